Source: an optimization exercise on an open RTL-to-GDS flow (aim: small area). Production flows keep margins and buffers that such runs may drop. Where RTL was checked, it was by simulation tests only, not by an equivalence proof against the original. Runs are listed by start time; runs that overlapped did not see each other's results, and the first one shown may already differ from the original design. The series may have gaps, and a smaller design here may also do less where the tests do not look. No functional check of the RTL was part of runs 3, 4 and 10. The flow treats the clock pin as an ideal source, which a real chip does not have. Power is estimated from default activity; no workload was simulated.

==> design.v <==
module tensor_interface(
    input               clock,
    input               reset_n,
input [106:0]           config_in_tdata,
    input               config_in_tvalid,
    output              config_in_tready,
    output reg [15:0]   ar_addr,
    output reg          ar_valid,
input                   ar_ready,
    input [31:0]        r_data,
    input               r_last,
    input               r_valid,
    output              r_ready,
    output reg [15:0]   aw_addr,
    output reg          aw_valid,
    input               aw_ready,   
    output reg [31:0]   w_data,
    output              w_last,
    output reg          w_valid,
    input               w_ready,
    input               b_resp,
    input               b_valid,
    output              b_ready,
    output reg [31:0]   out_data,
    output reg          out_last,
    output reg          out_valid,
    input               out_ready        
);
reg [2:0] state,next_state;
reg [1:0] rd_wr; 
reg [10:0] rd_base_addr;
reg [15:0] no_of_rd;
reg [15:0] rd_addr_count;
reg [10:0] wr_base_addr;
reg [15:0] no_of_wr;
reg [15:0] wr_addr_count;
always @(posedge clock) begin
    if (!reset_n) no_of_rd <= 0;
    else if (config_in_tvalid && config_in_tready) begin
        rd_wr = config_in_tdata[106:105];
        case (config_in_tdata[104:102])
            0: no_of_rd <= 0;
            1: no_of_rd <= config_in_tdata[90:51] >> 2;
            2: no_of_rd <= config_in_tdata[90:51] >> 1;
            3: no_of_rd <= config_in_tdata[90:51];
            4: no_of_rd <= config_in_tdata[90:51];
            5: no_of_rd <= (config_in_tdata[90:51]*5)>>2 + 1;
            6: no_of_rd <= (config_in_tdata[90:51]*6)>>2 + 1;
            7: no_of_rd <= (config_in_tdata[90:51]*7)>>2 + 1;
            default: no_of_rd <= config_in_tdata[90:51];
        endcase
        rd_base_addr <= config_in_tdata[101:91];
        case (config_in_tdata[104:102])
            0: no_of_wr <= 0;
            1: no_of_wr <= config_in_tdata[39:0] >> 2;
            2: no_of_wr <= config_in_tdata[39:0] >> 1;
            3: no_of_wr <= config_in_tdata[39:0];
            4: no_of_wr <= config_in_tdata[39:0];
            5: no_of_wr <= (config_in_tdata[39:0]*5)>>2 + 1;
            6: no_of_wr <= (config_in_tdata[39:0]*6)>>2 + 1;
            7: no_of_wr <= (config_in_tdata[39:0]*7)>>2 + 1;
            default: no_of_wr <= config_in_tdata[39:0];
        endcase
        wr_base_addr <= config_in_tdata[50:40];
    end
end
always @(posedge clock) begin
    if (!reset_n) state <= 0;
    else state <= next_state;
end
always @(*) begin
    case (state)
        0:  if (config_in_tvalid) 
                if (config_in_tdata[106:105]==1) next_state = 3;
                else if (config_in_tdata[106:105]==2 || config_in_tdata[106:105]==3) next_state = 1;
                else next_state = 0;
            else next_state = 0;
        1:  if (ar_ready) next_state = 2;
            else next_state = 1;
        2:  if (r_valid && r_last) 
                if (rd_wr==3) next_state = 3;
                else next_state = 0;
            else next_state = 2;
        3:  if(aw_ready) next_state = 4;
            else next_state = 3;
        4:  if(w_ready && wr_addr_count == no_of_wr-1) next_state = 5;
            else next_state = 4;
        5:  if(b_valid && b_resp) next_state = 0;
            else next_state = 5;
        default: next_state = 0;
    endcase
end
always @(posedge clock) begin
    if (state == 1 && ar_ready) begin
        ar_addr  <= rd_base_addr;
        ar_valid <= 1;
    end
    else if (state == 2 && r_valid) begin
        ar_addr  <= rd_base_addr + rd_addr_count;
        ar_valid <= 1;
    end
    else begin 
        ar_addr  <= 0;
        ar_valid <= 0;
    end 
    if (state == 2) begin
        out_data  <= r_data;
        out_valid <= r_valid;
        out_last  <= r_last;
    end
    if (!reset_n) out_valid <= 0;
    if (state == 3 && aw_ready) begin
        aw_addr  <= wr_base_addr;
        aw_valid <= 1;
    end
    else if (state == 4 && w_ready) begin
        aw_addr  <= wr_base_addr + wr_addr_count;
        aw_valid <= 1;
    end
    else begin
        aw_addr  <= 0;
        aw_valid <= 0;
    end
    if (state == 4 && w_ready) begin
        w_data  <= 0; 
        w_valid <= 1;
    end
    if (!reset_n) w_valid <= 0;
    if (state == 0) rd_addr_count <= 0;
    else if(state == 2) rd_addr_count <= rd_addr_count + 1;
    if (state == 0) wr_addr_count <= 0;
    else if(state == 4) wr_addr_count <= wr_addr_count + 1;
end
assign w_last = 1'b0;
assign b_ready = state == 5;
assign r_ready = out_ready && (state==2);
assign config_in_tready = state == 0;
endmodule
==> run.sh <==
#!/bin/bash
# synth_recipe.tcl (not shown) runs the flow's synth.tcl, then flattens the netlist and writes it again
# the make line also repeats each setting of config.mk as NAME=value (left out here)
make -C /OpenROAD-flow-scripts/flow DESIGN_CONFIG=/design/flow/config.mk WORK_HOME=/design/flow/orfs CLKGATE_MAP_FILE= SYNTH_SCRIPT=/design/flow/synth_recipe.tcl finish
==> config.mk <==
export PLATFORM = sky130hd
export DESIGN_NAME = tensor_interface
export DESIGN_NICKNAME = tensor_interface
export VERILOG_FILES = /design/flow/design.v
export SDC_FILE = /design/flow/constraint.sdc
export NUM_CORES = 4
export LEC_CHECK = 0
export CAP_MARGIN = 20
export CORE_MARGIN = 2
export CORE_UTILIZATION = 40
export SLEW_MARGIN = 20
==> constraint.sdc <==
create_clock -name core_clock -period 6.0 [get_ports {clock}]
set_input_delay 1.2000 -clock core_clock [delete_from_list [all_inputs] [get_ports {clock}]]
set_output_delay 1.2000 -clock core_clock [all_outputs]
set_load 0.01 [all_outputs]
==> run summary, run 1 <==
* Multi-input gate area at 0.00620 mm²
* Global Route Usage Sum at 17.7%
* CTS Root Cell: clkbuf_16
* Cell row count at between 50 and 60
* Hold Path Depth at 1
* Die width at around 160 µm
* Unrepaired setup endpoints after global routing: no
* Share of cells above drive strength 1 at 5.79%
* Worst hold path class: flop to flop
* Sequential fraction of the synthesis area at 35.6%
* Capturing point of the worst reg2reg path: ar_addr[12]
* Final Hold Fails at 0
* Synth area leader: edfxtp_1
* Detail Route Antenna Nets at 0
* DP HPWL at between 15000 and 20000 µm
* Synth area leaders: edfxtp_1 22%, dfxtp_1 14%, ha_1 11%, xor2_1 4.8%, fa_1 4.1%
* Initial antenna violation count at 0
* Syn-to-layout area delta at 24.2%
* Yosys top cell area share at 21.6%
* CP Capture Type: flop
* CTS max path bufs at 2
* Residual DRC count at 0
* Max-slew violations at 0
* WHS Endpoint: w_valid
* H-tree level count at 4
* EDFF count, synth at 73
* Worst IR Drop VDD at between 0.15 and 0.2 mV
* Setup TNS at 0 ps
* Worst EP arrival at 4830 ps
* Initial core utilization at 40.5%
* Die Ht at 163 µm
* Drt first pass iters at 7
* Syn Area/Cell at 9.59 µm²
* Leakage power at 4.81 nW
* Slew @ Worst Pin at 946 ps
* Placer Congestion at 0.831
* Power Density at 229 mW/mm²
* R2R setup slack at 3240 ps
* Crit Path Category: primary input to flop
* Vias per inst at 5.21
* Largest net degree at the start of global routing at 43
* Synthesis-stage register bit count at approximately 140
* CTS tree: done
* Slowest cell on crit path: clkdlybuf4s50_1
* Core area at about 0.025 mm²
* Detailed Route Iter0 Violations at between 400 and 500
* Critical Path Max Stage Delay at 810 ps
* Total gr overflow at 0
* Worst r2r src: rd_base_addr[0]
* Fin nets at between 1k and 1.5k
* Die footprint at ~0.027 mm²
* Cell repeated most along the worst path: fa_1
* CP Cell Sequence: clkdlybuf4s50_1, fa_1, and2_1, fa_1, a21o_1, a22oi_1, o21bai_1, o41ai_2, a31oi_1, xnor2_1, a221oi_1, o211ai_1
* Clk Latency, worst-skew pair at around 420 ps
* Num CTS Buffers at 17
* F_max at 214 MHz
* WHS at 479 ps
* Setup violations, final at 0
* Gate Count Post-Synth at approximately 1.1k
* Num ports at 255
* Post-Syn Area at approximately 0.01 mm²
* YS warnings at 1
* Post-CTS Resized at 0
* Final min period at 4680 ps
* Data required time of the worst path at ~6000 ps
* Avg WL per Cell at 15.3 µm
* Final Util at 50.3%
* CP startpoint: config_in_tdata[2]
* Critical path fanouts, max at 11
* Port bufs at 160
* Clock-pin transition on the worst setup and hold timing paths at roughly 70 ps
* Hold Crit Start: w_valid
* Status: finished clean
* Main synth FF type: edfxtp_1
* Cts hold-fix bufs at 0
* Postcts setup bufs at 0
* Final wirelength at 23800 µm
* CTS sink count at 144
* Tcrit/Tclk final at 78.0%
* FF+latch area at 0.00361 mm²
* Diode count at 0
* Worst Skew at between 10 and 15 ps
* Netlist cell types at 77
* Vias in the first global route at around 7.7k
* Max-Cap Viols at 0
* Setup crit start kind: primary input
* # fillers at 2292
* Routed vias at just over 8k
* FF-to-FF path depth at 10
* Global-route wire length before repair at 38200 µm
* Synth async-reset ratio at 0%
* Relative slew margins at 36.7%
-- Yosys cell counts (all sizes together), types with 5 or more instances --
library cell	count
nor2	82
o21bai	8
fa	21
o21a	5
nor3b	7
inv	25
and2	6
o31ai	7
o221ai	6
nand4	7
dfxtp	71
xor2	56
xnor2	45
a21oi	83
buf	39
a221oi	8
o21ai	73
a21o	19
nand2b	8
nand2	89
and3	13
nor3	28
clkbuf	23
o211ai	8
a22o	8
mux2i	17
nand3b	5
or3	16
a211oi	20
ha	86
nor2b	9
a31oi	8
nand3	28
edfxtp	73
-- critical path: cells and delay by family --
kind,cells,cell delay [ps]
buffers and inverters,1,810
and+or+nand+nor,1,160
adders and majority gates,2,920
AOI/OAI and AO/OA,7,1570
xor gates and xnor gates,1,160
-- how the worst max path moves through the flow --
stage          slack, ps      endpoint
6_report            1320  no_of_wr[15]
3_3_place_gp         950  no_of_wr[15]
3_5_place_dp         890  no_of_wr[15]
5_1_grt             1080  no_of_wr[15]
2_1_floorplan       2150  no_of_wr[15]
4_1_cts             1340  no_of_wr[15]
-- flip-flops by register name (all words and copies together), names as in the netlist, 2 cells and up --
register	flops
rd_base_addr	11
ar_addr	16
wr_base_addr	11
no_of_wr	16
wr_addr_count	16
state	3
rd_wr	2
rd_addr_count	16
aw_addr	16
out_data	32
-- cells by family after synthesis --
| kind of cell | synth area share [%] |
|---|---|
| other cells | 0.0370 |
| compound gates | 19.2 |
| buf+inv | 4.48 |
| simple gates | 14.9 |
| mux | 2.23 |
| flops | 35.6 |
| xor+xnor | 8.73 |
| fa+ha+maj | 14.8 |
-- cell usage in the layout, fill, tap and decap left out, types with 27 or more instances in the layout --
| master | netlist | final |
|---|---|---|
| clkdlybuf4s50_1 | 0 | 160 |
| nand2_1 | 89 | 89 |
| ha_1 | 86 | 86 |
| a21oi_1 | 81 | 81 |
| nor2_1 | 80 | 79 |
| edfxtp_1 | 73 | 73 |
| o21ai_0 | 72 | 72 |
| dfxtp_1 | 71 | 71 |
| xor2_1 | 56 | 56 |
| xnor2_1 | 45 | 45 |
| conb_1 | 1 | 33 |
| nand3_1 | 27 | 27 |
-- report_power, final --
group / switching (W) / leakage (nW) / internal [W]
Sequential: 0.0000253 / 1.25 / 0.00108
Combinational: 0.000379 / 3.27 / 0.000319
Clock: 0.000420 / 0.292 / 0.000661
-- per-stage QoR --
| stage | setup WS, ps | area (µm²) | cells | power (W) |
|---|---|---|---|---|
| after CTS | 1340 | 12600 | 1557 | 0.00292 |
| final | 1320 | 12600 | 1557 | 0.00289 |
| after global routing | 1080 | 12600 | 1557 | 0.00304 |
| after floorplan | 2150 | 10300 | 1089 | 0.00161 |
| after detailed placement | 888 | 12000 | 1525 | 0.00183 |
| after global placement | 946 | 12000 | 1525 | 0.00182 |
-- metal layers --
| metal | share of wire (%) | GRT usage, % | vias to the layer above |
|---|---|---|---|
| met2 | 47 | 30.0 | 174 |
| met5 | 0 | 0 | - |
| li1 | - | - | 4147 |
| met1 | 48 | 23.9 | 3777 |
| met3 | 3.9 | 2.13 | 19 |
| met4 | 1.2 | 4.87 | 0 |
-- final cells by class --
cell class	instances	area share (%)
Multi-Input combinational cell	858	49.2
Sequential cell	144	28.7
Timing Repair Buffer	168	13.2
Clock buffer	18	3.41
Tap cell	330	3.28
Clock inverter	14	1.43
Inverter	25	0.745
==> inputs of run 2 (changes only) <==
==> design.v (replaced) <==
module tensor_interface(
    input               clock,
    input               reset_n,
    input [106:0]       config_in_tdata,
    input               config_in_tvalid,
    output              config_in_tready,
    output reg [15:0]   ar_addr,
    output reg          ar_valid,
    input               ar_ready,
    input [31:0]        r_data,
    input               r_last,
    input               r_valid,
    output              r_ready,
    output reg [15:0]   aw_addr,
    output reg          aw_valid,
    input               aw_ready,
    output [31:0]       w_data,
    output              w_last,
    output reg          w_valid,
    input               w_ready,
    input               b_resp,
    input               b_valid,
    output              b_ready,
    output reg [31:0]   out_data,
    output reg          out_last,
    output reg          out_valid,
    input               out_ready
);
localparam [2:0] S_IDLE = 3'd0,
                 S_AR   = 3'd1,
                 S_R1   = 3'd2,    
                 S_R    = 3'd3,
                 S_AW   = 3'd4,
                 S_W1   = 3'd5,    
                 S_W    = 3'd6,
                 S_B    = 3'd7;
reg [2:0]  state, next_state;
reg        rd_then_wr;    
reg        wr_nz;         
reg [15:0] wr_left;       
wire [1:0]  mode = config_in_tdata[106:105];
wire [2:0]  esz  = config_in_tdata[104:102];
wire [39:0] dim  = config_in_tdata[39:0];
wire [18:0] mul_a = esz[1] & esz[0] ? {dim[15:0], 3'b0} : {dim[16:0], 2'b0};
wire [18:0] mul_b = esz[1] & esz[0] ? ~dim[18:0] :
                    esz[0]          ? dim[18:0] : {dim[17:0], 1'b0};
wire [18:0] mul   = mul_a + mul_b + (esz[1] & esz[0]);
reg  [15:0] n_beats;
always @(*) begin
    case (esz)
        3'd0:       n_beats = 16'd0;
        3'd1:       n_beats = dim[17:2];
        3'd2:       n_beats = dim[16:1];
        3'd3, 3'd4: n_beats = dim[15:0];
        default:    n_beats = mul[18:3];
    endcase
end
wire in_r = state == S_R1 || state == S_R;
wire in_w = state == S_W1 || state == S_W;
always @(*) begin
    case (state)
        S_IDLE: next_state = !config_in_tvalid ? S_IDLE :
                             mode == 2'd1 ? S_AW :
                             mode[1] ? S_AR : S_IDLE;
        S_AR:   next_state = ar_ready ? S_R1 : S_AR;
        S_R1,
        S_R:    next_state = (r_valid && r_last) ? (rd_then_wr ? S_AW : S_IDLE) : S_R;
        S_AW:   next_state = aw_ready ? S_W1 : S_AW;
        S_W1,
        S_W:    next_state = (w_ready && wr_nz && wr_left == 16'd1) ? S_B : S_W;
        default: next_state = (b_valid && b_resp) ? S_IDLE : S_B;
    endcase
end
always @(posedge clock) begin
    if (!reset_n) state <= S_IDLE;
    else          state <= next_state;
end
always @(posedge clock) begin
    if (state == S_IDLE) begin
        rd_then_wr <= mode[0];
        wr_nz      <= |n_beats;
        wr_left    <= n_beats;
        ar_addr    <= {5'd0, config_in_tdata[101:91]};
        aw_addr    <= {5'd0, config_in_tdata[50:40]};
    end
    if (state == S_R) ar_addr <= ar_addr + 16'd1;
    if (state == S_W) aw_addr <= aw_addr + 16'd1;
    if (in_w) wr_left <= wr_left - 16'd1;
    ar_valid <= (state == S_AR && ar_ready) || (in_r && r_valid);
    aw_valid <= (state == S_AW && aw_ready) || (in_w && w_ready);
    if (in_r) begin
        out_data  <= r_data;
        out_valid <= r_valid;
        out_last  <= r_last;
    end
    if (in_w && w_ready) w_valid <= 1'b1;
    if (!reset_n) begin
        out_valid <= 1'b0;
        w_valid   <= 1'b0;
    end
end
assign w_data           = 32'd0;
assign w_last           = 1'b0;
assign b_ready          = state == S_B;
assign r_ready          = out_ready && in_r;
assign config_in_tready = state == S_IDLE;
endmodule
==> run summary, run 2 <==
* Setup TNS at 0 ps
* CTS sink count at 90
* FF-to-FF path depth at 4
* CP Cell Sequence: clkdlybuf4s50_1, and2_1, buf_4, mux2_2, ha_1, a2111oi_2, buf_4, and2_1, a2111o_1, a21boi_2, o211ai_1, a2111oi_2, nand4_1
* Vias per inst at 5.13
* Port bufs at 160
* Most common cell in the netlist: edfxtp_1
* Hold Path Depth at 2
* Cell count along the critical path at 13
* Clk Latency, worst-skew pair at about 340 ps
* Setup crit start kind: primary input
* Vias in the first global route at 4688
* Worst path top cell family by delay: compound AO/OA/AOI/OAI gates
* Largest net degree at the start of global routing at 57
* Worst Skew at between 8 and 9 ps
* Data required time of the worst path at 6060 ps
* Slew @ Worst Pin at 1030 ps
* Biggest register: out_data
* Synthesis-stage register bit count at 90
* Syn-to-layout area delta at 31.9%
* Cts hold-fix bufs at 0
* Num CTS Buffers at 9
* Unrepaired setup endpoints after global routing: no
* Global Route Usage Sum at 18.0%
* Max-slew violations at 0
* Placed insts at ~1.0k
* Placer Congestion at slightly above 0.8
* Num ports at 255
* Netlist cell types at between 60 and 70
* Worst hold path class: flop to flop
* Sequential fraction of the synthesis area at 41.9%
* Status: finished clean
* Crit Path Category: primary input to flop
* Detail Route Antenna Nets at 0
* Setup violations, final at 0
* DP HPWL at 12000 µm
* Final Hold Fails at 0
* Relative slew margins at 31.5%
* Share of cells above drive strength 1 at 7.05%
* Max reg flops at 32
* Initial core utilization at between 40 and 50%
* Core area at between 0.015 and 0.02 mm²
* Slowest cell on crit path: clkdlybuf4s50_1
* Postcts setup bufs at 0
* CTS tree: done
* Drt first pass iters at 5
* Yosys top cell area share at 39.7%
* Worst EP arrival at around 4800 ps
* Critical Path Max Stage Delay at 470 ps
* Crit path buf inv count at 3
* Syn Area/Cell at 9.34 µm²
* Fin cells at 1034
* Residual DRC count at 0
* Fin nets at 988
* Synth async-reset ratio at 0%
* Worst IR Drop VDD at 0.174 mV
* Leakage power at between 3 and 4 nW
* Initial antenna violation count at 0
* YS warnings at 1
* Power Density at 252 mW/mm²
* CP Capture Type: flop
* Main synth FF type: edfxtp_1
* CTS max path bufs at 2
* Top post-synthesis cells by count: 83 x edfxtp_1, 73 x nor2_1, 63 x nand2_1
* Die footprint at 0.0167 mm²
* Detailed Route Iter0 Violations at 262
* Post-Syn Area at 0.00628 mm²
* Commonest cells after routing, fill and taps aside: 159 x clkdlybuf4s50_1, 83 x edfxtp_1, 73 x nor2_1, 63 x nand2_1, 62 x a21oi_1
* Most common cell after layout, fill and taps aside: clkdlybuf4s50_1
* Critical path fanouts, max at 12
* EDFF count, synth at 83
* Synth area leaders: edfxtp_1 40%, xnor2_1 5.2%, a21oi_1 4.9%, nor2_1 4.4%, mux2_2 4.1%
* Final min period at 4750 ps
* Routed vias at 5305
* CTS Root Cell: clkbuf_16
* Global-route wire length before repair at between 20000 and 25000 µm
* WHS at 489 ps
* F_max at ~210 MHz
* Final wirelength at 15600 µm
* Max-Cap Viols at 0
* Gate Count Post-Synth at approximately 670
* Die width at approximately 130 µm
* H-tree level count at 3
* Clock-pin transition on the worst setup and hold timing paths at 70 ps
* Post-CTS Resized at 0
* Cell row count at 45
* Avg WL per Cell at around 15 µm
* Die Ht at approximately 130 µm
* Synth area leader: edfxtp_1
* Tcrit/Tclk final at 79.2%
* Total gr overflow at 0
* Diode count at 0
-- run 2: cell count changes after synthesis, sizes merged, moves of 21 or more --
cell,delta
ha,-66
dfxtp,-64
xor2,-36
o21ai,-29
nand2,-26
fa,-21
-- run 2: metal layers --
layer / part of all wire, % / vias up / track usage [%]
met5: 0 / - / 0
met4: 0.80 / 0 / 4.22
met3: 7.0 / 8 / 2.81
met2: 47 / 171 / 29.6
met1: 45 / 2447 / 25.0
li1: - / 2679 / -
-- run 2: final timing paths --
| check | slack (ps) | start | end |
|---|---|---|---|
| hold reg to reg | 490 | w_valid | w_valid |
| setup / recovery | 1250 | config_in_tdata[103] | wr_nz |
| hold / removal | 490 | w_valid | w_valid |
| setup reg to reg | 3080 | state[1] | ar_addr[14] |
-- run 2: cell families (layout without fill, tap and decap cells) --
logic type / after synthesis / after routing / share of synthesized area, %
compound gates: 161 / 161 / 16.3
mux: 32 / 32 / 5.56
fa+ha+maj: 20 / 20 / 3.99
flops: 90 / 90 / 41.9
xor+xnor: 57 / 57 / 7.95
buf+inv: 81 / 200 / 6.96
other cells: 1 / 33 / 0.0597
simple gates: 230 / 230 / 17.2
-- run 2: tightest hold or removal path, stage by stage, from the launching register on --
cell and delay [ps]:
dfxtp_1 330, nor2_1 50, nor2_1 80
-- run 2: report_power, final --
group | total, W | switching (W) | internal (W) | leakage, nW
clock network | 0.000620 | 0.000247 | 0.000373 | 0.160
registers | 0.000863 | 0.0000720 | 0.000791 | 0.868
logic | 0.000606 | 0.000312 | 0.000294 | 2.00
total | 0.00209 | 0.000631 | 0.00146 | 3.03
-- run 2: final cells by class --
cell class	count	area (µm²)
tap	211	264
fill	1375	6980
clock buffer	9	225
timing repair buffer	168	1660
inverter	16	60.1
clock inverter	7	108
sequential	90	2630
multi-input combinational	533	3340
-- run 2: metrics by stage --
stage          utilization [%]  area, µm²  total power, W  setup slack, ps
2_1_floorplan                -       6400         0.00125             1130
3_3_place_gp              52.1       7950         0.00147              888
3_5_place_dp              52.1       7950         0.00148              911
4_1_cts                   54.3       8280         0.00211             1260
5_1_grt                   54.3       8280         0.00220              968
6_report                  54.3       8280         0.00209             1250
==> inputs of run 3 (changes only) <==
--- a/design.v
+++ b/design.v
@@ -4,14 +4,14 @@
     input [106:0]       config_in_tdata,
     input               config_in_tvalid,
     output              config_in_tready,
-    output reg [15:0]   ar_addr,
+    output [15:0]       ar_addr,
     output reg          ar_valid,
     input               ar_ready,
     input [31:0]        r_data,
     input               r_last,
     input               r_valid,
     output              r_ready,
-    output reg [15:0]   aw_addr,
+    output [15:0]       aw_addr,
     output reg          aw_valid,
     input               aw_ready,
     output [31:0]       w_data,
@@ -38,23 +38,41 @@
 reg        rd_then_wr;    
 reg        wr_nz;         
 reg [15:0] wr_left;       
+reg [10:0] wr_base;
+reg [15:0] addr;          
 wire [1:0]  mode = config_in_tdata[106:105];
 wire [2:0]  esz  = config_in_tdata[104:102];
 wire [39:0] dim  = config_in_tdata[39:0];
-wire [18:0] mul_a = esz[1] & esz[0] ? {dim[15:0], 3'b0} : {dim[16:0], 2'b0};
-wire [18:0] mul_b = esz[1] & esz[0] ? ~dim[18:0] :
-                    esz[0]          ? dim[18:0] : {dim[17:0], 1'b0};
-wire [18:0] mul   = mul_a + mul_b + (esz[1] & esz[0]);
-reg  [15:0] n_beats;
-always @(*) begin
-    case (esz)
-        3'd0:       n_beats = 16'd0;
-        3'd1:       n_beats = dim[17:2];
-        3'd2:       n_beats = dim[16:1];
-        3'd3, 3'd4: n_beats = dim[15:0];
-        default:    n_beats = mul[18:3];
-    endcase
-end
+wire        e7    = esz == 3'd7;
+wire        a_4d  = esz == 3'd2 || esz == 3'd5 || esz == 3'd6;
+wire        a_8d  = esz == 3'd3 || esz == 3'd4 || e7;
+wire        b_1d  = esz == 3'd5;
+wire        b_2d  = esz == 3'd1 || esz == 3'd6;
+wire [18:0] mul_a = ({19{a_4d}} & {dim[16:0], 2'b0}) | ({19{a_8d}} & {dim[15:0], 3'b0});
+wire [18:0] mul_b = ({19{b_1d}} & dim[18:0]) | ({19{b_2d}} & {dim[17:0], 1'b0}) |
+                    ({19{e7}} & ~dim[18:0]);
+wire [18:0] mul;
+wire [19:0] cc;
+assign cc[0] = e7;
+assign {cc[7], mul[6:0]} = mul_a[6:0] + mul_b[6:0] + cc[0];
+wire [6:0] s0_1 = mul_a[12:7] + mul_b[12:7];
+wire [6:0] s1_1 = mul_a[12:7] + mul_b[12:7] + 1'b1;
+assign {cc[13], mul[12:7]} = cc[7] ? s1_1 : s0_1;
+wire [6:0] s0_2 = mul_a[18:13] + mul_b[18:13];
+wire [6:0] s1_2 = mul_a[18:13] + mul_b[18:13] + 1'b1;
+assign {cc[19], mul[18:13]} = cc[13] ? s1_2 : s0_2;
+wire [15:0] n_beats = mul[18:3];
+genvar gi;
+wire [15:0] addr_inc, wl_dec;
+wire [16:0] addr_c, wl_b;
+assign addr_c[0] = 1'b1;
+assign wl_b[0]   = 1'b1;
+generate for (gi = 0; gi < 16; gi = gi + 1) begin : g_inc
+    assign addr_inc[gi] = addr[gi] ^ addr_c[gi];
+    assign addr_c[gi+1] = addr[gi] & addr_c[gi];
+    assign wl_dec[gi]   = wr_left[gi] ^ wl_b[gi];
+    assign wl_b[gi+1]   = ~wr_left[gi] & wl_b[gi];
+end endgenerate
 wire in_r = state == S_R1 || state == S_R;
 wire in_w = state == S_W1 || state == S_W;
 always @(*) begin
@@ -78,14 +96,17 @@
 always @(posedge clock) begin
     if (state == S_IDLE) begin
         rd_then_wr <= mode[0];
-        wr_nz      <= |n_beats;
         wr_left    <= n_beats;
-        ar_addr    <= {5'd0, config_in_tdata[101:91]};
-        aw_addr    <= {5'd0, config_in_tdata[50:40]};
+        wr_base    <= config_in_tdata[50:40];
     end
-    if (state == S_R) ar_addr <= ar_addr + 16'd1;
-    if (state == S_W) aw_addr <= aw_addr + 16'd1;
-    if (in_w) wr_left <= wr_left - 16'd1;
+    if (state == S_AW) wr_nz <= |wr_left;
+    if (in_w) wr_left <= wl_dec;
+    case (state)
+        S_IDLE:     addr <= {5'd0, config_in_tdata[101:91]};
+        S_AW:       addr <= {5'd0, wr_base};
+        S_R, S_W:   addr <= addr_inc;
+        default:    ;
+    endcase
     ar_valid <= (state == S_AR && ar_ready) || (in_r && r_valid);
     aw_valid <= (state == S_AW && aw_ready) || (in_w && w_ready);
     if (in_r) begin
@@ -99,6 +120,8 @@
         w_valid   <= 1'b0;
     end
 end
+assign ar_addr          = addr;
+assign aw_addr          = addr;
 assign w_data           = 32'd0;
 assign w_last           = 1'b0;
 assign b_ready          = state == S_B;
--- a/config.mk
+++ b/config.mk
@@ -8,4 +8,5 @@
 export CAP_MARGIN = 20
 export CORE_MARGIN = 2
 export CORE_UTILIZATION = 40
+export CTS_BUF_LIST = sky130_fd_sc_hd__clkbuf_8
 export SLEW_MARGIN = 20
==> run summary, run 3 <==
* Die width at 122 µm
* Residual DRC count at 0
* Initial core utilization at approximately two fifths
* Postcts setup bufs at 0
* Slowest cell on crit path: clkdlybuf4s50_1
* Biggest register: out_data
* F_max at 197 MHz
* Die Ht at 122 µm
* Sequential fraction of the synthesis area at 44.9%
* Synthesis-stage register bit count at 85
* Core area at 0.0133 mm²
* Critical Path Max Stage Delay at 740 ps
* Placer Congestion at 0.790
* Worst IR Drop VDD at roughly 0.11 mV
* Gate Count Post-Synth at a little under 500
* Clock-pin transition on the worst setup and hold timing paths at 90 ps
* Detail Route Antenna Nets at 0
* Max-slew violations at 0
* Critical path fanouts, max at 17
* # fillers at 1205
* CTS Root Cell: clkbuf_8
* Netlist cell types at 58
* P_sw at 0.000507 W
* Final Hold Fails at 0
* Avg WL per Cell at 15.5 µm
* Combinational share of power at 28.7%
* Commonest cells after routing, fill and taps aside: 160 x clkdlybuf4s50_1, 78 x edfxtp_1, 47 x ha_1, 46 x a22o_1, 39 x nand2_1
* Leakage power at 3.05 nW
* Cell row count at 42
* Largest net degree at the start of global routing at 36
* Num CTS Buffers at 9
* Synth area leader: edfxtp_1
* Switching fraction of total power at between 20% and 30%
* CP Cell Sequence: clkdlybuf4s50_1, nand2_1, o21bai_2, a22o_1, ha_1, a21o_1, and4_4, or4_4, and4_4, a21oi_1, nor4_1, o31a_1
* Most common cell after layout, fill and taps aside: clkdlybuf4s50_1
* Setup TNS at 0 ps
* Diode count at 0
* Routed vias at 4073
* Placed insts at 799
* YS warnings at 1
* CTS max path bufs at 2
* Worst Skew at 12.2 ps
* Unrepaired setup endpoints after global routing: no
* Slew @ Worst Pin at 1030 ps
* Num ports at 255
* Clk network pwr share at about a quarter
* Max reg flops at 32
* Internal Pwr Total at ~0.0012 W
* Cell repeated most along the worst path: and4_4
* Synth async-reset ratio at 0%
* Final Util at 54.7%
* Worst path top cell family by delay: compound AO/OA/AOI/OAI gates
* CTS tree: done
* Syn Area/Cell at 11.2 µm²
* Data required time of the worst path at a little over 6000 ps
* Synth area leaders: edfxtp_1 42%, ha_1 11%, a22o_1 7.3%, buf_4 6.8%, xor2_1 4.0%
* Vias in the first global route at roughly 3.8k
* Crit path buf inv count at 1
* Worst hold path class: flop to flop
* Main synth FF type: edfxtp_1
* Sequential group share of total power at 45.3%
* Fin cells at 815
* Most common cell in the netlist: edfxtp_1
* EDFF count, synth at just under 80
* Setup violations, final at 0
* Fin nets at 833
* Drt first pass iters at 4
* Cts hold-fix bufs at 0
* Total gr overflow at 0
* Relative slew margins at 31.1%
* Setup crit start kind: primary input
* DP HPWL at 9930 µm
* Global-route wire length before repair at slightly below 20000 µm
* Status: finished clean
* Vias per inst at 5.00
* Detailed Route Iter0 Violations at 260
* CTS sink count at 85
* Share of cells above drive strength 1 at 6.26%
* Post-Syn Area at 0.00553 mm²
* Top post-synthesis cells by count: 78 x edfxtp_1, 50 x buf_4, 47 x ha_1
* Clk Latency, worst-skew pair at 360 ps
* Final min period at 5070 ps
* Initial antenna violation count at 0
* Worst EP arrival at 5180 ps
* Final wirelength at ~13000 µm
* Post-CTS Resized at 0
* Top Registers: out_data (32), addr (16), wr_left (16)
* Power Density at 240 mW/mm²
* Crit Path Category: primary input to flop
* H-tree level count at 3
* Yosys top cell area share at approximately 42%
* Max-Cap Viols at 0
* Tcrit/Tclk final at 84.5%
* Syn-to-layout area delta at 32.0%
* Port bufs at between 150 and 200
* Global Route Usage Sum at 16.9%
* CP Capture Type: flop
* Die footprint at 0.0148 mm²
run 3: stage by stage:
stage	hold slack (ps)	total power [W]	cell area [µm²]	worst slack, ps
floorplan	519	0.00112	5650	1360
global placement	484	0.00130	7080	599
detailed placement	503	0.00131	7080	529
CTS	526	0.00177	7300	916
global route	542	0.00186	7300	687
finish	513	0.00175	7300	929
run 3: power groups by stage:
| stage | Clock, W | Sequential, W | Combinational (W) |
|---|---|---|---|
| finish | 0.000454 | 0.000794 | 0.000503 |
| global route | 0.000495 | 0.000805 | 0.000561 |
| CTS | 0.000467 | 0.000796 | 0.000508 |
| detailed placement | 0 | 0.000810 | 0.000503 |
| global placement | 0 | 0.000805 | 0.000496 |
| floorplan | 0 | 0.000802 | 0.000318 |
run 3: cells by family (layout without fill, tap and decap cells):
logic type	Yosys count	count (layout)	synth area share, %
AO/OA/AOI/OAI	114	114	16.1
XOR/XNOR	36	36	5.70
adder cells (fa/ha/maj)	49	49	11.4
buffers and inverters	92	204	10.0
flip-flops	85	85	44.9
multiplexers	4	4	0.747
other	1	33	0.0678
AND/OR/NAND/NOR	114	114	11.1
run 3: area by class of cell:
cell class	count	area, µm²	share of cell area [%]
clock inverters	7	97.6	1.34
well taps	176	220	3.02
multi-input cells	350	2630	36.0
repair buffers	170	1680	23.0
clock buffers	9	124	1.70
inverters	18	67.6	0.926
flip-flops and latches	85	2480	34.0
run 3: routing by layer:
layer | share of wire (%) | track usage (%) | vias up | wire length [µm]
li1 | - | - | 2041 | -
met1 | 46 | 23.1 | 1866 | 5840
met2 | 45 | 26.8 | 158 | 5630
met3 | 8.1 | 5.15 | 8 | 1020
met4 | 0.87 | 3.52 | 0 | 110
met5 | 0 | 0 | - | 0
run 3: path summary, 6_finish.rpt:
kind	to	slack [ps]	startpoint	cells past startpoint
max	wr_left[13]	930	config_in_tdata[102]	12
min	w_valid	510	w_valid	2
max reg2reg	addr[15]	2350	addr[0]	16
min reg2reg	w_valid	510	w_valid	2
run 3: worst register-to-register path, cell delays in order (launching register included):
cell and delay, ps:
edfxtp_1 470, ha_1 240, ha_1 180, ha_1 180
ha_1 190, ha_1 180, ha_1 180, ha_1 190
ha_1 180, ha_1 180, ha_1 180, ha_1 180
ha_1 180, ha_1 180, ha_1 180, xor2_1 160
and3_1 180
==> inputs of run 4 (changes only) <==
--- a/config.mk
+++ b/config.mk
@@ -8,5 +8,4 @@
 export CAP_MARGIN = 20
 export CORE_MARGIN = 2
 export CORE_UTILIZATION = 40
-export CTS_BUF_LIST = sky130_fd_sc_hd__clkbuf_8
 export SLEW_MARGIN = 20
==> run summary, run 4 <==
* Worst path top cell family by delay: compound AO/OA/AOI/OAI gates
* Top Registers: out_data (32), addr (16), wr_left (16)
* FF+latch area at about 0.0025 mm²
* Multi-input gate area at 0.00263 mm²
* Detailed Route Iter0 Violations at 227
* Setup TNS at 0 ps
* Port bufs at 160
* Slowest cell on crit path: clkdlybuf4s50_1
* Unrepaired setup endpoints after global routing: no
* Global Route Usage Sum at 17.0%
* Top post-synthesis cells by count: 78 x edfxtp_1, 50 x buf_4, 47 x ha_1
* Worst hold path class: flop to flop
* Clk Latency, worst-skew pair at 340 ps
* Crit path buf inv count at 1
* Leakage power at 3.09 nW
* Synth async-reset ratio at 0%
* Post-synthesis adder-cell area fraction at 11.4%
* Main synth FF type: edfxtp_1
* CP Cell Sequence: clkdlybuf4s50_1, nand2_1, o21bai_2, a22o_1, ha_1, a21o_1, and4_4, or4_4, and4_4, a21oi_1, nor4_1, o31a_1
* Synthesis-stage register bit count at 85
* Diode count at 0
* Xor/xnor share of the synthesized area at 5.70%
* CP Capture Type: flop
* Max-Cap Viols at 0
* Cell row count at 42
* Post-Syn Area at 0.00553 mm²
* EDFF count, synth at 78
* CTS max path bufs at 2
* Max reg flops at 32
* Cts hold-fix bufs at 0
* CTS sink count at 85
* Vias in the first global route at 3773
* Status: finished clean
* YS warnings at 1
* Die footprint at 0.0148 mm²
* Synth area leader: edfxtp_1
* Initial core utilization at between 40% and 50%
* Postcts setup bufs at 0
* Cell repeated most along the worst path: and4_4
* Syn Area/Cell at ~11 µm²
* Post-CTS Resized at 0
* Data required time of the worst path at about 6000 ps
* Mux share of post-synthesis cell area at 0.747%
* Critical Path Max Stage Delay at 740 ps
* Final wirelength at 12600 µm
* Power Density at 256 mW/mm²
* Commonest cells after routing, fill and taps aside: 160 x clkdlybuf4s50_1, 78 x edfxtp_1, 47 x ha_1, 46 x a22o_1, 39 x nand2_1
* Routed vias at 4075
* Largest net degree at the start of global routing at 36
* Setup crit start kind: primary input
* Synth area leaders: edfxtp_1 42%, ha_1 11%, a22o_1 7.3%, buf_4 6.8%, xor2_1 4.0%
* Slew @ Worst Pin at 1010 ps
* Final min period at a little over 5000 ps
* Gate Count Post-Synth at 495
* Relative slew margins at 32.2%
* Most common cell after layout, fill and taps aside: clkdlybuf4s50_1
* Setup violations, final at 0
* Worst IR Drop VDD at between 0.1 and 0.15 mV
* Tcrit/Tclk final at ~85%
* Initial antenna violation count at 0
* Post-Synth Simple-Gate Area at between 10 and 15%
* Avg WL per Cell at 15.4 µm
* Critical path fanouts, max at 17
* Num CTS Buffers at 9
* Die width at ~120 µm
* Placer Congestion at 0.790
* Residual DRC count at 0
* Biggest register: out_data
* Vias per inst at 5.00
* Sequential fraction of the synthesis area at 44.9%
* Final Hold Fails at 0
* Netlist cell types at a little under 60
* Worst EP arrival at 5190 ps
* Worst Skew at 10.3 ps
* Fin nets at 833
* CTS tree: done
* Synth Area in Compound Gates at 16.1%
* Syn-to-layout area delta at 33.9%
* Clock-pin transition on the worst setup and hold timing paths at around 60 ps
* Most common cell in the netlist: edfxtp_1
* Yosys top cell area share at 42.4%
* Share of cells above drive strength 1 at around 6.3%
* H-tree level count at 3
* Total gr overflow at 0
* Max-slew violations at 0
* Num ports at 255
* CTS Root Cell: clkbuf_16
* Detail Route Antenna Nets at 0
* Largest family of logic cells by synthesized area: compound AO/OA/AOI/OAI gates
* DP HPWL at about 9900 µm
* Crit Path Category: primary input to flop
* Drt first pass iters at 4
* Core area at approximately 0.013 mm²
* Final Total Pwr at between 0.0015 and 0.002 W
* Global-route wire length before repair at 19800 µm
* Die Ht at between 100 and 150 µm
* # fillers at between 1k and 1.5k
* F_max at 196 MHz
run 4: cell counts after synthesis:
No cell type changed its count.
run 4: metal layers:
layer | GRT usage, % | up-vias | share of wire (%)
li1 | - | 2046 | -
met1 | 23.3 | 1859 | 47
met2 | 26.6 | 162 | 44
met3 | 4.40 | 8 | 8.0
met4 | 4.74 | 0 | 0.99
met5 | 0 | - | 0
run 4: area by class of cell:
type                    instances  share of cell area (%)
multi-input cells             350                    35.5
flip-flops and latches         85                    33.5
repair buffers                170                    22.7
clock buffers                   9                    3.04
well taps                     176                    2.98
clock inverters                 7                    1.32
inverters                      18                   0.913
run 4: cell families (layout without fill, tap and decap cells):
family | after synthesis | count (layout)
AOI/OAI and AO/OA | 114 | 114
and+or+nand+nor | 114 | 114
adders and majority gates | 49 | 49
muxes | 4 | 4
DFF | 85 | 85
other | 1 | 33
xor gates and xnor gates | 36 | 36
buffers and inverters | 92 | 204
run 4: path summary, 6_finish.rpt:
| check | startpoint | endpoint | slack (ps) | depth (start not counted) |
|---|---|---|---|---|
| max | config_in_tdata[102] | wr_left[13] | 890 | 12 |
| min | w_valid | w_valid | 510 | 2 |
| max reg2reg | addr[0] | addr[15] | 2360 | 16 |
| min reg2reg | w_valid | w_valid | 510 | 2 |
run 4: worst register-to-register path, stage by stage (launching register included):
cell,delay (ps)
edfxtp_1,460
ha_1,240
ha_1,180
ha_1,180
ha_1,200
ha_1,180
ha_1,180
ha_1,190
ha_1,180
ha_1,180
ha_1,180
ha_1,180
ha_1,180
ha_1,180
ha_1,180
xor2_1,160
and3_1,180
run 4: report_power, final:
part | switching (W) | internal, W | total (W)
registers | 0.0000490 | 0.000746 | 0.000795
clock network | 0.000230 | 0.000367 | 0.000596
logic | 0.000241 | 0.000262 | 0.000503
total | 0.000519 | 0.00137 | 0.00189
run 4: through the flow:
step / instances / util, % / hold slack, ps / worst slack [ps] / area [µm²]
global placement: 799 / 53.0 / 484 / 599 / 7080
global route: 815 / 55.4 / 537 / 645 / 7400
finish: 815 / 55.4 / 506 / 894 / 7400
floorplan: 527 / - / 519 / 1360 / 5650
CTS: 815 / 55.4 / 520 / 884 / 7400
detailed placement: 799 / 53.0 / 503 / 529 / 7080
==> inputs of run 5 (changes only) <==
--- a/design.v
+++ b/design.v
@@ -43,14 +43,18 @@
 wire [1:0]  mode = config_in_tdata[106:105];
 wire [2:0]  esz  = config_in_tdata[104:102];
 wire [39:0] dim  = config_in_tdata[39:0];
-wire        e7    = esz == 3'd7;
-wire        a_4d  = esz == 3'd2 || esz == 3'd5 || esz == 3'd6;
-wire        a_8d  = esz == 3'd3 || esz == 3'd4 || e7;
-wire        b_1d  = esz == 3'd5;
-wire        b_2d  = esz == 3'd1 || esz == 3'd6;
-wire [18:0] mul_a = ({19{a_4d}} & {dim[16:0], 2'b0}) | ({19{a_8d}} & {dim[15:0], 3'b0});
+wire idle = state == S_IDLE;
+wire in_r = state == S_R1 || state == S_R;
+wire in_w = state == S_W1 || state == S_W;
+wire        e7    = idle && esz == 3'd7;
+wire        a_4d  = idle && (esz == 3'd2 || esz == 3'd5 || esz == 3'd6);
+wire        a_8d  = idle && (esz == 3'd3 || esz == 3'd4 || esz == 3'd7);
+wire        b_1d  = idle && esz == 3'd5;
+wire        b_2d  = idle && (esz == 3'd1 || esz == 3'd6);
+wire [18:0] mul_a = ({19{a_4d}} & {dim[16:0], 2'b0}) | ({19{a_8d}} & {dim[15:0], 3'b0}) |
+                    ({19{in_w}} & {wr_left, 3'b0});
 wire [18:0] mul_b = ({19{b_1d}} & dim[18:0]) | ({19{b_2d}} & {dim[17:0], 1'b0}) |
-                    ({19{e7}} & ~dim[18:0]);
+                    ({19{e7}} & ~dim[18:0]) | {{16{in_w}}, 3'b0};
 wire [18:0] mul;
 wire [19:0] cc;
 assign cc[0] = e7;
@@ -61,20 +65,14 @@
 wire [6:0] s0_2 = mul_a[18:13] + mul_b[18:13];
 wire [6:0] s1_2 = mul_a[18:13] + mul_b[18:13] + 1'b1;
 assign {cc[19], mul[18:13]} = cc[13] ? s1_2 : s0_2;
-wire [15:0] n_beats = mul[18:3];
 genvar gi;
-wire [15:0] addr_inc, wl_dec;
-wire [16:0] addr_c, wl_b;
+wire [15:0] addr_inc;
+wire [16:0] addr_c;
 assign addr_c[0] = 1'b1;
-assign wl_b[0]   = 1'b1;
 generate for (gi = 0; gi < 16; gi = gi + 1) begin : g_inc
     assign addr_inc[gi] = addr[gi] ^ addr_c[gi];
     assign addr_c[gi+1] = addr[gi] & addr_c[gi];
-    assign wl_dec[gi]   = wr_left[gi] ^ wl_b[gi];
-    assign wl_b[gi+1]   = ~wr_left[gi] & wl_b[gi];
 end endgenerate
-wire in_r = state == S_R1 || state == S_R;
-wire in_w = state == S_W1 || state == S_W;
 always @(*) begin
     case (state)
         S_IDLE: next_state = !config_in_tvalid ? S_IDLE :
@@ -96,11 +94,10 @@
 always @(posedge clock) begin
     if (state == S_IDLE) begin
         rd_then_wr <= mode[0];
-        wr_left    <= n_beats;
         wr_base    <= config_in_tdata[50:40];
     end
     if (state == S_AW) wr_nz <= |wr_left;
-    if (in_w) wr_left <= wl_dec;
+    if (idle || in_w) wr_left <= mul[18:3];
     case (state)
         S_IDLE:     addr <= {5'd0, config_in_tdata[101:91]};
         S_AW:       addr <= {5'd0, wr_base};
--- a/config.mk
+++ b/config.mk
@@ -8,4 +8,5 @@
 export CAP_MARGIN = 20
 export CORE_MARGIN = 2
 export CORE_UTILIZATION = 40
+export CTS_BUF_LIST = sky130_fd_sc_hd__clkbuf_8
 export SLEW_MARGIN = 20
==> run summary, run 5 <==
* Status: finished clean
* CP endpoint: wr_left[11]
* Synth area leader: edfxtp_1
* Netlist cell types at 54
* Drt first pass iters at 5
* Critical path fanouts, max at 17
* Fin nets at roughly 780
* DP HPWL at 9850 µm
* Syn Area/Cell at 11.2 µm²
* Post-CTS Resized at 0
* Largest net degree at the start of global routing at 37
* Worst hold path class: flop to flop
* Clk Latency, worst-skew pair at 370 ps
* Top post-synthesis cells by count: 78 x edfxtp_1, 65 x nand2_1, 49 x buf_4
* Unrepaired setup endpoints after global routing: no
* Vias per inst at around 5.1
* Yosys top cell area share at 46.1%
* Synth area leaders: edfxtp_1 46%, ha_1 7.9%, buf_4 7.2%, nand2_1 4.8%, a222oi_1 3.2%
* YS warnings at 1
* Max-Cap Viols at 0
* Most common cell in the netlist: edfxtp_1
* DP Worst Slack at 774 ps
* Worst EP arrival at about 5000 ps
* CP Capture Type: flop
* Tcrit/Tclk final at 80.8%
* Syn-to-layout area delta at 33.9%
* Detailed Route Iter0 Violations at 309
* CTS max path bufs at 2
* Synth async-reset ratio at 0%
* CTS sink count at 85
* Setup TNS at 0 ps
* Cts hold-fix bufs at 0
* Leakage power at between 2 and 3 nW
* Commonest cells after routing, fill and taps aside: 160 x clkdlybuf4s50_1, 78 x edfxtp_1, 65 x nand2_1, 33 x conb_1, 32 x ha_1
* FF-to-FF path depth at 12
* Num ports at 255
* Worst Skew at 9.26 ps
* Die width at 117 µm
* Setup violations, final at 0
* Core area at 0.0125 mm²
* Global-route wire length before repair at 19200 µm
* Die footprint at 0.0136 mm²
* Routed vias at 3960
* Clock-pin transition on the worst setup and hold timing paths at around 90 ps
* Setup crit start kind: primary input
* CTS Root Cell: clkbuf_8
* CTS tree: done
* Data required time of the worst path at 6110 ps
* Biggest register: out_data
* Slew @ Worst Pin at 978 ps
* Avg WL per Cell at 16.6 µm
* Worst IR Drop VDD at 0.105 mV
* CP Cell Sequence: clkdlybuf4s50_1, or3b_2, a21oi_1, buf_4, nand2_1, o2111ai_1, ha_1, fa_1, nand3_1, a2111oi_0, a221oi_1, a211oi_4, xnor2_1, mux2_1
* Num CTS Buffers at 9
* F_max at approximately 210 MHz
* Postcts setup bufs at 0
* Crit Path Category: primary input to flop
* Gate Count Post-Synth at 454
* Final min period at 4850 ps
* Initial antenna violation count at 0
* Cell row count at 41
* Final Total Pwr at 0.00167 W
* Residual DRC count at 0
* Most common cell after layout, fill and taps aside: clkdlybuf4s50_1
* H-tree level count at 3
* Die Ht at 117 µm
* Post-Syn Area at 0.00508 mm²
* Final Hold Fails at 0
* Top Registers: out_data (32), addr (16), wr_left (16)
* Slowest cell on crit path: clkdlybuf4s50_1
* Sequential fraction of the synthesis area at 48.8%
* Critical Path Max Stage Delay at 560 ps
* Max reg flops at 32
* Final setup margin at 1150 ps
* Vias in the first global route at 3671
* Power Density at 246 mW/mm²
* Worst r2r src: state[1]
* Final wirelength at 12800 µm
* Diode count at 0
* Placer Congestion at just over 0.8
* Initial core utilization at 40.6%
* Port bufs at 160
* Main synth FF type: edfxtp_1
* Synthesis-stage register bit count at 85
* Max-slew violations at 0
* Relative slew margins at 34.5%
* # fillers at 1145
* Detail Route Antenna Nets at 0
* Global Route Usage Sum at 18.5%
* EDFF count, synth at 78
* Capturing point of the worst reg2reg path: wr_left[11]
* Total gr overflow at 0
* R2R setup slack at between 1500 and 2000 ps
* Share of cells above drive strength 1 at 5.31%
* CP startpoint: config_in_tdata[102]
[run 5: changes by cell type in the layout (fill, tap and decap cells not counted), sizes merged, moves of 4 or more]
cell     change
nand2       +26
o211ai       -5
nand4        +5
xor2        -11
a22o        -46
ha          -15
o31ai        -4
a222oi      +16
o2111ai     +15
nand3        -5
[run 5: worst min path at each step]
stage	start	to	slack, ps	cells past startpoint
2_1_floorplan	wr_base[10]	addr[10]	520	2
4_1_cts	w_valid	w_valid	510	2
5_1_grt	w_valid	w_valid	550	2
6_report	w_valid	w_valid	510	2
3_5_place_dp	w_valid	w_valid	490	2
3_3_place_gp	w_valid	w_valid	480	2
[run 5: area by class of cell]
type                            instances  area, µm²  area share [%]
Inverter                               21       81.3            1.19
Sequential cell                        85       2480            36.5
Clock inverter                          7       51.3           0.754
Timing Repair Buffer                  167       1650            24.3
Multi-Input combinational cell        314       2200            32.3
Clock buffer                            9        124            1.82
Tap cell                              172        215            3.16
[run 5: worst max-delay path: cells and delay by family]
| kind | cells | cell delay [ps] |
|---|---|---|
| adder cells (fa/ha/maj) | 2 | 430 |
| buffers and inverters | 2 | 800 |
| XOR/XNOR | 1 | 220 |
| AO/OA/AOI/OAI | 5 | 1250 |
| multiplexers | 1 | 390 |
| AND/OR/NAND/NOR | 3 | 660 |
[run 5: metrics by stage]
stage / area, µm² / hold WS, ps / instances / util [%]
5_1_grt: 6810 / 546 / 775 / 54.4
3_3_place_gp: 6630 / 478 / 759 / 53.0
2_1_floorplan: 5200 / 519 / 486 / -
3_5_place_dp: 6630 / 486 / 759 / 53.0
4_1_cts: 6810 / 507 / 775 / 54.4
6_report: 6810 / 510 / 775 / 54.4
[run 5: kinds of logic after synthesis]
logic type | synth area share, %
and+or+nand+nor | 12.2
xor gates and xnor gates | 4.75
muxes | 1.43
buffers and inverters | 10.4
adders and majority gates | 8.66
other | 0.0738
DFF | 48.8
AOI/OAI and AO/OA | 13.7
[run 5: routing by layer]
layer  global-route usage (%)  routed length [µm]  vias up
met3                     3.53                 959       13
met1                     24.5                5550     1882
met4                     5.80                 160        0
li1                         -                   -     1903
met2                     30.6                6170      162
met5                        0                   0        -
[run 5: power by group]
group / switching (W) / internal, W / total (W)
Combinational: 0.000249 / 0.000243 / 0.000491
Clock: 0.000220 / 0.000152 / 0.000372
Sequential: 0.0000525 / 0.000756 / 0.000809
==> inputs of run 6 (changes only) <==
==> flow/run.sh (new file) <==
#!/bin/bash
# The standard ORFS layout (standard.sh, the standard flow's own synthesis and steps),
# with two changes to the cells the flow picks:
#  - the port buffers are sky130_fd_sc_hd__buf_1 (buffer_ports -buffer_cell)
#    instead of the delay-cell buffer buffer_ports picks by itself;
#  - clock tree synthesis builds from clkbuf_8 and adds no dummy loads.
# Every step's full output goes to standard.log here; ORFS also keeps its
# per-step logs under orfs/logs.
set -euo pipefail
export BUFFER_PORTS_ARGS="-buffer_cell sky130_fd_sc_hd__buf_1"
export CTS_ARGS="-sink_clustering_enable -repair_clock_nets -dont_use_dummy_load -buf_list sky130_fd_sc_hd__clkbuf_8"
bash standard.sh > standard.log 2>&1
==> standard.sh (new file) <==
#!/bin/bash
# synth_recipe.tcl (not shown) runs the flow's synth.tcl, then flattens the netlist and writes it again
# the make line also repeats each setting of config.mk as NAME=value (left out here)
make -C /OpenROAD-flow-scripts/flow DESIGN_CONFIG=/design/flow/config.mk WORK_HOME=/design/flow/orfs CLKGATE_MAP_FILE= SYNTH_SCRIPT=/design/flow/synth_recipe.tcl "${@:-finish}"
--- a/config.mk
+++ b/config.mk
@@ -8,5 +8,4 @@
 export CAP_MARGIN = 20
 export CORE_MARGIN = 2
 export CORE_UTILIZATION = 40
-export CTS_BUF_LIST = sky130_fd_sc_hd__clkbuf_8
 export SLEW_MARGIN = 20
removed: run.sh
==> run summary, run 6 <==
* Status: finished clean
* Final wirelength at ~12000 µm
* Fin nets at 781
* Setup TNS at 0 ps
* Post-Place Cell Area at 0.00563 mm²
* Initial core utilization at 40.6%
* Slew @ Worst Pin at 949 ps
* Synth area leaders: edfxtp_1 46%, ha_1 7.9%, buf_4 7.2%, nand2_1 4.8%, a222oi_1 3.2%
* Cts hold-fix bufs at 0
* Core area at 0.0125 mm²
* EDFF count, synth at 78
* Most common cell in the netlist: edfxtp_1
* Sequential fraction of the synthesis area at 48.8%
* Main synth FF type: edfxtp_1
* F_max at roughly 210 MHz
* Num ports at 255
* Residual DRC count at 0
* Worst EP arrival at 4800 ps
* Syn Area/Cell at 11.2 µm²
* Yosys top cell area share at a little under half
* Fin area at 0.00575 mm²
* Initial antenna violation count at 0
* CTS Root Cell: clkbuf_8
* YS warnings at 1
* Largest net degree at the start of global routing at 37
* Max-slew violations at 0
* Share of cells above drive strength 1 at 4.20%
* Total gr overflow at 0
* H-tree level count at 3
* Crit Path Category: primary input to flop
* Relative slew margins at 36.6%
* CTS sink count at 85
* Detailed Route Iter0 Violations at 307
* Top Registers: out_data (32), addr (16), wr_left (16)
* Synthesis-stage register bit count at 85
* Synth async-reset ratio at 0%
* Die Ht at 117 µm
* Tcrit/Tclk final at 78.5%
* Drt first pass iters at 5
* Detail Route Antenna Nets at 0
* Most common cell after layout, fill and taps aside: buf_1
* Avg WL per Cell at 15.3 µm
* Num CTS Buffers at 9
* Post-CTS Resized at 0
* Netlist cell types at 54
* Data required time of the worst path at approximately 6100 ps
* CTS tree: done
* Setup crit start kind: primary input
* Die width at 117 µm
* Clock-pin transition on the worst setup and hold timing paths at 70 ps
* Worst IR Drop VDD at 0.107 mV
* CP Capture Type: flop
* Final Total Pwr at 0.00151 W
* Commonest cells after routing, fill and taps aside: 160 x buf_1, 78 x edfxtp_1, 65 x nand2_1, 33 x conb_1, 32 x ha_1
* CTS max path bufs at 2
* Biggest register: out_data
* Syn-to-layout area delta at 13.2%
* Global Route Usage Sum at 16.9%
* DP Worst Slack at 994 ps
* Final Hold Fails at 0
* Routed vias at 3902
* Top post-synthesis cells by count: 78 x edfxtp_1, 65 x nand2_1, 49 x buf_4
* Power Density at 263 mW/mm²
* Worst hold path class: flop to flop
* Placer Congestion at 0.837
* Global-route wire length before repair at roughly 18000 µm
* Clk Latency, worst-skew pair at about 350 ps
* Final min period at 4710 ps
* Max reg flops at 32
* Setup violations, final at 0
* Critical path fanouts, max at 17
* Postcts setup bufs at 0
* DP HPWL at 8990 µm
* Leakage power at 2.28 nW
* Vias per inst at 5.09
* Max-Cap Viols at 0
* Port bufs at between 150 and 200
* Unrepaired setup endpoints after global routing: no
* Cell row count at between 40 and 50
* Die footprint at 0.0136 mm²
* Vias in the first global route at about 3.6k
* Synth area leader: edfxtp_1
* Final setup margin at between 1000 and 1500 ps
* Worst Skew at approximately 13 ps
* Gate Count Post-Synth at 454
* Post-Syn Area at 0.00508 mm²
* WHS at 496 ps
* Diode count at 0
run 6: kinds of logic (layout without fill, tap and decap cells):
group | after synthesis | in the layout | synth area share (%)
compound gates | 85 | 85 | 13.7
xor+xnor | 26 | 26 | 4.75
fa+ha+maj | 34 | 34 | 8.66
buf+inv | 87 | 196 | 10.4
flops | 85 | 85 | 48.8
mux | 7 | 7 | 1.43
other cells | 1 | 33 | 0.0738
simple gates | 129 | 129 | 12.2
run 6: layout make-up:
| class | count | area (µm²) |
|---|---|---|
| inverter | 21 | 81.3 |
| tap | 172 | 215 |
| multi-input combinational | 314 | 2200 |
| sequential | 85 | 2480 |
| fill | 1206 | 6760 |
| clock buffer | 9 | 124 |
| timing repair buffer | 166 | 646 |
run 6: path summary, 6_finish.rpt:
path,to,from,cells past startpoint,slack (ps)
max reg2reg,wr_left[11],state[1],12,1470
max,wr_left[11],config_in_tdata[102],14,1290
min reg2reg,w_valid,w_valid,2,500
min,w_valid,w_valid,2,500
run 6: report_power, final:
group,switching [W],leakage (nW),internal [W]
sequential,0.0000509,0.827,0.000757
combinational,0.000243,1.39,0.000150
clock,0.000177,0.0647,0.000134
run 6: stage by stage:
stage	util, %	std cells
after floorplan	-	486
after global placement	45.0	758
after detailed placement	45.0	758
after CTS	46.0	767
after global routing	46.0	767
final	46.0	767
run 6: routing by layer:
metal	vias to the layer above	track usage, %	part of all wire [%]	routed length (µm)
li1	1900	-	-	-
met2	184	28.9	49	5730
met1	1801	21.4	41	4820
met5	-	0	0	0
met4	0	7.22	1.9	221
met3	17	2.49	8.0	935
run 6: critical path, cell delays in order:
cell and delay, ps:
buf_1 190, or3b_2 470, a21oi_1 180, buf_4 260
nand2_1 80, o2111ai_1 110, ha_1 240, fa_1 230
nand3_1 130, a2111oi_0 530, a221oi_1 180, a211oi_4 420
xnor2_1 210, mux2_1 350
==> inputs of run 7 (changes only) <==
--- a/design.v
+++ b/design.v
@@ -46,7 +46,7 @@
 wire idle = state == S_IDLE;
 wire in_r = state == S_R1 || state == S_R;
 wire in_w = state == S_W1 || state == S_W;
-wire        e7    = idle && esz == 3'd7;
+wire        sub_d = idle && esz == 3'd7;
 wire        a_4d  = idle && (esz == 3'd2 || esz == 3'd5 || esz == 3'd6);
 wire        a_8d  = idle && (esz == 3'd3 || esz == 3'd4 || esz == 3'd7);
 wire        b_1d  = idle && esz == 3'd5;
@@ -54,18 +54,30 @@
 wire [18:0] mul_a = ({19{a_4d}} & {dim[16:0], 2'b0}) | ({19{a_8d}} & {dim[15:0], 3'b0}) |
                     ({19{in_w}} & {wr_left, 3'b0});
 wire [18:0] mul_b = ({19{b_1d}} & dim[18:0]) | ({19{b_2d}} & {dim[17:0], 1'b0}) |
-                    ({19{e7}} & ~dim[18:0]) | {{16{in_w}}, 3'b0};
+                    ({19{sub_d}} & ~dim[18:0]) | {{16{in_w}}, 3'b0};
+function automatic blk_start(input integer i);
+    blk_start = i == 0 || i == 6 || i == 11 || i == 15;
+endfunction
+genvar gi;
 wire [18:0] mul;
-wire [19:0] cc;
-assign cc[0] = e7;
-assign {cc[7], mul[6:0]} = mul_a[6:0] + mul_b[6:0] + cc[0];
-wire [6:0] s0_1 = mul_a[12:7] + mul_b[12:7];
-wire [6:0] s1_1 = mul_a[12:7] + mul_b[12:7] + 1'b1;
-assign {cc[13], mul[12:7]} = cc[7] ? s1_1 : s0_1;
-wire [6:0] s0_2 = mul_a[18:13] + mul_b[18:13];
-wire [6:0] s1_2 = mul_a[18:13] + mul_b[18:13] + 1'b1;
-assign {cc[19], mul[18:13]} = cc[13] ? s1_2 : s0_2;
-genvar gi;
+wire [18:0] rs, is;        
+wire [19:0] rc, ic;        
+wire [19:0] bc;            
+generate for (gi = 0; gi < 19; gi = gi + 1) begin : g_mul
+    wire r_in = gi == 0 ? sub_d : blk_start(gi) ? 1'b0 : rc[gi];
+    wire i_in = blk_start(gi) ? 1'b1 : ic[gi];
+    assign rs[gi]   = mul_a[gi] ^ mul_b[gi] ^ r_in;
+    assign rc[gi+1] = (mul_a[gi] & mul_b[gi]) | (r_in & (mul_a[gi] ^ mul_b[gi]));
+    assign is[gi]   = rs[gi] ^ i_in;
+    assign ic[gi+1] = rs[gi] & i_in;
+    if (gi == 0)
+        assign bc[gi] = 1'b0;
+    else if (blk_start(gi))
+        assign bc[gi] = rc[gi] | (bc[gi-1] & ic[gi]);
+    else
+        assign bc[gi] = bc[gi-1];
+    assign mul[gi] = bc[gi] ? is[gi] : rs[gi];
+end endgenerate
 wire [15:0] addr_inc;
 wire [16:0] addr_c;
 assign addr_c[0] = 1'b1;
==> run summary, run 7 <==
* CTS Root Cell: clkbuf_8
* Die Ht at 113 µm
* Worst hold path class: flop to flop
* Sequential fraction of the synthesis area at 51.9%
* Top Registers: out_data (32), addr (16), wr_left (16)
* Setup TNS at 0 ps
* CP Capture Type: flop
* Synthesis-stage register bit count at 85
* Fin nets at 742
* Drt first pass iters at 5
* Max-Cap Viols at 0
* Port bufs at 160
* CTS max path bufs at 2
* CP Cell Sequence: buf_1, or3b_2, a21oi_1, nand2_1, o2111ai_1, ha_1, inv_1, fa_1, fa_1, fa_1, fa_1, inv_1, ha_1, nor2b_1, o21ai_0, a21boi_0, xnor3_1, xor2_1
* R2R setup slack at 880 ps
* Final Total Pwr at 0.00152 W
* Power Density at 280 mW/mm²
* CTS tree: done
* Switching fraction of total power at 31.1%
* Sequential group share of total power at a little over half
* P_sw at roughly 0.00047 W
* YS warnings at 1
* Max-slew violations at 0
* Worst Skew at 15.5 ps
* Syn-to-layout area delta at 13.7%
* Initial antenna violation count at 0
* Cell row count at 39
* Die width at 113 µm
* Clk Latency, worst-skew pair at 350 ps
* Slowest cell on crit path: fa_1
* Post-Syn Area at 0.00478 mm²
* Combinational share of power at 24.7%
* Gate Count Post-Synth at 406
* Worst EP arrival at 5620 ps
* Postcts setup bufs at 0
* EDFF count, synth at 78
* Met3 global-route usage at 4.77%
* Diode count at 0
* Internal Pwr Total at 0.00105 W
* Critical path fanouts, max at 7
* Data required time of the worst path at just over 6000 ps
* Yosys top cell area share at 49.0%
* Post-CTS Resized at 0
* F_max at around 180 MHz
* Unrepaired setup endpoints after global routing: no
* Final wirelength at ~11000 µm
* Commonest cells after routing, fill and taps aside: 160 x buf_1, 78 x edfxtp_1, 56 x nand2_1, 33 x conb_1, 27 x ha_1
* Cell repeated most along the worst path: fa_1
* Global Route Usage Sum at 16.8%
* Crit Path Category: primary input to flop
* DP HPWL at slightly above 8000 µm
* Max reg flops at 32
* Most common cell after layout, fill and taps aside: buf_1
* Status: finished clean
* Vias per inst at 5.11
* Tcrit/Tclk final at 92.0%
* Clock-pin transition on the worst setup and hold timing paths at 80 ps
* Relative slew margins at about a third
* Num CTS Buffers at 9
* Placer Congestion at 0.801
* Share of cells above drive strength 1 at under 10%
* Die footprint at 0.0128 mm²
* Final Util at 47.0%
* Synth async-reset ratio at 0%
* Clk network pwr share at about a fifth
* Initial core utilization at 41.4%
* Slew @ Worst Pin at 973 ps
* Residual DRC count at 0
* Critical Path Max Stage Delay at 540 ps
* Global-route wire length before repair at 16600 µm
* Setup crit start kind: primary input
* Main synth FF type: edfxtp_1
* Synth area leader: edfxtp_1
* Detailed Route Iter0 Violations at 295
* CTS sink count at 85
* Biggest register: out_data
* GR Layer Usage met2 at 28.9%
* Leakage power at 2.14 nW
* Routed vias at ~3.5k
* Total gr overflow at 0
* Num ports at about 260
* # fillers at 1109
* Largest net degree at the start of global routing at 37
* Top post-synthesis cells by count: 78 x edfxtp_1, 56 x nand2_1, 49 x buf_4
* Cts hold-fix bufs at 0
* Avg WL per Cell at 15.7 µm
* Met1 usage at 20.5%
* Vias in the first global route at 3374
* Syn Area/Cell at 11.8 µm²
* Final min period at 5520 ps
* Netlist cell types at 42
* Grt peak-use layer: met2
* Worst IR Drop VDD at about 0.14 mV
* Final Hold Fails at 0
* Synth area leaders: edfxtp_1 49%, buf_4 7.7%, ha_1 7.1%, fa_1 5.0%, nand2_1 4.4%
* H-tree level count at 3
* Placed insts at between 600 and 700
* Detail Route Antenna Nets at 0
* Fin cells at 694
* Core area at 0.0116 mm²
* Setup violations, final at 0
* Most common cell in the netlist: edfxtp_1
## run 7: cell types whose count changed in the layout (fill, tap and decap cells not counted), moves of 5 or more
cell | before | now
o2111ai_1 | 15 | 6
a21oi_1 | 16 | 21
xor2_1 | 14 | 6
ha_1 | 32 | 27
xnor2_1 | 11 | 2
buf_4 | 6 | 11
nand4_1 | 7 | 2
o211ai_1 | 1 | 10
fa_1 | 2 | 12
nand2_1 | 65 | 56
## run 7: through the flow
stage	cell area [µm²]	hold slack [ps]	worst slack [ps]
finish	5440	508	481
global route	5440	551	179
CTS	5440	517	437
detailed placement	5320	495	63.1
global placement	5320	494	157
floorplan	4900	502	461
## run 7: path summary, 6_finish.rpt
kind,from,end,cells after the start
max,config_in_tdata[102],wr_left[15],18
min,out_valid,out_valid,2
max reg2reg,state[2],wr_left[15],17
min reg2reg,out_valid,out_valid,2
## run 7: cell type report
class / instances / area [µm²] / area share [%]
multi-input combinational: 266 / 1900 / 34.9
tap: 143 / 179 / 3.29
inverter: 20 / 75.1 / 1.38
timing repair buffer: 171 / 683 / 12.6
sequential: 85 / 2480 / 45.6
clock buffer: 9 / 124 / 2.28
## run 7: routing by layer
layer / up-vias / share of wire [%] / wire, µm
li1: 1696 / - / -
met1: 1660 / 41 / 4480
met2: 181 / 51 / 5500
met3: 7 / 7.7 / 840
met4: 0 / 0.58 / 63
met5: - / 0 / 0
## run 7: kinds of logic (layout without fill, tap and decap cells)
group	count (synthesis)	in the layout	synth area share, %
and+or+nand+nor	104	104	10.1
adders and majority gates	39	39	12.1
AOI/OAI and AO/OA	77	77	11.8
muxes	4	4	0.915
DFF	85	85	51.9
xor gates and xnor gates	9	9	1.94
buffers and inverters	87	200	11.1
other	1	33	0.0784
## run 7: critical path, delay by kind of cell
kind            cells  cell delay [ps]
compound gates      4              800
xor+xnor            2              360
fa+ha+maj           6             2290
buf+inv             3              290
simple gates        3              680
## run 7: power groups by stage
stage                     combinational [W]  sequential, W  clock (W)
after detailed placement           0.000378       0.000842          0
after CTS                          0.000380       0.000830   0.000332
after floorplan                    0.000276       0.000836          0
final                              0.000375       0.000829   0.000317
after global placement             0.000367       0.000838          0
after global routing               0.000430       0.000839   0.000353
==> inputs of run 8 (changes only) <==
--- a/config.mk
+++ b/config.mk
@@ -5,7 +5,8 @@
 export SDC_FILE = /design/flow/constraint.sdc
 export NUM_CORES = 4
 export LEC_CHECK = 0
-export CAP_MARGIN = 20
+export CAP_MARGIN = 0
 export CORE_MARGIN = 2
 export CORE_UTILIZATION = 40
-export SLEW_MARGIN = 20
+export GPL_TIMING_DRIVEN = 0
+export SLEW_MARGIN = 0
==> run summary, run 8 <==
* Status: finished clean
* Setup crit start kind: primary input
* Total gr overflow at 0
* DP HPWL at 8730 µm
* Largest net degree at the start of global routing at 36
* Num CTS Buffers at 9
* Detail Route Antenna Nets at 0
* Main synth FF type: edfxtp_1
* Die footprint at 0.0128 mm²
* Worst hold path class: flop to flop
* Routed length on met3 at between 700 and 800 µm
* Placed insts at 742
* Tcrit/Tclk final at a little over nine tenths
* Core area at 0.0116 mm²
* F_max at 173 MHz
* Synthesis-stage register bit count at between 80 and 90
* Vias in the first global route at approximately 3.6k
* Setup TNS at 0 ps
* Placer Congestion at 0.870
* Final Hold Fails at 0
* Die Ht at 113 µm
* Critical path fanouts, max at 10
* Netlist cell types at 42
* Max-slew violations at 0
* Num ports at around 260
* Top Registers: out_data (32), addr (16), wr_left (16)
* Worst EP arrival at 5850 ps
* Residual DRC count at 0
* EDFF count, synth at 78
* Syn Area/Cell at 11.8 µm²
* Leakage power at 2.43 nW
* CTS Root Cell: clkbuf_8
* Data required time of the worst path at 6080 ps
* Slew @ Worst Pin at 1010 ps
* Post-Place Cell Area at 0.00572 mm²
* Top sig layer: met4
* CTS tree: done
* Final wirelength at ~11000 µm
* Max reg flops at 32
* Final min period at 5760 ps
* Syn-to-layout area delta at 23.3%
* Commonest cells after routing, fill and taps aside: 160 x buf_1, 78 x edfxtp_1, 56 x nand2_1, 55 x buf_4, 33 x conb_1
* Detailed Route Iter0 Violations at 340
* Avg WL per Cell at between 10 and 15 µm
* Post-Syn Area at about 0.0048 mm²
* Unrepaired setup endpoints after global routing: no
* Worst Skew at between 20 and 25 ps
* Worst IR Drop VDD at 0.0797 mV
* Max-Cap Viols at 0
* Relative slew margins at 32.3%
* Sequential fraction of the synthesis area at 51.9%
* Synth async-reset ratio at 0%
* H-tree level count at 3
* Final Util at between 50% and 60%
* Synth area leader: edfxtp_1
* Cts hold-fix bufs at 0
* Drt first pass iters at 8
* Die width at 113 µm
* Cell row count at 39
* Routed wl met2 at 5470 µm
* Most common cell after layout, fill and taps aside: buf_1
* Gate Count Post-Synth at 406
* Fin area at 0.00590 mm²
* Yosys top cell area share at 49.0%
* M1 WL at 4820 µm
* CTS max path bufs at 2
* Setup violations, final at 0
* Share of cells above drive strength 1 at between 10 and 15%
* Port bufs at 160
* Global-route wire length before repair at roughly 18000 µm
* Crit Path Category: primary input to flop
* Synth area leaders: edfxtp_1 49%, buf_4 7.7%, ha_1 7.1%, fa_1 5.0%, nand2_1 4.4%
* Top post-synthesis cells by count: 78 x edfxtp_1, 56 x nand2_1, 49 x buf_4
* Clk Latency, worst-skew pair at 340 ps
* Diode count at 0
* Global Route Usage Sum at 17.5%
* YS warnings at 1
* Initial core utilization at 41.4%
* Power Density at roughly 270 mW/mm²
* CP Capture Type: flop
* Clock-pin transition on the worst setup and hold timing paths at 80 ps
* Routed vias at between 3k and 4k
* Final Total Pwr at 0.00157 W
* Fin cells at 757
* CTS sink count at 85
* Most common cell in the netlist: edfxtp_1
* Vias per inst at slightly below 5
* Fin nets at roughly 810
* Biggest register: out_data
* Initial antenna violation count at 0
## run 8: cell counts after synthesis
Identical to the previous run, type by type.
## run 8: path summary, 6_finish.rpt
path              slack (ps)                  from  cells past startpoint     endpoint
setup reg to reg         530              state[1]                     21  wr_left[15]
hold reg to reg          500             out_valid                      2    out_valid
setup / recovery         240  config_in_tdata[104]                     16  wr_left[15]
hold / removal           500             out_valid                      2    out_valid
## run 8: where the power goes
part	switching, W	internal (W)
Clock	0.000180	0.000135
Combinational	0.000245	0.000187
Sequential	0.0000570	0.000771
Total	0.000482	0.00109
## run 8: what timing repair did
action,4_1_cts,5_1_grt
hold endpoints to repair,0,0
gates resized for setup,2,5
pin swaps,0,1
endpoints found under the setup margin,3,5
setup buffers,0,6
## run 8: cells by family after synthesis
family | synth area share, %
AND/OR/NAND/NOR | 10.1
buffers and inverters | 11.1
flip-flops | 51.9
AO/OA/AOI/OAI | 11.8
adder cells (fa/ha/maj) | 12.1
XOR/XNOR | 1.94
multiplexers | 0.915
other | 0.0784
## run 8: layout make-up
| class | count | area (µm²) |
|---|---|---|
| multi-input combinational | 266 | 1910 |
| fill | 1073 | 5670 |
| timing repair buffer | 167 | 666 |
| inverter | 20 | 78.8 |
| sequential | 85 | 2480 |
| buffer | 67 | 460 |
| clock buffer | 9 | 124 |
| tap | 143 | 179 |
## run 8: per-stage QoR
stage          hold slack [ps]  worst slack, ps
6_report                   498              236
5_1_grt                    562             2.45
3_3_place_gp               479             -377
4_1_cts                    504             64.4
2_1_floorplan              502              461
3_5_place_dp               484             -447
## run 8: worst max-delay path: stages
cell and delay, ps:
buf_1 160, or3b_2 480, a21oi_2 340, clkbuf_1 430
a222oi_1 190, fa_1 430, fa_1 460, fa_1 460
fa_1 540, inv_1 50, ha_1 170, nor2b_1 140
o21ai_0 280, a21boi_0 160, xnor3_1 200, xor2_1 150
## run 8: layer usage
metal  GRT usage (%)  up-vias
met1            22.4     1749
met4            5.85        0
met5               0        -
li1                -     1821
met3            4.07       12
met2            29.2      168
==> inputs of run 9 (changes only) <==
--- a/flow/run.sh
+++ b/flow/run.sh
@@ -8,5 +8,5 @@
 # per-step logs under orfs/logs.
 set -euo pipefail
 export BUFFER_PORTS_ARGS="-buffer_cell sky130_fd_sc_hd__buf_1"
-export CTS_ARGS="-sink_clustering_enable -repair_clock_nets -dont_use_dummy_load -buf_list sky130_fd_sc_hd__clkbuf_8"
+export CTS_ARGS="-sink_clustering_enable -repair_clock_nets -dont_use_dummy_load -sink_clustering_size 10 -sink_clustering_max_diameter 60 -buf_list {sky130_fd_sc_hd__clkbuf_4 sky130_fd_sc_hd__clkbuf_8}"
 bash standard.sh > standard.log 2>&1
==> config.mk (replaced) <==
export PLATFORM = sky130hd
export DESIGN_NAME = tensor_interface
export DESIGN_NICKNAME = tensor_interface
export VERILOG_FILES = /design/flow/design.v
export SDC_FILE = /design/flow/constraint.sdc
export NUM_CORES = 4
export LEC_CHECK = 0
export CAP_MARGIN = 20
export CORE_MARGIN = 2
export CORE_UTILIZATION = 65
export SLEW_MARGIN = 20
==> run summary, run 9 <==
* Clk Latency, worst-skew pair at 350 ps
* CP Capture Type: flop
* Data required time of the worst path at 6080 ps
* Routed vias at roughly 3.6k
* Num ports at 255
* Placer Congestion at 0.806
* GR Layer Usage met2 at 42.4%
* # fillers at 529
* Met1 usage at 36.4%
* Clock-pin transition on the worst setup and hold timing paths at around 80 ps
* Main synth FF type: edfxtp_1
* Detailed Route Iter0 Violations at 222
* Hold Crit Start: w_valid
* Synth Area in Compound Gates at 11.8%
* CP startpoint: config_in_tdata[102]
* Sequential fraction of the synthesis area at 51.9%
* Most common cell after layout, fill and taps aside: buf_1
* EDFF count, synth at 78
* Post-Syn Area at 0.00478 mm²
* Post-CTS Resized at 0
* CTS max path bufs at 2
* Top Registers: out_data (32), addr (16), wr_left (16)
* Vias in the first global route at roughly 3.4k
* Residual DRC count at 0
* Xor/xnor share of the synthesized area at 1.94%
* Relative slew margins at about 37%
* Netlist cell types at 42
* Final Util at between 70% and 80%
* Drt first pass iters at 10
* Die Ht at between 80 and 90 µm
* Biggest register: out_data
* Worst path top cell family by delay: adder cells
* CTS tree: done
* Vias per inst at between 5 and 6
* Total gr overflow at 0
* DP HPWL at 8180 µm
* Largest family of logic cells by synthesized area: adder cells
* Gate Count Post-Synth at 406
* Synthesis-stage register bit count at 85
* Port bufs at between 150 and 200
* Commonest cells after routing, fill and taps aside: 160 x buf_1, 78 x edfxtp_1, 56 x nand2_1, 33 x conb_1, 27 x ha_1
* Mux share of post-synthesis cell area at 0.916%
* Die width at roughly 90 µm
* Postcts setup bufs at 0
* Post-synthesis adder-cell area fraction at 12.1%
* Slew @ Worst Pin at 949 ps
* Setup crit start kind: primary input
* Initial antenna violation count at 1
* Worst Skew at 22.2 ps
* Worst hold path class: flop to flop
* Yosys top cell area share at 49.0%
* Final Hold Fails at 0
* H-tree level count at 3
* Critical Path Max Stage Delay at roughly 490 ps
* Most common cell in the netlist: edfxtp_1
* Synth async-reset ratio at 0%
* Worst EP arrival at 5560 ps
* F_max at roughly 180 MHz
* Die footprint at just over 0.008 mm²
* Max-Cap Viols at 0
* Power Density at 281 mW/mm²
* CTS Root Cell: clkbuf_8
* Max reg flops at 32
* Final wirelength at 10700 µm
* Worst IR Drop VDD at 0.167 mV
* Detail Route Antenna Nets at 0
* Status: finished clean
* Core area at 0.00718 mm²
* Syn-to-layout area delta at 12.5%
* CTS sink count at 85
* Crit Path Category: primary input to flop
* YS warnings at 1
* Worst r2r src: state[1]
* CP Cell Sequence: buf_1, or3b_2, a21oi_1, nand2_1, o2111ai_1, ha_1, inv_1, fa_1, fa_1, fa_1, fa_1, inv_1, ha_1, nor2b_1, o21ai_0, a21boi_0, xnor3_1, xor2_1
* Num CTS Buffers at 9
* Largest net degree at the start of global routing at 37
* Tcrit/Tclk final at between 90% and 100%
* Global Route Usage Sum at 26.8%
* Max-slew violations at 0
* Final min period at 5470 ps
* Leakage power at 2.14 nW
* Critical path fanouts, max at 7
* Crit path buf inv count at 3
* Synth area leaders: edfxtp_1 49%, buf_4 7.7%, ha_1 7.1%, fa_1 5.0%, nand2_1 4.4%
* Avg WL per Cell at 16.5 µm
* Setup violations, final at 0
* Initial core utilization at 66.7%
* Post-Synth Simple-Gate Area at between 10% and 20%
* Cell repeated most along the worst path: fa_1
* Syn Area/Cell at 11.8 µm²
* Cts hold-fix bufs at 0
* Cell row count at 31
* Unrepaired setup endpoints after global routing: no
* Grt peak-use layer: met2
* Share of cells above drive strength 1 at 5.09%
* Synth area leader: edfxtp_1
* Global-route wire length before repair at 16900 µm
* Met3 global-route usage at 5.36%
* Fin nets at 741
* Slowest cell on crit path: fa_1
* Setup TNS at 0 ps
* Top post-synthesis cells by count: 78 x edfxtp_1, 56 x nand2_1, 49 x buf_4
==> run 9: cell count changes in the layout (fill, tap and decap cells not counted), moves of 2 or more <==
cell	change
buf_4	-45
buf_6	-3
clkbuf_1	-13
clkbuf_2	-2
==> run 9: metal layers <==
layer  up-vias  part of all wire (%)  wire length (µm)
met4         0                   2.9               314
met2       211                    48              5130
met5         -                     0                 0
met3        17                   9.4              1010
met1      1658                    40              4250
li1       1696                     -                 -
==> run 9: logic make-up after synthesis <==
family          after synthesis
compound gates               77
xor+xnor                      9
fa+ha+maj                    39
buf+inv                      87
flops                        85
mux                           4
other cells                   1
simple gates                104
==> run 9: area by class of cell <==
class / instances / area, µm² / share of cell area [%]
sequential: 85 / 2480 / 46.2
multi-input combinational: 266 / 1900 / 35.2
timing repair buffer: 170 / 676 / 12.6
clock buffer: 9 / 124 / 2.30
tap: 99 / 124 / 2.30
inverter: 20 / 75.1 / 1.40
antenna: 1 / 2.50 / 0.0465
==> run 9: tightest hold or removal path: cells and delay by family, from the launching register on <==
family,cells,cell delay [ps]
simple gates,1,70
flops,1,330
compound gates,1,40
==> run 9: worst paths after layout <==
check / to / slack [ps] / depth (start not counted)
max reg2reg: wr_left[15] / 930 / 17
min reg2reg: w_valid / 480 / 2
max: wr_left[15] / 530 / 18
min: w_valid / 480 / 2
==> run 9: power breakdown <==
group | switching, W | internal (W)
registers | 0.0000583 | 0.000771
clock network | 0.000172 | 0.000134
logic | 0.000232 | 0.000146
total | 0.000462 | 0.00105
==> run 9: through the flow <==
step	hold slack [ps]	setup WS, ps	total power [W]	instances	instance area, µm²
2_1_floorplan	502	461	0.00111	438	4900
3_3_place_gp	460	225	0.00119	640	5250
3_5_place_dp	464	131	0.00122	640	5250
4_1_cts	490	478	0.00152	649	5380
5_1_grt	523	263	0.00160	650	5380
6_report	481	526	0.00151	650	5380
==> inputs of run 10 (changes only) <==
--- a/design.v
+++ b/design.v
@@ -35,8 +35,7 @@
                  S_W    = 3'd6,
                  S_B    = 3'd7;
 reg [2:0]  state, next_state;
-reg        rd_then_wr;    
-reg        wr_nz;         
+reg        flag;          
 reg [15:0] wr_left;       
 reg [10:0] wr_base;
 reg [15:0] addr;          
@@ -92,10 +91,10 @@
                              mode[1] ? S_AR : S_IDLE;
         S_AR:   next_state = ar_ready ? S_R1 : S_AR;
         S_R1,
-        S_R:    next_state = (r_valid && r_last) ? (rd_then_wr ? S_AW : S_IDLE) : S_R;
+        S_R:    next_state = (r_valid && r_last) ? (flag ? S_AW : S_IDLE) : S_R;
         S_AW:   next_state = aw_ready ? S_W1 : S_AW;
         S_W1,
-        S_W:    next_state = (w_ready && wr_nz && wr_left == 16'd1) ? S_B : S_W;
+        S_W:    next_state = (w_ready && flag && wr_left == 16'd1) ? S_B : S_W;
         default: next_state = (b_valid && b_resp) ? S_IDLE : S_B;
     endcase
 end
@@ -105,10 +104,10 @@
 end
 always @(posedge clock) begin
     if (state == S_IDLE) begin
-        rd_then_wr <= mode[0];
+        flag       <= mode[0];
         wr_base    <= config_in_tdata[50:40];
     end
-    if (state == S_AW) wr_nz <= |wr_left;
+    if (state == S_AW) flag <= |wr_left;
     if (idle || in_w) wr_left <= mul[18:3];
     case (state)
         S_IDLE:     addr <= {5'd0, config_in_tdata[101:91]};
--- a/flow/run.sh
+++ b/flow/run.sh
@@ -8,5 +8,5 @@
 # per-step logs under orfs/logs.
 set -euo pipefail
 export BUFFER_PORTS_ARGS="-buffer_cell sky130_fd_sc_hd__buf_1"
-export CTS_ARGS="-sink_clustering_enable -repair_clock_nets -dont_use_dummy_load -sink_clustering_size 10 -sink_clustering_max_diameter 60 -buf_list {sky130_fd_sc_hd__clkbuf_4 sky130_fd_sc_hd__clkbuf_8}"
+export CTS_ARGS="-sink_clustering_enable -repair_clock_nets -dont_use_dummy_load -buf_list sky130_fd_sc_hd__clkbuf_8"
 bash standard.sh > standard.log 2>&1
--- a/config.mk
+++ b/config.mk
@@ -7,5 +7,5 @@
 export LEC_CHECK = 0
 export CAP_MARGIN = 20
 export CORE_MARGIN = 2
-export CORE_UTILIZATION = 65
+export CORE_UTILIZATION = 40
 export SLEW_MARGIN = 20
==> run summary, run 10 <==
* Clk Latency, worst-skew pair at around 360 ps
* Vias per inst at between 5 and 6
* CP Capture Type: flop
* Worst Skew at roughly 19 ps
* Detail Route Antenna Nets at 0
* Total gr overflow at 0
* Synth async-reset ratio at 0%
* Max-slew violations at 0
* Most common cell in the netlist: edfxtp_1
* Final wirelength at 11300 µm
* Port bufs at 160
* Synthesis-stage register bit count at 84
* Power Density at 278 mW/mm²
* Setup crit start kind: primary input
* Cell repeated most along the worst path: fa_1
* Leakage power at 2.09 nW
* Die width at 114 µm
* Syn-to-layout area delta at 13.5%
* Max-Cap Viols at 0
* Slowest cell on crit path: fa_1
* Clk network pwr share at 20.6%
* Main synth FF type: edfxtp_1
* Core area at 0.0119 mm²
* Num ports at 255
* CTS Root Cell: clkbuf_8
* Final min period at 5520 ps
* Share of cells above drive strength 1 at 5.17%
* Worst hold path class: flop to flop
* Initial antenna violation count at 0
* Top post-synthesis cells by count: 77 x edfxtp_1, 49 x buf_4, 36 x nand2_1
* Fin nets at 752
* Postcts setup bufs at 0
* CTS sink count at 84
* CTS tree: done
* Relative slew margins at 37.1%
* Residual DRC count at 0
* Commonest cells after routing, fill and taps aside: 160 x buf_1, 77 x edfxtp_1, 36 x nand2_1, 33 x conb_1, 27 x ha_1
* Initial core utilization at between 40% and 50%
* Netlist cell types at between 40 and 50
* Biggest register: out_data
* Num CTS Buffers at 9
* Final Hold Fails at 0
* F_max at 181 MHz
* Internal Pwr Total at roughly 0.0010 W
* CTS max path bufs at 2
* Clock-pin transition on the worst setup and hold timing paths at around 70 ps
* Most common cell after layout, fill and taps aside: buf_1
* Die footprint at 0.0130 mm²
* Avg WL per Cell at 16.0 µm
* Combinational share of power at 25.5%
* Vias in the first global route at between 3k and 4k
* Diode count at 0
* Setup TNS at 0 ps
* Crit Path Category: primary input to flop
* Routed vias at between 3k and 4k
* Global Route Usage Sum at 17.2%
* Worst IR Drop VDD at 0.114 mV
* Data required time of the worst path at between 6000 and 7000 ps
* Drt first pass iters at 6
* Status: finished clean
* Unrepaired setup endpoints after global routing: no
* DP HPWL at about 8800 µm
* H-tree level count at 3
* Sequential fraction of the synthesis area at between 50% and 60%
* EDFF count, synth at 77
* Critical path fanouts, max at 7
* Top Registers: out_data (32), addr (16), wr_left (16)
* Placer Congestion at 0.902
* Max reg flops at 32
* Gate Count Post-Synth at 419
* Worst EP arrival at about 5600 ps
* Setup violations, final at 0
* Post-CTS Resized at 0
* Syn Area/Cell at approximately 12 µm²
* Largest net degree at the start of global routing at 36
* YS warnings at 1
* Critical Path Max Stage Delay at 510 ps
* Cts hold-fix bufs at 0
* Post-Place Cell Area at 0.00536 mm²
* Sequential group share of total power at 53.9%
* Cell row count at 40
* Synth area leader: edfxtp_1
* Slew @ Worst Pin at 942 ps
* Synth area leaders: edfxtp_1 48%, buf_4 7.6%, ha_1 7.0%, fa_1 5.0%, a222oi_1 3.3%
* Detailed Route Iter0 Violations at 284
* Die Ht at 114 µm
* Switching fraction of total power at 31.4%
* Post-Syn Area at 0.00483 mm²
* Global-route wire length before repair at 17300 µm
* P_sw at 0.000478 W
* Yosys top cell area share at a little under half
* CP Cell Sequence: buf_1, or3b_2, a21oi_1, nand2_1, o2111ai_1, ha_1, inv_1, fa_1, fa_1, fa_1, fa_1, inv_1, ha_1, nor2b_1, o21ai_0, buf_4, a21boi_0, xnor3_1, xor2_1
* Tcrit/Tclk final at 91.9%
* Fin area at 0.00549 mm²
==> run 10: cells by family after synthesis <==
group,after synthesis,share of synthesized area (%)
muxes,3,0.673
DFF,84,50.8
buffers and inverters,92,11.3
xor gates and xnor gates,8,1.73
adders and majority gates,39,12.0
AOI/OAI and AO/OA,96,14.0
and+or+nand+nor,96,9.50
other,1,0.0776
==> run 10: critical path, delay by kind of cell <==
kind	cells	cell delay, ps
buf+inv	4	460
compound gates	4	670
xor+xnor	2	410
simple gates	3	700
fa+ha+maj	6	2180
==> run 10: area by class of cell <==
class,instances,area (µm²)
Clock buffer,9,124
Fill cell,1160,6430
Inverter,22,82.6
Multi-Input combinational cell,275,1960
Sequential cell,84,2450
Tap cell,147,184
Timing Repair Buffer,171,683
==> run 10: layer usage <==
metal  vias to the layer above  global-route usage (%)  wire length, µm
met1                      1691                    20.8             4670
met3                        17                    3.99              854
met2                       152                    29.7             5610
met4                         0                    7.15              213
met5                         -                       0                0
li1                       1765                       -                -
==> run 10: worst paths after layout <==
path | from | end | slack (ps) | cells after the start
min | w_valid | w_valid | 510 | 2
max | config_in_tdata[102] | wr_left[15] | 480 | 19
min reg2reg | w_valid | w_valid | 510 | 2
max reg2reg | state[0] | wr_left[15] | 1010 | 18
==> run 10: per-stage QoR <==
step | cells | utilization (%) | total power, W | hold slack, ps | setup WS (ps)
final | 708 | 46.1 | 0.00152 | 507 | 485
after global routing | 708 | 46.1 | 0.00162 | 543 | 121
after CTS | 708 | 46.1 | 0.00154 | 514 | 468
after detailed placement | 699 | 45.0 | 0.00123 | 492 | 114
after global placement | 699 | 45.0 | 0.00121 | 484 | 228
after floorplan | 451 | - | 0.00111 | 524 | 443
==> run 10: power by group through the flow <==
stage	sequential, W	combinational [W]	clock, W
CTS	0.000822	0.000393	0.000326
detailed placement	0.000835	0.000392	0
global route	0.000830	0.000444	0.000342
floorplan	0.000824	0.000289	0
finish	0.000822	0.000388	0.000314
global placement	0.000830	0.000381	0
==> inputs of run 11 (changes only) <==
--- a/design.v
+++ b/design.v
@@ -55,7 +55,7 @@
 wire [18:0] mul_b = ({19{b_1d}} & dim[18:0]) | ({19{b_2d}} & {dim[17:0], 1'b0}) |
                     ({19{sub_d}} & ~dim[18:0]) | {{16{in_w}}, 3'b0};
 function automatic blk_start(input integer i);
-    blk_start = i == 0 || i == 6 || i == 11 || i == 15;
+    blk_start = i == 0 || i == 8 || i == 12 || i == 16;
 endfunction
 genvar gi;
 wire [18:0] mul;
==> run summary, run 11 <==
* Netlist cell types at between 40 and 50
* Crit path buf inv count at 3
* Setup TNS at 0 ps
* P_sw at 0.000434 W
* Detail Route Antenna Nets at 0
* Worst Skew at 15.2 ps
* Crit Path Category: primary input to flop
* Power Density at 269 mW/mm²
* Post-Syn Area at 0.00471 mm²
* Commonest cells after routing, fill and taps aside: 160 x buf_1, 77 x edfxtp_1, 39 x nand2_1, 33 x conb_1, 31 x nor2_1
* Worst path top cell family by delay: adder cells
* Clk network pwr share at between 20% and 30%
* Biggest register: out_data
* Cell repeated most along the worst path: fa_1
* Most common cell after layout, fill and taps aside: buf_1
* Total gr overflow at 0
* DP HPWL at about 7900 µm
* Synth area leader: edfxtp_1
* Vias per inst at about 5.0
* Num ports at about 260
* Relative slew margins at 33.8%
* Top Registers: out_data (32), addr (16), wr_left (16)
* Final Hold Fails at 0
* Max-Cap Viols at 0
* # fillers at about 1.1k
* Synth area leaders: edfxtp_1 49%, buf_4 7.8%, ha_1 6.6%, fa_1 5.1%, a222oi_1 3.4%
* Syn-to-layout area delta at 14.4%
* Leakage power at 2.10 nW
* CTS tree: done
* Placer Congestion at roughly 0.80
* Syn Area/Cell at 11.9 µm²
* Worst hold path class: flop to flop
* Die width at 113 µm
* Max reg flops at 32
* Sequential fraction of the synthesis area at 52.1%
* YS warnings at 1
* Avg WL per Cell at 15.1 µm
* Slowest cell on crit path: or3b_2
* Worst IR Drop VDD at 0.111 mV
* Top post-synthesis cells by count: 77 x edfxtp_1, 49 x buf_4, 39 x nand2_1
* EDFF count, synth at 77
* Vias in the first global route at around 3.2k
* Num CTS Buffers at 9
* Port bufs at 160
* Placed insts at between 600 and 700
* Largest net degree at the start of global routing at 37
* WHS at 469 ps
* Die footprint at between 0.01 and 0.015 mm²
* CTS max path bufs at 2
* Setup crit start kind: primary input
* Main synth FF type: edfxtp_1
* Detailed Route Iter0 Violations at about 250
* Gate Count Post-Synth at 396
* Initial core utilization at 41.1%
* Global-route wire length before repair at 16200 µm
* CP Capture Type: flop
* Synth async-reset ratio at 0%
* Yosys top cell area share at 49.1%
* Critical path fanouts, max at 7
* Data required time of the worst path at slightly above 6000 ps
* Routed vias at 3456
* Clk Latency, worst-skew pair at around 350 ps
* Setup violations, final at 0
* Final wirelength at 10400 µm
* Sequential group share of total power at 55.3%
* Cell row count at 39
* H-tree level count at 3
* F_max at 191 MHz
* Core area at 0.0115 mm²
* Fin cells at 688
* Most common cell in the netlist: edfxtp_1
* Final min period at 5250 ps
* CTS Root Cell: clkbuf_8
* Slew @ Worst Pin at 992 ps
* Initial antenna violation count at 0
* Post-CTS Resized at 0
* Worst EP arrival at 5340 ps
* Postcts setup bufs at 0
* Fin nets at 733
* Status: finished clean
* Combinational share of power at 22.9%
* CTS sink count at 84
* Drt first pass iters at 6
* Share of cells above drive strength 1 at 6.62%
* CP Cell Sequence: buf_1, or3b_2, a21oi_1, a221o_1, ha_1, a31oi_1, fa_1, fa_1, fa_1, fa_1, inv_1, fa_1, a21boi_1, o21ai_0, buf_4, nand2_1, xnor3_1, xnor2_1
* Residual DRC count at 0
* Synthesis-stage register bit count at 84
* Die Ht at ~110 µm
* Global Route Usage Sum at 16.2%
* Critical Path Max Stage Delay at 470 ps
* Max-slew violations at 0
* Switching fraction of total power at 29.9%
* Clock-pin transition on the worst setup and hold timing paths at around 60 ps
* Internal Pwr Total at 0.00102 W
* Cts hold-fix bufs at 0
* Unrepaired setup endpoints after global routing: no
* Tcrit/Tclk final at 87.5%
run 11: cell count changes after synthesis, moves of 3 or more:
| cell | previous run | this run |
|---|---|---|
| nor3_1 | 8 | 1 |
| nand2_1 | 36 | 39 |
| nor2_1 | 20 | 31 |
| a211oi_1 | 7 | 0 |
| mux2_2 | 2 | 7 |
| a31oi_1 | 4 | 1 |
| o22ai_1 | 15 | 11 |
| a21oi_1 | 25 | 13 |
run 11: through the flow:
step           total power (W)  area (µm²)  utilization, %  setup slack, ps
2_1_floorplan          0.00105        4830               -              241
3_3_place_gp           0.00114        5260            45.9              388
3_5_place_dp           0.00115        5260            45.9              369
4_1_cts                0.00146        5390            47.0              739
5_1_grt                0.00154        5390            47.0              567
6_report               0.00145        5390            47.0              752
run 11: area by class of cell:
type	instances	area [µm²]	area share (%)
multi-input combinational	257	1860	34.5
timing repair buffer	172	691	12.8
sequential	84	2450	45.5
antenna	1	2.50	0.0464
tap	143	179	3.32
clock buffer	9	124	2.30
inverter	22	82.6	1.53
run 11: routing by layer:
layer | wire [µm] | GRT usage [%]
met3 | 904 | 3.51
met5 | 0 | 0
met4 | 144 | 6.50
met2 | 5020 | 27.3
met1 | 4300 | 20.4
run 11: power groups by stage:
stage	sequential [W]	combinational (W)	clock, W
final	0.000801	0.000333	0.000316
after global routing	0.000809	0.000381	0.000351
after CTS	0.000801	0.000336	0.000327
after detailed placement	0.000813	0.000336	0
after global placement	0.000810	0.000328	0
after floorplan	0.000810	0.000245	0
run 11: cell families after synthesis:
group | count (synthesis) | synth area share, %
adder cells (fa/ha/maj) | 37 | 11.7
XOR/XNOR | 8 | 1.94
multiplexers | 8 | 1.89
AO/OA/AOI/OAI | 74 | 11.7
AND/OR/NAND/NOR | 97 | 9.38
other | 1 | 0.0796
buffers and inverters | 87 | 11.2
flip-flops | 84 | 52.1
run 11: path summary, 6_finish.rpt:
| kind | cells past startpoint | slack [ps] | startpoint | to |
|---|---|---|---|---|
| max | 18 | 750 | config_in_tdata[102] | wr_left[15] |
| min | 1 | 470 | w_valid | w_valid |
| max reg2reg | 19 | 980 | state[0] | wr_left[15] |
| min reg2reg | 1 | 470 | w_valid | w_valid |
==> inputs of run 12 (changes only) <==
--- a/config.mk
+++ b/config.mk
@@ -5,7 +5,7 @@
 export SDC_FILE = /design/flow/constraint.sdc
 export NUM_CORES = 4
 export LEC_CHECK = 0
-export CAP_MARGIN = 20
+export CAP_MARGIN = 0
 export CORE_MARGIN = 2
 export CORE_UTILIZATION = 40
-export SLEW_MARGIN = 20
+export SLEW_MARGIN = 0
==> run summary, run 12 <==
* Total gr overflow at 0
* Vias per inst at roughly 5
* Avg WL per Cell at 15.1 µm
* Cell repeated most along the worst path: fa_1
* Worst Skew at 15.2 ps
* CTS Root Cell: clkbuf_8
* Gate Count Post-Synth at 396
* Most common cell in the netlist: edfxtp_1
* CTS max path bufs at 2
* H-tree level count at 3
* Relative slew margins at 33.8%
* Most common cell after layout, fill and taps aside: buf_1
* Core area at 0.0115 mm²
* Syn Area/Cell at roughly 12 µm²
* Die footprint at approximately 0.013 mm²
* Residual DRC count at 0
* Yosys top cell area share at around 50%
* EDFF count, synth at 77
* YS warnings at 1
* P_sw at 0.000434 W
* Max reg flops at 32
* Top post-synthesis cells by count: 77 x edfxtp_1, 49 x buf_4, 39 x nand2_1
* Power Density at 269 mW/mm²
* Top Registers: out_data (32), addr (16), wr_left (16)
* Initial core utilization at between 40% and 50%
* CTS sink count at 84
* Data required time of the worst path at approximately 6000 ps
* Biggest register: out_data
* Fin nets at 733
* Detail Route Antenna Nets at 0
* Tcrit/Tclk final at between 80% and 90%
* DP HPWL at 7870 µm
* Setup TNS at 0 ps
* Slew @ Worst Pin at about 990 ps
* Leakage power at roughly 2.1 nW
* Post-Syn Area at about 0.0047 mm²
* Main synth FF type: edfxtp_1
* Netlist cell types at 49
* Synth area leader: edfxtp_1
* Synthesis-stage register bit count at 84
* CP Capture Type: flop
* Crit Path Category: primary input to flop
* Slowest cell on crit path: or3b_2
* Placer Congestion at 0.804
* Final wirelength at 10400 µm
* Synth async-reset ratio at 0%
* Vias in the first global route at 3215
* Worst IR Drop VDD at 0.111 mV
* Final min period at approximately 5200 ps
* F_max at 191 MHz
* Cts hold-fix bufs at 0
* Die width at 113 µm
* Sequential fraction of the synthesis area at 52.1%
* Status: finished clean
* Syn-to-layout area delta at 14.4%
* Switching fraction of total power at between 20% and 30%
* Global Route Usage Sum at 16.2%
* CP Cell Sequence: buf_1, or3b_2, a21oi_1, a221o_1, ha_1, a31oi_1, fa_1, fa_1, fa_1, fa_1, inv_1, fa_1, a21boi_1, o21ai_0, buf_4, nand2_1, xnor3_1, xnor2_1
* Worst hold path class: flop to flop
* # fillers at 1068
* Share of cells above drive strength 1 at 6.62%
* Setup violations, final at 0
* Internal Pwr Total at 0.00102 W
* Multi-input gate area at 0.00186 mm²
* Clk network pwr share at ~22%
* Crit path buf inv count at 3
* Setup crit start kind: primary input
* Final Hold Fails at 0
* Synth area leaders: edfxtp_1 49%, buf_4 7.8%, ha_1 6.6%, fa_1 5.1%, a222oi_1 3.4%
* Routed vias at 3456
* Global-route wire length before repair at about 16000 µm
* Port bufs at 160
* Die Ht at ~110 µm
* Postcts setup bufs at 0
* Worst path top cell family by delay: adder cells
* Post-CTS Resized at 0
* Clk Latency, worst-skew pair at around 350 ps
* Final setup margin at approximately 750 ps
* FF+latch area at 0.00245 mm²
* Commonest cells after routing, fill and taps aside: 160 x buf_1, 77 x edfxtp_1, 39 x nand2_1, 33 x conb_1, 31 x nor2_1
* WHS at 469 ps
* Critical path fanouts, max at 7
* Worst EP arrival at 5340 ps
* Detailed Route Iter0 Violations at 247
* Critical Path Max Stage Delay at 470 ps
* Unrepaired setup endpoints after global routing: no
* Max-Cap Viols at 0
* Sequential group share of total power at 55.3%
* CTS tree: done
* Initial antenna violation count at 0
* Clock-pin transition on the worst setup and hold timing paths at 60 ps
* DP Worst Slack at 369 ps
* Cell row count at 39
* Num ports at approximately 260
* Drt first pass iters at 6
* Combinational share of power at 22.9%
* Max-slew violations at 0
* Num CTS Buffers at 9
* Largest net degree at the start of global routing at 37
## run 12: cell counts in the layout (fill, tap and decap cells not counted)
Identical to the previous run, type by type.
## run 12: per-stage QoR
step	cells	area, µm²	util (%)	total power [W]
after detailed placement	678	5260	45.9	0.00115
final	688	5390	47.0	0.00145
after floorplan	428	4830	-	0.00105
after global placement	678	5260	45.9	0.00114
after global routing	687	5390	47.0	0.00154
after CTS	687	5390	47.0	0.00146
## run 12: worst paths after layout
kind	from	end	slack [ps]	cells past startpoint
setup / recovery	config_in_tdata[102]	wr_left[15]	750	18
hold / removal	w_valid	w_valid	470	1
setup reg to reg	state[0]	wr_left[15]	980	19
hold reg to reg	w_valid	w_valid	470	1
## run 12: layout make-up
type	count	share of cell area (%)
timing repair buffer	172	12.8
clock buffer	9	2.30
inverter	22	1.53
tap	143	3.32
antenna	1	0.0464
sequential	84	45.5
multi-input combinational	257	34.5
## run 12: power groups by stage
stage	clock network (W)	registers, W	logic [W]
5_1_grt	0.000351	0.000809	0.000381
6_report	0.000316	0.000801	0.000333
3_3_place_gp	0	0.000810	0.000328
3_5_place_dp	0	0.000813	0.000336
2_1_floorplan	0	0.000810	0.000245
4_1_cts	0.000327	0.000801	0.000336
## run 12: kinds of logic (layout without fill, tap and decap cells)
| kind of cell | Yosys count | count (layout) | synth area share, % |
|---|---|---|---|
| and+or+nand+nor | 97 | 97 | 9.38 |
| xor gates and xnor gates | 8 | 8 | 1.94 |
| adders and majority gates | 37 | 37 | 11.7 |
| buffers and inverters | 87 | 203 | 11.2 |
| DFF | 84 | 84 | 52.1 |
| AOI/OAI and AO/OA | 74 | 74 | 11.7 |
| other | 1 | 34 | 0.0796 |
| muxes | 8 | 8 | 1.89 |
## run 12: layer usage
layer / track usage (%) / vias to the layer above / share of wire (%)
li1: - / 1673 / -
met5: 0 / - / 0
met1: 20.4 / 1612 / 41
met4: 6.50 / 0 / 1.4
met2: 27.3 / 159 / 48
met3: 3.51 / 12 / 8.7
## run 12: worst register-to-register path: stages (launching register included)
cell	delay (ps)
dfxtp_1	300
buf_4	170
or3_1	460
inv_2	260
and2_1	200
buf_4	230
o21bai_1	140
a31oi_1	130
fa_1	470
fa_1	460
fa_1	460
fa_1	430
inv_1	90
fa_1	200
a21boi_1	90
o21ai_0	150
buf_4	150
nand2_1	70
xnor3_1	190
xnor2_1	130
==> inputs of run 13 (changes only) <==
--- a/config.mk
+++ b/config.mk
@@ -5,7 +5,7 @@
 export SDC_FILE = /design/flow/constraint.sdc
 export NUM_CORES = 4
 export LEC_CHECK = 0
-export CAP_MARGIN = 0
+export CAP_MARGIN = 50
 export CORE_MARGIN = 2
 export CORE_UTILIZATION = 40
-export SLEW_MARGIN = 0
+export SLEW_MARGIN = 50
==> run summary, run 13 <==
* Status: finished clean
* Postcts setup bufs at 0
* Unrepaired setup endpoints after global routing: no
* Fin area at 0.00543 mm²
* Clk network pwr share at 21.5%
* Vias in the first global route at roughly 3.2k
* Crit Path Category: primary input to flop
* Initial core utilization at 41.1%
* YS warnings at 1
* Leakage power at 2.12 nW
* Critical Path Max Stage Delay at 470 ps
* Placer Congestion at between 0.8 and 0.9
* Routed vias at 3440
* Post-CTS Resized at 0
* Die Ht at 113 µm
* Most common cell after layout, fill and taps aside: buf_1
* Setup violations, final at 0
* Cell row count at 39
* Multi-input gate area at between 0.0015 and 0.002 mm²
* Final Hold Fails at 0
* Num ports at approximately 260
* Slew @ Worst Pin at ~610 ps
* Global-route wire length before repair at 16100 µm
* Syn-to-layout area delta at 15.3%
* Sequential group share of total power at 55.2%
* # fillers at 1079
* Critical path fanouts, max at 7
* CTS max path bufs at 2
* P_sw at 0.000431 W
* Yosys top cell area share at 49.1%
* Power Density at approximately 270 mW/mm²
* Fin nets at 735
* CTS tree: done
* Core area at roughly 0.011 mm²
* Die width at 113 µm
* Capturing point of the worst reg2reg path: wr_left[15]
* Initial antenna violation count at 0
* FF-to-FF path depth at 19
* Netlist cell types at 49
* Worst Skew at 18.1 ps
* Sequential fraction of the synthesis area at 52.1%
* Hold Crit Start: w_valid
* Drt first pass iters at 7
* H-tree level count at 3
* Top Registers: out_data (32), addr (16), wr_left (16)
* Tcrit/Tclk final at 88.1%
* Total gr overflow at 0
* CTS Root Cell: clkbuf_8
* Commonest cells after routing, fill and taps aside: 160 x buf_1, 77 x edfxtp_1, 38 x nand2_1, 33 x conb_1, 31 x nor2_1
* Max reg flops at 32
* Final setup margin at between 700 and 800 ps
* Diode count at 0
* Slowest cell on crit path: or3b_2
* Relative slew margins at 59.1%
* Avg WL per Cell at 15.0 µm
* Combinational share of power at 23.4%
* Share of cells above drive strength 1 at 7.14%
* Synth async-reset ratio at 0%
* Post-Syn Area at 0.00471 mm²
* Data required time of the worst path at 6080 ps
* F_max at 189 MHz
* Setup crit start kind: primary input
* Detailed Route Iter0 Violations at 289
* Biggest register: out_data
* Post-Place Cell Area at 0.00531 mm²
* Synth area leaders: edfxtp_1 49%, buf_4 7.8%, ha_1 6.6%, fa_1 5.1%, a222oi_1 3.4%
* Clk Latency, worst-skew pair at 340 ps
* Placed insts at a little under 700
* DP Worst Slack at 335 ps
* Fin cells at slightly below 700
* Vias per inst at 4.99
* Setup TNS at 0 ps
* Max-slew violations at 0
* Internal Pwr Total at 0.00102 W
* CP Capture Type: flop
* Cts hold-fix bufs at 0
* Main synth FF type: edfxtp_1
* Cell repeated most along the worst path: fa_1
* Hold Path Depth at 1
* Port bufs at 160
* EDFF count, synth at 77
* Switching fraction of total power at 29.7%
* Largest net degree at the start of global routing at 18
* Detail Route Antenna Nets at 0
* CTS sink count at 84
* Worst hold path class: flop to flop
* Final Util at 47.4%
* Worst IR Drop VDD at around 0.12 mV
* CP Cell Sequence: buf_1, or3b_2, a21oi_1, a221o_1, ha_1, a31oi_1, fa_1, fa_1, fa_1, fa_1, inv_1, fa_1, a21boi_1, o21ai_0, buf_4, nand2_1, xnor3_1, xnor2_1
* Global Route Usage Sum at approximately 16%
* Worst EP arrival at 5360 ps
* Clock-pin transition on the worst setup and hold timing paths at 60 ps
* Max-Cap Viols at 0
* Num CTS Buffers at 9
* Syn Area/Cell at approximately 12 µm²
* Synth area leader: edfxtp_1
* Most common cell in the netlist: edfxtp_1
* Gate Count Post-Synth at 396
* WHS Endpoint: w_valid
* Residual DRC count at 0
* FF+latch area at around 0.0025 mm²
* Synthesis-stage register bit count at 84
* R2R setup slack at roughly 950 ps
* Worst r2r src: state[0]
* Die footprint at 0.0127 mm²
* Final wirelength at 10300 µm
* Final min period at 5290 ps
* DP HPWL at 7970 µm
* Top post-synthesis cells by count: 77 x edfxtp_1, 49 x buf_4, 39 x nand2_1
run 13: power by group through the flow:
stage | Clock (W) | Sequential [W] | Combinational [W]
floorplan | 0 | 0.000810 | 0.000245
global placement | 0 | 0.000810 | 0.000328
detailed placement | 0 | 0.000813 | 0.000341
CTS | 0.000326 | 0.000800 | 0.000342
global route | 0.000348 | 0.000808 | 0.000385
finish | 0.000312 | 0.000800 | 0.000339
run 13: worst max path at each step:
stage / start / to / slack (ps) / cells past startpoint
after floorplan: config_in_tdata[104] / wr_left[15] / 240 / 16
after global placement: config_in_tdata[102] / wr_left[15] / 390 / 18
after detailed placement: config_in_tdata[102] / wr_left[15] / 330 / 18
after CTS: config_in_tdata[102] / wr_left[15] / 700 / 18
after global routing: config_in_tdata[102] / wr_left[15] / 460 / 18
final: config_in_tdata[102] / wr_left[15] / 710 / 18
run 13: cells by family (layout without fill, tap and decap cells):
group / count (synthesis) / in the layout / share of synthesized area, %
flops: 84 / 84 / 52.1
mux: 8 / 8 / 1.89
compound gates: 74 / 74 / 11.7
fa+ha+maj: 37 / 37 / 11.7
xor+xnor: 8 / 8 / 1.94
simple gates: 97 / 97 / 9.38
other cells: 1 / 33 / 0.0796
buf+inv: 87 / 205 / 11.2
run 13: critical path, delay by kind of cell:
family	cells	cell delay, ps
simple gates	2	540
buf+inv	3	430
fa+ha+maj	6	2150
compound gates	5	730
xor+xnor	2	320
run 13: per-stage QoR:
step	hold slack, ps	power [W]
2_1_floorplan	509	0.00105
3_3_place_gp	451	0.00114
3_5_place_dp	460	0.00115
4_1_cts	476	0.00147
5_1_grt	490	0.00154
6_report	469	0.00145
run 13: final cells by class:
type	instances	area share, %
clock buffers	9	2.28
repair buffers	174	13.5
inverters	22	1.52
multi-input cells	257	34.2
flip-flops and latches	84	45.2
well taps	143	3.29
run 13: layer usage:
metal  track usage, %  up-vias  share of wire, %
met2             27.9      163                49
met3             3.56       10               8.2
met4             5.53        0               1.1
met5                0        -                 0
met1             19.8     1592                42
li1                 -     1675                 -
==> inputs of run 14 (changes only) <==
==> flow/run.sh (replaced) <==
#!/bin/bash
# The standard ORFS layout (standard.sh, the standard flow's own synthesis and steps),
# with changes to the cells the flow picks:
#  - the port buffers are sky130_fd_sc_hd__buf_1 (buffer_ports -buffer_cell)
#    instead of the delay-cell buffer buffer_ports picks by itself;
#  - clock tree synthesis builds from clkbuf_4 and adds no dummy loads;
#    after it, fix_clk.tcl makes the leaf clock buffers with many sinks
#    clkbuf_8 so that the flip-flop clock pins keep a low slew.
# Each run's full output goes to a log here (cts.log, fix_clk.log,
# finish.log); ORFS also keeps its per-step logs under orfs/logs.
set -euo pipefail
export BUFFER_PORTS_ARGS="-buffer_cell sky130_fd_sc_hd__buf_1"
export CTS_ARGS="-sink_clustering_enable -repair_clock_nets -dont_use_dummy_load -buf_list sky130_fd_sc_hd__clkbuf_4"
bash standard.sh cts > cts.log 2>&1
RESULTS=orfs/results/sky130hd/tensor_interface/base RESULTS_DIR=orfs/results/sky130hd/tensor_interface/base \
  openroad -no_init -exit flow/fix_clk.tcl > fix_clk.log 2>&1
bash standard.sh > finish.log 2>&1
==> flow/fix_clk.tcl (new file) <==
# Make every clkbuf_4 that drives 11 or more clock sinks a clkbuf_8, then
# legalize the placement again.
set odb $::env(RESULTS)/4_cts.odb
read_db $odb
set db [ord::get_db]
set block [ord::get_db_block]
set big [$db findMaster sky130_fd_sc_hd__clkbuf_8]
foreach inst [$block getInsts] {
  if {[[$inst getMaster] getName] ne "sky130_fd_sc_hd__clkbuf_4"} { continue }
  set net [[$inst findITerm X] getNet]
  set n [expr {[llength [$net getITerms]] - 1}]
  if {$n >= 11} {
    puts "upsize [$inst getName] ($n sinks)"
    $inst swapMaster $big
  }
}
detailed_placement
check_placement -verbose
write_db $odb
--- a/config.mk
+++ b/config.mk
@@ -5,7 +5,7 @@
 export SDC_FILE = /design/flow/constraint.sdc
 export NUM_CORES = 4
 export LEC_CHECK = 0
-export CAP_MARGIN = 50
+export CAP_MARGIN = 20
 export CORE_MARGIN = 2
 export CORE_UTILIZATION = 40
-export SLEW_MARGIN = 50
+export SLEW_MARGIN = 20
==> run summary, run 14 <==
* CTS max path bufs at 2
* Post-Syn Area at 0.00471 mm²
* Port bufs at 160
* Postcts setup bufs at 0
* Synth area leader: edfxtp_1
* CTS tree: done
* Synth area leaders: edfxtp_1 49%, buf_4 7.8%, ha_1 6.6%, fa_1 5.1%, a222oi_1 3.4%
* Most common cell in the netlist: edfxtp_1
* Netlist cell types at 49
* Setup crit start kind: primary input
* Core area at 0.0115 mm²
* Most common cell after layout, fill and taps aside: buf_1
* Final Hold Fails at 0
* Cell row count at 39
* Gate Count Post-Synth at 396
* Routed vias at 3441
* Fin nets at 733
* Clk Latency, worst-skew pair at 430 ps
* Syn-to-layout area delta at 13.6%
* Vias in the first global route at 3224
* Yosys top cell area share at between 40% and 50%
* Commonest cells after routing, fill and taps aside: 160 x buf_1, 77 x edfxtp_1, 39 x nand2_1, 33 x conb_1, 31 x nor2_1
* Placer Congestion at 0.804
* Power Density at 261 mW/mm²
* Avg WL per Cell at 15.0 µm
* Max reg flops at 32
* Worst EP arrival at 5350 ps
* Drt first pass iters at 4
* Top post-synthesis cells by count: 77 x edfxtp_1, 49 x buf_4, 39 x nand2_1
* Main synth FF type: edfxtp_1
* Global Route Usage Sum at 16.2%
* Num CTS Buffers at 9
* Die width at 113 µm
* Setup TNS at 0 ps
* Leakage power at ~2.1 nW
* Crit Path Category: primary input to flop
* Residual DRC count at 0
* Initial antenna violation count at 0
* Max-Cap Viols at 0
* Biggest register: out_data
* Slew @ Worst Pin at about 990 ps
* Die Ht at ~110 µm
* Worst hold path class: flop to flop
* Global-route wire length before repair at 16100 µm
* Max-slew violations at 0
* Tcrit/Tclk final at 86.3%
* Num ports at 255
* Critical path fanouts, max at 7
* Die footprint at 0.0127 mm²
* Detail Route Antenna Nets at 0
* WHS at around 480 ps
* Top Registers: out_data (32), addr (16), wr_left (16)
* # fillers at ~1.1k
* Worst Skew at approximately 36 ps
* Final setup margin at 822 ps
* Share of cells above drive strength 1 at 6.62%
* Sequential fraction of the synthesis area at 52.1%
* Vias per inst at 5.00
* Clock-pin transition on the worst setup and hold timing paths at 100 ps
* CP Capture Type: flop
* H-tree level count at 3
* Synthesis-stage register bit count at 84
* Synth async-reset ratio at 0%
* Worst IR Drop VDD at about 0.11 mV
* Setup violations, final at 0
* Final min period at 5180 ps
* Final Util at approximately 47%
* YS warnings at 1
* CTS sink count at 84
* Post-CTS Resized at 0
* CTS Root Cell: clkbuf_4
* Initial core utilization at 41.1%
* Largest net degree at the start of global routing at 37
* Cts hold-fix bufs at 0
* Status: finished clean
* Unrepaired setup endpoints after global routing: no
* Fin area at 0.00535 mm²
* Syn Area/Cell at 11.9 µm²
* DP Worst Slack at ~370 ps
* EDFF count, synth at 77
* Total gr overflow at 0
* F_max at 193 MHz
* Final wirelength at 10300 µm
* Post-Place Cell Area at 0.00526 mm²
* DP HPWL at 7870 µm
* Data required time of the worst path at roughly 6200 ps
* Relative slew margins at 33.5%
* Detailed Route Iter0 Violations at between 200 and 300
run 14: cell counts after synthesis:
No cell type changed its count.
run 14: critical path: stages:
cell and delay (ps):
buf_1 190, or3b_2 470, a21oi_1 200, a221o_1 180, ha_1 130, a31oi_1 100
fa_1 460, fa_1 460, fa_1 460, fa_1 430, inv_1 90, fa_1 200
a21boi_1 90, o21ai_0 150, buf_4 150, nand2_1 70, xnor3_1 190, xnor2_1 130
run 14: layout make-up:
type                    count  area, µm²  area share (%)
multi-input cells         257       1860            34.7
flip-flops and latches     84       2450            45.8
clock buffers               9       86.3            1.61
diodes                      1       2.50          0.0468
inverters                  22       82.6            1.54
repair buffers            172        691            12.9
well taps                 143        179            3.34
run 14: cells by family after synthesis:
| family | count (synthesis) | synth area share (%) |
|---|---|---|
| AND/OR/NAND/NOR | 97 | 9.38 |
| buffers and inverters | 87 | 11.2 |
| flip-flops | 84 | 52.1 |
| AO/OA/AOI/OAI | 74 | 11.7 |
| adder cells (fa/ha/maj) | 37 | 11.7 |
| XOR/XNOR | 8 | 1.94 |
| multiplexers | 8 | 1.89 |
| other | 1 | 0.0796 |
run 14: stage by stage:
step / power (W) / cells
floorplan: 0.00105 / 428
global placement: 0.00114 / 678
detailed placement: 0.00115 / 678
CTS: 0.00139 / 687
global route: 0.00149 / 687
finish: 0.00140 / 688
run 14: final timing paths:
path	slack, ps	from	end	cells past startpoint
max	820	config_in_tdata[102]	wr_left[15]	18
min	480	w_valid	w_valid	1
max reg2reg	980	state[0]	wr_left[15]	19
min reg2reg	480	w_valid	w_valid	1
run 14: layer usage:
| layer | part of all wire [%] | vias to the layer above | global-route usage [%] |
|---|---|---|---|
| li1 | - | 1678 | - |
| met1 | 41 | 1602 | 20.3 |
| met2 | 48 | 148 | 26.8 |
| met3 | 8.9 | 13 | 4.16 |
| met4 | 1.7 | 0 | 6.50 |
| met5 | 0 | - | 0 |
run 14: report_power, final:
group	switching, W	internal, W	total, W
Sequential	0.0000508	0.000750	0.000800
Clock	0.000174	0.0000912	0.000266
Combinational	0.000201	0.000131	0.000332
Total	0.000426	0.000972	0.00140
==> inputs of run 15 (changes only) <==
--- a/flow/run.sh
+++ b/flow/run.sh
@@ -12,6 +12,6 @@
 export BUFFER_PORTS_ARGS="-buffer_cell sky130_fd_sc_hd__buf_1"
 export CTS_ARGS="-sink_clustering_enable -repair_clock_nets -dont_use_dummy_load -buf_list sky130_fd_sc_hd__clkbuf_4"
 bash standard.sh cts > cts.log 2>&1
-RESULTS=orfs/results/sky130hd/tensor_interface/base RESULTS_DIR=orfs/results/sky130hd/tensor_interface/base \
+RESULTS=orfs/results/sky130hd/tensor_interface/base \
   openroad -no_init -exit flow/fix_clk.tcl > fix_clk.log 2>&1
 bash standard.sh > finish.log 2>&1
==> flow/fix_clk.tcl (replaced) <==
# After clock tree synthesis:
#  1. make every clkbuf_4 that drives 11 or more clock sinks a clkbuf_8, so
#     that the flip-flop clock pins keep a low slew;
#  2. try each buf_4 that placement's repair inserted as a buf_2 or buf_1,
#     and keep the smaller cell only when timing still has margin and there
#     is no slew or capacitance violation;
# then legalize the placement again.
set results $::env(RESULTS)
set platform $::env(FLOW_HOME)/platforms/sky130hd
read_liberty $platform/lib/sky130_fd_sc_hd__tt_025C_1v80.lib
read_db $results/4_cts.odb
read_sdc $results/4_cts.sdc
source $platform/setRC.tcl
set_propagated_clock [all_clocks]
set db [ord::get_db]
set block [ord::get_db_block]

foreach inst [$block getInsts] {
  if {[[$inst getMaster] getName] ne "sky130_fd_sc_hd__clkbuf_4"} { continue }
  set net [[$inst findITerm X] getNet]
  set n [expr {[llength [$net getITerms]] - 1}]
  if {$n >= 11} {
    puts "upsize [$inst getName] ($n sinks)"
    replace_cell [get_cells [$inst getName]] sky130_fd_sc_hd__clkbuf_8
  }
}

estimate_parasitics -placement
proc ok {} {
  return [expr {[sta::max_slew_violation_count] == 0
                && [sta::max_capacitance_violation_count] == 0
                && [sta::worst_slack_cmd max] > 0.4}]
}
puts "before: slack [sta::worst_slack_cmd max] ok [ok]"
foreach inst [$block getInsts] {
  if {[[$inst getMaster] getName] ne "sky130_fd_sc_hd__buf_4"} { continue }
  set name [$inst getName]
  foreach small {sky130_fd_sc_hd__buf_1 sky130_fd_sc_hd__buf_2} {
    replace_cell [get_cells $name] $small
    estimate_parasitics -placement
    if {[ok]} {
      puts "downsize $name to $small"
      break
    }
    replace_cell [get_cells $name] sky130_fd_sc_hd__buf_4
    estimate_parasitics -placement
  }
}
puts "after: slack [sta::worst_slack_cmd max] ok [ok]"
detailed_placement
check_placement -verbose
write_db $results/4_cts.odb
==> run summary, run 15 <==
* Power Density at 261 mW/mm²
* Max reg flops at 32
* Main synth FF type: edfxtp_1
* Yosys top cell area share at 49.1%
* P_sw at approximately 0.00043 W
* Syn Area/Cell at ~12 µm²
* Max-slew violations at 0
* Largest net degree at the start of global routing at 37
* Global Route Usage Sum at 16.2%
* Clk Latency, worst-skew pair at 430 ps
* Worst r2r src: state[0]
* Slew @ Worst Pin at 995 ps
* Placer Congestion at 0.804
* Clk network pwr share at 19.0%
* Commonest cells after routing, fill and taps aside: 160 x buf_1, 77 x edfxtp_1, 39 x nand2_1, 33 x conb_1, 31 x nor2_1
* Setup violations, final at 0
* Switching fraction of total power at 30.5%
* Most common cell after layout, fill and taps aside: buf_1
* Crit path buf inv count at 3
* Routed wl met2 at 4980 µm
* Residual DRC count at 0
* Die Ht at 113 µm
* CTS sink count at 84
* Num CTS Buffers at 9
* Slowest cell on crit path: or3b_2
* Relative slew margins at 33.5%
* Initial antenna violation count at 0
* Worst hold path class: flop to flop
* Top Registers: out_data (32), addr (16), wr_left (16)
* Max-Cap Viols at 0
* Initial core utilization at 41.1%
* DP HPWL at about 8000 µm
* Tcrit/Tclk final at 86.3%
* Capturing point of the worst reg2reg path: wr_left[15]
* Drt first pass iters at 4
* WHS Endpoint: w_valid
* Syn-to-layout area delta at 13.6%
* Worst EP arrival at 5350 ps
* Sequential fraction of the synthesis area at 52.1%
* Worst path top cell family by delay: adder cells
* Top post-synthesis cells by count: 77 x edfxtp_1, 49 x buf_4, 39 x nand2_1
* Num ports at 255
* Port bufs at 160
* Cell row count at 39
* Setup TNS at 0 ps
* Die width at between 100 and 150 µm
* FF-to-FF path depth at 19
* Crit Path Category: primary input to flop
* Detailed Route Iter0 Violations at approximately 260
* Hold Crit Start: w_valid
* CP Cell Sequence: buf_1, or3b_2, a21oi_1, a221o_1, ha_1, a31oi_1, fa_1, fa_1, fa_1, fa_1, inv_1, fa_1, a21boi_1, o21ai_0, buf_4, nand2_1, xnor3_1, xnor2_1
* Internal Pwr Total at 0.000972 W
* Biggest register: out_data
* CP Capture Type: flop
* CTS max path bufs at 2
* Global-route wire length before repair at 16100 µm
* Routed length on met3 at 918 µm
* R2R setup slack at 980 ps
* Setup crit start kind: primary input
* Synthesis-stage register bit count at 84
* Netlist cell types at 49
* Post-Syn Area at around 0.0047 mm²
* Final wirelength at ~10000 µm
* Synth Area in Compound Gates at between 10% and 20%
* CTS Root Cell: clkbuf_4
* Mux share of post-synthesis cell area at 1.89%
* Cell repeated most along the worst path: fa_1
* Status: finished clean
* H-tree level count at 3
* Worst Skew at 35.9 ps
* Data required time of the worst path at a little over 6000 ps
* Cts hold-fix bufs at 0
* Top sig layer: met4
* CTS tree: done
* Post-synthesis adder-cell area fraction at 11.7%
* Combinational share of power at between 20% and 30%
* Post-Synth Simple-Gate Area at 9.38%
* Vias in the first global route at 3224
* Worst IR Drop VDD at around 0.11 mV
* Unrepaired setup endpoints after global routing: no
* Fin nets at 733
* Hold Path Depth at 1
* Vias per inst at 5.00
* Critical Path Max Stage Delay at approximately 470 ps
* Leakage power at between 2 and 2.5 nW
* Largest family of logic cells by synthesized area: adder cells
* Avg WL per Cell at 15.0 µm
* EDFF count, synth at 77
* Most common cell in the netlist: edfxtp_1
* Core area at 0.0115 mm²
* Final min period at 5180 ps
* Routed vias at 3441
* WHS at approximately 480 ps
* Detail Route Antenna Nets at 0
* Synth async-reset ratio at 0%
* Gate Count Post-Synth at 396
* Xor/xnor share of the synthesized area at under 10%
* YS warnings at 1
* Die footprint at roughly 0.013 mm²
* Synth area leaders: edfxtp_1 49%, buf_4 7.8%, ha_1 6.6%, fa_1 5.1%, a222oi_1 3.4%
* F_max at 193 MHz
* Synth area leader: edfxtp_1
* Final Hold Fails at 0
* M1 WL at 4220 µm
* Share of cells above drive strength 1 at around 6.6%
* Total gr overflow at 0
* Postcts setup bufs at 0
* Final Total Pwr at 0.00140 W
* Critical path fanouts, max at 7
* Sequential group share of total power at 57.3%
* Post-CTS Resized at 0
* Clock-pin transition on the worst setup and hold timing paths at 100 ps
-- run 15: cell counts in the layout (fill, tap and decap cells not counted) --
No cell type changed its count.
-- run 15: through the flow --
step           std cells  utilization (%)  setup WS [ps]  area [µm²]
6_report             688             46.7            822        5350
3_3_place_gp         678             45.9            388        5260
5_1_grt              687             46.6            676        5350
3_5_place_dp         678             45.9            369        5260
4_1_cts              687             46.5            828        5330
2_1_floorplan        428                -            241        4830
-- run 15: worst register-to-register path, cell delays in order, from the launching register on --
cell and delay [ps]:
dfxtp_1 310, buf_4 170, or3_1 460, inv_2 260, and2_1 200, buf_4 230
o21bai_1 140, a31oi_1 120, fa_1 470, fa_1 460, fa_1 460, fa_1 430
inv_1 90, fa_1 200, a21boi_1 90, o21ai_0 150, buf_4 150, nand2_1 70
xnor3_1 190, xnor2_1 130
-- run 15: worst max path at each step --
| stage | from | depth (start not counted) | endpoint |
|---|---|---|---|
| after global placement | config_in_tdata[102] | 18 | wr_left[15] |
| after floorplan | config_in_tdata[104] | 16 | wr_left[15] |
| after global routing | config_in_tdata[103] | 18 | wr_left[15] |
| final | config_in_tdata[102] | 18 | wr_left[15] |
| after detailed placement | config_in_tdata[103] | 18 | wr_left[15] |
| after CTS | config_in_tdata[102] | 18 | wr_left[15] |
-- run 15: power groups by stage --
stage,clock network (W),logic [W],registers [W]
floorplan,0,0.000245,0.000810
global placement,0,0.000328,0.000810
CTS,0.000256,0.000336,0.000800
global route,0.000303,0.000381,0.000809
detailed placement,0,0.000336,0.000813
finish,0.000266,0.000332,0.000800
-- run 15: metal layers --
| metal | vias up | track usage (%) |
|---|---|---|
| met5 | - | 0 |
| met4 | 0 | 6.50 |
| met3 | 13 | 4.16 |
| met2 | 148 | 26.8 |
| met1 | 1602 | 20.3 |
| li1 | 1678 | - |
-- run 15: kinds of logic after synthesis --
logic type / count (synthesis)
XOR/XNOR: 8
adder cells (fa/ha/maj): 37
buffers and inverters: 87
AO/OA/AOI/OAI: 74
other: 1
AND/OR/NAND/NOR: 97
multiplexers: 8
flip-flops: 84
-- run 15: area by class of cell --
cell class	instances	area, µm²
antenna	1	2.50
clock buffer	9	86.3
fill	1074	6120
inverter	22	82.6
multi-input combinational	257	1860
sequential	84	2450
tap	143	179
timing repair buffer	172	691
==> inputs of run 16 (changes only) <==
--- a/flow/fix_clk.tcl
+++ b/flow/fix_clk.tcl
@@ -29,9 +29,9 @@
 proc ok {} {
   return [expr {[sta::max_slew_violation_count] == 0
                 && [sta::max_capacitance_violation_count] == 0
-                && [sta::worst_slack_cmd max] > 0.4}]
+                && [sta::worst_slack_cmd max] > 0.4e-9}]
 }
-puts "before: slack [sta::worst_slack_cmd max] ok [ok]"
+puts "before: slack [sta::worst_slack_cmd max] slew [sta::max_slew_violation_count] cap [sta::max_capacitance_violation_count] ok [ok]"
 foreach inst [$block getInsts] {
   if {[[$inst getMaster] getName] ne "sky130_fd_sc_hd__buf_4"} { continue }
   set name [$inst getName]
==> run summary, run 16 <==
* Final wirelength at between 10000 and 15000 µm
* Detailed Route Iter0 Violations at 219
* Commonest cells after routing, fill and taps aside: 170 x buf_1, 77 x edfxtp_1, 39 x nand2_1, 33 x conb_1, 31 x nor2_1
* Sequential fraction of the synthesis area at 52.1%
* Syn Area/Cell at 11.9 µm²
* Clock-pin transition on the worst setup and hold timing paths at 100 ps
* Data required time of the worst path at 6180 ps
* Initial antenna violation count at 0
* Worst EP arrival at 5720 ps
* Cell repeated most along the worst path: fa_1
* F_max at 180 MHz
* Worst Skew at 34.3 ps
* Initial core utilization at around 41%
* CTS Root Cell: clkbuf_4
* Detail Route Antenna Nets at 0
* Global Route Usage Sum at 16.1%
* Total gr overflow at 0
* Fin nets at 733
* Final min period at 5540 ps
* Most common cell in the netlist: edfxtp_1
* Netlist cell types at 49
* YS warnings at 1
* Critical path fanouts, max at 17
* Syn-to-layout area delta at 12.7%
* CP Capture Type: flop
* Num CTS Buffers at 9
* Final Hold Fails at 0
* DP HPWL at 7870 µm
* Clk Latency, worst-skew pair at 430 ps
* Top Registers: out_data (32), addr (16), wr_left (16)
* Internal Pwr Total at a little under 0.001 W
* Critical Path Max Stage Delay at 580 ps
* EDFF count, synth at 77
* Main synth FF type: edfxtp_1
* Global-route wire length before repair at between 15000 and 20000 µm
* Status: finished clean
* Avg WL per Cell at 15.0 µm
* Tcrit/Tclk final at between 90% and 100%
* Cts hold-fix bufs at 0
* Post-CTS Resized at 0
* Share of cells above drive strength 1 at 4.78%
* Unrepaired setup endpoints after global routing: no
* Top post-synthesis cells by count: 77 x edfxtp_1, 49 x buf_4, 39 x nand2_1
* Num ports at roughly 260
* Setup crit start kind: flop
* Slowest cell on crit path: buf_1
* Slew @ Worst Pin at 980 ps
* Cell row count at 39
* # fillers at 1085
* CTS tree: done
* Residual DRC count at 0
* Gate Count Post-Synth at 396
* Die footprint at 0.0127 mm²
* Switching fraction of total power at 30.6%
* Port bufs at 160
* Core area at 0.0115 mm²
* Max reg flops at 32
* Most common cell after layout, fill and taps aside: buf_1
* Largest net degree at the start of global routing at 37
* Die Ht at 113 µm
* P_sw at approximately 0.00043 W
* Power Density at 262 mW/mm²
* Die width at around 110 µm
* Routed vias at 3450
* Sequential group share of total power at 57.5%
* CTS sink count at 84
* Crit Path Category: flop to flop
* Synth async-reset ratio at 0%
* Post-Syn Area at 0.00471 mm²
* Relative slew margins at between 30% and 40%
* Placed insts at 678
* CTS max path bufs at 2
* Max-Cap Viols at 0
* Yosys top cell area share at 49.1%
* CP Cell Sequence: buf_2, or3_1, inv_2, and2_1, buf_1, o21bai_1, a31oi_1, fa_1, fa_1, fa_1, fa_1, inv_1, fa_1, a21boi_1, o21ai_0, buf_1, nand2_1, xnor3_1, xnor2_1
* Worst hold path class: flop to flop
* Placer Congestion at about 0.80
* Drt first pass iters at 5
* Combinational share of power at 23.4%
* WHS at 477 ps
* Max-slew violations at 0
* Setup TNS at 0 ps
* Vias per inst at 5.01
* Vias in the first global route at between 3k and 4k
* Worst IR Drop VDD at ~0.11 mV
* Synthesis-stage register bit count at 84
* Clk network pwr share at 19.1%
* Biggest register: out_data
* Leakage power at 2.05 nW
* Synth area leader: edfxtp_1
* Fin cells at 688
* Postcts setup bufs at 0
* H-tree level count at 3
* Setup violations, final at 0
* Synth area leaders: edfxtp_1 49%, buf_4 7.8%, ha_1 6.6%, fa_1 5.1%, a222oi_1 3.4%
## run 16: power groups by stage
stage	Combinational, W	Clock [W]	Sequential (W)
6_report	0.000325	0.000267	0.000800
5_1_grt	0.000374	0.000303	0.000809
4_1_cts	0.000336	0.000256	0.000800
3_5_place_dp	0.000336	0	0.000813
3_3_place_gp	0.000328	0	0.000810
2_1_floorplan	0.000245	0	0.000810
## run 16: metrics by stage
stage / setup slack, ps / total power (W) / cell area, µm² / util, %
after global placement: 388 / 0.00114 / 5260 / 45.9
final: 459 / 0.00139 / 5310 / 46.3
after detailed placement: 369 / 0.00115 / 5260 / 45.9
after global routing: 149 / 0.00149 / 5310 / 46.3
after CTS: 828 / 0.00139 / 5330 / 46.5
after floorplan: 241 / 0.00105 / 4830 / -
## run 16: cells by family (layout without fill, tap and decap cells)
group	after synthesis	after routing	share of synthesized area [%]
buf+inv	87	203	11.2
fa+ha+maj	37	37	11.7
simple gates	97	97	9.38
flops	84	84	52.1
other cells	1	34	0.0796
compound gates	74	74	11.7
xor+xnor	8	8	1.94
mux	8	8	1.89
## run 16: per-layer routing
layer	wire length (µm)	part of all wire [%]	GRT usage, %
met4	147	1.4	6.50
met2	4960	48	26.7
met1	4280	42	20.3
met3	917	8.9	4.16
met5	0	0	0
## run 16: path summary, 6_finish.rpt
| kind | start | to | slack (ps) | depth (start not counted) |
|---|---|---|---|---|
| worst min register to register | w_valid | w_valid | 480 | 1 |
| worst max-delay path | state[0] | wr_left[15] | 460 | 19 |
| worst max register to register | state[0] | wr_left[15] | 460 | 19 |
| worst min-delay path | w_valid | w_valid | 480 | 1 |
## run 16: worst max-delay path, delay by kind of cell, from the launching register on
kind                       cells  cell delay (ps)
AOI/OAI and AO/OA              4              560
and+or+nand+nor                3              780
xor gates and xnor gates       2              330
DFF                            1              310
buffers and inverters          5             1320
adders and majority gates      5             2000
## run 16: cell type report
cell class,instances,area [µm²],share of cell area (%)
Sequential cell,84,2450,46.2
Multi-Input combinational cell,257,1860,35.0
Timing Repair Buffer,172,648,12.2
Tap cell,143,179,3.37
Clock buffer,9,86.3,1.63
Inverter,22,82.6,1.56
Antenna cell,1,2.50,0.0471
==> inputs of run 17 (changes only) <==
--- a/flow/fix_clk.tcl
+++ b/flow/fix_clk.tcl
@@ -1,9 +1,10 @@
 # After clock tree synthesis:
 #  1. make every clkbuf_4 that drives 11 or more clock sinks a clkbuf_8, so
 #     that the flip-flop clock pins keep a low slew;
-#  2. try each buf_4 that placement's repair inserted as a buf_2 or buf_1,
-#     and keep the smaller cell only when timing still has margin and there
-#     is no slew or capacitance violation;
+#  2. try each logic cell and buffer (not the port buffers, ties or clock
+#     cells) in its smaller drive strengths, and keep a smaller cell only
+#     when timing still has margin and there is no slew or capacitance
+#     violation;
 # then legalize the placement again.
 set results $::env(RESULTS)
 set platform $::env(FLOW_HOME)/platforms/sky130hd
@@ -32,17 +33,35 @@
                 && [sta::worst_slack_cmd max] > 0.4e-9}]
 }
 puts "before: slack [sta::worst_slack_cmd max] slew [sta::max_slew_violation_count] cap [sta::max_capacitance_violation_count] ok [ok]"
+# smaller drive strengths of each cell, by cell name without its _N suffix
+set smaller_of [dict create]
+foreach lib [$db getLibs] {
+  foreach m [$lib getMasters] {
+    if {[regexp {^(.*)_(\d+)$} [$m getName] -> base num]} {
+      dict lappend smaller_of $base [list $num [$m getName]]
+    }
+  }
+}
 foreach inst [$block getInsts] {
-  if {[[$inst getMaster] getName] ne "sky130_fd_sc_hd__buf_4"} { continue }
   set name [$inst getName]
-  foreach small {sky130_fd_sc_hd__buf_1 sky130_fd_sc_hd__buf_2} {
+  set master [[$inst getMaster] getName]
+  if {[regexp {^(input|output)} $name]} { continue }
+  if {[regexp {clkbuf|clkinv|conb|tap|fill|decap|__df|__edf} $master]} { continue }
+  if {![regexp {^(.*)_(\d+)$} $master -> base num]} { continue }
+  set tries {}
+  foreach c [lsort -integer -index 0 [dict get $smaller_of $base]] {
+    if {[lindex $c 0] < $num && [get_lib_cells -quiet [lindex $c 1]] ne ""} {
+      lappend tries [lindex $c 1]
+    }
+  }
+  foreach small $tries {
     replace_cell [get_cells $name] $small
     estimate_parasitics -placement
     if {[ok]} {
-      puts "downsize $name to $small"
+      puts "downsize $name from $master to $small"
       break
     }
-    replace_cell [get_cells $name] sky130_fd_sc_hd__buf_4
+    replace_cell [get_cells $name] $master
     estimate_parasitics -placement
   }
 }
==> run summary, run 17 <==
* Status: finished clean
* Largest net degree at the start of global routing at 37
* DP HPWL at 7870 µm
* Post-Syn Area at ~0.0047 mm²
* Biggest register: out_data
* Detailed Route Iter0 Violations at 196
* Routed vias at 3442
* Avg WL per Cell at 14.9 µm
* Commonest cells after routing, fill and taps aside: 169 x buf_1, 77 x edfxtp_1, 39 x nand2_1, 33 x conb_1, 31 x nor2_1
* EDFF count, synth at 77
* Yosys top cell area share at between 40% and 50%
* Detail Route Antenna Nets at 0
* Most common cell after layout, fill and taps aside: buf_1
* Setup TNS at 0 ps
* Crit Path Category: primary input to flop
* Synthesis-stage register bit count at 84
* Synth async-reset ratio at 0%
* Max reg flops at 32
* H-tree level count at 3
* Critical Path Max Stage Delay at around 620 ps
* Netlist cell types at 49
* Die width at 113 µm
* Leakage power at roughly 2.1 nW
* Setup violations, final at 0
* Final Total Pwr at 0.00138 W
* Residual DRC count at 0
* Initial core utilization at roughly two fifths
* Vias in the first global route at 3219
* Final setup margin at 469 ps
* Gate Count Post-Synth at 396
* Top post-synthesis cells by count: 77 x edfxtp_1, 49 x buf_4, 39 x nand2_1
* Syn-to-layout area delta at 12.4%
* Post-CTS Resized at 0
* Die footprint at around 0.013 mm²
* Synth area leader: edfxtp_1
* Cell row count at 39
* Worst EP arrival at ~5700 ps
* Slowest cell on crit path: buf_1
* Worst r2r src: state[0]
* Relative slew margins at 34.7%
* Met3 global-route usage at 4.16%
* WHS at 478 ps
* Sequential fraction of the synthesis area at 52.1%
* Top Registers: out_data (32), addr (16), wr_left (16)
* Main synth FF type: edfxtp_1
* GR Layer Usage met2 at 26.7%
* Slew @ Worst Pin at 977 ps
* Clk Latency, worst-skew pair at 430 ps
* Cts hold-fix bufs at 0
* Postcts setup bufs at 0
* Die Ht at 113 µm
* Total gr overflow at 0
* Drt first pass iters at 6
* DP Worst Slack at 369 ps
* Cell repeated most along the worst path: fa_1
* Clock-pin transition on the worst setup and hold timing paths at 100 ps
* Critical path fanouts, max at 16
* CTS max path bufs at 2
* CP Cell Sequence: buf_1, or3b_1, a21oi_1, buf_1, a21oi_1, fa_1, fa_1, fa_1, fa_1, inv_1, fa_1, a21boi_0, o21ai_0, buf_2, nand2_1, xnor3_1, xnor2_1
* Port bufs at 160
* CTS sink count at 84
* YS warnings at 1
* Vias per inst at 5.00
* Final wirelength at between 10000 and 15000 µm
* Global-route wire length before repair at around 16000 µm
* Synth area leaders: edfxtp_1 49%, buf_4 7.8%, ha_1 6.6%, fa_1 5.1%, a222oi_1 3.4%
* Max-slew violations at 0
* Fin cells at 688
* Final Hold Fails at 0
* Worst Skew at ~38 ps
* Global Route Usage Sum at 16.1%
* Core area at 0.0115 mm²
* Power Density at 261 mW/mm²
* CP startpoint: config_in_tdata[102]
* Hold Crit Start: w_valid
* CP Capture Type: flop
* Tcrit/Tclk final at 92.2%
* Num CTS Buffers at 9
* Final min period at 5530 ps
* Initial antenna violation count at 0
* Share of cells above drive strength 1 at 2.39%
* Max-Cap Viols at 0
* Data required time of the worst path at between 6000 and 7000 ps
* Grt peak-use layer: met2
* Fin nets at 733
* Met1 usage at 20.1%
* Worst hold path class: flop to flop
* Placed insts at 678
* CTS tree: done
* Setup crit start kind: primary input
* Unrepaired setup endpoints after global routing: no
* Placer Congestion at 0.804
* Most common cell in the netlist: edfxtp_1
* Syn Area/Cell at 11.9 µm²
* Num ports at 255
* Worst IR Drop VDD at between 0.1 and 0.15 mV
* F_max at 181 MHz
* CTS Root Cell: clkbuf_4
[run 17: changes by cell type in the layout (fill, tap and decap cells not counted), moves of 3 or more]
cell and delta:
mux2_1 +7, and2_1 -3, and2_0 +4, mux2_2 -7
[run 17: cell families (layout without fill, tap and decap cells)]
group,Yosys count,after routing,share of synthesized area (%)
buffers and inverters,87,203,11.2
DFF,84,84,52.1
other,1,34,0.0796
adders and majority gates,37,37,11.7
muxes,8,8,1.89
AOI/OAI and AO/OA,74,74,11.7
xor gates and xnor gates,8,8,1.94
and+or+nand+nor,97,97,9.38
[run 17: layout make-up]
| class | instances | area (µm²) |
|---|---|---|
| fill | 1089 | 6170 |
| sequential | 84 | 2450 |
| multi-input combinational | 257 | 1840 |
| timing repair buffer | 172 | 649 |
| tap | 143 | 179 |
| clock buffer | 9 | 86.3 |
| inverter | 22 | 82.6 |
| antenna | 1 | 2.50 |
[run 17: final timing paths]
path                       to  slack (ps)  cells past startpoint
hold / removal        w_valid         480                      1
setup / recovery  wr_left[15]         470                     17
hold reg to reg       w_valid         480                      1
setup reg to reg  wr_left[15]         520                     18
[run 17: power by group]
group | leakage (nW) | internal, W | switching [W]
sequential | 0.815 | 0.000750 | 0.0000503
clock | 0.0492 | 0.0000912 | 0.000173
combinational | 1.19 | 0.000120 | 0.000199
[run 17: metal layers]
layer,vias up,share of wire [%]
met1,1595,42
met2,158,48
met4,0,1.3
met3,12,9.0
met5,-,0
li1,1677,-
[run 17: worst max-delay path, delay by kind of cell]
family | cells | cell delay (ps)
adder cells (fa/ha/maj) | 5 | 1990
buffers and inverters | 4 | 1060
AO/OA/AOI/OAI | 4 | 670
XOR/XNOR | 2 | 320
AND/OR/NAND/NOR | 2 | 460
[run 17: per-stage QoR]
step / util (%) / area (µm²)
2_1_floorplan: - / 4830
3_3_place_gp: 45.9 / 5260
3_5_place_dp: 45.9 / 5260
4_1_cts: 46.5 / 5330
5_1_grt: 46.2 / 5290
6_report: 46.2 / 5300
==> inputs of run 18 (changes only) <==
==> flow/run.sh (replaced) <==
#!/bin/bash
# The standard ORFS layout (standard.sh, the standard flow's own synthesis and steps),
# with changes to the cells the flow picks:
#  - the port buffers are sky130_fd_sc_hd__buf_1 (buffer_ports -buffer_cell)
#    instead of the delay-cell buffer buffer_ports picks by itself;
#  - clock tree synthesis builds from clkbuf_4 and adds no dummy loads;
#  - after clock tree synthesis, fix_clk.tcl makes the leaf clock buffers
#    with many sinks clkbuf_8 (for the flip-flop clock-pin slew) and tries
#    the logic cells in smaller drive strengths, and try_unbuffer.tcl tries
#    removing each buffer that placement's repair inserted; both keep a
#    change only when timing keeps its margin with no slew or capacitance
#    violation.
# Each run's full output goes to a log here (cts.log, fix_clk.log,
# unbuffer.log, finish.log); ORFS also keeps its per-step logs under
# orfs/logs.
set -euo pipefail
export BUFFER_PORTS_ARGS="-buffer_cell sky130_fd_sc_hd__buf_1"
export CTS_ARGS="-sink_clustering_enable -repair_clock_nets -dont_use_dummy_load -buf_list sky130_fd_sc_hd__clkbuf_4"
export RESULTS=orfs/results/sky130hd/tensor_interface/base
bash standard.sh cts > cts.log 2>&1
openroad -no_init -exit flow/fix_clk.tcl > fix_clk.log 2>&1
: > unbuffer.log
for b in $(cat buffers.txt); do
  BUF=$b openroad -no_init -exit flow/try_unbuffer.tcl >> unbuffer.log 2>&1 || true
done
bash standard.sh > finish.log 2>&1
--- a/flow/fix_clk.tcl
+++ b/flow/fix_clk.tcl
@@ -69,3 +69,12 @@
 detailed_placement
 check_placement -verbose
 write_db $results/4_cts.odb
+# the buffers that placement's repair inserted, for try_unbuffer.tcl
+set f [open buffers.txt w]
+foreach inst [$block getInsts] {
+  if {[regexp {^place} [$inst getName]]
+      && [regexp {__buf_} [[$inst getMaster] getName]]} {
+    puts $f [$inst getName]
+  }
+}
+close $f
==> flow/try_unbuffer.tcl (new file) <==
# Remove the buffer named by BUF when timing keeps its margin and there is no
# slew or capacitance violation without it; otherwise leave the design as
# it was.
set results $::env(RESULTS)
set platform $::env(FLOW_HOME)/platforms/sky130hd
read_liberty $platform/lib/sky130_fd_sc_hd__tt_025C_1v80.lib
read_db $results/4_cts.odb
read_sdc $results/4_cts.sdc
source $platform/setRC.tcl
set_propagated_clock [all_clocks]
remove_buffers [get_cells $::env(BUF)]
estimate_parasitics -placement
set slack [sta::worst_slack_cmd max]
set slew [sta::max_slew_violation_count]
set cap [sta::max_capacitance_violation_count]
if {$slew == 0 && $cap == 0 && $slack > 0.4e-9} {
  puts "removed $::env(BUF): slack $slack"
  write_db $results/4_cts.odb
} else {
  puts "kept $::env(BUF): slack $slack slew $slew cap $cap"
}
==> run summary, run 18 <==
* Status: finished clean
* Critical path fanouts, max at 16
* Most common cell after layout, fill and taps aside: buf_1
* FF-to-FF path depth at 17
* Most common cell in the netlist: edfxtp_1
* R2R setup slack at 510 ps
* P_sw at 0.000423 W
* Yosys top cell area share at slightly below 50%
* Port bufs at 160
* Initial core utilization at 41.1%
* Synth area leader: edfxtp_1
* Die Ht at 113 µm
* Initial antenna violation count at 0
* Global-route wire length before repair at 16000 µm
* Max reg flops at 32
* Postcts setup bufs at 0
* YS warnings at 1
* Data required time of the worst path at between 6000 and 7000 ps
* Max-Cap Viols at 0
* Detail Route Antenna Nets at 0
* Worst hold path class: flop to flop
* Fin nets at 730
* Synth async-reset ratio at 0%
* CTS max path bufs at 2
* Capturing point of the worst reg2reg path: wr_left[15]
* Final setup margin at 469 ps
* Setup crit start kind: primary input
* Sequential group share of total power at 58.3%
* Tcrit/Tclk final at 92.2%
* Max-slew violations at 0
* Clock-pin transition on the worst setup and hold timing paths at 100 ps
* EDFF count, synth at 77
* Setup TNS at 0 ps
* Netlist cell types at 49
* Num CTS Buffers at 9
* Fin cells at around 690
* Detailed Route Iter0 Violations at 226
* Die width at 113 µm
* Core area at 0.0115 mm²
* Worst IR Drop VDD at around 0.11 mV
* Hold Crit Start: w_valid
* Num ports at 255
* Final Total Pwr at 0.00138 W
* Die footprint at roughly 0.013 mm²
* Vias in the first global route at 3206
* F_max at 181 MHz
* Syn-to-layout area delta at 12.2%
* Leakage power at 2.04 nW
* Cell row count at 39
* Largest net degree at the start of global routing at 37
* CTS Root Cell: clkbuf_4
* CTS tree: done
* Final wirelength at 10300 µm
* Worst EP arrival at 5700 ps
* Vias per inst at about 5
* Relative slew margins at around a third
* Main synth FF type: edfxtp_1
* DP Worst Slack at 369 ps
* Internal Pwr Total at 0.000961 W
* Final Hold Fails at 0
* Combinational share of power at 22.6%
* Final Util at 46.1%
* Routed vias at 3427
* Placer Congestion at 0.804
* Clk Latency, worst-skew pair at 430 ps
* CP Capture Type: flop
* Post-CTS Resized at 0
* Setup violations, final at 0
* Cts hold-fix bufs at 0
* Drt first pass iters at 5
* Synth area leaders: edfxtp_1 49%, buf_4 7.8%, ha_1 6.6%, fa_1 5.1%, a222oi_1 3.4%
* Worst r2r src: state[1]
* H-tree level count at 3
* DP HPWL at 7870 µm
* Sequential fraction of the synthesis area at 52.1%
* Power Density at ~260 mW/mm²
* Gate Count Post-Synth at around 400
* Final min period at 5530 ps
* Clk network pwr share at 19.1%
* Slew @ Worst Pin at between 900 and 1000 ps
* Global Route Usage Sum at about 16%
* Unrepaired setup endpoints after global routing: no
* Avg WL per Cell at ~15 µm
* Synthesis-stage register bit count at 84
* Top Registers: out_data (32), addr (16), wr_left (16)
* Hold Path Depth at 1
* Placed insts at 678
* WHS Endpoint: w_valid
* Syn Area/Cell at 11.9 µm²
* Residual DRC count at 0
* CTS sink count at 84
* Top post-synthesis cells by count: 77 x edfxtp_1, 49 x buf_4, 39 x nand2_1
* Biggest register: out_data
* Worst Skew at 38.4 ps
* Crit Path Category: primary input to flop
* Total gr overflow at 0
* Switching fraction of total power at 30.5%
* Share of cells above drive strength 1 at approximately 2.2%
* Commonest cells after routing, fill and taps aside: 167 x buf_1, 77 x edfxtp_1, 39 x nand2_1, 33 x conb_1, 31 x nor2_1
* Post-Syn Area at between 0.004 and 0.005 mm²
[run 18: cell counts after synthesis]
Identical to the previous run, type by type.
[run 18: worst max path at each step]
stage	start	endpoint	slack, ps	cells after the start
3_5_place_dp	config_in_tdata[103]	wr_left[15]	370	18
4_1_cts	config_in_tdata[102]	wr_left[15]	830	18
3_3_place_gp	config_in_tdata[102]	wr_left[15]	390	18
6_report	config_in_tdata[102]	wr_left[15]	470	17
2_1_floorplan	config_in_tdata[104]	wr_left[15]	240	16
5_1_grt	state[1]	wr_left[15]	180	17
[run 18: power by group through the flow]
stage / clock network [W] / registers, W / logic, W
2_1_floorplan: 0 / 0.000810 / 0.000245
3_3_place_gp: 0 / 0.000810 / 0.000328
3_5_place_dp: 0 / 0.000813 / 0.000336
4_1_cts: 0.000256 / 0.000800 / 0.000336
5_1_grt: 0.000303 / 0.000816 / 0.000360
6_report: 0.000265 / 0.000806 / 0.000313
[run 18: final cells by class]
class                      count  area (µm²)
timing repair buffer         169         637
multi-input combinational    257        1840
sequential                    84        2450
fill                        1087        6180
antenna                        1        2.50
tap                          143         179
clock buffer                   9        86.3
inverter                      22        82.6
[run 18: critical path, stage by stage]
cell      delay (ps)
buf_1            180
or3b_1           380
a21oi_1          190
buf_1            620
a21oi_1          200
fa_1             460
fa_1             460
fa_1             460
fa_1             420
inv_1             90
fa_1             190
a21boi_0         130
o21ai_0          150
buf_2            160
nand2_1           80
xnor3_1          190
xnor2_1          130
[run 18: cells by family (layout without fill, tap and decap cells)]
logic type / count (synthesis) / in the layout / synth area share, %
AO/OA/AOI/OAI: 74 / 74 / 11.7
multiplexers: 8 / 8 / 1.89
AND/OR/NAND/NOR: 97 / 97 / 9.38
adder cells (fa/ha/maj): 37 / 37 / 11.7
buffers and inverters: 87 / 200 / 11.2
flip-flops: 84 / 84 / 52.1
XOR/XNOR: 8 / 8 / 1.94
other: 1 / 34 / 0.0796
[run 18: per-stage QoR]
step | instance area, µm² | hold WS (ps)
6_report | 5280 | 477
5_1_grt | 5280 | 501
4_1_cts | 5330 | 485
3_5_place_dp | 5260 | 460
3_3_place_gp | 5260 | 451
2_1_floorplan | 4830 | 509
[run 18: layer usage]
| metal | routed length (µm) | vias to the layer above | track usage [%] |
|---|---|---|---|
| met3 | 942 | 14 | 4.16 |
| met4 | 140 | 0 | 6.50 |
| met2 | 4920 | 160 | 26.6 |
| met5 | 0 | - | 0 |
| li1 | - | 1671 | - |
| met1 | 4260 | 1582 | 20.1 |
==> inputs of run 19 (changes only) <==
--- a/flow/fix_clk.tcl
+++ b/flow/fix_clk.tcl
@@ -30,7 +30,7 @@
 proc ok {} {
   return [expr {[sta::max_slew_violation_count] == 0
                 && [sta::max_capacitance_violation_count] == 0
-                && [sta::worst_slack_cmd max] > 0.4e-9}]
+                && [sta::worst_slack_cmd max] > 0.25e-9}]
 }
 puts "before: slack [sta::worst_slack_cmd max] slew [sta::max_slew_violation_count] cap [sta::max_capacitance_violation_count] ok [ok]"
 # smaller drive strengths of each cell, by cell name without its _N suffix
--- a/flow/try_unbuffer.tcl
+++ b/flow/try_unbuffer.tcl
@@ -13,7 +13,7 @@
 set slack [sta::worst_slack_cmd max]
 set slew [sta::max_slew_violation_count]
 set cap [sta::max_capacitance_violation_count]
-if {$slew == 0 && $cap == 0 && $slack > 0.4e-9} {
+if {$slew == 0 && $cap == 0 && $slack > 0.25e-9} {
   puts "removed $::env(BUF): slack $slack"
   write_db $results/4_cts.odb
 } else {
==> run summary, run 19 <==
* Synth Area in Compound Gates at about an eighth
* Most common cell after layout, fill and taps aside: buf_1
* Fin area at between 0.005 and 0.006 mm²
* Setup violations, final at 0
* CP startpoint: state[1]
* Worst EP arrival at ~5700 ps
* Worst hold path class: flop to flop
* Detailed Route Iter0 Violations at 262
* Netlist cell types at 49
* Post-Place Cell Area at 0.00526 mm²
* Synth area leader: edfxtp_1
* Unrepaired setup endpoints after global routing: no
* Cell repeated most along the worst path: fa_1
* Gate Count Post-Synth at 396
* Clk Latency, worst-skew pair at 430 ps
* Routed vias at 3440
* Max-slew violations at 0
* R2R setup slack at approximately 440 ps
* DP Worst Slack at about 370 ps
* Vias per inst at 5.04
* Sequential fraction of the synthesis area at 52.1%
* Setup crit start kind: flop
* Mux share of post-synthesis cell area at 1.89%
* Avg WL per Cell at 15.1 µm
* Final setup margin at approximately 440 ps
* Most common cell in the netlist: edfxtp_1
* Crit Path Category: flop to flop
* Num CTS Buffers at 9
* CTS Root Cell: clkbuf_4
* CTS tree: done
* Setup TNS at 0 ps
* Synthesis-stage register bit count at 84
* Die width at 113 µm
* Max-Cap Viols at 0
* Post-Synth Simple-Gate Area at 9.38%
* Critical Path Max Stage Delay at 600 ps
* Worst r2r src: state[1]
* Xor/xnor share of the synthesized area at 1.94%
* CTS max path bufs at 2
* Final min period at 5560 ps
* Post-synthesis adder-cell area fraction at 11.7%
* F_max at around 180 MHz
* CTS sink count at 84
* Power Density at 262 mW/mm²
* Post-Syn Area at 0.00471 mm²
* Placer Congestion at 0.804
* Crit path buf inv count at 3
* Main synth FF type: edfxtp_1
* Drt first pass iters at 7
* Detail Route Antenna Nets at 0
* Worst IR Drop VDD at 0.111 mV
* YS warnings at 1
* Port bufs at 160
* Worst path top cell family by delay: adder cells
* Biggest register: out_data
* Commonest cells after routing, fill and taps aside: 165 x buf_1, 77 x edfxtp_1, 39 x nand2_1, 33 x conb_1, 31 x nor2_1
* Global Route Usage Sum at 16.1%
* Largest family of logic cells by synthesized area: adder cells
* Initial core utilization at 41.1%
* Synth area leaders: edfxtp_1 49%, buf_4 7.8%, ha_1 6.6%, fa_1 5.1%, a222oi_1 3.4%
* Synth async-reset ratio at 0%
* Residual DRC count at 0
* Yosys top cell area share at 49.1%
* Status: finished clean
* # fillers at around 1.1k
* Clock-pin transition on the worst setup and hold timing paths at 100 ps
* Relative slew margins at 35.2%
* EDFF count, synth at 77
* Tcrit/Tclk final at around 93%
* Final wirelength at just over 10000 µm
* Fin nets at 728
* Leakage power at 2.04 nW
* Initial antenna violation count at 0
* Data required time of the worst path at 6170 ps
* Top post-synthesis cells by count: 77 x edfxtp_1, 49 x buf_4, 39 x nand2_1
* Slowest cell on crit path: o21a_1
* Worst Skew at 37.2 ps
* Global-route wire length before repair at 16000 µm
* Share of cells above drive strength 1 at under 10%
* Die footprint at 0.0127 mm²
* Cell row count at 39
* Hold Crit Start: w_valid
* Largest net degree at the start of global routing at 37
* Placed insts at between 600 and 700
* Slew @ Worst Pin at 970 ps
* Top Registers: out_data (32), addr (16), wr_left (16)
* Critical path fanouts, max at 18
* H-tree level count at 3
* Vias in the first global route at 3188
* Syn-to-layout area delta at 12.1%
* Total gr overflow at 0
* DP HPWL at 7870 µm
* WHS at 477 ps
* Syn Area/Cell at between 10 and 15 µm²
* Max reg flops at 32
* Core area at 0.0115 mm²
* Cts hold-fix bufs at 0
* Fin cells at 683
* CP Capture Type: flop
* Num ports at 255
* Final Hold Fails at 0
* Die Ht at 113 µm
* CP Cell Sequence: or3_1, inv_1, o21a_1, and2_0, ha_1, a31oi_1, fa_1, fa_1, fa_1, fa_1, inv_1, fa_1, a21boi_0, o21ai_0, buf_2, nand2_1, xnor3_1, xnor2_1
## run 19: layout make-up
| type | instances | area [µm²] | area share [%] |
|---|---|---|---|
| clock buffer | 9 | 86.3 | 1.64 |
| antenna | 1 | 2.50 | 0.0474 |
| multi-input combinational | 257 | 1850 | 35.0 |
| sequential | 84 | 2450 | 46.5 |
| tap | 143 | 179 | 3.39 |
| timing repair buffer | 167 | 629 | 11.9 |
| inverter | 22 | 82.6 | 1.56 |
## run 19: logic make-up after synthesis
group	Yosys count
AOI/OAI and AO/OA	74
other	1
buffers and inverters	87
xor gates and xnor gates	8
and+or+nand+nor	97
adders and majority gates	37
muxes	8
DFF	84
## run 19: final timing paths
path / cells past startpoint / end
min: 1 / w_valid
max: 18 / wr_left[15]
min reg2reg: 1 / w_valid
max reg2reg: 18 / wr_left[15]
## run 19: per-layer routing
metal | global-route usage, % | vias to the layer above | part of all wire, %
met4 | 6.34 | 0 | 1.4
li1 | - | 1667 | -
met1 | 20.1 | 1592 | 41
met3 | 4.16 | 13 | 9.2
met2 | 26.7 | 168 | 48
met5 | 0 | - | 0
## run 19: report_power, final
group / switching [W] / total (W) / internal [W] / leakage, nW
Clock: 0.000175 / 0.000266 / 0.0000912 / 0.0492
Combinational: 0.000194 / 0.000313 / 0.000119 / 1.18
Sequential: 0.0000558 / 0.000806 / 0.000750 / 0.815
## run 19: per-stage QoR
stage                     utilization (%)  power, W
after global routing                 46.0   0.00148
after detailed placement             45.9   0.00115
after CTS                            46.5   0.00139
after floorplan                         -   0.00105
after global placement               45.9   0.00114
final                                46.0   0.00138
## run 19: what timing repair did
item | in CTS | in global routing
resized for setup | 0 | 1
setup endpoints to repair | 0 | 1
setup buffers | 0 | 0

-- afterwards: timing with drivers on the ports --
The flow's constraints put no driver on any port. The routed layouts listed below were extracted and timed again, unchanged, in two steps.
Step 1 (the two cells are an assumption about what drives the block):
set clk [get_ports {clock}]
set_driving_cell -lib_cell sky130_fd_sc_hd__clkbuf_16 $clk
set_driving_cell -lib_cell sky130_fd_sc_hd__buf_2 [delete_from_list [all_inputs] $clk]
Step 2, shift: input delay + t, output delay - t, t = (earliest + latest rising clock arrival at the registers) / 2. This alone moves slack from input paths to output paths.
Three values: no drivers, after step 1, after step 2; two values: the first two.
| run | t, ns | slack for setup (ns) | hold slack, ns | worst slew at a driven data input, ns | pins driven straight from the clock port |
|---|---|---|---|---|---|
| run 1 | 0.454 | 1.320 / 1.332 / 0.878 | 0.479 / 0.479 / 0.479 | 0.06 | 1 |
| run 2 | 0.374 | 1.247 / 1.263 / 0.888 | 0.489 / 0.489 / 0.489 | 0.06 | 1 |
| run 3 | 0.388 | 0.929 / 0.939 / 0.552 | 0.513 / 0.513 / 0.513 | 0.07 | 1 |
| run 4 | 0.372 | 0.894 / 0.909 / 0.537 | 0.506 / 0.506 / 0.506 | 0.07 | 1 |
| run 5 | 0.398 | 1.150 / 1.138 / 0.741 | 0.510 / 0.510 / 0.510 | 0.07 | 1 |
| run 6 | 0.379 | 1.287 / 1.277 / 0.898 | 0.496 / 0.496 / 0.496 | 0.06 | 1 |
| run 7 | 0.377 | 0.481 / 0.462 / 0.086 | 0.508 / 0.508 / 0.508 | 0.05 | 1 |
| run 8 | 0.364 | 0.236 / 0.220 / -0.144 | 0.498 / 0.498 / 0.498 | 0.05 | 1 |
| run 9 | 0.377 | 0.526 / 0.524 / 0.147 | 0.481 / 0.481 / 0.481 | 0.11 | 1 |
| run 10 | 0.385 | 0.485 / 0.456 / 0.072 | 0.507 / 0.507 / 0.507 | 0.06 | 1 |
| run 11 | 0.379 | 0.752 / 0.740 / 0.361 | 0.469 / 0.469 / 0.469 | 0.06 | 1 |
| run 12 | 0.379 | 0.752 / 0.740 / 0.361 | 0.469 / 0.469 / 0.469 | 0.06 | 1 |
| run 13 | 0.369 | 0.714 / 0.704 / 0.335 | 0.469 / 0.469 / 0.469 | 0.05 | 1 |
| run 14 | 0.443 | 0.822 / 0.809 / 0.366 | 0.476 / 0.476 / 0.476 | 0.06 | 1 |
| run 15 | 0.443 | 0.822 / 0.809 / 0.366 | 0.476 / 0.476 / 0.476 | 0.06 | 1 |
| run 16 | 0.441 | 0.459 / 0.459 / 0.112 | 0.477 / 0.477 / 0.477 | 0.06 | 1 |
| run 17 | 0.441 | 0.469 / 0.456 / 0.015 | 0.478 / 0.478 / 0.478 | 0.06 | 1 |
| run 18 | 0.441 | 0.469 / 0.456 / 0.015 | 0.477 / 0.477 / 0.477 | 0.06 | 1 |
| run 19 | 0.445 | 0.440 / 0.431 / -0.013 | 0.477 / 0.477 / 0.477 | 0.06 | 1 |
Met with ideal ports but missed after step 2: setup timing in run 8 and run 19.
